Background: an optimization exercise with open tools, aiming at small area and a short achievable clock period. Do not read the settings as production practice. Only simulation tests tie the RTL to the original design; equivalence was not proved. Order is by start time. A run may have started before the one above it ended, and the first run may already hold edits. Not every run is shown, and edits may drop behaviour that the tests do not exercise.

File: design/flow/config.mk
export PLATFORM = sky130hd
export DESIGN_NAME = unidadeProcessamento
export DESIGN_NICKNAME = unidadeProcessamento
export VERILOG_FILES = /design/flow/design.v
export SDC_FILE = /design/flow/constraint.sdc
export NUM_CORES = 4
export LEC_CHECK = 0
export CAP_MARGIN = 20
export CORE_MARGIN = 2
export CORE_UTILIZATION = 40
export SLEW_MARGIN = 20
File: design/flow/constraint.sdc
create_clock -name core_clock -period 550.0 [get_ports {clk}]
set_input_delay 110.0000 -clock core_clock [delete_from_list [all_inputs] [get_ports {clk}]]
set_output_delay 110.0000 -clock core_clock [all_outputs]
set_load 0.01 [all_outputs]
File: design/flow/design.v
module UC (opcode, onWriteReg, writeDataMem, onop, onskip, muxEnd,  
ctrlM5, selectSize, selectDado, selectD, HLT, endPCorReg, flagw, outputEnable, notOUT);
input [5:0] opcode;
output reg onWriteReg, writeDataMem, onop, onskip, muxEnd, flagw, outputEnable, notOUT;
output reg [1:0] ctrlM5, selectDado;
output reg [2:0] selectSize;
output reg selectD, HLT, endPCorReg;
parameter adc = 6'b0, sub = 6'b1, adci = 6'b10, subi = 6'b00011, And = 6'b100, Or = 6'b101, Not = 6'b110,
lowo = 6'b00111, stwo = 6'b01000, loi = 6'b1001, mov = 6'b01010, slel = 6'b01011, sril = 6'b1100, jump = 6'b1101,
jmpr = 6'b01110, beq = 6'b01111, bneq = 6'b10000, blz = 6'b10001, slet = 6'b10010, sgrt = 6'b10011, in = 6'b10100,
out = 6'b10101, nop = 6'b10110, hlt = 6'b10111, mult = 6'b11000, multi = 6'b11001, jal = 6'b11010, beqi = 6'b11011, 
bneqi = 6'b11100, div = 6'b11101, divi = 6'b11110, mod = 6'b11111, modi = 6'b100000, sleti = 6'b100001, sgrti = 6'b100010,
exclusiveOR = 6'b100011, notand = 6'b100100, notor = 6'b100101, andi = 6'b100110, ori = 6'b100111, blt = 6'b101000, 
bgrt= 6'b101001, blti = 6'b101010, bgrti = 6'b101011, scan = 6'b101100;
always @ (opcode) begin
	case (opcode) 
		adc: begin
			onWriteReg = 1;
			writeDataMem = 0;	
			outputEnable = 0;	
			flagw = 0;
			notOUT = 1;
			onop = 1;	
			onskip = 0;
			muxEnd = 1;	
			ctrlM5 = 2'b10;	
			selectSize = 3'b0;
			selectDado = 0;	
			selectD = 0;
			HLT = 0;
			endPCorReg = 0;
		end
		sub:  begin
			onWriteReg = 1;
			writeDataMem = 0;	
			outputEnable = 0;	
			flagw = 0;
			notOUT = 1;
			onop = 1;	
			onskip = 0;
			muxEnd = 1;	
			ctrlM5 = 2'b10;	
			selectSize = 3'b0;
			selectDado = 0;	
			selectD = 0;
			HLT = 0;
			endPCorReg = 0;
		end
		adci:  begin
			onWriteReg = 1;
			writeDataMem = 0;	
			outputEnable = 0;
		   flagw = 0;
			notOUT = 1;	
			onop = 1;	
			onskip = 0;
			muxEnd = 1;		
			ctrlM5 = 2'b01;	
			selectSize = 3'b0;
			selectDado = 0;	
			selectD = 1;
			HLT = 0;
			endPCorReg = 0;
		end
		subi:
		begin
			onWriteReg = 1;
			writeDataMem = 0;	
			outputEnable = 0;	
			flagw = 0;
			notOUT = 1;	
			onop = 1;	
			onskip = 0;
			muxEnd = 1;
			ctrlM5 = 2'b01;	
			selectSize = 3'b0;
			selectDado = 0;	
			selectD = 1;
			HLT = 0;
			endPCorReg = 0;
		end
		And: begin
			onWriteReg = 1;
			writeDataMem = 0;	
			outputEnable = 0;
		   flagw = 0;
			notOUT = 1;		
			onop = 1;	
			onskip = 0;
			muxEnd = 1;	
			ctrlM5 = 2'b10;	
			selectSize = 3'b0;
			selectDado = 0;	
			selectD = 0;	
			HLT = 0;
			endPCorReg = 0;
		end
		Or:  begin
			onWriteReg = 1;
			writeDataMem = 0;	
			outputEnable = 0;	
			flagw = 0;
			notOUT = 1;	
			onop = 1;	
			onskip = 0;
			muxEnd = 1;	
			ctrlM5 = 2'b10;	
			selectSize = 3'b0;
			selectDado = 0;	
			selectD = 0;
			HLT = 0;
			endPCorReg = 0;
		end
	Not: begin
			onWriteReg = 1;
			writeDataMem = 0;	
			outputEnable = 0;	
			flagw = 0;
			notOUT = 1;	
			onop = 1;	
			onskip = 0;
			muxEnd = 1;	
			ctrlM5 = 2'b01;	
			selectSize = 3'b0;
			selectDado = 0;	
			selectD = 1'b0;
			HLT = 0;
			endPCorReg = 0;
		end
	lowo: begin
			onWriteReg = 1;
			writeDataMem = 0;	
			outputEnable = 0;	
			flagw = 0;
			notOUT = 1;	
			onop = 1;	
			onskip = 0;
			muxEnd = 1;	
			ctrlM5 = 2'b01;	
			selectSize = 3'b0;
			selectDado = 2'b10;	
			selectD = 1;
			HLT = 0;
			endPCorReg = 0;
		end
		stwo: begin
			onWriteReg = 0;
			writeDataMem = 1;	
			outputEnable = 0;	
			flagw = 0;
			notOUT = 1;	
			onop = 1;	
			onskip = 0;
			muxEnd = 1;	
			ctrlM5 = 2'b0;	
			selectSize = 3'b0;
			selectDado = 2'b0;	
			selectD = 1;
			HLT = 0;
			endPCorReg = 0;
		end
		loi: begin
			onWriteReg = 1;
			writeDataMem = 0;	
			outputEnable = 0;	
			flagw = 0;
			notOUT = 1;	
			onop = 0;	
			onskip = 0;
			muxEnd = 1;	
			ctrlM5 = 0;	
			selectSize = 3'b01;
			selectDado = 2'b11;	
			selectD = 1'b0;
			HLT = 0;
			endPCorReg = 0;
		end
		mov: begin
			onWriteReg = 1;
			writeDataMem = 0;	
			outputEnable = 0;	
			flagw = 0;
			notOUT = 1;	
			onop = 0;	
			onskip = 0;
			muxEnd = 1;	
			ctrlM5 = 2'b01;	
			selectSize = 3'b0;
			selectDado = 2'b01;	
			selectD = 1'b0;
			HLT = 0;
			endPCorReg = 0;
		end
		slel: begin
			onWriteReg = 1;
			writeDataMem = 0;	
			outputEnable = 0;	
			flagw = 0;
			notOUT = 1;	
			onop = 1;	
			onskip = 0;
			muxEnd = 1;	
			ctrlM5 = 2'b01;	
			selectSize = 3'b0;
			selectDado = 0;	
			selectD = 1;
			HLT = 0;
			endPCorReg = 0;
		end
		sril: begin
			onWriteReg = 1;
			writeDataMem = 0;	
			outputEnable = 0;	
			flagw = 0;
			notOUT = 1;	
			onop = 1;	
			onskip = 0;
			muxEnd = 1;	
			ctrlM5 = 1;	
			selectSize = 3'b0;
			selectDado = 0;	
			selectD = 1;
			HLT = 0;
			endPCorReg = 0;
		end
		jump: begin
			onWriteReg = 0;
			writeDataMem = 0;	
			outputEnable = 0;	
			flagw = 0;
			notOUT = 1;	
			onop = 0;	
			onskip = 1;
			muxEnd = 0;	
			ctrlM5 = 2'b0;	
			selectSize = 3'b0;
			selectDado = 2'b0;	
			selectD = 1'b0;
			HLT = 0;
			endPCorReg = 0;
		end
		jmpr: begin
			onWriteReg = 0;
			writeDataMem = 0;	
			outputEnable = 0;	
			flagw = 0;
			notOUT = 1;	
			onop = 0;	
			onskip = 1;
			muxEnd = 0;	
			ctrlM5 = 0;	
			selectSize = 0;
			selectDado = 0;	
			selectD = 0;
			HLT = 0;
			endPCorReg = 1;
		end
		beq: begin
			onWriteReg = 0;
			writeDataMem = 0;	
			outputEnable = 0;	
			flagw = 0;
			notOUT = 1;	
			onop = 1;	
			onskip = 1;
			muxEnd = 0;	
			ctrlM5 = 2'b0;	
			selectSize = 3'b0;
			selectDado = 2'b0;	
			selectD = 0;	
			HLT = 0;
			endPCorReg = 0;
		end
		bneq: begin
			onWriteReg = 0;
			writeDataMem = 0;	
			outputEnable = 0;	
			flagw = 0;
			notOUT = 1;	
			onop = 1;	
			onskip = 1;
			muxEnd = 0;	
			ctrlM5 = 2'b0;	
			selectSize = 3'b0;
			selectDado = 2'b0;	
			selectD = 0;
			HLT = 0;
			endPCorReg = 0;
		end
		blz: begin
			onWriteReg = 0;
			writeDataMem = 0;	
			outputEnable = 0;	
			flagw = 0;
			notOUT = 1;	
			onop = 1;	
			onskip = 1;
			muxEnd = 0;	
			ctrlM5 = 2'b0;	
			selectSize = 3'b0;
			selectDado = 2'b0;	
			selectD = 1'b0;
			HLT = 0;
			endPCorReg = 0;
		end
		slet: begin
			onWriteReg = 1;
			writeDataMem = 0;	
			outputEnable = 0;
		   flagw = 0;
			notOUT = 1;	
			onop = 1;	
			onskip = 0;
			muxEnd = 1;	
			ctrlM5 = 2'b10;	
			selectSize = 3'b0;
			selectDado = 0;	
			selectD = 0;
			HLT = 0;
			endPCorReg = 0;
		end
		sgrt: begin
			onWriteReg = 1;
			writeDataMem = 0;	
			outputEnable = 0;	
			flagw = 0;
			notOUT = 1;	
			onop = 1;	
			onskip = 0;
			muxEnd = 1;	
			ctrlM5 = 2'b10;	
			selectSize = 3'b0;
			selectDado = 0;	
			selectD = 0;
			HLT = 0;
			endPCorReg = 0;
		end
		in: begin
			onWriteReg = 1;
			writeDataMem = 0;	
			outputEnable = 0;	
			flagw = 0;
			notOUT = 1;	
			onop = 0;	
			onskip = 0;
			muxEnd = 1;	
			ctrlM5 = 2'b0;	
			selectSize = 3'b11;
			selectDado = 2'b11;	
			selectD = 1;
			HLT = 0;
			endPCorReg = 0;
		end
		out: begin
			onWriteReg = 0;
			writeDataMem = 0;	
			outputEnable = 1;	
			flagw = 0;
			notOUT = 0;	
			onop = 0;	
			onskip = 0;
			muxEnd = 1;	
			ctrlM5 = 2'b0;	
			selectSize = 3'b0;
			selectDado = 2'b0;	
			selectD = 1'b0;
			HLT = 0;
			endPCorReg = 0;
		end
		nop: 
		begin
			onWriteReg = 0;
			writeDataMem = 0;	
			outputEnable = 0;	
			flagw = 0;
			notOUT = 1;	
			onop = 0;	
			onskip = 0;
			muxEnd = 1;	
			ctrlM5 = 0;
			selectSize = 3'b0;
			selectDado = 0;	
			selectD = 0;
			HLT = 0;
			endPCorReg = 0;
		end
		hlt: begin
			onWriteReg = 0;
			writeDataMem = 0;	
			outputEnable = 0;	
			flagw = 0;
			notOUT = 0;
			onop = 0;	
			onskip = 0;
			muxEnd = 1;
			ctrlM5 = 2'b0;	
			selectSize = 3'b0;
			selectDado = 2'b0;	
			selectD = 1'b0;
			HLT = 1;
			endPCorReg = 0;
		end
		mult: begin
			onWriteReg = 1;
			writeDataMem = 0;	
			outputEnable = 0;	
			flagw = 0;
			notOUT = 1;
			onop = 1;	
			onskip = 0;
			muxEnd = 1;	
			ctrlM5 = 2'b10;	
			selectSize = 3'b0;
			selectDado = 0;	
			selectD = 0;	
			HLT = 0;
			endPCorReg = 0;
		end
		multi: begin
			onWriteReg = 1;
			writeDataMem = 0;	
			outputEnable = 0;	
			flagw = 0;
			notOUT = 1;
			onop = 1;	
			onskip = 0;
			muxEnd = 1;	
			ctrlM5 = 2'b01;	
			selectSize = 3'b0;
			selectDado = 0;	
			selectD = 1;
			HLT = 0;
			endPCorReg = 0;
			end
		jal: begin 
			onWriteReg = 1;
			writeDataMem = 0;	
			outputEnable = 0;	
			flagw = 0;
			notOUT = 1;
			onop = 0;	
			onskip = 1;
			muxEnd = 0;		
			ctrlM5 = 2'b00;	
			selectSize = 3'b10;
			selectDado = 2'b11;	
			selectD = 1'b0;
			HLT = 0;
			endPCorReg = 0;
		end
		beqi: begin
			onWriteReg = 0;
			writeDataMem = 0;	
			outputEnable = 0;	
			flagw = 0;
			notOUT = 1;
			onop = 1;	
			onskip = 1;
			muxEnd = 0;	
			ctrlM5 = 2'b0;	
			selectSize = 3'b100;
			selectDado = 2'b0;	
			selectD = 1;	
			HLT = 0;
			endPCorReg = 0;
		end
		bneqi: begin
			onWriteReg = 0;
			writeDataMem = 0;	
			outputEnable = 0;	
			flagw = 0;
			notOUT = 1;
			onop = 1;	
			onskip = 1;
			muxEnd = 0;	
			ctrlM5 = 2'b0;	
			selectSize = 3'b100;
			selectDado = 2'b0;	
			selectD = 1;
			HLT = 0;
			endPCorReg = 0;
		end
		div: begin
			onWriteReg = 1;
			writeDataMem = 0;	
			outputEnable = 0;	
			flagw = 0;
			notOUT = 1;
			onop = 1;	
			onskip = 0;
			muxEnd = 1;	
			ctrlM5 = 2'b10;	
			selectSize = 3'b0;
			selectDado = 0;	
			selectD = 0;
			HLT = 0;
			endPCorReg = 0;
		end
		divi: begin
			onWriteReg = 1;
			writeDataMem = 0;	
			outputEnable = 0;	
			flagw = 0;
			notOUT = 1;
			onop = 1;	
			onskip = 0;
			muxEnd = 1;	
			ctrlM5 = 2'b01;	
			selectSize = 3'b1;
			selectDado = 0;	
			selectD = 1;
			HLT = 0;
			endPCorReg = 0;
		end
		mod: begin
			onWriteReg = 1;
			writeDataMem = 0;	
			outputEnable = 0;	
			flagw = 0;
			notOUT = 1;
			onop = 1;	
			onskip = 0;
			muxEnd = 1;	
			ctrlM5 = 2'b10;	
			selectSize = 3'b0;
			selectDado = 0;	
			selectD = 0;
			HLT = 0;
			endPCorReg = 0;
		end
		modi: begin
			onWriteReg = 1;
			writeDataMem = 0;	
			outputEnable = 0;	
			flagw = 0;
			notOUT = 1;
			onop = 1;	
			onskip = 0;
			muxEnd = 1;	
			ctrlM5 = 2'b01;	
			selectSize = 3'b1;
			selectDado = 0;	
			selectD = 1;
			HLT = 0;
			endPCorReg = 0;
		end		
		sleti: begin
			onWriteReg = 1;
			writeDataMem = 0;	
			outputEnable = 0;	
			flagw = 0;
			notOUT = 1;
			onop = 1;	
			onskip = 0;
			muxEnd = 1;	
			ctrlM5 = 2'b01;	
			selectSize = 3'b0;
			selectDado = 0;	
			selectD = 1;
			HLT = 0;
			endPCorReg = 0;
		end
		sgrti: begin
			onWriteReg = 1;
			writeDataMem = 0;	
			outputEnable = 0;	
			flagw = 0;
			notOUT = 1;
			onop = 1;	
			onskip = 0;
			muxEnd = 1;	
			ctrlM5 = 2'b1;	
			selectSize = 3'b0;
			selectDado = 0;	
			selectD = 1;
			HLT = 0;
			endPCorReg = 0;
		end
		exclusiveOR: begin
			onWriteReg = 1;
			writeDataMem = 0;	
			outputEnable = 0;	
			flagw = 0;
			notOUT = 1;
			onop = 1;	
			onskip = 0;
			muxEnd = 1;	
			ctrlM5 = 2'b10;	
			selectSize = 3'b0;
			selectDado = 0;	
			selectD = 0;
			HLT = 0;
			endPCorReg = 0;
		end
		notand: begin
			onWriteReg = 1;
			writeDataMem = 0;	
			outputEnable = 0;	
			flagw = 0;
			notOUT = 1;
			onop = 1;	
			onskip = 0;
			muxEnd = 1;	
			ctrlM5 = 2'b10;	
			selectSize = 3'b0;
			selectDado = 0;	
			selectD = 0;
			HLT = 0;
			endPCorReg = 0;
		end
		notor: begin
			onWriteReg = 1;
			writeDataMem = 0;	
			outputEnable = 0;	
			flagw = 0;
			notOUT = 1;
			onop = 1;	
			onskip = 0;
			muxEnd = 1;	
			ctrlM5 = 2'b10;	
			selectSize = 3'b0;
			selectDado = 0;	
			selectD = 0;
			HLT = 0;
			endPCorReg = 0;
		end
		andi: begin
			onWriteReg = 1;
			writeDataMem = 0;	
			outputEnable = 0;	
			flagw = 0;
			notOUT = 1;
			onop = 1;	
			onskip = 0;
			muxEnd = 1;
			ctrlM5 = 2'b01;	
			selectSize = 3'b0;
			selectDado = 0;	
			selectD = 1;
			HLT = 0;
			endPCorReg = 0;
		end
		ori: begin
			onWriteReg = 1;
			writeDataMem = 0;	
			outputEnable = 0;	
			flagw = 0;
			notOUT = 1;
			onop = 1;	
			onskip = 0;
			muxEnd = 1;
			ctrlM5 = 2'b01;	
			selectSize = 3'b0;
			selectDado = 0;	
			selectD = 1;
			HLT = 0;
			endPCorReg = 0;
		end
		blt: begin
			onWriteReg = 0;
			writeDataMem = 0;	
			outputEnable = 0;	
			flagw = 0;
			notOUT = 1;
			onop = 1;	
			onskip = 1;
			muxEnd = 0;	
			ctrlM5 = 2'b0;	
			selectSize = 3'b0;
			selectDado = 2'b0;	
			selectD = 0;	
			HLT = 0;
			endPCorReg = 0;
		end
		bgrt: begin
			onWriteReg = 0;
			writeDataMem = 0;	
			outputEnable = 0;	
			flagw = 0;
			notOUT = 1;
			onop = 1;	
			onskip = 1;
			muxEnd = 0;	
			ctrlM5 = 2'b0;	
			selectSize = 3'b0;
			selectDado = 2'b0;	
			selectD = 0;	
			HLT = 0;
			endPCorReg = 0;
		end
		blti: begin
			onWriteReg = 0;
			writeDataMem = 0;	
			outputEnable = 0;	
			flagw = 0;
			notOUT = 1;
			onop = 1;	
			onskip = 1;
			muxEnd = 0;	
			ctrlM5 = 2'b0;	
			selectSize = 3'b100;
			selectDado = 2'b0;	
			selectD = 1;	
			HLT = 0;
			endPCorReg = 0;
		end
		bgrti: begin
			onWriteReg = 0;
			writeDataMem = 0;	
			outputEnable = 0;	
			flagw = 0;
			notOUT = 1;
			onop = 1;	
			onskip = 1;
			muxEnd = 0;	
			ctrlM5 = 2'b0;	
			selectSize = 3'b100;
			selectDado = 2'b0;	
			selectD = 1;	
			HLT = 0;
			endPCorReg = 0;
		end
		scan: begin
			onWriteReg = 0;
			writeDataMem = 0;	
			outputEnable = 0;	
			flagw = 1;
			notOUT = 0;
			onop = 0;	
			onskip = 0;
			muxEnd = 1;	
			ctrlM5 = 2'b0;	
			selectSize = 3'b0;
			selectDado = 2'b0;	
			selectD = 1;	
			HLT = 0;
			endPCorReg = 0;
		end
		default: begin
			onWriteReg = 0;
			writeDataMem = 0;	
			outputEnable = 0;	
			flagw = 0;
			notOUT = 1;
			onop = 0;	
			onskip = 0;
			muxEnd = 0;	
			ctrlM5 = 0;	
			selectSize = 0;
			selectDado = 0;	
			selectD = 0;
			HLT = 0;
			endPCorReg = 0;
		end
	endcase
end
endmodule
module controle2(nfuncao, onOP, controle);
	input [5:0] nfuncao;
	input onOP;
	output reg [4:0] controle;
	parameter adc = 6'b00000, sub = 6'b00001, adci = 6'b00010, subi = 6'b00011, e = 6'b00100,
	ou = 6'b00101, n = 6'b00110, lowo = 6'b00111 , stwo = 6'b01000, slel = 6'b01011,
	sril = 6'b01100, beq = 6'b01111, bneq = 6'b10000, blz = 6'b10001, slet = 6'b10010,
	sgrt = 6'b10011, mult = 6'b11000, multi = 6'b11001, beqi = 6'b11011, bneqi = 6'b11100,
	div = 6'b11101, divi = 6'b11110, mod = 6'b11111, modi = 6'b100000, sleti = 6'b100001, 
	sgrti = 6'b100010, exclusiveOR = 6'b100011, notand = 6'b100100, notor = 6'b100101, 
	andi = 6'b100110, ori = 6'b100111, blt = 6'b101000, bgrt= 6'b101001, blti = 6'b101010, 
	bgrti = 6'b101011;
	always @(*) begin
		if(onOP) begin
			case (nfuncao)
				adc: controle = 5'b0;
				sub: controle = 5'b1;
				adci: controle = 5'b0;
				subi: controle = 5'b1;
				e: controle = 5'b10;
				ou: controle = 5'b11;
				n: controle = 5'b100;
				lowo: controle = 5'b0;
				stwo: controle = 5'b0;
				slel: controle = 5'b101;
				sril: controle = 5'b110;
				beq: controle = 5'b111;
				bneq: controle = 5'b1000;
				blz: controle = 5'b1001;
				slet: controle = 5'b1010;
				sgrt: controle = 5'b1011;
				mult: controle = 5'b1100;
				multi: controle = 5'b1100;
				beqi: controle = 5'b111;
				bneqi: controle = 5'b1000;
				div: controle = 5'b1101;
				divi: controle = 5'b1101;
				mod: controle = 5'b1110;
				modi: controle = 5'b1110;
				sleti: controle = 5'b1010;
				sgrti: controle = 5'b1011;
				exclusiveOR: controle = 5'b1111;
				notand: controle = 5'b10000;
				notor: controle = 5'b10001;
				andi: controle = 5'b10;
				ori: controle = 5'b11;
				blt: controle = 5'b10010;
				bgrt: controle = 5'b10011;
				blti: controle = 5'b10010;
				bgrti: controle = 5'b10011;
				default: controle = 5'b11111;
				endcase
			end
		else controle = 5'b11111;
	end
endmodule 
module ULA  (controle, DA, DB, ULAresult, negativo, zero, overflow);
  input [4:0] controle;
  input [31:0] DA;
  input [31:0] DB;
  output reg [31:0] ULAresult;
  output zero;
  output negativo;
  integer i;
  reg [63:0] multResult;
  output reg overflow;
  reg [32:0] resultOF;
	parameter adc = 5'b0, sub = 5'b1, e = 5'b10, ou = 5'b11, n = 5'b100, 
	slel = 5'b101, sril = 5'b110, beq = 5'b111, bneq = 5'b1000, 
	blz = 5'b1001, slet =5'b1010, sgrt = 5'b1011, mult = 5'b1100, div = 5'b1101, 
	mod = 5'b1110, exor = 5'b1111, notand = 5'b10000, notor = 5'b10001, blt = 5'b10010, bgrt = 5'b10011;
  always @ (*) begin
    resultOF = 0;
    multResult = 0;
    i = 0;
    case(controle)
      adc: begin 
		resultOF = DA + DB;  
		overflow = 0;
		if(resultOF[32] == 1) begin
			overflow = 1;
			resultOF = 0;
		end
		ULAresult = resultOF;
		end
      sub: begin  
			ULAresult = DA - DB;	
			overflow = 0;
			end
      e: begin ULAresult = DA & DB;  
			overflow = 0;
			end
      ou: begin ULAresult = DA | DB;  
			overflow = 0;
			end
      n: begin ULAresult = !DA;
			overflow = 0;
			end
		sril: begin ULAresult = DA >> DB;  
				overflow = 0;
				end
      slel: begin 
			ULAresult = DA << DB;
			overflow = 0;
		end
      beq: begin 
				if (DA == DB) ULAresult = 0;  
				else ULAresult = 1;
				overflow = 0;
			 end
      bneq: begin
					if(DA != DB) ULAresult = 1;  
					else ULAresult = 0;
					overflow = 0;
				end
      blz: begin 
			  ULAresult = DA;
			  overflow = 0;
			  end
      sgrt: begin if (DA > DB) ULAresult = 1;  
				else ULAresult =0;
				overflow = 0;
				end
      slet:  begin if (DA < DB) ULAresult = 1;  
				else ULAresult =0;
				overflow = 0;
				end
		mult: begin
			overflow = 0;
				multResult = DA * DB;
				for (i = 32; i <= 63; i = i + 1) begin
					if (multResult[i]) begin
						overflow = 1;
						multResult = 0;
					end
				end
				ULAresult = multResult [31:0];
		end
		div: begin
			if (DB == 0) ULAresult = 32'hFFFFFFFF;
			else ULAresult = DA / DB;
			overflow = 0;
		end
		mod: begin
			if (DB == 0) ULAresult = DA;
			else ULAresult = DA % DB;
			overflow = 0;
		end
		exor: begin 
			ULAresult = DA  ^ DB;
			overflow = 0;
		end
		notand: begin 
			ULAresult = ~(DA & DB);
			overflow = 0;
		end
		notor: begin 
			ULAresult = ~(DA | DB);
			overflow = 0;
		end
		blt: begin
			if(DA<DB)
				ULAresult = 0;
			else
				ULAresult = 1;
			overflow = 0;
		end
		bgrt: begin 
			if(DA>DB)
				ULAresult = 0;
			else 
				ULAresult = 1;
			overflow = 0;
		end
		default: begin
			ULAresult = 0;
			overflow = 0;
		end
    endcase
    end
	assign zero = (ULAresult==0);
	assign negativo = ($signed (ULAresult) < 0);
endmodule
module regFile(readReg1, readReg2, writeReg, writeData, writeAddress,  readData1, readData2, ck);
	input [4:0] readReg1, readReg2;
	input [31:0] writeData;
	input [4:0] writeAddress;
	input ck, writeReg;
	output  [31:0] readData1, readData2;
	reg [31:0] registers[31:0];
	always @ (posedge ck) begin
		if (writeReg) 
			registers[writeAddress] <= writeData;
	end
		assign readData1 = registers[readReg1];
	   assign readData2 = registers[readReg2];
endmodule
module MEMdados(ck, ONescrita, dadoEscrita, endereco, dadoLeitura);
	input ck, ONescrita;
	input [8:0] endereco;
	input [31:0] dadoEscrita;
	output reg[31:0] dadoLeitura;	
	reg [31:0] memoria [31:0];
	always @ (negedge ck) begin	
		if (ONescrita) begin
			memoria[endereco[4:0]] <= dadoEscrita;
			dadoLeitura <= 0;
		end
		else
			dadoLeitura <= memoria[endereco[4:0]];
	end	
endmodule
module controle1 (ONcontrole1, controle, jump, pc, endereco, zero, negativo, endout);
	input ONcontrole1;
	input [5:0] controle;
	input [8:0] endereco, pc;
	input zero, negativo;
	output reg jump;
	output reg [8:0] endout;
	reg [8:0] add;
	parameter beq = 6'b01111, bneq = 6'b10000, blz = 6'b10001, jmp = 6'b01101, jmpr = 6'b01110, jal = 6'b11010,
	beqi = 6'b11011, bneqi = 6'b11100, blt = 6'b101000, bgrt= 6'b101001, blti = 6'b101010, bgrti = 6'b101011;
	always @ (*) begin 
		add = pc;
		endout = add;
		jump = 0;
		if (ONcontrole1) begin
		case (controle)
			beq:  
				if(zero==1) begin
					endout = add + endereco;
					jump =0;
				end
				else begin 
					endout = add;
					jump = 0;
				end
			beqi:  
				if(zero==1) begin
					endout = add + endereco;
					jump =0;
				end
				else begin 
					endout = add;
					jump = 0;
				end
			bneq:  
				if(zero == 0) begin
					endout = add + endereco;
					jump =0;
				end
				else begin 
					endout = add;
					jump = 0;
				end
			bneqi:  
				if(zero == 0) begin
					endout = add + endereco;
					jump =0;
				end
				else begin 
					endout = add;
					jump = 0;
				end
			blz:  
				if(negativo==1) begin
					endout = add + endereco;
					jump = 0;
				end
				else begin 
					endout = add;
					jump = 0;
				end
			jmp: begin  
				endout = endereco;
				jump = 1;
			end
			jmpr: begin
				endout = endereco;
				jump = 1;
			end
			jal: begin  
				endout = endereco;
				jump = 1;
			end
			blt: begin  
				if(zero==1) 
					endout = add + endereco;
				else
					endout = add;
				jump = 0;
			end
			bgrt: begin  
				if(zero==1) 
					endout = add + endereco;
				else
					endout = add;
				jump = 0;
			end
			blti: begin  
				if(zero==1) 
					endout = add + endereco;
				else 
					endout = add;
				jump = 0;
			end
			bgrti: begin  
				if(zero==1) 
					endout = add + endereco;
				else 
					endout = add;
				jump = 0;
			end
		endcase	
	end
	end
endmodule 
module extensorSinal (selectSize, imm12, imm16, imm21, imm9, imm18, out32);
	input [2:0] selectSize;
	input [11:0] imm12;
	input [15:0] imm16;
	input [20:0] imm21;
	input [8:0] imm9;
	input [17:0] imm18;
	output reg [31:0] out32;
	parameter i16 = 3'b0, i21 = 3'b01, i9 = 3'b10, i18 = 3'b11, i12 = 3'b100;
	always @ (*) begin
		case (selectSize)
			i16: out32 = {16'b0, imm16};
			i21: out32 = {11'b0, imm21};
			i9: out32 =  {23'b0, imm9};
			i18: out32 = {14'b0, imm18};
			i12: out32 = {10'b0, imm12};
			default: out32 = 32'b0;
		endcase
	end
endmodule
module muxEndereco (ctrl, jIN, EA,EB, jOUT, Eout);
	input ctrl, jIN;
	input [8:0] EA, EB;
	output reg jOUT;
	output reg [8:0] Eout;
	always @(*) begin
		case (ctrl)
			1'b0: begin Eout = EA;	
							jOUT = jIN;
					end
			1'b1: begin Eout = EB;
							jOUT = 0;
					end
		endcase
	end
endmodule
module muxEnd (ctrl,EA,EB,Eout);
	input ctrl;
	input [8:0] EA, EB;
	output reg [8:0] Eout;
	always @(*) begin
		case (ctrl)
			1'b0: Eout = EA;				
			1'b1:  Eout = EB;
		endcase
	end
endmodule
module MUX(select, DA, DB, outMUX);
	input [31:0] DA, DB;
	input select;
	output reg[31:0] outMUX;
	always @ (*) begin
		case (select)
			1'b0: outMUX = DA;
			1'b1: outMUX = DB;
		endcase;
	end
endmodule
module mux4 (select, DA, DB,DC, DD, outD);
input [1:0] select;
input [31:0] DA, DB, DC, DD;
output reg [31:0] outD;
always @ (*) begin
 case (select)
	2'b0: outD = DA;
	2'b01: outD = DB;
	2'b10: outD = DC;
	2'b11: outD = DD;
 endcase
end
endmodule
module mux5bits (ctl, DA, DB, DC, outD);
	input [1:0] ctl;
	input [4:0] DA, DB, DC;
	output reg [4:0] outD;
	always @ (*) begin
		case (ctl) 
			2'b00: outD = DA;
			2'b01: outD = DB;
			2'b10: outD = DC;
			default: outD = 0;
		endcase
	end
endmodule
module binToBCD(flagw, outputEnable, notOUT, HLT, dataBin, dmilhao, milhao, cmilhar, dmilhar, milhar, centesimal, decimal, unidade);
	input flagw, outputEnable, notOUT, HLT;
	input [31:0] dataBin;
	output reg [3:0] dmilhao , milhao, cmilhar, dmilhar, centesimal, milhar, decimal, unidade;
	integer i;
	always @(*) begin
	dmilhao = 4'b1010;
	milhao = 4'b1010;
	cmilhar = 4'b1010;
	dmilhar = 4'b1010;
	milhar = 4'b1010;
	centesimal = 4'b1010;
	decimal = 4'b1010;
	unidade = 4'b1010;
	i = 0;
	if (notOUT == 1) begin
		unidade = 4'b1010;
		decimal = 4'b1010;
		centesimal = 4'b1010;
		milhar = 4'b1010;
		dmilhar = 4'b1010;
		cmilhar = 4'b1010;
		milhao = 4'b1010;
		dmilhao = 4'b1010;
	end
	if(flagw ==1) begin
		unidade = 4'b1011;
		decimal = 4'b1011;
		centesimal = 4'b1011;
		milhar = 4'b1011;
		dmilhar = 4'b1011;
		cmilhar = 4'b1011;
		milhao = 4'b1011;
		dmilhao =4'b1011;
	end
	if(HLT ==1) begin
		unidade = 4'b1110;
		decimal = 4'b1101;
		centesimal = 4'b1100;
		milhar = 4'b1010;
		dmilhar = 4'b1010;
		cmilhar = 4'b1010;
		milhao = 4'b1010;
		dmilhao = 4'b1010;
	end		
	if (outputEnable ==1) begin
	dmilhao = 4'd0;
	milhao = 4'd0;
	cmilhar =  4'd0;
	dmilhar = 4'd0;
	milhar = 4'd0;
	centesimal = 4'd0;
	decimal = 4'd0;
	unidade = 4'd0;
	for(i = 31; i>=0; i = i-1 ) begin
		if(dmilhao > 4)
			dmilhao = dmilhao + 3;
		if(milhao > 4)
			milhao = milhao + 3;
		if(cmilhar > 4)
			cmilhar = cmilhar + 3;
		if(dmilhar > 4)
			dmilhar = dmilhar + 3;
		if(milhar > 4)
			milhar = milhar + 3;
		if(centesimal > 4)
			centesimal = centesimal + 3;
		if(decimal > 4)
			decimal = decimal + 3;
		if (unidade > 4)
			unidade = unidade + 3;
		dmilhao = dmilhao << 1;
		dmilhao [0] = milhao [3];
		milhao = milhao << 1;
		milhao [0] = cmilhar [3];
		cmilhar = cmilhar << 1;
		cmilhar [0] = dmilhar [3];
		dmilhar = dmilhar << 1;
		dmilhar[0] = milhar [3];
		milhar = milhar << 1;
		milhar [0] = centesimal [3];
		centesimal = centesimal << 1;
		centesimal [0] = decimal [3];
		decimal = decimal << 1;
		decimal [0] = unidade [3];
		unidade = unidade <<1;
		unidade [0] = dataBin[i];
	end
	end
end	
endmodule
module display7segmentos(numero, outDisplay);	
	input [3:0] numero;
	output reg [6:0] outDisplay;
	always@(*)
		case(numero)
			4'b0000 : outDisplay = ~7'b1111110; 
			4'b0001 : outDisplay = ~7'b0110000; 
			4'b0010 : outDisplay = ~7'b1101101; 
			4'b0011 : outDisplay = ~7'b1111001; 
			4'b0100 : outDisplay = ~7'b0110011; 
			4'b0101 : outDisplay = ~7'b1011011; 
			4'b0110 : outDisplay = ~7'b1011111; 
			4'b0111 : outDisplay = ~7'b1110000; 
			4'b1000 : outDisplay = ~7'b1111111; 
			4'b1001 : outDisplay = ~7'b1111011; 
			4'b1010 : outDisplay = ~7'b0000000; 
			4'b1011 : outDisplay = ~7'b0000001; 
			4'b1100 : outDisplay = ~7'b0110111; 
			4'b1101 : outDisplay = ~7'b0001110;  
			4'b1110 : outDisplay = ~7'b1000110;  
			default : outDisplay = ~7'b0000000; 
		endcase
endmodule 
module programCounter(ck, jump, endereco, nHLT, reset, OUTendereco, hlt);
	input ck, jump, nHLT, reset, hlt;
	input [8:0] endereco;
	output reg [8:0] OUTendereco;
	always @ (posedge ck) begin
		if (reset)
			OUTendereco <= 9'b0;
		else if (hlt && !nHLT)
			OUTendereco <= OUTendereco;
		else if (jump)
			OUTendereco <= endereco;
		else
			OUTendereco <= endereco + 9'd1;
	end
endmodule
module unidadeProcessamento(clk, instr, switches, reset, zero, neg, overflow, nHLT, endereco, result,
sdmilhao, smilhao, scmilhar, sdmilhar, smilhar ,scentesimal, sdecimal, sunidade) ;
	output  [8:0] endereco;
	input [31:0] instr;
	input [17:0] switches;
	input nHLT;
	input clk;
	input wire reset;
	wire [31:0] DA, DB;
	wire [31:0] instrucao, wd, outIM, outmuxdado;
	wire onWriteReg, writeDataMem, outputEnable, onop, onskip, muxEnd;
	wire hlt, endPCorReg, flagw, notOUT ;
	wire [1:0] ctrlM5, selectDado;
	wire [2:0] selectSize;
	wire selectD;
	wire [4:0] gravaEnd, reg1, ende;
	wire [31:0] outmux, outIOunit;
	wire [31:0] dadoLeitura;
	wire [8:0] outskip, skipEnd, pcin;
	wire  j, jmp;
	output wire zero, neg;
	wire [4:0] controle;
	output wire overflow;
	wire [31:0] outOC;
	wire [3:0] dmilhao , milhao, cmilhar, dmilhar, centesimal, milhar, decimal, unidade;
	output [6:0] sdmilhao, smilhao, scmilhar, sdmilhar, smilhar ,scentesimal, sdecimal, sunidade;
	output [31:0]result;
	wire neg_nHLT;
	wire neg_reset;
	assign neg_nHLT =  ~nHLT;
	assign neg_reset = ~reset;
	assign instrucao = instr;
	UC unidade_de_controle(.opcode(instrucao[31:26]), 
		 .onWriteReg(onWriteReg), 
		 .writeDataMem(writeDataMem), 
		 .onop(onop), 
		 .onskip(onskip), 
		 .muxEnd(muxEnd), 
		 .ctrlM5(ctrlM5), 
		 .selectSize(selectSize), 
		 .selectDado(selectDado), 
		 .selectD(selectD), 
		 .HLT(hlt),
		 .endPCorReg(endPCorReg),
		 .flagw (flagw), 
		 .outputEnable(outputEnable), 
		 .notOUT(notOUT)
);
	programCounter Program_counter(.ck(clk), 
							 .jump(jmp), 
							 .endereco(pcin),
							 .nHLT(neg_nHLT),
							 .reset(neg_reset),
							 .OUTendereco(endereco),
							 .hlt(hlt)
);
	muxEndereco selecionaProxEndereco(.ctrl(muxEnd), 
					 .jIN(j), 
					 .EA(outskip),
					 .EB(endereco), 
					 .jOUT(jmp), 
					 .Eout(pcin)
	);
	mux5bits selecionaOndeGrava(.ctl(ctrlM5), 
				 .DA(instrucao[25:21]), 
				 .DB(instrucao[20:16]), 
				 .DC(instrucao[15:11]),
				 .outD(gravaEnd)
	);
	regFile Banco_de_Registradores(.readReg1(instrucao[25:21]), 
			  .readReg2(instrucao[20:16]), 
			  .writeReg(onWriteReg), 
			  .writeData(outmux), 
			  .writeAddress(gravaEnd), 
			  .readData1(DA), 
			  .readData2(DB), 
			  .ck(clk)
	);
	extensorSinal Extensor_de_Sinal(.selectSize(selectSize), 
											  .imm12(instrucao[20:9]),
											  .imm16(instrucao[15:0]), 
											  .imm21(instrucao[20:0]), 
											  .imm9(endereco),
											  .imm18(switches),
											  .out32(wd)
	);
	MUX selecionaImediatoOuReg (.select(selectD), 
				.DA(DB), 
				.DB(wd), 
				.outMUX(outIM)
	);
	controle2 OPcontrol(.nfuncao(instrucao[31:26]), 
				 .onOP(onop), 
				 .controle(controle)
	);
	ULA Unidade_Logica_Aritmetica(.controle(controle), 
		 .DA(DA), 
		 .DB(outIM), 
		 .ULAresult(result), 
		 .negativo(neg), 
		 .zero(zero),
		 .overflow(overflow)
	);
	muxEnd PCorREG(.ctrl(endPCorReg),
						.EA(instrucao[8:0]),
						.EB(DA[8:0]),
						.Eout(skipEnd));
	controle1 skip (.ONcontrole1(onskip), 
				  .controle(instrucao[31:26]), 
				  .jump(j), 
				  .pc(endereco), 
				  .endereco(skipEnd), 
				  .zero(zero), 
				  .negativo(neg), 
				  .endout(outskip));
	MEMdados memoria_de_dados(.ck(clk), 
									  .ONescrita(writeDataMem), 
									  .dadoEscrita(DB), 
									  .endereco(result[8:0]), 
									  .dadoLeitura(dadoLeitura)
	);
	mux4 selecionaOdadoQueVaiSerGravadoNoBanco(.select(selectDado), 
			.DA(result), 
			.DB(DA),
			.DC(dadoLeitura), 
			.DD(wd), 
			.outD(outmux)
	);
	binToBCD conversorBCD(.flagw(flagw), 
				.outputEnable(outputEnable), 
				.notOUT(notOUT),
				.HLT(hlt),
				.dataBin(DA), 
				.dmilhao(dmilhao), 
				.milhao(milhao), 
				.cmilhar(cmilhar), 
				.dmilhar(dmilhar), 
				.milhar(milhar), 
				.centesimal(centesimal), 
				.decimal(decimal), 
				.unidade(unidade));
	display7segmentos H (.numero(dmilhao), .outDisplay(sdmilhao));
	display7segmentos G (.numero(milhao), .outDisplay(smilhao));
	display7segmentos F (.numero(cmilhar), .outDisplay(scmilhar));
	display7segmentos E (.numero(dmilhar), .outDisplay(sdmilhar));
	display7segmentos D (.numero(milhar), .outDisplay(smilhar));
	display7segmentos C (.numero(centesimal), .outDisplay(scentesimal));
	display7segmentos B (.numero(decimal), .outDisplay(sdecimal));
	display7segmentos A (.numero(unidade), .outDisplay(sunidade));
endmodule
File: design/flow/run.sh
#!/bin/bash
# synth_recipe.tcl (not shown) runs the flow's synth.tcl, then flattens the netlist and writes it again
# the make line also repeats each setting of config.mk as NAME=value (left out here)
make -C /OpenROAD-flow-scripts/flow DESIGN_CONFIG=/design/flow/config.mk WORK_HOME=/design/flow/orfs CLKGATE_MAP_FILE= SYNTH_SCRIPT=/design/flow/synth_recipe.tcl finish
==> results.txt, run 1 <==
- Remaining design rule violation count: 0
- Data arrival time of the critical path: 248.09 ns
- Most frequent standard cell in the layout excluding fill and tap cells: sky130_fd_sc_hd__inv_1
- Number of antenna violations at the first check in global routing: 47
- Sort of element at the end of the critical path: register
- Peak fanout along the critical path: 62
- Startpoint types: input pin
- Vertical extent of the die: 674.6 µm
- Basic-gate share of the synthesized area counting and, or, nand and nor cells: 13.98%
- Total of endpoints with negative setup slack in the final report: 0
- Root buffer selected by CTS: sky130_fd_sc_hd__clkbuf_16
- Category of the critical setup timing path: input pin to register
- Proportion of synthesized area in mux cells: 12.67%
- Number of vias per cell: 6.074
- Smallest hold slack: 0.5802 ns
- Port Buf Inserts: 152
- Number of synthesis warnings: 15
- Clock Skews: 0.09438 ns
- Num ports: 153
- Die Outline Area: 455100 µm²
- Worst min-delay path endpoint: Program_counter.OUTendereco[0]
- Post-synth net total: 19420
- Filler cell count in the final layout: 41700
- Wire length after detailed routing: 669.5 mm
- Remaining antenna violation count: 0
- GPL Wtd Cong: 1.049
- Number of standard cells after synthesis: 17210
- Iteration-0 DRC count of the detailed router: 17050
- Post-synthesis instance area: 179900 µm²
- Critical R2R Launch: Banco_de_Registradores.registers[14][28]
- Reg-to-reg setup timing slack: 137.53 ns
- Yosys reg bits: 2089
- Kind of cell adding the most delay to the critical path: compound AO/OA/AOI/OAI gates
- Share of the core filled with cells: 44.70%
- Initial Util: 40.11%
- Skew-Pair Late Insertion Delay: 0.89 ns
- First-pass GRT wire length: 966.7 mm
- Buffers inserted by post-CTS timing repair: 0
- CP Depth: 625
- Number of flops mapped to enable cells by yosys: 2048
- Setup repair after global routing missed its margin: false
- Hold/Removal Path Class: register to register
- Sequential area share after synthesis: 34.65%
- Syn avg cell area: 10.45 µm²
- Worst r2r dst: memoria_de_dados.memoria[8][6]
- Most frequent cells in the layout: sky130_fd_sc_hd__inv_1, sky130_fd_sc_hd__nand2_1, sky130_fd_sc_hd__edfxtp_1, sky130_fd_sc_hd__nor2_1, sky130_fd_sc_hd__ha_1
- Worst Reg2Reg Path Length in Cells: 623
- Post-DR wirelength/cell: 27.56 µm
- Sum Neg Setup Slack: 0 ns
- Status: no timing/DRC/antenna violations
- Slowest library cell on the worst path: sky130_fd_sc_hd__nor2_2
- TritonRoute pass-1 iters: 6
- Hold Crit Depth: 2
- Nets@finish: 20390
- CTS Buf Count: 192
- Core area: 448500 µm²
- Number of resized instances in the post-cts repair step: 0
- Number of hold-repair buffers added at the cts stage: 0
- Required time of the worst setup path: 275.49 ns
- Crit path capture: memoria_de_dados.memoria[8][6]
- Number of global-route vias before repair: 144100
- CTS tree: done
- Global-route congestion overflow total: 0
- Worst-Margin Slew: 1.290 ns
- Distinct cell type count after synthesis: 140
- Slew Limit Headroom: 13.99%
- Proportion of register bits with asynchronous set or reset after synthesis: 0%
- Signed area change from the synthesized netlist to the final layout: 11.46%
- Detailed placer's ending HPWL: 475.7 mm
- Fraction of synthesized cell area in xor and xnor cells: 1.185%
- Die X-Extent: 674.6 µm
- Slowest Stage Delay on Critical Path: 0.92 ns
- Pin count of the biggest net entering global routing: 162
- Most used flip-flop cell after synthesis: sky130_fd_sc_hd__edfxtp_1
- Most frequent cell on the critical path: sky130_fd_sc_hd__o21a_1
- Startpoint of the worst setup timing path: instr[16]
- Number of rows created at floorplan: 246
- Clock-pin slew reported for the worst setup and hold paths after clock tree synthesis: 0.07 ns
- Worst path buffer plus inverter count: 29
- Number of pins exceeding their max-slew limit in the final report: 0
- Number of sinks driven by the clock tree: 2089
- Overall track demand over capacity in global routing: 28.72%
- Share of layout cells above drive strength 1: 12.68%
- HP Start: Program_counter.OUTendereco[0]
- Hold Vio Cnt, Final: 0
- Total vias in the final route: 147500
- Fraction of the mapped netlist area in compound gates: 14.01%
- Bufs on Longest Clock Path: 4
- # H-tree levels: 4
- Count of max-cap constraint violations: 0
- Main combinational cell family by area after synthesis: adder cells
- Adder-cell share of the synthesized area: 18.76%
## area by class of cell
type / count / area [µm²] / area share [%]
Antenna cell: 15 / 37.54 / 0.01872
Clock buffer: 204 / 4935 / 2.462
Clock inverter: 1188 / 5241 / 2.614
Inverter: 1362 / 5127 / 2.558
Multi-Input combinational cell: 12890 / 110300 / 55.02
Sequential cell: 2089 / 62320 / 31.09
Tap cell: 5952 / 7447 / 3.715
Timing Repair Buffer: 586 / 5066 / 2.527
## cell families after synthesis
logic type               Yosys count
AO/OA/AOI/OAI                   3485
XOR/XNOR                         240
adder cells (fa/ha/maj)         2157
buffers and inverters           2224
flip-flops                      2089
multiplexers                    1431
AND/OR/NAND/NOR                 5580
## routing by layer
layer  wire, µm  GRT usage, %
met5        216             0
met4      42250         15.65
met3      72540         7.502
met2     294900         44.41
met1     259600         36.78
## state kept, by name, summed over array words and instances (netlist names)
signal                            flops
memoria_de_dados.dadoLeitura         32
Banco_de_Registradores.registers   1024
memoria_de_dados.memoria           1024
Program_counter.OUTendereco           9
## cell usage after synthesis, drive strengths merged, types with 80 or more instances
cell type  instances  area [µm²]
nand2           2208        8288
fa               900       18020
mux2i            264        2693
ha              1257       15730
xnor2            176        1564
and3             283        1775
and2             152       950.9
a221oi            80       779.5
a211oi           148        1179
o21a             477        3582
o21ai            540        2721
a21o             158        1186
mux2             552        6242
inv             1339        5026
clkbuf           618        2320
o31ai             96       749.5
mux4             615       13850
nand2b            92       575.6
o211ai           125       953.4
a21oi            540        2706
a31oi            246        1564
nand3            292        1466
nand4            136       857.1
edfxtp          2048       61500
a311oi           161        1453
nor2            1438        5405
buf              243        1095
nor3             559        2830
## per-stage QoR
| stage | worst slack [ns] | instance area, µm² | std cells |
|---|---|---|---|
| final | 27.39 | 200500 | 24290 |
| after floorplan | 39.56 | 179900 | 17210 |
| after global routing | 17.46 | 200400 | 24280 |
| after global placement | 30.23 | 189900 | 22870 |
| after CTS | 29.00 | 200200 | 24270 |
| after detailed placement | 28.66 | 190000 | 22870 |
Power of run 1 is not shown: the default activity estimate is doubtful for this run.
==> run 2, diff against run 1 <==
==> design/flow/design.v (replaced) <==
module rca #(parameter W = 32) (a, b, ci, s, co);
	input [W-1:0] a, b;
	input ci;
	output [W-1:0] s;
	output co;
	wire [W:0] c;
	assign c[0] = ci;
	genvar i;
	generate for (i = 0; i < W; i = i + 1) begin : fab
		assign s[i] = a[i] ^ b[i] ^ c[i];
		assign c[i+1] = (a[i] & b[i]) | (c[i] & (a[i] ^ b[i]));
	end endgenerate
	assign co = c[W];
endmodule
module divu32(n, d, q, r);
	input [31:0] n, d;
	output [31:0] q, r;
	wire [33:0] d1 = {2'b00, d};
	wire [33:0] d3 = d1 + {1'b0, d, 1'b0};
	wire [34:0] hz1, hz3;    
	assign hz1[34] = 1'b1;
	assign hz3[34] = 1'b1;
	genvar k;
	generate for (k = 33; k >= 0; k = k - 1) begin : hz
		assign hz1[k] = hz1[k+1] & ~d1[k];
		assign hz3[k] = hz3[k+1] & ~d3[k];
	end endgenerate
	wire [31:0] rm [0:16];
	assign rm[16] = 32'd0;
	genvar s, m, l, i;
	generate for (s = 15; s >= 0; s = s - 1) begin : st
		localparam W = 32 - 2 * s;
		wire [W-1:0] x;
		if (W == 2) begin : top
			assign x = n[31:30];
		end else begin : oth
			assign x = {rm[s+1][W-3:0], n[2*s+1], n[2*s]};
		end
		wire [W-1:0] f [1:3];
		wire [3:1] ge;
		for (m = 1; m <= 3; m = m + 1) begin : cm
			localparam B = (m == 2) ? 1 : 0;       
			localparam V = W - B;
			localparam L = (V <= 2) ? 1 : (V <= 4) ? 2 : (V <= 8) ? 3 : (V <= 16) ? 4 : 5;
			wire [V-1:0] xv = x[W-1:B];
			wire [V-1:0] yv = (m == 3) ? d3[V-1:0] : d1[V-1:0];
			wire [V-1:0] g [0:L];
			wire [V-1:0] p [0:L];
			wire [V-1:0] pp = ~(xv ^ yv);
			assign g[0] = (xv & ~yv) | {{(V-1){1'b0}}, pp[0]};
			assign p[0] = pp;
			for (l = 0; l < L; l = l + 1) begin : lv
				for (i = 0; i < V; i = i + 1) begin : bt
					if (((i >> l) & 1) == 1) begin : cb
						localparam integer J = ((i >> (l + 1)) << (l + 1)) + (1 << l) - 1;
						assign g[l+1][i] = g[l][i] | (p[l][i] & g[l][J]);
						assign p[l+1][i] = p[l][i] & p[l][J];
					end else begin : ps
						assign g[l+1][i] = g[l][i];
						assign p[l+1][i] = p[l][i];
					end
				end
			end
			wire [V:0] c = {g[L], 1'b1};
			if (B == 1) begin : sh
				assign f[m] = {pp ^ c[V-1:0], x[0]};
			end else begin : ns
				assign f[m] = pp ^ c[V-1:0];
			end
			wire hz = (m == 3) ? hz3[W] : (m == 2) ? hz1[W-1] : hz1[W];
			assign ge[m] = hz & c[V];
		end
		assign q[2*s+1] = ge[2];
		assign q[2*s] = ge[3] | (ge[1] & ~ge[2]);
		wire [W-1:0] nr = ge[3] ? f[3] : ge[2] ? f[2] : ge[1] ? f[1] : x;
		if (W == 32) begin : last
			assign rm[s] = nr;
		end else begin : mid
			assign rm[s] = {{(32-W){1'b0}}, nr};
		end
	end endgenerate
	assign r = rm[0];
endmodule
module mul32lo(a, b, p, ovf);
	input [31:0] a, b;
	output [31:0] p;
	output ovf;
	wire [33:0] bx = {2'b00, b};
	wire [32:0] ax = {1'b0, a};
	wire one0 = bx[0] ^ 1'b0;
	wire two0 = (bx[1] & ~bx[0] & ~1'b0) | (~bx[1] & bx[0] & 1'b0);
	wire neg0 = bx[1];
	wire pp0_0 = ((one0 & ax[0]) | (two0 & 1'b0)) ^ neg0;
	wire pp0_1 = ((one0 & ax[1]) | (two0 & ax[0])) ^ neg0;
	wire pp0_2 = ((one0 & ax[2]) | (two0 & ax[1])) ^ neg0;
	wire pp0_3 = ((one0 & ax[3]) | (two0 & ax[2])) ^ neg0;
	wire pp0_4 = ((one0 & ax[4]) | (two0 & ax[3])) ^ neg0;
	wire pp0_5 = ((one0 & ax[5]) | (two0 & ax[4])) ^ neg0;
	wire pp0_6 = ((one0 & ax[6]) | (two0 & ax[5])) ^ neg0;
	wire pp0_7 = ((one0 & ax[7]) | (two0 & ax[6])) ^ neg0;
	wire pp0_8 = ((one0 & ax[8]) | (two0 & ax[7])) ^ neg0;
	wire pp0_9 = ((one0 & ax[9]) | (two0 & ax[8])) ^ neg0;
	wire pp0_10 = ((one0 & ax[10]) | (two0 & ax[9])) ^ neg0;
	wire pp0_11 = ((one0 & ax[11]) | (two0 & ax[10])) ^ neg0;
	wire pp0_12 = ((one0 & ax[12]) | (two0 & ax[11])) ^ neg0;
	wire pp0_13 = ((one0 & ax[13]) | (two0 & ax[12])) ^ neg0;
	wire pp0_14 = ((one0 & ax[14]) | (two0 & ax[13])) ^ neg0;
	wire pp0_15 = ((one0 & ax[15]) | (two0 & ax[14])) ^ neg0;
	wire pp0_16 = ((one0 & ax[16]) | (two0 & ax[15])) ^ neg0;
	wire pp0_17 = ((one0 & ax[17]) | (two0 & ax[16])) ^ neg0;
	wire pp0_18 = ((one0 & ax[18]) | (two0 & ax[17])) ^ neg0;
	wire pp0_19 = ((one0 & ax[19]) | (two0 & ax[18])) ^ neg0;
	wire pp0_20 = ((one0 & ax[20]) | (two0 & ax[19])) ^ neg0;
	wire pp0_21 = ((one0 & ax[21]) | (two0 & ax[20])) ^ neg0;
	wire pp0_22 = ((one0 & ax[22]) | (two0 & ax[21])) ^ neg0;
	wire pp0_23 = ((one0 & ax[23]) | (two0 & ax[22])) ^ neg0;
	wire pp0_24 = ((one0 & ax[24]) | (two0 & ax[23])) ^ neg0;
	wire pp0_25 = ((one0 & ax[25]) | (two0 & ax[24])) ^ neg0;
	wire pp0_26 = ((one0 & ax[26]) | (two0 & ax[25])) ^ neg0;
	wire pp0_27 = ((one0 & ax[27]) | (two0 & ax[26])) ^ neg0;
	wire pp0_28 = ((one0 & ax[28]) | (two0 & ax[27])) ^ neg0;
	wire pp0_29 = ((one0 & ax[29]) | (two0 & ax[28])) ^ neg0;
	wire pp0_30 = ((one0 & ax[30]) | (two0 & ax[29])) ^ neg0;
	wire pp0_31 = ((one0 & ax[31]) | (two0 & ax[30])) ^ neg0;
	wire pp0_32 = ((one0 & ax[32]) | (two0 & ax[31])) ^ neg0;
	wire one1 = bx[2] ^ bx[1];
	wire two1 = (bx[3] & ~bx[2] & ~bx[1]) | (~bx[3] & bx[2] & bx[1]);
	wire neg1 = bx[3];
	wire pp1_0 = ((one1 & ax[0]) | (two1 & 1'b0)) ^ neg1;
	wire pp1_1 = ((one1 & ax[1]) | (two1 & ax[0])) ^ neg1;
	wire pp1_2 = ((one1 & ax[2]) | (two1 & ax[1])) ^ neg1;
	wire pp1_3 = ((one1 & ax[3]) | (two1 & ax[2])) ^ neg1;
	wire pp1_4 = ((one1 & ax[4]) | (two1 & ax[3])) ^ neg1;
	wire pp1_5 = ((one1 & ax[5]) | (two1 & ax[4])) ^ neg1;
	wire pp1_6 = ((one1 & ax[6]) | (two1 & ax[5])) ^ neg1;
	wire pp1_7 = ((one1 & ax[7]) | (two1 & ax[6])) ^ neg1;
	wire pp1_8 = ((one1 & ax[8]) | (two1 & ax[7])) ^ neg1;
	wire pp1_9 = ((one1 & ax[9]) | (two1 & ax[8])) ^ neg1;
	wire pp1_10 = ((one1 & ax[10]) | (two1 & ax[9])) ^ neg1;
	wire pp1_11 = ((one1 & ax[11]) | (two1 & ax[10])) ^ neg1;
	wire pp1_12 = ((one1 & ax[12]) | (two1 & ax[11])) ^ neg1;
	wire pp1_13 = ((one1 & ax[13]) | (two1 & ax[12])) ^ neg1;
	wire pp1_14 = ((one1 & ax[14]) | (two1 & ax[13])) ^ neg1;
	wire pp1_15 = ((one1 & ax[15]) | (two1 & ax[14])) ^ neg1;
	wire pp1_16 = ((one1 & ax[16]) | (two1 & ax[15])) ^ neg1;
	wire pp1_17 = ((one1 & ax[17]) | (two1 & ax[16])) ^ neg1;
	wire pp1_18 = ((one1 & ax[18]) | (two1 & ax[17])) ^ neg1;
	wire pp1_19 = ((one1 & ax[19]) | (two1 & ax[18])) ^ neg1;
	wire pp1_20 = ((one1 & ax[20]) | (two1 & ax[19])) ^ neg1;
	wire pp1_21 = ((one1 & ax[21]) | (two1 & ax[20])) ^ neg1;
	wire pp1_22 = ((one1 & ax[22]) | (two1 & ax[21])) ^ neg1;
	wire pp1_23 = ((one1 & ax[23]) | (two1 & ax[22])) ^ neg1;
	wire pp1_24 = ((one1 & ax[24]) | (two1 & ax[23])) ^ neg1;
	wire pp1_25 = ((one1 & ax[25]) | (two1 & ax[24])) ^ neg1;
	wire pp1_26 = ((one1 & ax[26]) | (two1 & ax[25])) ^ neg1;
	wire pp1_27 = ((one1 & ax[27]) | (two1 & ax[26])) ^ neg1;
	wire pp1_28 = ((one1 & ax[28]) | (two1 & ax[27])) ^ neg1;
	wire pp1_29 = ((one1 & ax[29]) | (two1 & ax[28])) ^ neg1;
	wire pp1_30 = ((one1 & ax[30]) | (two1 & ax[29])) ^ neg1;
	wire one2 = bx[4] ^ bx[3];
	wire two2 = (bx[5] & ~bx[4] & ~bx[3]) | (~bx[5] & bx[4] & bx[3]);
	wire neg2 = bx[5];
	wire pp2_0 = ((one2 & ax[0]) | (two2 & 1'b0)) ^ neg2;
	wire pp2_1 = ((one2 & ax[1]) | (two2 & ax[0])) ^ neg2;
	wire pp2_2 = ((one2 & ax[2]) | (two2 & ax[1])) ^ neg2;
	wire pp2_3 = ((one2 & ax[3]) | (two2 & ax[2])) ^ neg2;
	wire pp2_4 = ((one2 & ax[4]) | (two2 & ax[3])) ^ neg2;
	wire pp2_5 = ((one2 & ax[5]) | (two2 & ax[4])) ^ neg2;
	wire pp2_6 = ((one2 & ax[6]) | (two2 & ax[5])) ^ neg2;
	wire pp2_7 = ((one2 & ax[7]) | (two2 & ax[6])) ^ neg2;
	wire pp2_8 = ((one2 & ax[8]) | (two2 & ax[7])) ^ neg2;
	wire pp2_9 = ((one2 & ax[9]) | (two2 & ax[8])) ^ neg2;
	wire pp2_10 = ((one2 & ax[10]) | (two2 & ax[9])) ^ neg2;
	wire pp2_11 = ((one2 & ax[11]) | (two2 & ax[10])) ^ neg2;
	wire pp2_12 = ((one2 & ax[12]) | (two2 & ax[11])) ^ neg2;
	wire pp2_13 = ((one2 & ax[13]) | (two2 & ax[12])) ^ neg2;
	wire pp2_14 = ((one2 & ax[14]) | (two2 & ax[13])) ^ neg2;
	wire pp2_15 = ((one2 & ax[15]) | (two2 & ax[14])) ^ neg2;
	wire pp2_16 = ((one2 & ax[16]) | (two2 & ax[15])) ^ neg2;
	wire pp2_17 = ((one2 & ax[17]) | (two2 & ax[16])) ^ neg2;
	wire pp2_18 = ((one2 & ax[18]) | (two2 & ax[17])) ^ neg2;
	wire pp2_19 = ((one2 & ax[19]) | (two2 & ax[18])) ^ neg2;
	wire pp2_20 = ((one2 & ax[20]) | (two2 & ax[19])) ^ neg2;
	wire pp2_21 = ((one2 & ax[21]) | (two2 & ax[20])) ^ neg2;
	wire pp2_22 = ((one2 & ax[22]) | (two2 & ax[21])) ^ neg2;
	wire pp2_23 = ((one2 & ax[23]) | (two2 & ax[22])) ^ neg2;
	wire pp2_24 = ((one2 & ax[24]) | (two2 & ax[23])) ^ neg2;
	wire pp2_25 = ((one2 & ax[25]) | (two2 & ax[24])) ^ neg2;
	wire pp2_26 = ((one2 & ax[26]) | (two2 & ax[25])) ^ neg2;
	wire pp2_27 = ((one2 & ax[27]) | (two2 & ax[26])) ^ neg2;
	wire pp2_28 = ((one2 & ax[28]) | (two2 & ax[27])) ^ neg2;
	wire one3 = bx[6] ^ bx[5];
	wire two3 = (bx[7] & ~bx[6] & ~bx[5]) | (~bx[7] & bx[6] & bx[5]);
	wire neg3 = bx[7];
	wire pp3_0 = ((one3 & ax[0]) | (two3 & 1'b0)) ^ neg3;
	wire pp3_1 = ((one3 & ax[1]) | (two3 & ax[0])) ^ neg3;
	wire pp3_2 = ((one3 & ax[2]) | (two3 & ax[1])) ^ neg3;
	wire pp3_3 = ((one3 & ax[3]) | (two3 & ax[2])) ^ neg3;
	wire pp3_4 = ((one3 & ax[4]) | (two3 & ax[3])) ^ neg3;
	wire pp3_5 = ((one3 & ax[5]) | (two3 & ax[4])) ^ neg3;
	wire pp3_6 = ((one3 & ax[6]) | (two3 & ax[5])) ^ neg3;
	wire pp3_7 = ((one3 & ax[7]) | (two3 & ax[6])) ^ neg3;
	wire pp3_8 = ((one3 & ax[8]) | (two3 & ax[7])) ^ neg3;
	wire pp3_9 = ((one3 & ax[9]) | (two3 & ax[8])) ^ neg3;
	wire pp3_10 = ((one3 & ax[10]) | (two3 & ax[9])) ^ neg3;
	wire pp3_11 = ((one3 & ax[11]) | (two3 & ax[10])) ^ neg3;
	wire pp3_12 = ((one3 & ax[12]) | (two3 & ax[11])) ^ neg3;
	wire pp3_13 = ((one3 & ax[13]) | (two3 & ax[12])) ^ neg3;
	wire pp3_14 = ((one3 & ax[14]) | (two3 & ax[13])) ^ neg3;
	wire pp3_15 = ((one3 & ax[15]) | (two3 & ax[14])) ^ neg3;
	wire pp3_16 = ((one3 & ax[16]) | (two3 & ax[15])) ^ neg3;
	wire pp3_17 = ((one3 & ax[17]) | (two3 & ax[16])) ^ neg3;
	wire pp3_18 = ((one3 & ax[18]) | (two3 & ax[17])) ^ neg3;
	wire pp3_19 = ((one3 & ax[19]) | (two3 & ax[18])) ^ neg3;
	wire pp3_20 = ((one3 & ax[20]) | (two3 & ax[19])) ^ neg3;
	wire pp3_21 = ((one3 & ax[21]) | (two3 & ax[20])) ^ neg3;
	wire pp3_22 = ((one3 & ax[22]) | (two3 & ax[21])) ^ neg3;
	wire pp3_23 = ((one3 & ax[23]) | (two3 & ax[22])) ^ neg3;
	wire pp3_24 = ((one3 & ax[24]) | (two3 & ax[23])) ^ neg3;
	wire pp3_25 = ((one3 & ax[25]) | (two3 & ax[24])) ^ neg3;
	wire pp3_26 = ((one3 & ax[26]) | (two3 & ax[25])) ^ neg3;
	wire one4 = bx[8] ^ bx[7];
	wire two4 = (bx[9] & ~bx[8] & ~bx[7]) | (~bx[9] & bx[8] & bx[7]);
	wire neg4 = bx[9];
	wire pp4_0 = ((one4 & ax[0]) | (two4 & 1'b0)) ^ neg4;
	wire pp4_1 = ((one4 & ax[1]) | (two4 & ax[0])) ^ neg4;
	wire pp4_2 = ((one4 & ax[2]) | (two4 & ax[1])) ^ neg4;
	wire pp4_3 = ((one4 & ax[3]) | (two4 & ax[2])) ^ neg4;
	wire pp4_4 = ((one4 & ax[4]) | (two4 & ax[3])) ^ neg4;
	wire pp4_5 = ((one4 & ax[5]) | (two4 & ax[4])) ^ neg4;
	wire pp4_6 = ((one4 & ax[6]) | (two4 & ax[5])) ^ neg4;
	wire pp4_7 = ((one4 & ax[7]) | (two4 & ax[6])) ^ neg4;
	wire pp4_8 = ((one4 & ax[8]) | (two4 & ax[7])) ^ neg4;
	wire pp4_9 = ((one4 & ax[9]) | (two4 & ax[8])) ^ neg4;
	wire pp4_10 = ((one4 & ax[10]) | (two4 & ax[9])) ^ neg4;
	wire pp4_11 = ((one4 & ax[11]) | (two4 & ax[10])) ^ neg4;
	wire pp4_12 = ((one4 & ax[12]) | (two4 & ax[11])) ^ neg4;
	wire pp4_13 = ((one4 & ax[13]) | (two4 & ax[12])) ^ neg4;
	wire pp4_14 = ((one4 & ax[14]) | (two4 & ax[13])) ^ neg4;
	wire pp4_15 = ((one4 & ax[15]) | (two4 & ax[14])) ^ neg4;
	wire pp4_16 = ((one4 & ax[16]) | (two4 & ax[15])) ^ neg4;
	wire pp4_17 = ((one4 & ax[17]) | (two4 & ax[16])) ^ neg4;
	wire pp4_18 = ((one4 & ax[18]) | (two4 & ax[17])) ^ neg4;
	wire pp4_19 = ((one4 & ax[19]) | (two4 & ax[18])) ^ neg4;
	wire pp4_20 = ((one4 & ax[20]) | (two4 & ax[19])) ^ neg4;
	wire pp4_21 = ((one4 & ax[21]) | (two4 & ax[20])) ^ neg4;
	wire pp4_22 = ((one4 & ax[22]) | (two4 & ax[21])) ^ neg4;
	wire pp4_23 = ((one4 & ax[23]) | (two4 & ax[22])) ^ neg4;
	wire pp4_24 = ((one4 & ax[24]) | (two4 & ax[23])) ^ neg4;
	wire one5 = bx[10] ^ bx[9];
	wire two5 = (bx[11] & ~bx[10] & ~bx[9]) | (~bx[11] & bx[10] & bx[9]);
	wire neg5 = bx[11];
	wire pp5_0 = ((one5 & ax[0]) | (two5 & 1'b0)) ^ neg5;
	wire pp5_1 = ((one5 & ax[1]) | (two5 & ax[0])) ^ neg5;
	wire pp5_2 = ((one5 & ax[2]) | (two5 & ax[1])) ^ neg5;
	wire pp5_3 = ((one5 & ax[3]) | (two5 & ax[2])) ^ neg5;
	wire pp5_4 = ((one5 & ax[4]) | (two5 & ax[3])) ^ neg5;
	wire pp5_5 = ((one5 & ax[5]) | (two5 & ax[4])) ^ neg5;
	wire pp5_6 = ((one5 & ax[6]) | (two5 & ax[5])) ^ neg5;
	wire pp5_7 = ((one5 & ax[7]) | (two5 & ax[6])) ^ neg5;
	wire pp5_8 = ((one5 & ax[8]) | (two5 & ax[7])) ^ neg5;
	wire pp5_9 = ((one5 & ax[9]) | (two5 & ax[8])) ^ neg5;
	wire pp5_10 = ((one5 & ax[10]) | (two5 & ax[9])) ^ neg5;
	wire pp5_11 = ((one5 & ax[11]) | (two5 & ax[10])) ^ neg5;
	wire pp5_12 = ((one5 & ax[12]) | (two5 & ax[11])) ^ neg5;
	wire pp5_13 = ((one5 & ax[13]) | (two5 & ax[12])) ^ neg5;
	wire pp5_14 = ((one5 & ax[14]) | (two5 & ax[13])) ^ neg5;
	wire pp5_15 = ((one5 & ax[15]) | (two5 & ax[14])) ^ neg5;
	wire pp5_16 = ((one5 & ax[16]) | (two5 & ax[15])) ^ neg5;
	wire pp5_17 = ((one5 & ax[17]) | (two5 & ax[16])) ^ neg5;
	wire pp5_18 = ((one5 & ax[18]) | (two5 & ax[17])) ^ neg5;
	wire pp5_19 = ((one5 & ax[19]) | (two5 & ax[18])) ^ neg5;
	wire pp5_20 = ((one5 & ax[20]) | (two5 & ax[19])) ^ neg5;
	wire pp5_21 = ((one5 & ax[21]) | (two5 & ax[20])) ^ neg5;
	wire pp5_22 = ((one5 & ax[22]) | (two5 & ax[21])) ^ neg5;
	wire one6 = bx[12] ^ bx[11];
	wire two6 = (bx[13] & ~bx[12] & ~bx[11]) | (~bx[13] & bx[12] & bx[11]);
	wire neg6 = bx[13];
	wire pp6_0 = ((one6 & ax[0]) | (two6 & 1'b0)) ^ neg6;
	wire pp6_1 = ((one6 & ax[1]) | (two6 & ax[0])) ^ neg6;
	wire pp6_2 = ((one6 & ax[2]) | (two6 & ax[1])) ^ neg6;
	wire pp6_3 = ((one6 & ax[3]) | (two6 & ax[2])) ^ neg6;
	wire pp6_4 = ((one6 & ax[4]) | (two6 & ax[3])) ^ neg6;
	wire pp6_5 = ((one6 & ax[5]) | (two6 & ax[4])) ^ neg6;
	wire pp6_6 = ((one6 & ax[6]) | (two6 & ax[5])) ^ neg6;
	wire pp6_7 = ((one6 & ax[7]) | (two6 & ax[6])) ^ neg6;
	wire pp6_8 = ((one6 & ax[8]) | (two6 & ax[7])) ^ neg6;
	wire pp6_9 = ((one6 & ax[9]) | (two6 & ax[8])) ^ neg6;
	wire pp6_10 = ((one6 & ax[10]) | (two6 & ax[9])) ^ neg6;
	wire pp6_11 = ((one6 & ax[11]) | (two6 & ax[10])) ^ neg6;
	wire pp6_12 = ((one6 & ax[12]) | (two6 & ax[11])) ^ neg6;
	wire pp6_13 = ((one6 & ax[13]) | (two6 & ax[12])) ^ neg6;
	wire pp6_14 = ((one6 & ax[14]) | (two6 & ax[13])) ^ neg6;
	wire pp6_15 = ((one6 & ax[15]) | (two6 & ax[14])) ^ neg6;
	wire pp6_16 = ((one6 & ax[16]) | (two6 & ax[15])) ^ neg6;
	wire pp6_17 = ((one6 & ax[17]) | (two6 & ax[16])) ^ neg6;
	wire pp6_18 = ((one6 & ax[18]) | (two6 & ax[17])) ^ neg6;
	wire pp6_19 = ((one6 & ax[19]) | (two6 & ax[18])) ^ neg6;
	wire pp6_20 = ((one6 & ax[20]) | (two6 & ax[19])) ^ neg6;
	wire one7 = bx[14] ^ bx[13];
	wire two7 = (bx[15] & ~bx[14] & ~bx[13]) | (~bx[15] & bx[14] & bx[13]);
	wire neg7 = bx[15];
	wire pp7_0 = ((one7 & ax[0]) | (two7 & 1'b0)) ^ neg7;
	wire pp7_1 = ((one7 & ax[1]) | (two7 & ax[0])) ^ neg7;
	wire pp7_2 = ((one7 & ax[2]) | (two7 & ax[1])) ^ neg7;
	wire pp7_3 = ((one7 & ax[3]) | (two7 & ax[2])) ^ neg7;
	wire pp7_4 = ((one7 & ax[4]) | (two7 & ax[3])) ^ neg7;
	wire pp7_5 = ((one7 & ax[5]) | (two7 & ax[4])) ^ neg7;
	wire pp7_6 = ((one7 & ax[6]) | (two7 & ax[5])) ^ neg7;
	wire pp7_7 = ((one7 & ax[7]) | (two7 & ax[6])) ^ neg7;
	wire pp7_8 = ((one7 & ax[8]) | (two7 & ax[7])) ^ neg7;
	wire pp7_9 = ((one7 & ax[9]) | (two7 & ax[8])) ^ neg7;
	wire pp7_10 = ((one7 & ax[10]) | (two7 & ax[9])) ^ neg7;
	wire pp7_11 = ((one7 & ax[11]) | (two7 & ax[10])) ^ neg7;
	wire pp7_12 = ((one7 & ax[12]) | (two7 & ax[11])) ^ neg7;
	wire pp7_13 = ((one7 & ax[13]) | (two7 & ax[12])) ^ neg7;
	wire pp7_14 = ((one7 & ax[14]) | (two7 & ax[13])) ^ neg7;
	wire pp7_15 = ((one7 & ax[15]) | (two7 & ax[14])) ^ neg7;
	wire pp7_16 = ((one7 & ax[16]) | (two7 & ax[15])) ^ neg7;
	wire pp7_17 = ((one7 & ax[17]) | (two7 & ax[16])) ^ neg7;
	wire pp7_18 = ((one7 & ax[18]) | (two7 & ax[17])) ^ neg7;
	wire one8 = bx[16] ^ bx[15];
	wire two8 = (bx[17] & ~bx[16] & ~bx[15]) | (~bx[17] & bx[16] & bx[15]);
	wire neg8 = bx[17];
	wire pp8_0 = ((one8 & ax[0]) | (two8 & 1'b0)) ^ neg8;
	wire pp8_1 = ((one8 & ax[1]) | (two8 & ax[0])) ^ neg8;
	wire pp8_2 = ((one8 & ax[2]) | (two8 & ax[1])) ^ neg8;
	wire pp8_3 = ((one8 & ax[3]) | (two8 & ax[2])) ^ neg8;
	wire pp8_4 = ((one8 & ax[4]) | (two8 & ax[3])) ^ neg8;
	wire pp8_5 = ((one8 & ax[5]) | (two8 & ax[4])) ^ neg8;
	wire pp8_6 = ((one8 & ax[6]) | (two8 & ax[5])) ^ neg8;
	wire pp8_7 = ((one8 & ax[7]) | (two8 & ax[6])) ^ neg8;
	wire pp8_8 = ((one8 & ax[8]) | (two8 & ax[7])) ^ neg8;
	wire pp8_9 = ((one8 & ax[9]) | (two8 & ax[8])) ^ neg8;
	wire pp8_10 = ((one8 & ax[10]) | (two8 & ax[9])) ^ neg8;
	wire pp8_11 = ((one8 & ax[11]) | (two8 & ax[10])) ^ neg8;
	wire pp8_12 = ((one8 & ax[12]) | (two8 & ax[11])) ^ neg8;
	wire pp8_13 = ((one8 & ax[13]) | (two8 & ax[12])) ^ neg8;
	wire pp8_14 = ((one8 & ax[14]) | (two8 & ax[13])) ^ neg8;
	wire pp8_15 = ((one8 & ax[15]) | (two8 & ax[14])) ^ neg8;
	wire pp8_16 = ((one8 & ax[16]) | (two8 & ax[15])) ^ neg8;
	wire one9 = bx[18] ^ bx[17];
	wire two9 = (bx[19] & ~bx[18] & ~bx[17]) | (~bx[19] & bx[18] & bx[17]);
	wire neg9 = bx[19];
	wire pp9_0 = ((one9 & ax[0]) | (two9 & 1'b0)) ^ neg9;
	wire pp9_1 = ((one9 & ax[1]) | (two9 & ax[0])) ^ neg9;
	wire pp9_2 = ((one9 & ax[2]) | (two9 & ax[1])) ^ neg9;
	wire pp9_3 = ((one9 & ax[3]) | (two9 & ax[2])) ^ neg9;
	wire pp9_4 = ((one9 & ax[4]) | (two9 & ax[3])) ^ neg9;
	wire pp9_5 = ((one9 & ax[5]) | (two9 & ax[4])) ^ neg9;
	wire pp9_6 = ((one9 & ax[6]) | (two9 & ax[5])) ^ neg9;
	wire pp9_7 = ((one9 & ax[7]) | (two9 & ax[6])) ^ neg9;
	wire pp9_8 = ((one9 & ax[8]) | (two9 & ax[7])) ^ neg9;
	wire pp9_9 = ((one9 & ax[9]) | (two9 & ax[8])) ^ neg9;
	wire pp9_10 = ((one9 & ax[10]) | (two9 & ax[9])) ^ neg9;
	wire pp9_11 = ((one9 & ax[11]) | (two9 & ax[10])) ^ neg9;
	wire pp9_12 = ((one9 & ax[12]) | (two9 & ax[11])) ^ neg9;
	wire pp9_13 = ((one9 & ax[13]) | (two9 & ax[12])) ^ neg9;
	wire pp9_14 = ((one9 & ax[14]) | (two9 & ax[13])) ^ neg9;
	wire one10 = bx[20] ^ bx[19];
	wire two10 = (bx[21] & ~bx[20] & ~bx[19]) | (~bx[21] & bx[20] & bx[19]);
	wire neg10 = bx[21];
	wire pp10_0 = ((one10 & ax[0]) | (two10 & 1'b0)) ^ neg10;
	wire pp10_1 = ((one10 & ax[1]) | (two10 & ax[0])) ^ neg10;
	wire pp10_2 = ((one10 & ax[2]) | (two10 & ax[1])) ^ neg10;
	wire pp10_3 = ((one10 & ax[3]) | (two10 & ax[2])) ^ neg10;
	wire pp10_4 = ((one10 & ax[4]) | (two10 & ax[3])) ^ neg10;
	wire pp10_5 = ((one10 & ax[5]) | (two10 & ax[4])) ^ neg10;
	wire pp10_6 = ((one10 & ax[6]) | (two10 & ax[5])) ^ neg10;
	wire pp10_7 = ((one10 & ax[7]) | (two10 & ax[6])) ^ neg10;
	wire pp10_8 = ((one10 & ax[8]) | (two10 & ax[7])) ^ neg10;
	wire pp10_9 = ((one10 & ax[9]) | (two10 & ax[8])) ^ neg10;
	wire pp10_10 = ((one10 & ax[10]) | (two10 & ax[9])) ^ neg10;
	wire pp10_11 = ((one10 & ax[11]) | (two10 & ax[10])) ^ neg10;
	wire pp10_12 = ((one10 & ax[12]) | (two10 & ax[11])) ^ neg10;
	wire one11 = bx[22] ^ bx[21];
	wire two11 = (bx[23] & ~bx[22] & ~bx[21]) | (~bx[23] & bx[22] & bx[21]);
	wire neg11 = bx[23];
	wire pp11_0 = ((one11 & ax[0]) | (two11 & 1'b0)) ^ neg11;
	wire pp11_1 = ((one11 & ax[1]) | (two11 & ax[0])) ^ neg11;
	wire pp11_2 = ((one11 & ax[2]) | (two11 & ax[1])) ^ neg11;
	wire pp11_3 = ((one11 & ax[3]) | (two11 & ax[2])) ^ neg11;
	wire pp11_4 = ((one11 & ax[4]) | (two11 & ax[3])) ^ neg11;
	wire pp11_5 = ((one11 & ax[5]) | (two11 & ax[4])) ^ neg11;
	wire pp11_6 = ((one11 & ax[6]) | (two11 & ax[5])) ^ neg11;
	wire pp11_7 = ((one11 & ax[7]) | (two11 & ax[6])) ^ neg11;
	wire pp11_8 = ((one11 & ax[8]) | (two11 & ax[7])) ^ neg11;
	wire pp11_9 = ((one11 & ax[9]) | (two11 & ax[8])) ^ neg11;
	wire pp11_10 = ((one11 & ax[10]) | (two11 & ax[9])) ^ neg11;
	wire one12 = bx[24] ^ bx[23];
	wire two12 = (bx[25] & ~bx[24] & ~bx[23]) | (~bx[25] & bx[24] & bx[23]);
	wire neg12 = bx[25];
	wire pp12_0 = ((one12 & ax[0]) | (two12 & 1'b0)) ^ neg12;
	wire pp12_1 = ((one12 & ax[1]) | (two12 & ax[0])) ^ neg12;
	wire pp12_2 = ((one12 & ax[2]) | (two12 & ax[1])) ^ neg12;
	wire pp12_3 = ((one12 & ax[3]) | (two12 & ax[2])) ^ neg12;
	wire pp12_4 = ((one12 & ax[4]) | (two12 & ax[3])) ^ neg12;
	wire pp12_5 = ((one12 & ax[5]) | (two12 & ax[4])) ^ neg12;
	wire pp12_6 = ((one12 & ax[6]) | (two12 & ax[5])) ^ neg12;
	wire pp12_7 = ((one12 & ax[7]) | (two12 & ax[6])) ^ neg12;
	wire pp12_8 = ((one12 & ax[8]) | (two12 & ax[7])) ^ neg12;
	wire one13 = bx[26] ^ bx[25];
	wire two13 = (bx[27] & ~bx[26] & ~bx[25]) | (~bx[27] & bx[26] & bx[25]);
	wire neg13 = bx[27];
	wire pp13_0 = ((one13 & ax[0]) | (two13 & 1'b0)) ^ neg13;
	wire pp13_1 = ((one13 & ax[1]) | (two13 & ax[0])) ^ neg13;
	wire pp13_2 = ((one13 & ax[2]) | (two13 & ax[1])) ^ neg13;
	wire pp13_3 = ((one13 & ax[3]) | (two13 & ax[2])) ^ neg13;
	wire pp13_4 = ((one13 & ax[4]) | (two13 & ax[3])) ^ neg13;
	wire pp13_5 = ((one13 & ax[5]) | (two13 & ax[4])) ^ neg13;
	wire pp13_6 = ((one13 & ax[6]) | (two13 & ax[5])) ^ neg13;
	wire one14 = bx[28] ^ bx[27];
	wire two14 = (bx[29] & ~bx[28] & ~bx[27]) | (~bx[29] & bx[28] & bx[27]);
	wire neg14 = bx[29];
	wire pp14_0 = ((one14 & ax[0]) | (two14 & 1'b0)) ^ neg14;
	wire pp14_1 = ((one14 & ax[1]) | (two14 & ax[0])) ^ neg14;
	wire pp14_2 = ((one14 & ax[2]) | (two14 & ax[1])) ^ neg14;
	wire pp14_3 = ((one14 & ax[3]) | (two14 & ax[2])) ^ neg14;
	wire pp14_4 = ((one14 & ax[4]) | (two14 & ax[3])) ^ neg14;
	wire one15 = bx[30] ^ bx[29];
	wire two15 = (bx[31] & ~bx[30] & ~bx[29]) | (~bx[31] & bx[30] & bx[29]);
	wire neg15 = bx[31];
	wire pp15_0 = ((one15 & ax[0]) | (two15 & 1'b0)) ^ neg15;
	wire pp15_1 = ((one15 & ax[1]) | (two15 & ax[0])) ^ neg15;
	wire pp15_2 = ((one15 & ax[2]) | (two15 & ax[1])) ^ neg15;
	wire one16 = bx[32] ^ bx[31];
	wire two16 = (bx[33] & ~bx[32] & ~bx[31]) | (~bx[33] & bx[32] & bx[31]);
	wire neg16 = bx[33];
	wire pp16_0 = ((one16 & ax[0]) | (two16 & 1'b0)) ^ neg16;
	wire s1 = pp0_24 ^ pp1_22;
	wire c2 = pp0_24 & pp1_22;
	wire s3 = pp0_25 ^ pp1_23;
	wire c4 = pp0_25 & pp1_23;
	wire s5 = pp0_26 ^ pp1_24 ^ pp2_22;
	wire c6 = (pp0_26 & pp1_24) | (pp2_22 & (pp0_26 ^ pp1_24));
	wire s7 = pp3_20 ^ pp4_18;
	wire c8 = pp3_20 & pp4_18;
	wire s9 = pp0_27 ^ pp1_25 ^ pp2_23;
	wire c10 = (pp0_27 & pp1_25) | (pp2_23 & (pp0_27 ^ pp1_25));
	wire s11 = pp3_21 ^ pp4_19;
	wire c12 = pp3_21 & pp4_19;
	wire s13 = pp0_28 ^ pp1_26 ^ pp2_24;
	wire c14 = (pp0_28 & pp1_26) | (pp2_24 & (pp0_28 ^ pp1_26));
	wire s15 = pp3_22 ^ pp4_20 ^ pp5_18;
	wire c16 = (pp3_22 & pp4_20) | (pp5_18 & (pp3_22 ^ pp4_20));
	wire s17 = pp6_16 ^ pp7_14;
	wire c18 = pp6_16 & pp7_14;
	wire s19 = pp0_29 ^ pp1_27 ^ pp2_25;
	wire c20 = (pp0_29 & pp1_27) | (pp2_25 & (pp0_29 ^ pp1_27));
	wire s21 = pp3_23 ^ pp4_21 ^ pp5_19;
	wire c22 = (pp3_23 & pp4_21) | (pp5_19 & (pp3_23 ^ pp4_21));
	wire s23 = pp6_17 ^ pp7_15;
	wire c24 = pp6_17 & pp7_15;
	wire s25 = pp0_30 ^ pp1_28 ^ pp2_26;
	wire c26 = (pp0_30 & pp1_28) | (pp2_26 & (pp0_30 ^ pp1_28));
	wire s27 = pp3_24 ^ pp4_22 ^ pp5_20;
	wire c28 = (pp3_24 & pp4_22) | (pp5_20 & (pp3_24 ^ pp4_22));
	wire s29 = pp6_18 ^ pp7_16 ^ pp8_14;
	wire c30 = (pp6_18 & pp7_16) | (pp8_14 & (pp6_18 ^ pp7_16));
	wire s31 = pp9_12 ^ pp10_10;
	wire c32 = pp9_12 & pp10_10;
	wire s33 = pp0_31 ^ pp1_29 ^ pp2_27;
	wire c34 = (pp0_31 & pp1_29) | (pp2_27 & (pp0_31 ^ pp1_29));
	wire s35 = pp3_25 ^ pp4_23 ^ pp5_21;
	wire c36 = (pp3_25 & pp4_23) | (pp5_21 & (pp3_25 ^ pp4_23));
	wire s37 = pp6_19 ^ pp7_17 ^ pp8_15;
	wire c38 = (pp6_19 & pp7_17) | (pp8_15 & (pp6_19 ^ pp7_17));
	wire s39 = pp9_13 ^ pp10_11;
	wire c40 = pp9_13 & pp10_11;
	wire s41 = pp0_32 ^ pp1_30 ^ pp2_28;
	wire s43 = pp3_26 ^ pp4_24 ^ pp5_22;
	wire s45 = pp6_20 ^ pp7_18 ^ pp8_16;
	wire s47 = pp9_14 ^ pp10_12 ^ pp11_10;
	wire s49 = pp0_16 ^ pp1_14;
	wire c50 = pp0_16 & pp1_14;
	wire s51 = pp0_17 ^ pp1_15;
	wire c52 = pp0_17 & pp1_15;
	wire s53 = pp0_18 ^ pp1_16 ^ pp2_14;
	wire c54 = (pp0_18 & pp1_16) | (pp2_14 & (pp0_18 ^ pp1_16));
	wire s55 = pp3_12 ^ pp4_10;
	wire c56 = pp3_12 & pp4_10;
	wire s57 = pp0_19 ^ pp1_17 ^ pp2_15;
	wire c58 = (pp0_19 & pp1_17) | (pp2_15 & (pp0_19 ^ pp1_17));
	wire s59 = pp3_13 ^ pp4_11;
	wire c60 = pp3_13 & pp4_11;
	wire s61 = pp0_20 ^ pp1_18 ^ pp2_16;
	wire c62 = (pp0_20 & pp1_18) | (pp2_16 & (pp0_20 ^ pp1_18));
	wire s63 = pp3_14 ^ pp4_12 ^ pp5_10;
	wire c64 = (pp3_14 & pp4_12) | (pp5_10 & (pp3_14 ^ pp4_12));
	wire s65 = pp6_8 ^ pp7_6;
	wire c66 = pp6_8 & pp7_6;
	wire s67 = pp0_21 ^ pp1_19 ^ pp2_17;
	wire c68 = (pp0_21 & pp1_19) | (pp2_17 & (pp0_21 ^ pp1_19));
	wire s69 = pp3_15 ^ pp4_13 ^ pp5_11;
	wire c70 = (pp3_15 & pp4_13) | (pp5_11 & (pp3_15 ^ pp4_13));
	wire s71 = pp6_9 ^ pp7_7;
	wire c72 = pp6_9 & pp7_7;
	wire s73 = pp0_22 ^ pp1_20 ^ pp2_18;
	wire c74 = (pp0_22 & pp1_20) | (pp2_18 & (pp0_22 ^ pp1_20));
	wire s75 = pp3_16 ^ pp4_14 ^ pp5_12;
	wire c76 = (pp3_16 & pp4_14) | (pp5_12 & (pp3_16 ^ pp4_14));
	wire s77 = pp6_10 ^ pp7_8 ^ pp8_6;
	wire c78 = (pp6_10 & pp7_8) | (pp8_6 & (pp6_10 ^ pp7_8));
	wire s79 = pp9_4 ^ pp10_2;
	wire c80 = pp9_4 & pp10_2;
	wire s81 = pp0_23 ^ pp1_21 ^ pp2_19;
	wire c82 = (pp0_23 & pp1_21) | (pp2_19 & (pp0_23 ^ pp1_21));
	wire s83 = pp3_17 ^ pp4_15 ^ pp5_13;
	wire c84 = (pp3_17 & pp4_15) | (pp5_13 & (pp3_17 ^ pp4_15));
	wire s85 = pp6_11 ^ pp7_9 ^ pp8_7;
	wire c86 = (pp6_11 & pp7_9) | (pp8_7 & (pp6_11 ^ pp7_9));
	wire s87 = pp9_5 ^ pp10_3;
	wire c88 = pp9_5 & pp10_3;
	wire s89 = s1 ^ pp2_20 ^ pp3_18;
	wire c90 = (s1 & pp2_20) | (pp3_18 & (s1 ^ pp2_20));
	wire s91 = pp4_16 ^ pp5_14 ^ pp6_12;
	wire c92 = (pp4_16 & pp5_14) | (pp6_12 & (pp4_16 ^ pp5_14));
	wire s93 = pp7_10 ^ pp8_8 ^ pp9_6;
	wire c94 = (pp7_10 & pp8_8) | (pp9_6 & (pp7_10 ^ pp8_8));
	wire s95 = pp10_4 ^ pp11_2 ^ pp12_0;
	wire c96 = (pp10_4 & pp11_2) | (pp12_0 & (pp10_4 ^ pp11_2));
	wire s97 = c2 ^ s3 ^ pp2_21;
	wire c98 = (c2 & s3) | (pp2_21 & (c2 ^ s3));
	wire s99 = pp3_19 ^ pp4_17 ^ pp5_15;
	wire c100 = (pp3_19 & pp4_17) | (pp5_15 & (pp3_19 ^ pp4_17));
	wire s101 = pp6_13 ^ pp7_11 ^ pp8_9;
	wire c102 = (pp6_13 & pp7_11) | (pp8_9 & (pp6_13 ^ pp7_11));
	wire s103 = pp9_7 ^ pp10_5 ^ pp11_3;
	wire c104 = (pp9_7 & pp10_5) | (pp11_3 & (pp9_7 ^ pp10_5));
	wire s105 = c4 ^ s5 ^ s7;
	wire c106 = (c4 & s5) | (s7 & (c4 ^ s5));
	wire s107 = pp5_16 ^ pp6_14 ^ pp7_12;
	wire c108 = (pp5_16 & pp6_14) | (pp7_12 & (pp5_16 ^ pp6_14));
	wire s109 = pp8_10 ^ pp9_8 ^ pp10_6;
	wire c110 = (pp8_10 & pp9_8) | (pp10_6 & (pp8_10 ^ pp9_8));
	wire s111 = pp11_4 ^ pp12_2 ^ pp13_0;
	wire c112 = (pp11_4 & pp12_2) | (pp13_0 & (pp11_4 ^ pp12_2));
	wire s113 = c6 ^ c8 ^ s9;
	wire c114 = (c6 & c8) | (s9 & (c6 ^ c8));
	wire s115 = s11 ^ pp5_17 ^ pp6_15;
	wire c116 = (s11 & pp5_17) | (pp6_15 & (s11 ^ pp5_17));
	wire s117 = pp7_13 ^ pp8_11 ^ pp9_9;
	wire c118 = (pp7_13 & pp8_11) | (pp9_9 & (pp7_13 ^ pp8_11));
	wire s119 = pp10_7 ^ pp11_5 ^ pp12_3;
	wire c120 = (pp10_7 & pp11_5) | (pp12_3 & (pp10_7 ^ pp11_5));
	wire s121 = c10 ^ c12 ^ s13;
	wire c122 = (c10 & c12) | (s13 & (c10 ^ c12));
	wire s123 = s15 ^ s17 ^ pp8_12;
	wire c124 = (s15 & s17) | (pp8_12 & (s15 ^ s17));
	wire s125 = pp9_10 ^ pp10_8 ^ pp11_6;
	wire c126 = (pp9_10 & pp10_8) | (pp11_6 & (pp9_10 ^ pp10_8));
	wire s127 = pp12_4 ^ pp13_2 ^ pp14_0;
	wire c128 = (pp12_4 & pp13_2) | (pp14_0 & (pp12_4 ^ pp13_2));
	wire s129 = c14 ^ c16 ^ c18;
	wire c130 = (c14 & c16) | (c18 & (c14 ^ c16));
	wire s131 = s19 ^ s21 ^ s23;
	wire c132 = (s19 & s21) | (s23 & (s19 ^ s21));
	wire s133 = pp8_13 ^ pp9_11 ^ pp10_9;
	wire c134 = (pp8_13 & pp9_11) | (pp10_9 & (pp8_13 ^ pp9_11));
	wire s135 = pp11_7 ^ pp12_5 ^ pp13_3;
	wire c136 = (pp11_7 & pp12_5) | (pp13_3 & (pp11_7 ^ pp12_5));
	wire s137 = c20 ^ c22 ^ c24;
	wire c138 = (c20 & c22) | (c24 & (c20 ^ c22));
	wire s139 = s25 ^ s27 ^ s29;
	wire c140 = (s25 & s27) | (s29 & (s25 ^ s27));
	wire s141 = s31 ^ pp11_8 ^ pp12_6;
	wire c142 = (s31 & pp11_8) | (pp12_6 & (s31 ^ pp11_8));
	wire s143 = pp13_4 ^ pp14_2 ^ pp15_0;
	wire c144 = (pp13_4 & pp14_2) | (pp15_0 & (pp13_4 ^ pp14_2));
	wire s145 = c26 ^ c28 ^ c30;
	wire c146 = (c26 & c28) | (c30 & (c26 ^ c28));
	wire s147 = c32 ^ s33 ^ s35;
	wire c148 = (c32 & s33) | (s35 & (c32 ^ s33));
	wire s149 = s37 ^ s39 ^ pp11_9;
	wire c150 = (s37 & s39) | (pp11_9 & (s37 ^ s39));
	wire s151 = pp12_7 ^ pp13_5 ^ pp14_3;
	wire c152 = (pp12_7 & pp13_5) | (pp14_3 & (pp12_7 ^ pp13_5));
	wire s153 = c34 ^ c36 ^ c38;
	wire s155 = c40 ^ s41 ^ s43;
	wire s157 = s45 ^ s47 ^ pp12_8;
	wire s159 = pp13_6 ^ pp14_4 ^ pp15_2;
	wire s161 = pp0_10 ^ pp1_8;
	wire c162 = pp0_10 & pp1_8;
	wire s163 = pp0_11 ^ pp1_9;
	wire c164 = pp0_11 & pp1_9;
	wire s165 = pp0_12 ^ pp1_10 ^ pp2_8;
	wire c166 = (pp0_12 & pp1_10) | (pp2_8 & (pp0_12 ^ pp1_10));
	wire s167 = pp3_6 ^ pp4_4;
	wire c168 = pp3_6 & pp4_4;
	wire s169 = pp0_13 ^ pp1_11 ^ pp2_9;
	wire c170 = (pp0_13 & pp1_11) | (pp2_9 & (pp0_13 ^ pp1_11));
	wire s171 = pp3_7 ^ pp4_5;
	wire c172 = pp3_7 & pp4_5;
	wire s173 = pp0_14 ^ pp1_12 ^ pp2_10;
	wire c174 = (pp0_14 & pp1_12) | (pp2_10 & (pp0_14 ^ pp1_12));
	wire s175 = pp3_8 ^ pp4_6 ^ pp5_4;
	wire c176 = (pp3_8 & pp4_6) | (pp5_4 & (pp3_8 ^ pp4_6));
	wire s177 = pp6_2 ^ pp7_0;
	wire c178 = pp6_2 & pp7_0;
	wire s179 = pp0_15 ^ pp1_13 ^ pp2_11;
	wire c180 = (pp0_15 & pp1_13) | (pp2_11 & (pp0_15 ^ pp1_13));
	wire s181 = pp3_9 ^ pp4_7 ^ pp5_5;
	wire c182 = (pp3_9 & pp4_7) | (pp5_5 & (pp3_9 ^ pp4_7));
	wire s183 = pp6_3 ^ pp7_1;
	wire c184 = pp6_3 & pp7_1;
	wire s185 = s49 ^ pp2_12 ^ pp3_10;
	wire c186 = (s49 & pp2_12) | (pp3_10 & (s49 ^ pp2_12));
	wire s187 = pp4_8 ^ pp5_6 ^ pp6_4;
	wire c188 = (pp4_8 & pp5_6) | (pp6_4 & (pp4_8 ^ pp5_6));
	wire s189 = pp7_2 ^ pp8_0 ^ neg8;
	wire c190 = (pp7_2 & pp8_0) | (neg8 & (pp7_2 ^ pp8_0));
	wire s191 = c50 ^ s51 ^ pp2_13;
	wire c192 = (c50 & s51) | (pp2_13 & (c50 ^ s51));
	wire s193 = pp3_11 ^ pp4_9 ^ pp5_7;
	wire c194 = (pp3_11 & pp4_9) | (pp5_7 & (pp3_11 ^ pp4_9));
	wire s195 = pp6_5 ^ pp7_3 ^ pp8_1;
	wire c196 = (pp6_5 & pp7_3) | (pp8_1 & (pp6_5 ^ pp7_3));
	wire s197 = c52 ^ s53 ^ s55;
	wire c198 = (c52 & s53) | (s55 & (c52 ^ s53));
	wire s199 = pp5_8 ^ pp6_6 ^ pp7_4;
	wire c200 = (pp5_8 & pp6_6) | (pp7_4 & (pp5_8 ^ pp6_6));
	wire s201 = pp8_2 ^ pp9_0 ^ neg9;
	wire c202 = (pp8_2 & pp9_0) | (neg9 & (pp8_2 ^ pp9_0));
	wire s203 = c54 ^ c56 ^ s57;
	wire c204 = (c54 & c56) | (s57 & (c54 ^ c56));
	wire s205 = s59 ^ pp5_9 ^ pp6_7;
	wire c206 = (s59 & pp5_9) | (pp6_7 & (s59 ^ pp5_9));
	wire s207 = pp7_5 ^ pp8_3 ^ pp9_1;
	wire c208 = (pp7_5 & pp8_3) | (pp9_1 & (pp7_5 ^ pp8_3));
	wire s209 = c58 ^ c60 ^ s61;
	wire c210 = (c58 & c60) | (s61 & (c58 ^ c60));
	wire s211 = s63 ^ s65 ^ pp8_4;
	wire c212 = (s63 & s65) | (pp8_4 & (s63 ^ s65));
	wire s213 = pp9_2 ^ pp10_0 ^ neg10;
	wire c214 = (pp9_2 & pp10_0) | (neg10 & (pp9_2 ^ pp10_0));
	wire s215 = c62 ^ c64 ^ c66;
	wire c216 = (c62 & c64) | (c66 & (c62 ^ c64));
	wire s217 = s67 ^ s69 ^ s71;
	wire c218 = (s67 & s69) | (s71 & (s67 ^ s69));
	wire s219 = pp8_5 ^ pp9_3 ^ pp10_1;
	wire c220 = (pp8_5 & pp9_3) | (pp10_1 & (pp8_5 ^ pp9_3));
	wire s221 = c68 ^ c70 ^ c72;
	wire c222 = (c68 & c70) | (c72 & (c68 ^ c70));
	wire s223 = s73 ^ s75 ^ s77;
	wire c224 = (s73 & s75) | (s77 & (s73 ^ s75));
	wire s225 = s79 ^ pp11_0 ^ neg11;
	wire c226 = (s79 & pp11_0) | (neg11 & (s79 ^ pp11_0));
	wire s227 = c74 ^ c76 ^ c78;
	wire c228 = (c74 & c76) | (c78 & (c74 ^ c76));
	wire s229 = c80 ^ s81 ^ s83;
	wire c230 = (c80 & s81) | (s83 & (c80 ^ s81));
	wire s231 = s85 ^ s87 ^ pp11_1;
	wire c232 = (s85 & s87) | (pp11_1 & (s85 ^ s87));
	wire s233 = c82 ^ c84 ^ c86;
	wire c234 = (c82 & c84) | (c86 & (c82 ^ c84));
	wire s235 = c88 ^ s89 ^ s91;
	wire c236 = (c88 & s89) | (s91 & (c88 ^ s89));
	wire s237 = s93 ^ s95 ^ neg12;
	wire c238 = (s93 & s95) | (neg12 & (s93 ^ s95));
	wire s239 = c90 ^ c92 ^ c94;
	wire c240 = (c90 & c92) | (c94 & (c90 ^ c92));
	wire s241 = c96 ^ s97 ^ s99;
	wire c242 = (c96 & s97) | (s99 & (c96 ^ s97));
	wire s243 = s101 ^ s103 ^ pp12_1;
	wire c244 = (s101 & s103) | (pp12_1 & (s101 ^ s103));
	wire s245 = c98 ^ c100 ^ c102;
	wire c246 = (c98 & c100) | (c102 & (c98 ^ c100));
	wire s247 = c104 ^ s105 ^ s107;
	wire c248 = (c104 & s105) | (s107 & (c104 ^ s105));
	wire s249 = s109 ^ s111 ^ neg13;
	wire c250 = (s109 & s111) | (neg13 & (s109 ^ s111));
	wire s251 = c106 ^ c108 ^ c110;
	wire c252 = (c106 & c108) | (c110 & (c106 ^ c108));
	wire s253 = c112 ^ s113 ^ s115;
	wire c254 = (c112 & s113) | (s115 & (c112 ^ s113));
	wire s255 = s117 ^ s119 ^ pp13_1;
	wire c256 = (s117 & s119) | (pp13_1 & (s117 ^ s119));
	wire s257 = c114 ^ c116 ^ c118;
	wire c258 = (c114 & c116) | (c118 & (c114 ^ c116));
	wire s259 = c120 ^ s121 ^ s123;
	wire c260 = (c120 & s121) | (s123 & (c120 ^ s121));
	wire s261 = s125 ^ s127 ^ neg14;
	wire c262 = (s125 & s127) | (neg14 & (s125 ^ s127));
	wire s263 = c122 ^ c124 ^ c126;
	wire c264 = (c122 & c124) | (c126 & (c122 ^ c124));
	wire s265 = c128 ^ s129 ^ s131;
	wire c266 = (c128 & s129) | (s131 & (c128 ^ s129));
	wire s267 = s133 ^ s135 ^ pp14_1;
	wire c268 = (s133 & s135) | (pp14_1 & (s133 ^ s135));
	wire s269 = c130 ^ c132 ^ c134;
	wire c270 = (c130 & c132) | (c134 & (c130 ^ c132));
	wire s271 = c136 ^ s137 ^ s139;
	wire c272 = (c136 & s137) | (s139 & (c136 ^ s137));
	wire s273 = s141 ^ s143 ^ neg15;
	wire c274 = (s141 & s143) | (neg15 & (s141 ^ s143));
	wire s275 = c138 ^ c140 ^ c142;
	wire c276 = (c138 & c140) | (c142 & (c138 ^ c140));
	wire s277 = c144 ^ s145 ^ s147;
	wire c278 = (c144 & s145) | (s147 & (c144 ^ s145));
	wire s279 = s149 ^ s151 ^ pp15_1;
	wire c280 = (s149 & s151) | (pp15_1 & (s149 ^ s151));
	wire s281 = c146 ^ c148 ^ c150;
	wire s283 = c152 ^ s153 ^ s155;
	wire s285 = s157 ^ s159 ^ pp16_0;
	wire s287 = pp0_6 ^ pp1_4;
	wire c288 = pp0_6 & pp1_4;
	wire s289 = pp0_7 ^ pp1_5;
	wire c290 = pp0_7 & pp1_5;
	wire s291 = pp0_8 ^ pp1_6 ^ pp2_4;
	wire c292 = (pp0_8 & pp1_6) | (pp2_4 & (pp0_8 ^ pp1_6));
	wire s293 = pp3_2 ^ pp4_0;
	wire c294 = pp3_2 & pp4_0;
	wire s295 = pp0_9 ^ pp1_7 ^ pp2_5;
	wire c296 = (pp0_9 & pp1_7) | (pp2_5 & (pp0_9 ^ pp1_7));
	wire s297 = pp3_3 ^ pp4_1;
	wire c298 = pp3_3 & pp4_1;
	wire s299 = s161 ^ pp2_6 ^ pp3_4;
	wire c300 = (s161 & pp2_6) | (pp3_4 & (s161 ^ pp2_6));
	wire s301 = pp4_2 ^ pp5_0 ^ neg5;
	wire c302 = (pp4_2 & pp5_0) | (neg5 & (pp4_2 ^ pp5_0));
	wire s303 = c162 ^ s163 ^ pp2_7;
	wire c304 = (c162 & s163) | (pp2_7 & (c162 ^ s163));
	wire s305 = pp3_5 ^ pp4_3 ^ pp5_1;
	wire c306 = (pp3_5 & pp4_3) | (pp5_1 & (pp3_5 ^ pp4_3));
	wire s307 = c164 ^ s165 ^ s167;
	wire c308 = (c164 & s165) | (s167 & (c164 ^ s165));
	wire s309 = pp5_2 ^ pp6_0 ^ neg6;
	wire c310 = (pp5_2 & pp6_0) | (neg6 & (pp5_2 ^ pp6_0));
	wire s311 = c166 ^ c168 ^ s169;
	wire c312 = (c166 & c168) | (s169 & (c166 ^ c168));
	wire s313 = s171 ^ pp5_3 ^ pp6_1;
	wire c314 = (s171 & pp5_3) | (pp6_1 & (s171 ^ pp5_3));
	wire s315 = c170 ^ c172 ^ s173;
	wire c316 = (c170 & c172) | (s173 & (c170 ^ c172));
	wire s317 = s175 ^ s177 ^ neg7;
	wire c318 = (s175 & s177) | (neg7 & (s175 ^ s177));
	wire s319 = c174 ^ c176 ^ c178;
	wire c320 = (c174 & c176) | (c178 & (c174 ^ c176));
	wire s321 = s179 ^ s181 ^ s183;
	wire c322 = (s179 & s181) | (s183 & (s179 ^ s181));
	wire s323 = c180 ^ c182 ^ c184;
	wire c324 = (c180 & c182) | (c184 & (c180 ^ c182));
	wire s325 = s185 ^ s187 ^ s189;
	wire c326 = (s185 & s187) | (s189 & (s185 ^ s187));
	wire s327 = c186 ^ c188 ^ c190;
	wire c328 = (c186 & c188) | (c190 & (c186 ^ c188));
	wire s329 = s191 ^ s193 ^ s195;
	wire c330 = (s191 & s193) | (s195 & (s191 ^ s193));
	wire s331 = c192 ^ c194 ^ c196;
	wire c332 = (c192 & c194) | (c196 & (c192 ^ c194));
	wire s333 = s197 ^ s199 ^ s201;
	wire c334 = (s197 & s199) | (s201 & (s197 ^ s199));
	wire s335 = c198 ^ c200 ^ c202;
	wire c336 = (c198 & c200) | (c202 & (c198 ^ c200));
	wire s337 = s203 ^ s205 ^ s207;
	wire c338 = (s203 & s205) | (s207 & (s203 ^ s205));
	wire s339 = c204 ^ c206 ^ c208;
	wire c340 = (c204 & c206) | (c208 & (c204 ^ c206));
	wire s341 = s209 ^ s211 ^ s213;
	wire c342 = (s209 & s211) | (s213 & (s209 ^ s211));
	wire s343 = c210 ^ c212 ^ c214;
	wire c344 = (c210 & c212) | (c214 & (c210 ^ c212));
	wire s345 = s215 ^ s217 ^ s219;
	wire c346 = (s215 & s217) | (s219 & (s215 ^ s217));
	wire s347 = c216 ^ c218 ^ c220;
	wire c348 = (c216 & c218) | (c220 & (c216 ^ c218));
	wire s349 = s221 ^ s223 ^ s225;
	wire c350 = (s221 & s223) | (s225 & (s221 ^ s223));
	wire s351 = c222 ^ c224 ^ c226;
	wire c352 = (c222 & c224) | (c226 & (c222 ^ c224));
	wire s353 = s227 ^ s229 ^ s231;
	wire c354 = (s227 & s229) | (s231 & (s227 ^ s229));
	wire s355 = c228 ^ c230 ^ c232;
	wire c356 = (c228 & c230) | (c232 & (c228 ^ c230));
	wire s357 = s233 ^ s235 ^ s237;
	wire c358 = (s233 & s235) | (s237 & (s233 ^ s235));
	wire s359 = c234 ^ c236 ^ c238;
	wire c360 = (c234 & c236) | (c238 & (c234 ^ c236));
	wire s361 = s239 ^ s241 ^ s243;
	wire c362 = (s239 & s241) | (s243 & (s239 ^ s241));
	wire s363 = c240 ^ c242 ^ c244;
	wire c364 = (c240 & c242) | (c244 & (c240 ^ c242));
	wire s365 = s245 ^ s247 ^ s249;
	wire c366 = (s245 & s247) | (s249 & (s245 ^ s247));
	wire s367 = c246 ^ c248 ^ c250;
	wire c368 = (c246 & c248) | (c250 & (c246 ^ c248));
	wire s369 = s251 ^ s253 ^ s255;
	wire c370 = (s251 & s253) | (s255 & (s251 ^ s253));
	wire s371 = c252 ^ c254 ^ c256;
	wire c372 = (c252 & c254) | (c256 & (c252 ^ c254));
	wire s373 = s257 ^ s259 ^ s261;
	wire c374 = (s257 & s259) | (s261 & (s257 ^ s259));
	wire s375 = c258 ^ c260 ^ c262;
	wire c376 = (c258 & c260) | (c262 & (c258 ^ c260));
	wire s377 = s263 ^ s265 ^ s267;
	wire c378 = (s263 & s265) | (s267 & (s263 ^ s265));
	wire s379 = c264 ^ c266 ^ c268;
	wire c380 = (c264 & c266) | (c268 & (c264 ^ c266));
	wire s381 = s269 ^ s271 ^ s273;
	wire c382 = (s269 & s271) | (s273 & (s269 ^ s271));
	wire s383 = c270 ^ c272 ^ c274;
	wire c384 = (c270 & c272) | (c274 & (c270 ^ c272));
	wire s385 = s275 ^ s277 ^ s279;
	wire c386 = (s275 & s277) | (s279 & (s275 ^ s277));
	wire s387 = c276 ^ c278 ^ c280;
	wire s389 = s281 ^ s283 ^ s285;
	wire s391 = pp0_4 ^ pp1_2;
	wire c392 = pp0_4 & pp1_2;
	wire s393 = pp0_5 ^ pp1_3;
	wire c394 = pp0_5 & pp1_3;
	wire s395 = s287 ^ pp2_2 ^ pp3_0;
	wire c396 = (s287 & pp2_2) | (pp3_0 & (s287 ^ pp2_2));
	wire s397 = c288 ^ s289 ^ pp2_3;
	wire c398 = (c288 & s289) | (pp2_3 & (c288 ^ s289));
	wire s399 = c290 ^ s291 ^ s293;
	wire c400 = (c290 & s291) | (s293 & (c290 ^ s291));
	wire s401 = c292 ^ c294 ^ s295;
	wire c402 = (c292 & c294) | (s295 & (c292 ^ c294));
	wire s403 = c296 ^ c298 ^ s299;
	wire c404 = (c296 & c298) | (s299 & (c296 ^ c298));
	wire s405 = c300 ^ c302 ^ s303;
	wire c406 = (c300 & c302) | (s303 & (c300 ^ c302));
	wire s407 = c304 ^ c306 ^ s307;
	wire c408 = (c304 & c306) | (s307 & (c304 ^ c306));
	wire s409 = c308 ^ c310 ^ s311;
	wire c410 = (c308 & c310) | (s311 & (c308 ^ c310));
	wire s411 = c312 ^ c314 ^ s315;
	wire c412 = (c312 & c314) | (s315 & (c312 ^ c314));
	wire s413 = c316 ^ c318 ^ s319;
	wire c414 = (c316 & c318) | (s319 & (c316 ^ c318));
	wire s415 = c320 ^ c322 ^ s323;
	wire c416 = (c320 & c322) | (s323 & (c320 ^ c322));
	wire s417 = c324 ^ c326 ^ s327;
	wire c418 = (c324 & c326) | (s327 & (c324 ^ c326));
	wire s419 = c328 ^ c330 ^ s331;
	wire c420 = (c328 & c330) | (s331 & (c328 ^ c330));
	wire s421 = c332 ^ c334 ^ s335;
	wire c422 = (c332 & c334) | (s335 & (c332 ^ c334));
	wire s423 = c336 ^ c338 ^ s339;
	wire c424 = (c336 & c338) | (s339 & (c336 ^ c338));
	wire s425 = c340 ^ c342 ^ s343;
	wire c426 = (c340 & c342) | (s343 & (c340 ^ c342));
	wire s427 = c344 ^ c346 ^ s347;
	wire c428 = (c344 & c346) | (s347 & (c344 ^ c346));
	wire s429 = c348 ^ c350 ^ s351;
	wire c430 = (c348 & c350) | (s351 & (c348 ^ c350));
	wire s431 = c352 ^ c354 ^ s355;
	wire c432 = (c352 & c354) | (s355 & (c352 ^ c354));
	wire s433 = c356 ^ c358 ^ s359;
	wire c434 = (c356 & c358) | (s359 & (c356 ^ c358));
	wire s435 = c360 ^ c362 ^ s363;
	wire c436 = (c360 & c362) | (s363 & (c360 ^ c362));
	wire s437 = c364 ^ c366 ^ s367;
	wire c438 = (c364 & c366) | (s367 & (c364 ^ c366));
	wire s439 = c368 ^ c370 ^ s371;
	wire c440 = (c368 & c370) | (s371 & (c368 ^ c370));
	wire s441 = c372 ^ c374 ^ s375;
	wire c442 = (c372 & c374) | (s375 & (c372 ^ c374));
	wire s443 = c376 ^ c378 ^ s379;
	wire c444 = (c376 & c378) | (s379 & (c376 ^ c378));
	wire s445 = c380 ^ c382 ^ s383;
	wire c446 = (c380 & c382) | (s383 & (c380 ^ c382));
	wire s447 = c384 ^ c386 ^ s387;
	wire s449 = pp0_2 ^ pp1_0;
	wire c450 = pp0_2 & pp1_0;
	wire s451 = pp0_3 ^ pp1_1;
	wire c452 = pp0_3 & pp1_1;
	wire s453 = s391 ^ pp2_0 ^ neg2;
	wire c454 = (s391 & pp2_0) | (neg2 & (s391 ^ pp2_0));
	wire s455 = c392 ^ s393 ^ pp2_1;
	wire c456 = (c392 & s393) | (pp2_1 & (c392 ^ s393));
	wire s457 = c394 ^ s395 ^ neg3;
	wire c458 = (c394 & s395) | (neg3 & (c394 ^ s395));
	wire s459 = c396 ^ s397 ^ pp3_1;
	wire c460 = (c396 & s397) | (pp3_1 & (c396 ^ s397));
	wire s461 = c398 ^ s399 ^ neg4;
	wire c462 = (c398 & s399) | (neg4 & (c398 ^ s399));
	wire s463 = c400 ^ s401 ^ s297;
	wire c464 = (c400 & s401) | (s297 & (c400 ^ s401));
	wire s465 = c402 ^ s403 ^ s301;
	wire c466 = (c402 & s403) | (s301 & (c402 ^ s403));
	wire s467 = c404 ^ s405 ^ s305;
	wire c468 = (c404 & s405) | (s305 & (c404 ^ s405));
	wire s469 = c406 ^ s407 ^ s309;
	wire c470 = (c406 & s407) | (s309 & (c406 ^ s407));
	wire s471 = c408 ^ s409 ^ s313;
	wire c472 = (c408 & s409) | (s313 & (c408 ^ s409));
	wire s473 = c410 ^ s411 ^ s317;
	wire c474 = (c410 & s411) | (s317 & (c410 ^ s411));
	wire s475 = c412 ^ s413 ^ s321;
	wire c476 = (c412 & s413) | (s321 & (c412 ^ s413));
	wire s477 = c414 ^ s415 ^ s325;
	wire c478 = (c414 & s415) | (s325 & (c414 ^ s415));
	wire s479 = c416 ^ s417 ^ s329;
	wire c480 = (c416 & s417) | (s329 & (c416 ^ s417));
	wire s481 = c418 ^ s419 ^ s333;
	wire c482 = (c418 & s419) | (s333 & (c418 ^ s419));
	wire s483 = c420 ^ s421 ^ s337;
	wire c484 = (c420 & s421) | (s337 & (c420 ^ s421));
	wire s485 = c422 ^ s423 ^ s341;
	wire c486 = (c422 & s423) | (s341 & (c422 ^ s423));
	wire s487 = c424 ^ s425 ^ s345;
	wire c488 = (c424 & s425) | (s345 & (c424 ^ s425));
	wire s489 = c426 ^ s427 ^ s349;
	wire c490 = (c426 & s427) | (s349 & (c426 ^ s427));
	wire s491 = c428 ^ s429 ^ s353;
	wire c492 = (c428 & s429) | (s353 & (c428 ^ s429));
	wire s493 = c430 ^ s431 ^ s357;
	wire c494 = (c430 & s431) | (s357 & (c430 ^ s431));
	wire s495 = c432 ^ s433 ^ s361;
	wire c496 = (c432 & s433) | (s361 & (c432 ^ s433));
	wire s497 = c434 ^ s435 ^ s365;
	wire c498 = (c434 & s435) | (s365 & (c434 ^ s435));
	wire s499 = c436 ^ s437 ^ s369;
	wire c500 = (c436 & s437) | (s369 & (c436 ^ s437));
	wire s501 = c438 ^ s439 ^ s373;
	wire c502 = (c438 & s439) | (s373 & (c438 ^ s439));
	wire s503 = c440 ^ s441 ^ s377;
	wire c504 = (c440 & s441) | (s377 & (c440 ^ s441));
	wire s505 = c442 ^ s443 ^ s381;
	wire c506 = (c442 & s443) | (s381 & (c442 ^ s443));
	wire s507 = c444 ^ s445 ^ s385;
	wire c508 = (c444 & s445) | (s385 & (c444 ^ s445));
	wire s509 = c446 ^ s447 ^ s389;
	wire [32:0] r0, r1;
	assign r0[0] = pp0_0;
	assign r1[0] = neg0;
	assign r0[1] = pp0_1;
	assign r1[1] = 1'b0;
	assign r0[2] = s449;
	assign r1[2] = neg1;
	assign r0[3] = c450;
	assign r1[3] = s451;
	assign r0[4] = c452;
	assign r1[4] = s453;
	assign r0[5] = c454;
	assign r1[5] = s455;
	assign r0[6] = c456;
	assign r1[6] = s457;
	assign r0[7] = c458;
	assign r1[7] = s459;
	assign r0[8] = c460;
	assign r1[8] = s461;
	assign r0[9] = c462;
	assign r1[9] = s463;
	assign r0[10] = c464;
	assign r1[10] = s465;
	assign r0[11] = c466;
	assign r1[11] = s467;
	assign r0[12] = c468;
	assign r1[12] = s469;
	assign r0[13] = c470;
	assign r1[13] = s471;
	assign r0[14] = c472;
	assign r1[14] = s473;
	assign r0[15] = c474;
	assign r1[15] = s475;
	assign r0[16] = c476;
	assign r1[16] = s477;
	assign r0[17] = c478;
	assign r1[17] = s479;
	assign r0[18] = c480;
	assign r1[18] = s481;
	assign r0[19] = c482;
	assign r1[19] = s483;
	assign r0[20] = c484;
	assign r1[20] = s485;
	assign r0[21] = c486;
	assign r1[21] = s487;
	assign r0[22] = c488;
	assign r1[22] = s489;
	assign r0[23] = c490;
	assign r1[23] = s491;
	assign r0[24] = c492;
	assign r1[24] = s493;
	assign r0[25] = c494;
	assign r1[25] = s495;
	assign r0[26] = c496;
	assign r1[26] = s497;
	assign r0[27] = c498;
	assign r1[27] = s499;
	assign r0[28] = c500;
	assign r1[28] = s501;
	assign r0[29] = c502;
	assign r1[29] = s503;
	assign r0[30] = c504;
	assign r1[30] = s505;
	assign r0[31] = c506;
	assign r1[31] = s507;
	assign r0[32] = c508;
	assign r1[32] = s509;
	wire [33:0] cy;
	wire [32:0] pr;
	assign cy[0] = 1'b0;
	genvar i;
	generate for (i = 0; i < 33; i = i + 1) begin : fin
		assign pr[i] = r0[i] ^ r1[i] ^ cy[i];
		assign cy[i+1] = (r0[i] & r1[i]) | (cy[i] & (r0[i] ^ r1[i]));
	end endgenerate
	assign p = pr[31:0];
	wire [31:0] ta;  
	assign ta[31] = a[31];
	generate for (i = 30; i >= 0; i = i - 1) begin : tz
		assign ta[i] = ta[i+1] | a[i];
	end endgenerate
	wire [31:1] g;
	generate for (i = 1; i < 32; i = i + 1) begin : ge
		assign g[i] = b[i] & ta[32-i];
	end endgenerate
	assign ovf = (|g) | pr[32];
endmodule
module ULA(op, DA, DB, imm, result, overflow, eq, lt, gt);
	input [5:0] op;
	input [31:0] DA, DB;
	input [20:0] imm;
	output reg [31:0] result;
	output reg overflow;
	output eq, lt, gt;
	wire i16 = (op == 6'd2) | (op == 6'd3) | (op == 6'd7) | (op == 6'd8) | (op == 6'd11) |
	           (op == 6'd12) | (op == 6'd25) | (op == 6'd33) | (op == 6'd34) | (op == 6'd38) | (op == 6'd39);
	wire i21 = (op == 6'd30) | (op == 6'd32);
	wire i12 = (op == 6'd27) | (op == 6'd28) | (op == 6'd42) | (op == 6'd43);
	wire [31:0] B = i16 ? {16'd0, imm[15:0]} : i21 ? {11'd0, imm} : i12 ? {20'd0, imm[20:9]} : DB;
	wire isadd = (op == 6'd0) | (op == 6'd2) | (op == 6'd7) | (op == 6'd8);
	wire [31:0] sum;
	wire cy;
	rca #(32) as (.a(DA), .b(isadd ? B : ~B), .ci(~isadd), .s(sum), .co(cy));
	assign eq = ~|sum;
	assign lt = ~cy;
	assign gt = cy & ~eq;
	wire [31:0] prod;
	wire movf;
	mul32lo mu (.a(DA), .b(B), .p(prod), .ovf(movf));
	wire [31:0] quo, rem;
	divu32 dv (.n(DA), .d(B), .q(quo), .r(rem));
	wire right = (op == 6'd12);
	reg [31:0] rin, rout;
	integer t;
	always @(*)
		for (t = 0; t < 32; t = t + 1) rin[t] = right ? DA[31-t] : DA[t];
	wire [31:0] sh = (|imm[15:5]) ? 32'd0 : (rin << imm[4:0]);
	always @(*)
		for (t = 0; t < 32; t = t + 1) rout[t] = right ? sh[31-t] : sh[t];
	always @(*) begin
		result = 32'd0;
		overflow = 1'b0;
		case (op)
			6'd0, 6'd2, 6'd7, 6'd8: begin result = cy ? 32'd0 : sum; overflow = cy; end
			6'd1, 6'd3: result = sum;
			6'd4, 6'd38: result = DA & B;
			6'd5, 6'd39: result = DA | B;
			6'd6: result = {31'd0, ~|DA};
			6'd11, 6'd12: result = rout;
			6'd15, 6'd16, 6'd27, 6'd28: result = {31'd0, ~eq};
			6'd17: result = DA;
			6'd18, 6'd33: result = {31'd0, lt};
			6'd19, 6'd34: result = {31'd0, gt};
			6'd24, 6'd25: begin result = movf ? 32'd0 : prod; overflow = movf; end
			6'd29, 6'd30: result = quo;
			6'd31, 6'd32: result = rem;
			6'd35: result = DA ^ B;
			6'd36: result = ~(DA & B);
			6'd37: result = ~(DA | B);
			6'd40, 6'd42: result = {31'd0, ~lt};
			6'd41, 6'd43: result = {31'd0, ~gt};
			default: ;
		endcase
	end
endmodule
module regFile(ck, we, wa, wd, ra1, ra2, rd1, rd2);
	input ck, we;
	input [4:0] wa, ra1, ra2;
	input [31:0] wd;
	output [31:0] rd1, rd2;
	reg [31:0] registers [0:31];
	always @(posedge ck)
		if (we) registers[wa] <= wd;
	wire [31:0] s1 = 32'd1 << ra1;
	wire [31:0] s2 = 32'd1 << ra2;
	genvar b, w;
	generate for (b = 0; b < 32; b = b + 1) begin : bt
		wire [31:0] col;
		for (w = 0; w < 32; w = w + 1) begin : wd_
			assign col[w] = registers[w][b];
		end
		mx32 m1 (.d(col), .s(s1), .y(rd1[b]));
		mx32 m2 (.d(col), .s(s2), .y(rd2[b]));
	end endgenerate
endmodule
module mx32(d, s, y);
	input [31:0] d, s;
	output y;
	assign y = |(d & s);
endmodule
module MEMdados(ck, we, addr, wd, rd);
	input ck, we;
	input [4:0] addr;
	input [31:0] wd;
	output [31:0] rd;
	reg [31:0] memoria [0:31];
	always @(posedge ck)
		if (we) memoria[addr] <= wd;
	wire [31:0] s = 32'd1 << addr;
	genvar b, w;
	generate for (b = 0; b < 32; b = b + 1) begin : bt
		wire [31:0] col;
		for (w = 0; w < 32; w = w + 1) begin : wd_
			assign col[w] = memoria[w][b];
		end
		mx32 m (.d(col), .s(s), .y(rd[b]));
	end endgenerate
endmodule
module binToBCD(dataBin, bcd);
	input [31:0] dataBin;
	output [31:0] bcd;
	wire [31:0] st [0:32];
	assign st[0] = 32'd0;
	function integer maxdig;
		input integer t, k;
		reg [63:0] v, p;
		integer i;
		begin
			v = (64'd1 << t) - 64'd1;
			p = 64'd1;
			for (i = 0; i < k; i = i + 1) p = p * 64'd10;
			if (v >= p * 64'd10) maxdig = 9;
			else maxdig = v / p;
		end
	endfunction
	genvar t, k;
	generate for (t = 0; t < 32; t = t + 1) begin : sh
		wire [31:0] c;    
		for (k = 0; k < 8; k = k + 1) begin : dg
			if (maxdig(t, k) >= 8) begin : full
				add3 a (.a(st[t][4*k +: 4]), .o(c[4*k +: 4]));
			end else if (maxdig(t, k) >= 5) begin : three
				add3s a (.a(st[t][4*k +: 3]), .o(c[4*k +: 4]));
			end else begin : none
				assign c[4*k +: 4] = st[t][4*k +: 4];
			end
		end
		assign st[t+1] = {c[30:0], dataBin[31-t]};
	end endgenerate
	assign bcd = st[32];
endmodule
module add3(a, o);
	input [3:0] a;
	output [3:0] o;
	assign o[3] = a[3] | (a[2] & (a[1] | a[0]));
	assign o[2] = (a[2] & ~a[1] & ~a[0]) | (a[3] & a[0]);
	assign o[1] = (a[1] & ~a[2]) | (a[1] & a[0]) | (a[3] & ~a[0]);
	assign o[0] = (~a[0] & ((a[2] & a[1]) | a[3])) | (a[0] & ~a[2] & ~a[3]);
endmodule
module add3s(a, o);
	input [2:0] a;
	output [3:0] o;
	assign o[3] = a[2] & (a[1] | a[0]);
	assign o[2] = a[2] & ~a[1] & ~a[0];
	assign o[1] = (a[1] & ~a[2]) | (a[1] & a[0]);
	assign o[0] = (~a[0] & a[2] & a[1]) | (a[0] & ~a[2]);
endmodule
module display7segmentos(numero, outDisplay);
	input [3:0] numero;
	output reg [6:0] outDisplay;
	always @(*)
		case (numero)
			4'd0: outDisplay = ~7'b1111110;
			4'd1: outDisplay = ~7'b0110000;
			4'd2: outDisplay = ~7'b1101101;
			4'd3: outDisplay = ~7'b1111001;
			4'd4: outDisplay = ~7'b0110011;
			4'd5: outDisplay = ~7'b1011011;
			4'd6: outDisplay = ~7'b1011111;
			4'd7: outDisplay = ~7'b1110000;
			4'd8: outDisplay = ~7'b1111111;
			default: outDisplay = ~7'b1111011;
		endcase
endmodule
module unidadeProcessamento(clk, instr, switches, reset, zero, neg, overflow, nHLT, endereco, result,
sdmilhao, smilhao, scmilhar, sdmilhar, smilhar ,scentesimal, sdecimal, sunidade) ;
	input clk;
	input [31:0] instr;
	input [17:0] switches;
	input reset;
	input nHLT;
	output zero, neg, overflow;
	output [8:0] endereco;
	output [31:0] result;
	output [6:0] sdmilhao, smilhao, scmilhar, sdmilhar, smilhar ,scentesimal, sdecimal, sunidade;
	wire [5:0] op = instr[31:26];
	wire [4:0] fA = instr[25:21];
	wire [4:0] fB = instr[20:16];
	wire [4:0] fC = instr[15:11];
	reg [8:0] pc;
	assign endereco = pc;
	wire [31:0] DA, DB, rdMem;
	wire eq, lt, gt;
	ULA Unidade_Logica_Aritmetica(.op(op), .DA(DA), .DB(DB), .imm(instr[20:0]),
		.result(result), .overflow(overflow), .eq(eq), .lt(lt), .gt(gt));
	assign zero = ~|result;
	assign neg = result[31];
	reg we;
	reg [1:0] dsel;    
	reg [2:0] wsel;    
	always @(*) begin
		we = 1'b1; dsel = 2'd1; wsel = 3'd0;
		case (op)
			6'd0, 6'd1, 6'd4, 6'd5, 6'd18, 6'd19, 6'd24, 6'd29, 6'd31, 6'd35, 6'd36, 6'd37: dsel = 2'd2;
			6'd2, 6'd3, 6'd6, 6'd11, 6'd12, 6'd25, 6'd30, 6'd32, 6'd33, 6'd34, 6'd38, 6'd39: dsel = 2'd1;
			6'd7: wsel = 3'd2;
			6'd9: begin dsel = 2'd0; wsel = 3'd3; end
			6'd10: wsel = 3'd1;
			6'd20: begin dsel = 2'd0; wsel = 3'd4; end
			6'd26: begin dsel = 2'd0; wsel = 3'd5; end
			default: we = 1'b0;
		endcase
	end
	wire [4:0] wa = (dsel == 2'd0) ? fA : (dsel == 2'd1) ? fB : fC;
	reg [31:0] wd;
	always @(*)
		case (wsel)
			3'd1: wd = DA;
			3'd2: wd = rdMem;
			3'd3: wd = {11'd0, instr[20:0]};
			3'd4: wd = {14'd0, switches};
			3'd5: wd = {23'd0, pc};
			default: wd = result;
		endcase
	regFile Banco_de_Registradores(.ck(clk), .we(we), .wa(wa), .wd(wd),
		.ra1(fA), .ra2(fB), .rd1(DA), .rd2(DB));
	MEMdados memoria_de_dados(.ck(clk), .we(op == 6'd8), .addr(result[4:0]), .wd(DB), .rd(rdMem));
	reg taken;
	always @(*)
		case (op)
			6'd15, 6'd27: taken = eq;
			6'd16, 6'd28: taken = ~eq;
			6'd17: taken = DA[31];
			6'd40, 6'd42: taken = lt;
			6'd41, 6'd43: taken = gt;
			default: taken = 1'b0;
		endcase
	wire [8:0] pc1 = pc + 9'd1;
	always @(posedge clk) begin
		if (~reset)
			pc <= 9'd0;
		else if (op == 6'd23 && nHLT)
			pc <= pc;
		else if (op == 6'd13 || op == 6'd26)
			pc <= instr[8:0];
		else if (op == 6'd14)
			pc <= DA[8:0];
		else if (taken)
			pc <= pc1 + instr[8:0];
		else
			pc <= pc1;
	end
	wire [31:0] bcd;
	binToBCD conversorBCD(.dataBin(DA), .bcd(bcd));
	wire [55:0] segd;
	genvar g;
	generate for (g = 0; g < 8; g = g + 1) begin : dg
		display7segmentos d7 (.numero(bcd[4*g +: 4]), .outDisplay(segd[7*g +: 7]));
	end endgenerate
	localparam [6:0] BLANK = ~7'b0000000, DASH = ~7'b0000001,
		HH = ~7'b0110111, LL = ~7'b0001110, TT = ~7'b1000110;
	reg [55:0] seg;
	always @(*)
		case (op)
			6'd21: seg = segd;
			6'd44: seg = {8{DASH}};
			6'd23: seg = {{5{BLANK}}, HH, LL, TT};
			default: seg = {8{BLANK}};
		endcase
	assign {sdmilhao, smilhao, scmilhar, sdmilhar, smilhar, scentesimal, sdecimal, sunidade} = seg;
endmodule
--- a/design/flow/config.mk
+++ b/design/flow/config.mk
@@ -5,7 +5,10 @@
 export SDC_FILE = /design/flow/constraint.sdc
 export NUM_CORES = 4
 export LEC_CHECK = 0
+export ABC_AREA = 1
 export CAP_MARGIN = 20
 export CORE_MARGIN = 2
-export CORE_UTILIZATION = 40
+export CORE_UTILIZATION = 62
+export PLACE_DENSITY = 0.7
 export SLEW_MARGIN = 20
+export SYNTH_HIERARCHICAL = 1
==> run 2 against run 1 <==
  * Non-clock buffer count up 11
  * Largest cell class unchanged
  * Routed wire length down 8.6%
  * Critical path type is now input pin to output pin
  * Die area decreased by 44%
  * Core utilization grew 24 points
  * Register-to-register slack better by 340 ns
  * Hold slack gained 0.037 ns
  * Final area is 15% lower
==> results.txt, run 2 <==
- Final cell count without fillers: 23360
- Fmax: 0.003432 GHz
- Data arrival time of the critical path: 181.36 ns
- Share of the core filled with cells: 68.25%
- Most frequent standard cell in the layout excluding fill and tap cells: sky130_fd_sc_hd__nand2_1
- Number of standard cells after synthesis: 19380
- Wire length after detailed routing: 612.2 mm
- Number of rows created at floorplan: 183
- Required time of the worst setup path: 440.00 ns
- Slowest library cell on the worst path: sky130_fd_sc_hd__nor2_2
- Total of endpoints with negative setup slack in the final report: 0
- Filler cell count in the final layout: 20320
- Skew-Pair Late Insertion Delay: 0.92 ns
- Post-synthesis instance area: 154800 µm²
- Kind of cell adding the most delay to the critical path: compound AO/OA/AOI/OAI gates
- Detailed placer's ending HPWL: 426.0 mm
- Number of antenna violations at the first check in global routing: 58
- Setup repair after global routing missed its margin: false
- Vertical extent of the die: 503.7 µm
- # H-tree levels: 4
- Bufs on Longest Clock Path: 3
- Remaining design rule violation count: 0
- Total vias in the final route: 142400
- Slew Limit Headroom: 19.06%
- TritonRoute pass-1 iters: 10
- Overall track demand over capacity in global routing: 47.60%
- First-pass GRT wire length: 870.3 mm
- Syn avg cell area: 7.986 µm²
- Startpoint types: input pin
- Clock-pin slew reported for the worst setup and hold paths after clock tree synthesis: 0.06 ns
- CTS Buf Count: 192
- Share of layout cells above drive strength 1: 9.176%
- Most frequent cell on the critical path: sky130_fd_sc_hd__nand2_1
- Clock Skews: 0.1033 ns
- Number of global-route vias before repair: 132300
- Most frequent cells in the layout: sky130_fd_sc_hd__nand2_1, sky130_fd_sc_hd__edfxtp_1, sky130_fd_sc_hd__nor2_1, sky130_fd_sc_hd__inv_1, sky130_fd_sc_hd__ha_1
- Hold Vio Cnt, Final: 0
- GPL Wtd Cong: 1.082
- Iteration-0 DRC count of the detailed router: 18860
- Core area: 248400 µm²
- Hold/Removal Path Class: register to register
- Root buffer selected by CTS: sky130_fd_sc_hd__clkbuf_16
- Number of resized instances in the post-cts repair step: 0
- Nets@finish: 21250
- Status: no timing/DRC/antenna violations
- Number of pins exceeding their max-slew limit in the final report: 0
- Tmin final: 291.36 ns
- Number of synthesis warnings: 13
- Category of the critical setup timing path: input pin to output pin
- Final critical-path setup slack: 258.64 ns
- Peak fanout along the critical path: 42
- Count of max-cap constraint violations: 0
- Remaining antenna violation count: 0
- Footprint of the multi-input gates: 86290 µm²
- CTS tree: done
- Critical R2R Launch: Banco_de_Registradores.registers[16][12]
- Post-synth net total: 20800
- Global-route congestion overflow total: 0
- Die X-Extent: 503.7 µm
- Sum Neg Setup Slack: 0 ns
- Pin count of the biggest net entering global routing: 68
- Worst-Margin Slew: 1.210 ns
- Port Buf Inserts: 152
- Area of all sequential standard cells: 61680 µm²
- Number of vias per cell: 6.098
- HP Start: pc[1]
- Num ports: 153
- Sort of element at the end of the critical path: output pin
- Worst path buffer plus inverter count: 41
- Cell Count Post-Placement: 22970
- Number of hold-repair buffers added at the cts stage: 0
- Startpoint of the worst setup timing path: instr[19]
- Number of sinks driven by the clock tree: 2057
- Slowest Stage Delay on Critical Path: 0.86 ns
- Buffers inserted by post-CTS timing repair: 0
- Initial Util: 62.31%
- Signed area change from the synthesized netlist to the final layout: 9.520%
- Die Outline Area: 253700 µm²
- Post-DR wirelength/cell: 26.21 µm
- Final critical-path share of the clock period: 52.97%
- Pre-CTS setup slack: 260.65 ns
==> run 2: worst reg2reg max path: cells and delay by family, from the launching register on <==
family          cells  cell delay (ns)
compound gates    139            28.23
flops               1             0.39
xor+xnor            1             0.59
simple gates      232            27.23
fa+ha+maj          20             7.29
buf+inv            37             7.56
==> run 2: metrics by stage <==
stage	hold slack, ns	instance area (µm²)
CTS	0.6148	169300
finish	0.6171	169500
global placement	0.5967	162800
global route	0.6568	169500
detailed placement	0.6053	162900
floorplan	0.5891	154800
==> run 2: path summary, 6_finish.rpt <==
check | endpoint | slack, ns | cells after the start
max | zero | 258.64 | 429
min | pc[1] | 0.62 | 2
max reg2reg | Banco_de_Registradores.registers[28][31] | 478.26 | 429
min reg2reg | pc[1] | 0.62 | 2
==> run 2: final cells by class <==
type,count,area share (%)
inverters,1564,3.482
clock buffers,232,2.922
repair buffers,597,2.937
clock inverters,126,0.8775
diodes,34,0.05018
well taps,3330,2.457
flip-flops and latches,2057,36.38
multi-input cells,15420,50.89
==> run 2: routing by layer <==
| metal | vias to the layer above | track usage [%] | share of wire, % |
|---|---|---|---|
| li1 | 64750 | - | - |
| met1 | 65530 | 55.59 | 33 |
| met2 | 9525 | 69.60 | 42 |
| met3 | 2603 | 16.28 | 14 |
| met4 | 34 | 42.27 | 11 |
| met5 | - | 0.01903 | 0.036 |
Power of run 2 is not shown: default switching activity piles up to over one toggle a cycle in this logic, so the estimate is an artifact.
==> run 3, diff against run 2 <==
--- a/design/flow/design.v
+++ b/design/flow/design.v
@@ -1,29 +1,19 @@
-module rca #(parameter W = 32) (a, b, ci, s, co);
-	input [W-1:0] a, b;
-	input ci;
-	output [W-1:0] s;
-	output co;
-	wire [W:0] c;
-	assign c[0] = ci;
-	genvar i;
-	generate for (i = 0; i < W; i = i + 1) begin : fab
-		assign s[i] = a[i] ^ b[i] ^ c[i];
-		assign c[i+1] = (a[i] & b[i]) | (c[i] & (a[i] ^ b[i]));
-	end endgenerate
-	assign co = c[W];
-endmodule
-module divu32(n, d, q, r);
+module divu32(n, d, q, r, rz);
 	input [31:0] n, d;
 	output [31:0] q, r;
+	output rz;       
 	wire [33:0] d1 = {2'b00, d};
 	wire [33:0] d3 = d1 + {1'b0, d, 1'b0};
-	wire [34:0] hz1, hz3;    
+	wire [34:0] hz1;         
 	assign hz1[34] = 1'b1;
-	assign hz3[34] = 1'b1;
 	genvar k;
 	generate for (k = 33; k >= 0; k = k - 1) begin : hz
 		assign hz1[k] = hz1[k+1] & ~d1[k];
-		assign hz3[k] = hz3[k+1] & ~d3[k];
+	end endgenerate
+	wire [32:0] hz3;
+	generate for (k = 2; k <= 32; k = k + 2) begin : h3
+		localparam [63:0] K = ((64'd1 << k) - 64'd1) / 64'd3;
+		assign hz3[k] = hz1[k-1] & (d[k-2:0] <= K[k-2:0]);
 	end endgenerate
 	wire [31:0] rm [0:16];
 	assign rm[16] = 32'd0;
@@ -75,6 +65,8 @@
 		wire [W-1:0] nr = ge[3] ? f[3] : ge[2] ? f[2] : ge[1] ? f[1] : x;
 		if (W == 32) begin : last
 			assign rm[s] = nr;
+			wire z1 = ~|f[1], z2 = ~|f[2], z3 = ~|f[3], z0 = ~|x;
+			assign rz = ge[3] ? z3 : ge[2] ? z2 : ge[1] ? z1 : z0;
 		end else begin : mid
 			assign rm[s] = {{(32-W){1'b0}}, nr};
 		end
@@ -1009,13 +1001,15 @@
 	end endgenerate
 	assign ovf = (|g) | pr[32];
 endmodule
-module ULA(op, DA, DB, imm, result, overflow, eq, lt, gt);
+module ULA(op, DA, DB, imm, result, overflow, zero, eq, lt, gt, maddr);
 	input [5:0] op;
 	input [31:0] DA, DB;
 	input [20:0] imm;
 	output reg [31:0] result;
 	output reg overflow;
+	output zero;
 	output eq, lt, gt;
+	output [4:0] maddr;      
 	wire i16 = (op == 6'd2) | (op == 6'd3) | (op == 6'd7) | (op == 6'd8) | (op == 6'd11) |
 	           (op == 6'd12) | (op == 6'd25) | (op == 6'd33) | (op == 6'd34) | (op == 6'd38) | (op == 6'd39);
 	wire i21 = (op == 6'd30) | (op == 6'd32);
@@ -1024,7 +1018,15 @@
 	wire isadd = (op == 6'd0) | (op == 6'd2) | (op == 6'd7) | (op == 6'd8);
 	wire [31:0] sum;
 	wire cy;
-	rca #(32) as (.a(DA), .b(isadd ? B : ~B), .ci(~isadd), .s(sum), .co(cy));
+	wire [31:0] bb = isadd ? B : ~B;
+	wire [32:0] ac;
+	assign ac[0] = ~isadd;
+	genvar ai;
+	generate for (ai = 0; ai < 32; ai = ai + 1) begin : addb
+		assign sum[ai] = DA[ai] ^ bb[ai] ^ ac[ai];
+		assign ac[ai+1] = (DA[ai] & bb[ai]) | (ac[ai] & (DA[ai] ^ bb[ai]));
+	end endgenerate
+	assign cy = ac[32];
 	assign eq = ~|sum;
 	assign lt = ~cy;
 	assign gt = cy & ~eq;
@@ -1032,7 +1034,9 @@
 	wire movf;
 	mul32lo mu (.a(DA), .b(B), .p(prod), .ovf(movf));
 	wire [31:0] quo, rem;
-	divu32 dv (.n(DA), .d(B), .q(quo), .r(rem));
+	wire remz;
+	divu32 dv (.n(DA), .d(B), .q(quo), .r(rem), .rz(remz));
+	assign maddr = cy ? 5'd0 : sum[4:0];
 	wire right = (op == 6'd12);
 	reg [31:0] rin, rout;
 	integer t;
@@ -1041,31 +1045,36 @@
 	wire [31:0] sh = (|imm[15:5]) ? 32'd0 : (rin << imm[4:0]);
 	always @(*)
 		for (t = 0; t < 32; t = t + 1) rout[t] = right ? sh[31-t] : sh[t];
+	reg [31:0] rest;
 	always @(*) begin
-		result = 32'd0;
+		rest = 32'd0;
 		overflow = 1'b0;
 		case (op)
-			6'd0, 6'd2, 6'd7, 6'd8: begin result = cy ? 32'd0 : sum; overflow = cy; end
-			6'd1, 6'd3: result = sum;
-			6'd4, 6'd38: result = DA & B;
-			6'd5, 6'd39: result = DA | B;
-			6'd6: result = {31'd0, ~|DA};
-			6'd11, 6'd12: result = rout;
-			6'd15, 6'd16, 6'd27, 6'd28: result = {31'd0, ~eq};
-			6'd17: result = DA;
-			6'd18, 6'd33: result = {31'd0, lt};
-			6'd19, 6'd34: result = {31'd0, gt};
-			6'd24, 6'd25: begin result = movf ? 32'd0 : prod; overflow = movf; end
-			6'd29, 6'd30: result = quo;
-			6'd31, 6'd32: result = rem;
-			6'd35: result = DA ^ B;
-			6'd36: result = ~(DA & B);
-			6'd37: result = ~(DA | B);
-			6'd40, 6'd42: result = {31'd0, ~lt};
-			6'd41, 6'd43: result = {31'd0, ~gt};
+			6'd0, 6'd2, 6'd7, 6'd8: begin rest = cy ? 32'd0 : sum; overflow = cy; end
+			6'd1, 6'd3: rest = sum;
+			6'd4, 6'd38: rest = DA & B;
+			6'd5, 6'd39: rest = DA | B;
+			6'd6: rest = {31'd0, ~|DA};
+			6'd11, 6'd12: rest = rout;
+			6'd15, 6'd16, 6'd27, 6'd28: rest = {31'd0, ~eq};
+			6'd17: rest = DA;
+			6'd18, 6'd33: rest = {31'd0, lt};
+			6'd19, 6'd34: rest = {31'd0, gt};
+			6'd24, 6'd25: begin rest = movf ? 32'd0 : prod; overflow = movf; end
+			6'd35: rest = DA ^ B;
+			6'd36: rest = ~(DA & B);
+			6'd37: rest = ~(DA | B);
+			6'd40, 6'd42: rest = {31'd0, ~lt};
+			6'd41, 6'd43: rest = {31'd0, ~gt};
 			default: ;
 		endcase
 	end
+	wire isdiv = (op == 6'd29) | (op == 6'd30);
+	wire ismod = (op == 6'd31) | (op == 6'd32);
+	always @(*)
+		result = isdiv ? quo : ismod ? rem : rest;
+	wire hzd = ~|B;
+	assign zero = isdiv ? (lt & ~hzd) : ismod ? remz : ~|rest;
 endmodule
 module regFile(ck, we, wa, wd, ra1, ra2, rd1, rd2);
 	input ck, we;
@@ -1195,9 +1204,9 @@
 	assign endereco = pc;
 	wire [31:0] DA, DB, rdMem;
 	wire eq, lt, gt;
+	wire [4:0] maddr;
 	ULA Unidade_Logica_Aritmetica(.op(op), .DA(DA), .DB(DB), .imm(instr[20:0]),
-		.result(result), .overflow(overflow), .eq(eq), .lt(lt), .gt(gt));
-	assign zero = ~|result;
+		.result(result), .overflow(overflow), .zero(zero), .eq(eq), .lt(lt), .gt(gt), .maddr(maddr));
 	assign neg = result[31];
 	reg we;
 	reg [1:0] dsel;    
@@ -1228,7 +1237,7 @@
 		endcase
 	regFile Banco_de_Registradores(.ck(clk), .we(we), .wa(wa), .wd(wd),
 		.ra1(fA), .ra2(fB), .rd1(DA), .rd2(DB));
-	MEMdados memoria_de_dados(.ck(clk), .we(op == 6'd8), .addr(result[4:0]), .wd(DB), .rd(rdMem));
+	MEMdados memoria_de_dados(.ck(clk), .we(op == 6'd8), .addr(maddr), .wd(DB), .rd(rdMem));
 	reg taken;
 	always @(*)
 		case (op)
==> design/flow/flow/run.sh (new file) <==
#!/bin/bash
set -euo pipefail
HERE=$(pwd)
python3 "$HERE/flow/make_synth.py" "$FLOW_HOME/scripts/synth.tcl" "$HERE/synth_recipe.tcl" "$HERE" > "$HERE/make_synth.log" 2>&1
bash "$HERE/standard.sh" SYNTH_SCRIPT="$HERE/mixed_synth_recipe.tcl" finish > "$HERE/standard_make.log" 2>&1
==> design/flow/flow/make_synth.py (new file) <==
#!/usr/bin/env python3
"""Write mixed_synth.tcl (ORFS synth.tcl with ABC run per module) and
mixed_synth_recipe.tcl (synth_recipe.tcl sourcing it) into the work folder."""
import sys
orfs_synth, synth_recipe, out = sys.argv[1:4]
AREA_MODULES = "divu32 mul32lo"
s = open(orfs_synth).read()
old = "  log_cmd abc {*}$abc_args\n"
assert s.count(old) == 1, "abc call not found"
new = (
    "  set abc_rest [lrange $abc_args 2 end]\n"
    "  log_cmd abc -script $::env(SCRIPTS_DIR)/abc_area.script {*}$abc_rest " + AREA_MODULES + "\n"
    "  log_cmd abc -script $::env(SCRIPTS_DIR)/abc_speed.script {*}$abc_rest * "
    + " ".join(m + " %d" for m in AREA_MODULES.split()) + "\n"
)
s = s.replace(old, new)
open(out + "/mixed_synth.tcl", "w").write(s)
b = open(synth_recipe).read()
src = "source $::env(SCRIPTS_DIR)/synth.tcl"
assert b.count(src) == 1, "synth.tcl source line not found"
b = b.replace(src, "source " + out + "/mixed_synth.tcl")
open(out + "/mixed_synth_recipe.tcl", "w").write(b)
print("wrote", out + "/mixed_synth.tcl", out + "/mixed_synth_recipe.tcl")
==> design/flow/standard.sh (new file) <==
#!/bin/bash
# synth_recipe.tcl (not shown) runs the flow's synth.tcl, then flattens the netlist and writes it again
# the make line also repeats each setting of config.mk as NAME=value (left out here)
make -C /OpenROAD-flow-scripts/flow DESIGN_CONFIG=/design/flow/config.mk WORK_HOME=/design/flow/orfs CLKGATE_MAP_FILE= SYNTH_SCRIPT=/design/flow/synth_recipe.tcl "${@:-finish}"
==> design/flow/config.mk (replaced) <==
export PLATFORM = sky130hd
export DESIGN_NAME = unidadeProcessamento
export DESIGN_NICKNAME = unidadeProcessamento
export VERILOG_FILES = /design/flow/design.v
export SDC_FILE = /design/flow/constraint.sdc
export NUM_CORES = 4
export LEC_CHECK = 0
export ABC_AREA = 0
export CAP_MARGIN = 20
export CORE_MARGIN = 2
export CORE_UTILIZATION = 70
export CTS_CLUSTER_DIAMETER = 90
export CTS_CLUSTER_SIZE = 30
export PLACE_DENSITY = 0.78
export SLEW_MARGIN = 20
export SYNTH_HIERARCHICAL = 1
removed: design/flow/run.sh
==> run 3 against run 2 <==
  * The run now fails in 5_1_grt
  * Synthesized cell count is 26% lower
  * Synthesized area is 4.7% lower
==> results.txt, run 3 <==
- Number of standard cells after synthesis: 14380
- Halt point of the flow: 5_1_grt
- # H-tree levels: 3
- Post-synthesis instance area: 147500 µm²
- Cell Count Post-Placement: 17390
- Bufs on Longest Clock Path: 3
- Buffers inserted by post-CTS timing repair: 0
- Post-synth net total: 15840
- Number of sinks driven by the clock tree: 2057
- Vertical extent of the die: 463.0 µm
- Die X-Extent: 463.0 µm
- Overall track demand over capacity in global routing: 79.26%
- Number of hold-repair buffers added at the cts stage: 0
- GPL Wtd Cong: 1.128
- Number of rows created at floorplan: 168
- Root buffer selected by CTS: sky130_fd_sc_hd__clkbuf_16
- Port Buf Inserts: 152
- Pre-CTS setup slack: 264.14 ns
- Pin count of the biggest net entering global routing: 48
- Global-route congestion overflow total: 325
- Status: stopped before the end
- Number of antenna violations at the first check in global routing: 163
- Error that ended the run: [ERROR GRT-0232] Routing congestion too high. Check the congestion heatmap in the GUI.
- Initial Util: 70.36%
- Number of synthesis warnings: 13
- Num ports: 153
- Syn avg cell area: 10.25 µm²
- Number of resized instances in the post-cts repair step: 0
- Detailed placer's ending HPWL: 437.4 mm
- CTS Buf Count: 80
==> run 3: metrics by stage <==
stage,hold WS [ns],instance area [µm²]
after floorplan,0.5621,147500
after global placement,0.6190,155000
after detailed placement,0.6264,155300
after CTS,0.6439,157600
==> run 3: how the worst max path moves through the flow <==
stage	startpoint	endpoint	cells past startpoint
after floorplan	instr[16]	neg	376
after global placement	instr[19]	result[0]	396
after detailed placement	instr[19]	result[0]	397
after CTS	instr[18]	result[21]	396
==> run 3: per-layer routing <==
metal / track usage [%] / GRT overflow
met1: 78.31 / 34
met2: 93.28 / 108
met3: 68.59 / 45
met4: 76.08 / 130
met5: 45.97 / 8

## static timing again, ports no longer ideal
No port has a modelled driver above. Below, the same layout with a new extraction and two added sets of constraints.
Step 1, drivers: a clkbuf_16 drives clk and a buf_2 each remaining input, both assumed.
Step 2 moves the port delays by t, midway between the first and last clock arrival at a register: inputs arrive t later, outputs are due t later. That takes back most of the time a late clock gives input paths.
Slacks: ideal / step 1 / step 2; pairs: ideal / step 1.
run: run 2
t, ns: 0.977
setup slack, ns: 258.644 / 258.623 / 258.623
worst hold slack (ns): 0.617 / 0.617 / 0.617
After both steps setup and hold are still met in run 2. For run 2, drivers alone change the setup slack by -0.021 ns; drivers and shift together by -0.021 ns.
